Context: an optimization exercise on an open-source flow, tuned for small area and a short achievable clock period. The choices shown serve that exercise and are no tape-out recipe.
At most, simulation tests tie the RTL to the original design; equivalence was not proved.
Order is by start time. A run may have started before the one above it ended, and the first run may already hold edits.
Some runs may be left out. An edit can pass the tests and still lose a function that they never use.
Only the layout flow was run in runs 2, 9 and 17; the RTL was not checked for function there.
Power and IR drop assume default switching activity.

`design/flow/run.sh`:
```
#!/bin/bash
# synth_recipe.tcl (not shown) runs the flow's synth.tcl, then flattens the netlist and writes it again
# the make line also repeats each setting of config.mk as NAME=value (left out here)
make -C /OpenROAD-flow-scripts/flow DESIGN_CONFIG=/design/flow/config.mk WORK_HOME=/design/flow/orfs CLKGATE_MAP_FILE= SYNTH_SCRIPT=/design/flow/synth_recipe.tcl finish
```
`design/flow/config.mk`:
```
export PLATFORM = sky130hd
export DESIGN_NAME = fifo_sync
export DESIGN_NICKNAME = fifo_sync
export VERILOG_FILES = /design/flow/design.v
export SDC_FILE = /design/flow/constraint.sdc
export NUM_CORES = 4
export LEC_CHECK = 0
export CAP_MARGIN = 20
export CORE_MARGIN = 2
export CORE_UTILIZATION = 40
export SLEW_MARGIN = 20
```
`design/flow/constraint.sdc`:
```
create_clock -name core_clock -period 3.2 [get_ports {clk}]
set_input_delay 0.6400 -clock core_clock [delete_from_list [all_inputs] [get_ports {clk}]]
set_output_delay 0.6400 -clock core_clock [all_outputs]
set_load 0.01 [all_outputs]
```
`design/flow/design.v`:
```
`timescale 1ns / 1ps
module fifo_sync #(
    parameter DATA_WIDTH         = 32,                       
    parameter DEPTH              = 16,                       
    parameter ADDR_WIDTH         = $clog2(DEPTH),            
    parameter ALMOST_FULL_THRESH = DEPTH - 2,                
    parameter ALMOST_EMPTY_THRESH = 2                        
) (
    input  wire                    clk,        
    input  wire                    rst_n,      
    input  wire                    wr_en,      
    input  wire [DATA_WIDTH-1:0]   wr_data,    
    output reg                     full,       
    output reg                     almost_full,   
    output reg                     overflow,   
    input  wire                    rd_en,      
    output reg  [DATA_WIDTH-1:0]   rd_data,    
    output reg                     empty,      
    output reg                     almost_empty,  
    output reg                     underflow,  
    output reg  [ADDR_WIDTH:0]     data_count,   
    output reg  [ADDR_WIDTH:0]     peak_count    
);
    reg [DATA_WIDTH-1:0] mem [0:DEPTH-1];
    reg [ADDR_WIDTH:0] wr_ptr;     
    reg [ADDR_WIDTH:0] rd_ptr;     
    wire [ADDR_WIDTH:0] next_wr_ptr;   
    wire [ADDR_WIDTH:0] next_rd_ptr;   
    wire [ADDR_WIDTH:0] next_data_count;   
    wire full_cond;    
    wire empty_cond;   
    wire do_write;     
    wire do_read;      
    wire [ADDR_WIDTH-1:0] wr_addr = wr_ptr[ADDR_WIDTH-1:0];
    wire [ADDR_WIDTH-1:0] rd_addr = rd_ptr[ADDR_WIDTH-1:0];
    assign empty_cond = (wr_ptr == rd_ptr);
    assign full_cond = (wr_ptr[ADDR_WIDTH-1:0] == rd_ptr[ADDR_WIDTH-1:0]) &&
                       (wr_ptr[ADDR_WIDTH] != rd_ptr[ADDR_WIDTH]);
    assign do_write = wr_en && !full;     
    assign do_read  = rd_en && !empty;    
    assign next_wr_ptr = do_write ? (wr_ptr + 1'b1) : wr_ptr;
    assign next_rd_ptr = do_read  ? (rd_ptr + 1'b1) : rd_ptr;
    assign next_data_count = next_wr_ptr - next_rd_ptr;
    always @(posedge clk) begin
        if (!rst_n) begin
            wr_ptr <= {(ADDR_WIDTH+1){1'b0}};
        end
        else if (do_write) begin
            mem[wr_addr] <= wr_data;
            wr_ptr <= wr_ptr + 1'b1;
        end
    end
    always @(posedge clk) begin
        if (!rst_n) begin
            rd_ptr <= {(ADDR_WIDTH+1){1'b0}};
            rd_data <= {DATA_WIDTH{1'b0}};
        end
        else if (do_read) begin
            rd_data <= mem[rd_addr];
            rd_ptr <= rd_ptr + 1'b1;
        end
    end
    always @(posedge clk) begin
        if (!rst_n) begin
            full         <= 1'b0;
            empty        <= 1'b1;   
            almost_full  <= 1'b0;
            almost_empty <= 1'b1;   
            data_count   <= {(ADDR_WIDTH+1){1'b0}};
        end
        else begin
            data_count <= next_data_count;
            full <= (next_wr_ptr[ADDR_WIDTH-1:0] == next_rd_ptr[ADDR_WIDTH-1:0]) &&
                    (next_wr_ptr[ADDR_WIDTH] != next_rd_ptr[ADDR_WIDTH]);
            empty <= (next_wr_ptr == next_rd_ptr);
            almost_full <= (next_data_count >= ALMOST_FULL_THRESH);
            almost_empty <= (next_data_count <= ALMOST_EMPTY_THRESH);
        end
    end
    always @(posedge clk) begin
        if (!rst_n) begin
            overflow  <= 1'b0;
            underflow <= 1'b0;
        end
        else begin
            overflow <= wr_en && full;
            underflow <= rd_en && empty;
        end
    end
    always @(posedge clk) begin
        if (!rst_n) begin
            peak_count <= {(ADDR_WIDTH+1){1'b0}};
        end
        else if (next_data_count > peak_count) begin
            peak_count <= next_data_count;
        end
    end
endmodule
```
==> results of run 1 <==
area by class of cell:
| class | instances | area [um^2] |
|---|---|---|
| flip-flops and latches | 570 | 16550 |
| inverters | 13 | 48.80 |
| repair buffers | 153 | 1535 |
| well taps | 696 | 870.8 |
| multi-input cells | 371 | 5134 |
| clock buffers | 75 | 1587 |
| clock inverters | 29 | 195.2 |
| fillers | 4374 | 27900 |
registers in the layout, summed over array words and instances, names as in the netlist:
signal	flops
rd_data	32
empty	1
almost_empty	1
data_count	5
rd_ptr	5
mem	512
overflow	1
almost_full	1
underflow	1
full	1
peak_count	5
wr_ptr	5
cell usage after synthesis, types with 3 or more instances:
library cell  instances  area share
a21boi_1             32       0.011
and2_1               16      0.0046
buf_1                 5     0.00086
buf_2                13      0.0030
clkbuf_1             32      0.0055
dfxtp_1              58       0.053
edfxtp_1            512        0.71
ha_1                 13      0.0075
inv_1                13      0.0022
mux2i_1               5      0.0023
mux4_2              160        0.17
nand2_1              73       0.013
nand4_1               3     0.00086
nor2_1               12      0.0021
nor2b_1              13      0.0037
xnor2_1               8      0.0032
xor2_1                5      0.0020
cells by family after synthesis:
group	synth area share
AO/OA/AOI/OAI	0.01459
XOR/XNOR	0.009017
adder cells (fa/ha/maj)	0.007926
buffers and inverters	0.01195
flip-flops	0.7591
multiplexers	0.1684
AND/OR/NAND/NOR	0.02906
per-stage QoR:
| stage | util | hold slack, ps | instance area (um^2) | setup WS, ps |
|---|---|---|---|---|
| after floorplan | - | 479.2 | 21850 | -108.9 |
| after global placement | 0.4473 | 444.1 | 24070 | -616.2 |
| after detailed placement | 0.4473 | 446.4 | 24070 | -691.2 |
| after CTS | 0.4805 | 454.8 | 25860 | 26.18 |
| after global routing | 0.4816 | 337.9 | 25920 | -2.739 |
| final | 0.4816 | 359.7 | 25920 | 190.4 |
how the worst max path moves through the flow:
| stage | from | end | slack [ps] | cells after the start |
|---|---|---|---|---|
| finish | rd_ptr[0] | peak_count[0] | 190 | 13 |
| global route | full | peak_count[0] | -3 | 14 |
| CTS | wr_en | peak_count[1] | 30 | 16 |
| detailed placement | rd_en | peak_count[1] | -690 | 16 |
| global placement | rd_en | peak_count[0] | -620 | 15 |
| floorplan | rd_en | peak_count[0] | -110 | 15 |
timing repair:
action / CTS / global route
hold endpoints to repair: 0 / 0
endpoints found under the setup margin: 4 / 5
gates resized for setup: 1 / 10
gates cloned: 0 / 0
pin swaps: 1 / 7
hold buffers: 0 / 0
setup buffers: 0 / 2
layout by cell type, fill, tap and decap left out, drive strengths merged:
| master | instances |
|---|---|
| edfxtp | 512 |
| mux4 | 160 |
| clkdlybuf4s50 | 80 |
| clkbuf | 75 |
| nand2 | 73 |
| buf | 71 |
| dfxtp | 58 |
| a21boi | 32 |
| clkinv | 25 |
| and2 | 16 |
| inv | 15 |
| nor2b | 14 |
| ha | 13 |
| nor2 | 12 |
| xnor2 | 9 |
| xor2 | 7 |
| mux2i | 5 |
| nand4 | 5 |
| o21ai | 4 |
| nand3b | 2 |
| nand2b | 2 |
| and3 | 2 |
| clkinvlp | 2 |
| dlymetal6s2s | 2 |
| a21oi | 2 |
| nor3 | 2 |
| a31oi | 2 |
| and2b | 1 |
| a221oi | 1 |
| or2b | 1 |
| nand3 | 1 |
| maj3 | 1 |
| xnor3 | 1 |
| o21a | 1 |
| mux2 | 1 |
| o41ai | 1 |
where the power goes:
| group | switching (mW) | internal, mW |
|---|---|---|
| registers | 0.0737 | 8.25 |
| logic | 0.897 | 1.04 |
| clock network | 2.80 | 3.50 |
worst reg2reg max path, stage by stage (launching register included):
cell      delay (ps)
dfxtp_4          390
ha_1             330
mux2i_4          200
xnor2_1          140
ha_4             180
nor2_4            90
nor2_2            40
a221oi_2         250
xor2_1           130
ha_1             370
buf_4            130
nand4_1          110
o21ai_2          210
mux2_4           310
per-layer routing:
layer,track usage,up-vias,wire (um)
met5,0,-,14
met4,0.04917,2,992
met3,0.02961,64,2256
met2,0.2855,235,23500
met1,0.2376,5473,20730
li1,-,4440,-
==> results.yml, run 1 <==
place:
  port-buffer-count: 83
  globalplace.congestion: 0.7462
  dp.final_hpwl_um: 25520
  place.detailed.instances: 1801
worst_setup_path:
  reg2reg_setup_slack_ps: 190
  critical_path_launch_point_type: "flop"
  r2r-start: "rd_ptr[0]"
  critical_path.reg2reg.endpoint: "peak_count[0]"
  timing.critical_path.to_type: "flop"
  cp_slowest_cell: "dfxtp_4"
  critical_path_arrival_ps: 3510
  critical-path-top-delay-family: "adder cells"
  crit_fanout: 5
  crit_type: "flop to flop"
  worst_path_largest_cell_delay_ps: 390
  worst_r2r_path_depth: 13
  timing.critical_path.buf_inv: 1
  cpMostUsedCell: "ha_1"
  worst_ep_required_time_ps: 3700
  critical_path.cell_chain: "ha_1 -> mux2i_4 -> xnor2_1 -> ha_4 -> nor2_4 -> nor2_2 -> a221oi_2 -> xor2_1 -> ha_1 -> buf_4 -> nand4_1 -> o21ai_2 -> mux2_4"
global_routing:
  vias_in_the_first_global_route: 10730
  grt_pass1_wl_um: 70760
  global_route_total_overflow: 0
  antenna_found_initial: 1
  grt.total_usage: 0.1726
  grt_start_max_net_pins: 129
power_and_ir_drop:
  leakage_dissipation_nw: 8.118
  powerDensity_nw_per_um2: 639.0
  total_power_consumption_mw: 16.56
  vdd_ir_drop_max_mv: 0.4348
yosys:
  average_footprint_of_a_synthesized_cell_um2: 21.68
  syn-cell-area_um2: 21780
  synth_ff_type: "edfxtp_1"
  synth_edf_count: 512
  ys_warn_count: 1
  yosys_register_bits: 570
  ys_seq_area_frac: 0.7591
  postSynthNetCount: 1054
  synth_cells: 1005
  synth_cell_types: 41
  ys_async_sr_fraction: 0
timing:
  layout_worst_path_cycle_share: 0.9405
  final_period_minus_worst_setup_slack_ps: 3010
  slew_violations: 0
  finClkSkew_ps: 12.33
  maxSlewHeadroom: 0.3850
  number_of_hold_slack_violations_in_the_final_timing_report: 0
  finalSetupViolCount: 0
  worstMarginPinSlew_ps: 922.5
  timing.setup.tns_ps: 0
  fmax_mhz: 332.3
detailed_routing:
  remaining_drc_errors: 0
  via_count: 10210
  wirelength_um: 47500
  first_drt_iteration_drcs: 834
  drtPass1Iterations: 5
  ant_nets: 0
  routed_wire_length_per_instance_um: 24.91
  detail_route.vias_per_cell: 5.356
die:
  rows: 85
  placeableCoreArea_um2: 53810
  die_h_um: 237.4
  die_width_um: 237.4
  start_util: 0.4048
  ioPinCount: 84
  design.die.area_um2: 56340
final_layout:
  final_cell_count_without_fillers: 1907
  drive_gt1_frac: 0.2940
  synthToLayoutAreaGrowth_pct: 18.96
  finalNetCount: 1217
  count_of_inserted_antenna_diode_cells: 0
run_status:
  outcome: "no timing/DRC/antenna violations"
cts:
  insertion_delay_ps: 620
  clock_tree_from_tritoncts: "yes"
  clock-sinks: 570
  clockBufferDepth: 3
  worst_setup_hold_path_clk_slew_ps: 60
  tritoncts.num_buffers: 59
  cts_max_level: 2
  ctsRootBufferMaster: "clkbuf_16"
worst_hold_path:
  hold_path.class: "input pin to flop"
  timing.hold.worst_path_depth: 2
  timing.hold.worst.start: "wr_en"
  hold-path-endpoint: "overflow"
job:
  max_cap_viol_count: 0
==> inputs of run 2 (changes only) <==
==> design/flow/design.v (replaced) <==
`timescale 1ns / 1ps
module fifo_sync #(
    parameter DATA_WIDTH          = 32,
    parameter DEPTH               = 16,
    parameter ADDR_WIDTH          = $clog2(DEPTH),
    parameter ALMOST_FULL_THRESH  = DEPTH - 2,
    parameter ALMOST_EMPTY_THRESH = 2
) (
    input  wire                    clk,
    input  wire                    rst_n,
    input  wire                    wr_en,
    input  wire [DATA_WIDTH-1:0]   wr_data,
    output reg                     full,
    output reg                     almost_full,
    output reg                     overflow,
    input  wire                    rd_en,
    output reg  [DATA_WIDTH-1:0]   rd_data,
    output reg                     empty,
    output reg                     almost_empty,
    output reg                     underflow,
    output reg  [ADDR_WIDTH:0]     data_count,
    output reg  [ADDR_WIDTH:0]     peak_count
);
    reg [DATA_WIDTH-1:0] mem [0:DEPTH-1];
    reg [ADDR_WIDTH-1:0] wr_ptr;
    reg [ADDR_WIDTH-1:0] rd_ptr;
    wire do_write = wr_en & ~full;
    wire do_read  = rd_en & ~empty;
    wire inc      = do_write & ~do_read;
    wire dec      = do_read & ~do_write;
    integer i;
    always @(posedge clk) begin
        for (i = 0; i < DEPTH; i = i + 1)
            if (!full && wr_ptr == i)
                mem[i] <= wr_data;
    end
    reg [DATA_WIDTH-1:0] rd_word;
    always @(*) begin
        rd_word = {DATA_WIDTH{1'b0}};
        for (i = 0; i < DEPTH; i = i + 1)
            rd_word = rd_word | (mem[i] & {DATA_WIDTH{rd_ptr == i}});
    end
    always @(posedge clk) begin
        if (!rst_n) begin
            wr_ptr  <= {ADDR_WIDTH{1'b0}};
            rd_ptr  <= {ADDR_WIDTH{1'b0}};
            rd_data <= {DATA_WIDTH{1'b0}};
        end else begin
            if (do_write) wr_ptr <= wr_ptr + 1'b1;
            if (do_read) begin
                rd_ptr  <= rd_ptr + 1'b1;
                rd_data <= rd_word;
            end
        end
    end
    wire [ADDR_WIDTH:0] cnt_up = data_count + 1'b1;
    wire [ADDR_WIDTH:0] cnt_dn = data_count - 1'b1;
    wire peak_hit = (peak_count == data_count);
    always @(posedge clk) begin
        if (!rst_n) begin
            full         <= 1'b0;
            empty        <= 1'b1;
            almost_full  <= 1'b0;
            almost_empty <= 1'b1;
            data_count   <= {(ADDR_WIDTH+1){1'b0}};
            peak_count   <= {(ADDR_WIDTH+1){1'b0}};
            overflow     <= 1'b0;
            underflow    <= 1'b0;
        end else begin
            overflow  <= wr_en & full;
            underflow <= rd_en & empty;
            if (inc) begin
                data_count   <= cnt_up;
                full         <= (cnt_up == DEPTH);
                empty        <= 1'b0;
                almost_full  <= (cnt_up >= ALMOST_FULL_THRESH);
                almost_empty <= (cnt_up <= ALMOST_EMPTY_THRESH);
                if (peak_hit) peak_count <= cnt_up;
            end else if (dec) begin
                data_count   <= cnt_dn;
                full         <= 1'b0;
                empty        <= (cnt_dn == 0);
                almost_full  <= (cnt_dn >= ALMOST_FULL_THRESH);
                almost_empty <= (cnt_dn <= ALMOST_EMPTY_THRESH);
            end
        end
    end
endmodule
==> results.yml, run 2 <==
run_status:
  outcome: "no timing/DRC/antenna violations"
detailed_routing:
  first_drt_iteration_drcs: 1354
  ant_nets: 0
  routed_wire_length_per_instance_um: 26.73
  remaining_drc_errors: 0
  detail_route.vias_per_cell: 5.991
  drtPass1Iterations: 5
  via_count: 13210
  wirelength_um: 58910
final_layout:
  mostFrequentLayoutCells: "edfxtp_1, a22oi_1, clkdlybuf4s50_1"
  drive_gt1_frac: 0.1107
  finalNetCount: 1511
  top_register: "mem"
  largest_register_ff_count: 512
  fillerInstances: 4554
  count_of_inserted_antenna_diode_cells: 0
  fin_area_um2: 25410
  synthToLayoutAreaGrowth_pct: 16.85
  final-seq-area_um2: 16500
  multiInputGateArea_um2: 4758
  biggestRegsByFlops: "mem x512, rd_data x32"
  layout_commonest_cell: "edfxtp_1"
worst_setup_path:
  critical_path.cell_chain: "clkdlybuf4s50_1"
  critical-path-top-delay-family: "flip-flops"
  timing.critical_path.to_type: "output port"
  crit_fanout: 17
  worst_path_largest_cell_delay_ps: 690
  critical_path_launch_point_type: "flop"
  reg2reg_setup_slack_ps: 750
  timing.critical_path.buf_inv: 1
  crit_type: "flop to output port"
  cp_slowest_cell: "dfxtp_1"
  worst_ep_required_time_ps: 2560
  critical_path_arrival_ps: 1940
yosys:
  syn-cell-area_um2: 21740
  synth_largest_area_cell: "edfxtp_1"
  ys_warn_count: 2
  average_footprint_of_a_synthesized_cell_um2: 15.72
  postSynthNetCount: 1432
  yosys_register_bits: 568
  synth_ff_type: "edfxtp_1"
  synth_cells: 1383
  synth_largest_type_area_fraction: 0.7071
  ys_seq_area_frac: 0.7587
  ys_async_sr_fraction: 0
  count_leader_synth: "edfxtp_1"
  synth_edf_count: 512
  synthTopCellsByArea: "edfxtp_1, dfxtp_1, a22oi_1, a21oi_1, o21ai_0"
  leading_post_synthesis_cells_by_instance_count: "edfxtp_1, a22oi_1, a21oi_1"
  synth_cell_types: 61
die:
  placeableCoreArea_um2: 53810
  ioPinCount: 84
  start_util: 0.4040
  design.die.area_um2: 56240
  die_width_um: 237.1
  rows: 85
  die_h_um: 237.1
place:
  dp.final_hpwl_um: 30370
  port-buffer-count: 83
  placed_instance_area_um2: 23600
  globalplace.congestion: 0.7557
  place_ws_ps: 412.8
cts:
  tritoncts.num_buffers: 55
  buffers_inserted_by_post_cts_timing_repair: 0
  post_cts.resized_instances: 0
  clock-sinks: 568
  cts-hold-fix-buffers: 0
  clock_tree_from_tritoncts: "yes"
  cts_max_level: 2
  ctsRootBufferMaster: "clkbuf_16"
  worst_setup_hold_path_clk_slew_ps: 60
  clockBufferDepth: 3
  insertion_delay_ps: 610
timing:
  number_of_hold_slack_violations_in_the_final_timing_report: 0
  maxSlewHeadroom: 0.4381
  hold-worst-slack_ps: 509.7
  fmax_mhz: 386.9
  finalSetupViolCount: 0
  timing.setup.tns_ps: 0
  layout_worst_path_cycle_share: 0.8077
  worstMarginPinSlew_ps: 841.9
  final_period_minus_worst_setup_slack_ps: 2585
  final.setup.worst_slack_ps: 615.5
  slew_violations: 0
  grt_setup_unrepaired: "no"
  finClkSkew_ps: 18.27
global_routing:
  grt.total_usage: 0.2089
  grt_start_max_net_pins: 62
  global_route_total_overflow: 0
  antenna_found_initial: 1
  vias_in_the_first_global_route: 13190
  grt_pass1_wl_um: 87170
worst_hold_path:
  hold_path.class: "flop to flop"
power_and_ir_drop:
  powerDensity_nw_per_um2: 634.0
  leakage_dissipation_nw: 8.025
  p_int_mw: 12.55
  switching_power_summed_over_all_nets_mw: 3.560
  clock_power_share: 0.402
  sequentialPowerShare: 0.524
  vdd_ir_drop_max_mv: 0.4125
  sw_frac_of_total: 0.2210
  total_power_consumption_mw: 16.11
  pwr-share-comb: 0.074
job:
  max_cap_viol_count: 0
## run 2: final timing paths
kind                                     from       endpoint  depth (start not counted)
worst max register to register      rd_ptr[0]     rd_data[6]                          7
worst min register to register  peak_count[1]  peak_count[1]                          2
worst max-delay path            data_count[0]  data_count[0]                          1
worst min-delay path            peak_count[1]  peak_count[1]                          2
## run 2: area by class of cell
type,instances,share of cell area
tap,696,0.03428
timing repair buffer,136,0.05555
inverter,14,0.002068
sequential,568,0.6496
clock inverter,24,0.01029
clock buffer,79,0.06092
multi-input combinational,687,0.1873
## run 2: cell families (layout without fill, tap and decap cells)
family	count (synthesis)	after routing	synth area share
adder cells (fa/ha/maj)	13	13	0.007481
XOR/XNOR	18	18	0.007251
buffers and inverters	128	253	0.02601
flip-flops	568	568	0.7587
AO/OA/AOI/OAI	431	431	0.1393
multiplexers	24	24	0.01416
AND/OR/NAND/NOR	201	201	0.04713
## run 2: routing by layer
metal	vias to the layer above	wire length, um	GRT usage
met5	-	14	0
met1	6770	25310	0.2943
met4	2	1347	0.05946
met2	561	27700	0.3344
met3	89	4548	0.03786
li1	5783	-	-
## run 2: metrics by stage
step,instances,util
after floorplan,1383,-
after global placement,2101,0.4385
after detailed placement,2101,0.4385
after CTS,2204,0.4721
after global routing,2204,0.4721
final,2204,0.4721
## run 2: power by group through the flow
stage	Clock, mW	Sequential [mW]	Combinational, mW
after floorplan	0	8.56	0.645
after detailed placement	0	8.59	1.19
after global placement	0	8.59	1.17
after CTS	6.58	8.43	1.19
after global routing	6.85	8.46	1.30
final	6.48	8.43	1.19
==> inputs of run 3 (changes only) <==
--- a/design/flow/design.v
+++ b/design/flow/design.v
@@ -22,40 +22,44 @@
     output reg  [ADDR_WIDTH:0]     peak_count
 );
     reg [DATA_WIDTH-1:0] mem [0:DEPTH-1];
-    reg [ADDR_WIDTH-1:0] wr_ptr;
-    reg [ADDR_WIDTH-1:0] rd_ptr;
-    wire do_write = wr_en & ~full;
-    wire do_read  = rd_en & ~empty;
+    reg [ADDR_WIDTH-1:0] wr_ptr;      
+    reg [DEPTH-1:0]      rd_sel;      
+    reg [ADDR_WIDTH:0]   cnt_n;
+    reg                  full_n;
+    reg                  empty_n;
+    wire [ADDR_WIDTH:0]  cnt = ~cnt_n;
+    wire do_write = wr_en & full_n;
+    wire do_read  = rd_en & empty_n;
     wire inc      = do_write & ~do_read;
     wire dec      = do_read & ~do_write;
     integer i;
     always @(posedge clk) begin
         for (i = 0; i < DEPTH; i = i + 1)
-            if (!full && wr_ptr == i)
+            if (full_n && wr_ptr == i)
                 mem[i] <= wr_data;
     end
     reg [DATA_WIDTH-1:0] rd_word;
     always @(*) begin
         rd_word = {DATA_WIDTH{1'b0}};
         for (i = 0; i < DEPTH; i = i + 1)
-            rd_word = rd_word | (mem[i] & {DATA_WIDTH{rd_ptr == i}});
+            rd_word = rd_word | (mem[i] & {DATA_WIDTH{rd_sel[i]}});
     end
     always @(posedge clk) begin
         if (!rst_n) begin
             wr_ptr  <= {ADDR_WIDTH{1'b0}};
-            rd_ptr  <= {ADDR_WIDTH{1'b0}};
+            rd_sel  <= {{(DEPTH-1){1'b0}}, 1'b1};
             rd_data <= {DATA_WIDTH{1'b0}};
         end else begin
             if (do_write) wr_ptr <= wr_ptr + 1'b1;
             if (do_read) begin
-                rd_ptr  <= rd_ptr + 1'b1;
+                rd_sel  <= {rd_sel[DEPTH-2:0], rd_sel[DEPTH-1]};
                 rd_data <= rd_word;
             end
         end
     end
-    wire [ADDR_WIDTH:0] cnt_up = data_count + 1'b1;
-    wire [ADDR_WIDTH:0] cnt_dn = data_count - 1'b1;
-    wire peak_hit = (peak_count == data_count);
+    wire [ADDR_WIDTH:0] cnt_up = cnt + 1'b1;
+    wire [ADDR_WIDTH:0] cnt_dn = cnt - 1'b1;
+    wire peak_hit = (peak_count == cnt);
     always @(posedge clk) begin
         if (!rst_n) begin
             full         <= 1'b0;
@@ -66,20 +70,29 @@
             peak_count   <= {(ADDR_WIDTH+1){1'b0}};
             overflow     <= 1'b0;
             underflow    <= 1'b0;
+            cnt_n        <= {(ADDR_WIDTH+1){1'b1}};
+            full_n       <= 1'b1;
+            empty_n      <= 1'b0;
         end else begin
-            overflow  <= wr_en & full;
-            underflow <= rd_en & empty;
+            overflow  <= wr_en & ~full_n;
+            underflow <= rd_en & ~empty_n;
             if (inc) begin
                 data_count   <= cnt_up;
+                cnt_n        <= ~cnt_up;
                 full         <= (cnt_up == DEPTH);
+                full_n       <= (cnt_up != DEPTH);
                 empty        <= 1'b0;
+                empty_n      <= 1'b1;
                 almost_full  <= (cnt_up >= ALMOST_FULL_THRESH);
                 almost_empty <= (cnt_up <= ALMOST_EMPTY_THRESH);
                 if (peak_hit) peak_count <= cnt_up;
             end else if (dec) begin
                 data_count   <= cnt_dn;
+                cnt_n        <= ~cnt_dn;
                 full         <= 1'b0;
+                full_n       <= 1'b1;
                 empty        <= (cnt_dn == 0);
+                empty_n      <= (cnt_dn != 0);
                 almost_full  <= (cnt_dn >= ALMOST_FULL_THRESH);
                 almost_empty <= (cnt_dn <= ALMOST_EMPTY_THRESH);
             end
--- a/design/flow/config.mk
+++ b/design/flow/config.mk
@@ -8,4 +8,5 @@
 export CAP_MARGIN = 20
 export CORE_MARGIN = 2
 export CORE_UTILIZATION = 40
+export SETUP_SLACK_MARGIN = 1.6
 export SLEW_MARGIN = 20
==> results.yml, run 3 <==
run_status:
  outcome: "no timing/DRC/antenna violations"
global_routing:
  vias_in_the_first_global_route: 12750
  global_route_total_overflow: 0
  grt_start_max_net_pins: 49
  grt.total_usage: 0.2344
  antenna_found_initial: 1
  grt_pass1_wl_um: 90610
worst_setup_path:
  reg2reg_setup_slack_ps: 1530
  critical-path-top-delay-family: "flip-flops"
  setup.worst_path.end: "rd_data[22]"
  critical_path_source: "rd_data[22]"
  worst_r2r_path_depth: 6
  critical_path.reg2reg.endpoint: "mem[0][26]"
  worst-path-stages: 1
  timing.critical_path.to_type: "output port"
  cp_slowest_cell: "dfxtp_4"
  critical_path_launch_point_type: "flop"
  worst_path_largest_cell_delay_ps: 360
  critical_path_arrival_ps: 1130
  critical_path.cell_chain: "buf_6"
  timing.critical_path.buf_inv: 1
  crit_type: "flop to output port"
  worst_ep_required_time_ps: 2560
  crit_fanout: 2
  r2r-start: "wr_ptr[0]"
timing:
  final_period_minus_worst_setup_slack_ps: 1770
  final.setup.worst_slack_ps: 1430
  layout_worst_path_cycle_share: 0.5532
  fmax_mhz: 564.9
  finClkSkew_ps: 45.44
  worstMarginPinSlew_ps: 623.3
  grt_setup_unrepaired: "yes"
  finalSetupViolCount: 0
  maxSlewHeadroom: 0.5832
  slew_violations: 0
  timing.setup.tns_ps: 0
  number_of_hold_slack_violations_in_the_final_timing_report: 0
final_layout:
  largest_register_ff_count: 512
  layout.core_utilization: 0.5185
  final_cell_count_without_fillers: 2199
  top_register: "mem"
  fin_area_um2: 27190
  synthToLayoutAreaGrowth_pct: 28.52
  finalNetCount: 1507
  layout_commonest_cell: "edfxtp_1"
  biggestRegsByFlops: "mem x512, rd_data x32, rd_sel x16"
  mostFrequentLayoutCells: "edfxtp_1, a22oi_1, buf_4"
  drive_gt1_frac: 0.2987
cts:
  insertion_delay_ps: 650
  worst_setup_hold_path_clk_slew_ps: 60
  cts_max_level: 2
  clock-sinks: 587
  tritoncts.num_buffers: 57
  clockBufferDepth: 3
  cts-hold-fix-buffers: 0
  ctsRootBufferMaster: "clkbuf_16"
  clock_tree_from_tritoncts: "yes"
yosys:
  synth_largest_type_area_fraction: 0.7267
  ys_warn_count: 2
  synthTopCellsByArea: "edfxtp_1, dfxtp_1, a22oi_1, a222oi_1, a2111oi_0"
  ys_seq_area_frac: 0.7976
  postSynthNetCount: 1304
  average_footprint_of_a_synthesized_cell_um2: 16.81
  synth_edf_count: 512
  syn-cell-area_um2: 21160
  synth_largest_area_cell: "edfxtp_1"
  leading_post_synthesis_cells_by_instance_count: "edfxtp_1, a22oi_1, dfxtp_1"
  yosys_register_bits: 587
  count_leader_synth: "edfxtp_1"
  ys_async_sr_fraction: 0
  synth_ff_type: "edfxtp_1"
  synth_cell_types: 38
  synth_cells: 1259
detailed_routing:
  dr_wl_met2_um: 30280
  via_count: 13150
  wirelength_um: 64880
  dr.max_layer_used: "met5"
  remaining_drc_errors: 0
  wl_met3_um: 6485
  route.layer.met1.wl_um: 26010
  routed_wire_length_per_instance_um: 29.50
  first_drt_iteration_drcs: 1738
  drtPass1Iterations: 6
  detail_route.vias_per_cell: 5.978
  ant_nets: 0
place:
  place.detailed.instances: 1981
  placed_instance_area_um2: 23140
  globalplace.congestion: 0.7819
  port-buffer-count: 83
  place_ws_ps: 673.6
  dp.final_hpwl_um: 28980
die:
  ioPinCount: 84
  design.die.area_um2: 54750
  rows: 84
  die_h_um: 234.0
  die_width_um: 234.0
  placeableCoreArea_um2: 52450
  start_util: 0.4034
worst_hold_path:
  hold_path.class: "input pin to flop"
power_and_ir_drop:
  leakage_dissipation_nw: 8.854
  powerDensity_nw_per_um2: 638.5
  vdd_ir_drop_max_mv: 0.4599
job:
  max_cap_viol_count: 0
## run 3: layer usage
| metal | up-vias | global-route usage |
|---|---|---|
| li1 | 5538 | - |
| met1 | 6735 | 0.3278 |
| met2 | 727 | 0.3695 |
| met3 | 143 | 0.03952 |
| met4 | 2 | 0.08703 |
| met5 | - | 0 |
## run 3: stage by stage
step                total power [mW]  hold WS, ps
CTS                            17.23        283.5
finish                         17.36        303.4
detailed placement             10.31        447.4
global route                   17.87        321.9
global placement               10.29        446.9
floorplan                      9.702        442.7
## run 3: cell families (layout without fill, tap and decap cells)
group	count (synthesis)	after routing	share of synthesized area
flops	587	587	0.7976
other cells	0	1	0
buf+inv	108	359	0.02200
xor+xnor	18	18	0.007451
fa+ha+maj	9	9	0.005322
compound gates	329	329	0.1170
mux	10	10	0.004731
simple gates	198	198	0.04583
## run 3: worst min-delay path by stage
stage / start / end / slack, ps / cells after the start
global placement: empty / empty / 450 / 1
CTS: rst_n / overflow / 280 / 3
detailed placement: full / full / 450 / 2
global route: rst_n / overflow / 320 / 3
finish: rst_n / overflow / 300 / 3
floorplan: empty_n / empty_n / 440 / 2
## run 3: cell type report
class / instances / area, um^2
Inverter: 14 / 67.56
Timing Repair Buffer: 238 / 2809
Antenna cell: 1 / 2.502
Fill cell: 4130 / 25250
Multi-Input combinational cell: 564 / 4503
Clock buffer: 84 / 1638
Clock inverter: 23 / 272.8
Tap cell: 688 / 860.8
Sequential cell: 587 / 17040
## run 3: power breakdown
| part | switching, mW | internal, mW |
|---|---|---|
| combinational | 0.981 | 0.759 |
| clock | 2.89 | 3.89 |
| sequential | 0.189 | 8.65 |
| total | 4.06 | 13.3 |
## run 3: what timing repair did
| action | CTS | global route |
|---|---|---|
| pin swaps | 21 | 39 |
| setup buffers | 72 | 32 |
| gates resized for setup | 401 | 66 |
| hold endpoints to repair | 0 | 0 |
| endpoints found under the setup margin | 611 | 174 |
| cloned | 2 | 4 |
==> inputs of run 4 (changes only) <==
--- a/design/flow/config.mk
+++ b/design/flow/config.mk
@@ -8,5 +8,4 @@
 export CAP_MARGIN = 20
 export CORE_MARGIN = 2
 export CORE_UTILIZATION = 40
-export SETUP_SLACK_MARGIN = 1.6
 export SLEW_MARGIN = 20
==> results.yml, run 4 <==
run_status:
  outcome: "no timing/DRC/antenna violations"
yosys:
  synth_edf_count: 512
  leading_post_synthesis_cells_by_instance_count: "edfxtp_1, a22oi_1, dfxtp_1"
  synth_cells: 1259
  syn-cell-area_um2: 21160
  yosys_register_bits: 587
  synth_largest_area_cell: "edfxtp_1"
  ys_warn_count: 2
  synth_ff_type: "edfxtp_1"
  postSynthNetCount: 1304
  synth_cell_types: 38
  average_footprint_of_a_synthesized_cell_um2: 16.81
  synth_largest_type_area_fraction: 0.7267
  ys_seq_area_frac: 0.7976
  count_leader_synth: "edfxtp_1"
  synthTopCellsByArea: "edfxtp_1, dfxtp_1, a22oi_1, a222oi_1, a2111oi_0"
  ys_async_sr_fraction: 0
global_routing:
  grt.total_usage: 0.2129
  grt_pass1_wl_um: 83480
  global_route_total_overflow: 0
  vias_in_the_first_global_route: 12120
  grt_start_max_net_pins: 49
  antenna_found_initial: 4
timing:
  layout_worst_path_cycle_share: 0.7357
  finalSetupViolCount: 0
  worstMarginPinSlew_ps: 1169
  fmax_mhz: 424.8
  grt_setup_unrepaired: "no"
  slew_violations: 0
  final_period_minus_worst_setup_slack_ps: 2354
  maxSlewHeadroom: 0.2208
  number_of_hold_slack_violations_in_the_final_timing_report: 0
  timing.setup.tns_ps: 0
  hold-worst-slack_ps: 450.2
  finClkSkew_ps: 41.43
die:
  die_width_um: 234.0
  ioPinCount: 84
  rows: 84
  placeableCoreArea_um2: 52450
  start_util: 0.4034
  die_h_um: 234.0
  design.die.area_um2: 54750
detailed_routing:
  detail_route.vias_per_cell: 5.924
  first_drt_iteration_drcs: 1557
  routed_wire_length_per_instance_um: 27.97
  via_count: 12320
  remaining_drc_errors: 0
  wirelength_um: 58180
  ant_nets: 0
  drtPass1Iterations: 6
worst_setup_path:
  critical_path_arrival_ps: 2660
  reg2reg_setup_slack_ps: 850
  crit_type: "flop to flop"
  critical_path_launch_point_type: "flop"
  timing.critical_path.to_type: "flop"
  crit_fanout: 14
  worst_ep_required_time_ps: 3510
final_layout:
  layout_commonest_cell: "edfxtp_1"
  mostFrequentLayoutCells: "edfxtp_1, a22oi_1, clkdlybuf4s50_1"
  biggestRegsByFlops: "mem x512, rd_data x32, rd_sel x16"
  layout.core_utilization: 0.4729
  fillerInstances: 4360
  finalNetCount: 1389
  final_cell_count_without_fillers: 2080
  top_register: "mem"
  final-seq-area_um2: 16900
  drive_gt1_frac: 0.1150
  synthToLayoutAreaGrowth_pct: 17.23
  largest_register_ff_count: 512
  multiInputGateArea_um2: 3953
cts:
  post_cts.resized_instances: 0
  tritoncts.num_buffers: 56
  worst_setup_hold_path_clk_slew_ps: 60
  ctsRootBufferMaster: "clkbuf_16"
  clock_tree_from_tritoncts: "yes"
  buffers_inserted_by_post_cts_timing_repair: 0
  insertion_delay_ps: 630
  cts-hold-fix-buffers: 0
  clockBufferDepth: 3
  clock-sinks: 587
  cts_max_level: 2
power_and_ir_drop:
  pwr-share-comb: 0.076
  sequentialPowerShare: 0.534
  vdd_ir_drop_max_mv: 0.4848
  powerDensity_nw_per_um2: 666.9
  p_int_mw: 12.77
  clock_power_share: 0.390
  total_power_consumption_mw: 16.54
  sw_frac_of_total: 0.2278
  leakage_dissipation_nw: 7.758
  switching_power_summed_over_all_nets_mw: 3.769
job:
  max_cap_viol_count: 0
place:
  dp.final_hpwl_um: 29160
  port-buffer-count: 83
  globalplace.congestion: 0.8031
  place.detailed.instances: 1974
worst_hold_path:
  hold_path.class: "flop to flop"
run 4: cell counts after synthesis:
No cell type changed its count.
run 4: worst max-delay path, cell delays in order (launching register included):
cell and delay [ps]:
dfxtp_1 690, nand2b_1 370, nor2_4 600, buf_4 390
run 4: kinds of logic (layout without fill, tap and decap cells):
| family | Yosys count | in the layout | synth area share |
|---|---|---|---|
| compound gates | 329 | 329 | 0.1170 |
| xor+xnor | 18 | 18 | 0.007451 |
| fa+ha+maj | 9 | 9 | 0.005322 |
| buf+inv | 108 | 240 | 0.02200 |
| flops | 587 | 587 | 0.7976 |
| mux | 10 | 10 | 0.004731 |
| other cells | 0 | 1 | 0 |
| simple gates | 198 | 198 | 0.04583 |
run 4: through the flow:
step,cell area (um^2),setup slack [ps]
CTS,24800,844.4
global placement,22990,368.9
detailed placement,22990,354.1
finish,24800,845.9
global route,24800,719.9
floorplan,21180,632.3
run 4: layout make-up:
type	count	share of cell area
Antenna cell	1	0.0001009
Clock buffer	75	0.06185
Clock inverter	30	0.01110
Inverter	14	0.002119
Multi-Input combinational cell	564	0.1594
Sequential cell	587	0.6814
Tap cell	688	0.03471
Timing Repair Buffer	121	0.04934
run 4: power by group through the flow:
stage / registers [mW] / clock network, mW / logic [mW]
5_1_grt: 8.86 / 6.85 / 1.36
3_3_place_gp: 8.99 / 0 / 1.25
3_5_place_dp: 8.99 / 0 / 1.26
6_report: 8.83 / 6.46 / 1.26
4_1_cts: 8.83 / 6.56 / 1.26
2_1_floorplan: 8.94 / 0 / 0.678
run 4: worst paths after layout:
path | from | to | cells after the start
min | data_count[2] | data_count[2] | 2
max | wr_ptr[3] | mem[8][29] | 3
min reg2reg | data_count[2] | data_count[2] | 2
max reg2reg | wr_ptr[3] | mem[8][29] | 3
run 4: routing by layer:
metal / GRT usage / wire [um] / part of all wire / up-vias
li1: - / - / - / 5268
met1: 0.2963 / 23920 / 0.41 / 6325
met2: 0.3421 / 27650 / 0.48 / 620
met3: 0.03928 / 5269 / 0.091 / 102
met4: 0.06349 / 1296 / 0.022 / 6
met5: 0 / 41 / 0.00070 / -
==> inputs of run 5 (changes only) <==
--- a/design/flow/config.mk
+++ b/design/flow/config.mk
@@ -7,5 +7,7 @@
 export LEC_CHECK = 0
 export CAP_MARGIN = 20
 export CORE_MARGIN = 2
-export CORE_UTILIZATION = 40
+export CORE_UTILIZATION = 65
+export PLACE_DENSITY = 0.75
+export SETUP_SLACK_MARGIN = 1.4
 export SLEW_MARGIN = 20
==> results.yml, run 5 <==
detailed_routing:
  detail_route.vias_per_cell: 6.849
  remaining_drc_errors: 0
  via_count: 12600
  routed_wire_length_per_instance_um: 29.94
  ant_nets: 0
  wirelength_um: 55060
  drtPass1Iterations: 6
  first_drt_iteration_drcs: 1725
place:
  place_ws_ps: 672.9
  globalplace.congestion: 0.8158
  dp.final_hpwl_um: 24970
  port-buffer-count: 83
worst_setup_path:
  crit_fanout: 34
  crit_type: "flop to flop"
  worst_ep_required_time_ps: 3640
  timing.critical_path.to_type: "flop"
  reg2reg_setup_slack_ps: 1350
  critical_path_arrival_ps: 2300
  critical_path_launch_point_type: "flop"
final_layout:
  fillerInstances: 1822
  largest_register_ff_count: 512
  top_register: "mem"
  mostFrequentLayoutCells: "edfxtp_1, a22oi_1, clkbuf_16"
  biggestRegsByFlops: "mem x512, rd_data x32, rd_sel x16"
  drive_gt1_frac: 0.1999
  layout.core_utilization: 0.7659
  synthToLayoutAreaGrowth_pct: 16.89
  layout_commonest_cell: "edfxtp_1"
  finalNetCount: 1395
cts:
  clock-sinks: 587
  clock_tree_from_tritoncts: "yes"
  tritoncts.num_buffers: 55
  insertion_delay_ps: 580
  worst_setup_hold_path_clk_slew_ps: 60
  clockBufferDepth: 3
  ctsRootBufferMaster: "clkbuf_16"
  cts_max_level: 2
yosys:
  average_footprint_of_a_synthesized_cell_um2: 16.81
  ys_async_sr_fraction: 0
  synth_cells: 1259
  synth_edf_count: 512
  ys_warn_count: 2
  synth_largest_area_cell: "edfxtp_1"
  leading_post_synthesis_cells_by_instance_count: "edfxtp_1, a22oi_1, dfxtp_1"
  yosys_register_bits: 587
  synth_ff_type: "edfxtp_1"
  synthTopCellsByArea: "edfxtp_1, dfxtp_1, a22oi_1, a222oi_1, a2111oi_0"
  syn-cell-area_um2: 21160
  synth_cell_types: 38
  ys_seq_area_frac: 0.7976
  postSynthNetCount: 1304
  count_leader_synth: "edfxtp_1"
  synth_largest_type_area_fraction: 0.7267
die:
  die_width_um: 184.4
  start_util: 0.6553
  design.die.area_um2: 34010
  placeableCoreArea_um2: 32290
  die_h_um: 184.4
  rows: 66
  ioPinCount: 84
global_routing:
  antenna_found_initial: 1
  grt_start_max_net_pins: 49
  grt_pass1_wl_um: 78890
  grt.total_usage: 0.3269
  global_route_total_overflow: 0
  vias_in_the_first_global_route: 12150
timing:
  finClkSkew_ps: 15.04
  finalSetupViolCount: 0
  timing.setup.tns_ps: 0
  worstMarginPinSlew_ps: 705.8
  grt_setup_unrepaired: "yes"
  final.setup.worst_slack_ps: 1345
  layout_worst_path_cycle_share: 0.5796
  fmax_mhz: 539.1
  maxSlewHeadroom: 0.5295
  hold-worst-slack_ps: 451.4
  final_period_minus_worst_setup_slack_ps: 1855
  slew_violations: 0
  number_of_hold_slack_violations_in_the_final_timing_report: 0
worst_hold_path:
  hold_path.class: "flop to flop"
job:
  max_cap_viol_count: 0
power_and_ir_drop:
  total_power_consumption_mw: 16.51
  powerDensity_nw_per_um2: 667.6
  vdd_ir_drop_max_mv: 0.5093
  leakage_dissipation_nw: 7.904
run_status:
  outcome: "no timing/DRC/antenna violations"
run 5: through the flow:
step	area (um^2)	cells
floorplan	21460	1259
finish	24730	1839
global placement	22680	1714
CTS	24730	1830
global route	24730	1839
detailed placement	22680	1714
run 5: cell type report:
class | instances | area (um^2) | area share
flip-flops and latches | 587 | 16990 | 0.6870
multi-input cells | 564 | 4154 | 0.1680
clock buffers | 78 | 1605 | 0.06491
repair buffers | 128 | 1187 | 0.04801
well taps | 442 | 553.0 | 0.02236
clock inverters | 25 | 180.2 | 0.007285
inverters | 14 | 57.56 | 0.002327
diodes | 1 | 2.502 | 0.0001012
run 5: cell families after synthesis:
logic type	synth area share
fa+ha+maj	0.005322
simple gates	0.04583
compound gates	0.1170
flops	0.7976
mux	0.004731
xor+xnor	0.007451
buf+inv	0.02200
run 5: final timing paths:
path                            cells after the start    endpoint       from
worst max register to register                      4  rd_data[1]  rd_sel[9]
worst min-delay path                                1       empty      empty
worst min register to register                      1       empty      empty
worst max-delay path                                4  rd_data[1]  rd_sel[9]
run 5: worst max-delay path: stages, from the launching register on:
cell and delay, ps:
dfxtp_4 520, a222oi_1 470, nand3_1 120, a2111oi_0 470, nor2_1 100
run 5: what timing repair did:
item,in CTS,in global routing
setup buffers,13,8
resized for setup,200,55
hold buffers,0,0
pin swaps,6,2
setup endpoints to repair,601,89
run 5: layer usage:
metal	vias up	GRT usage	share of wire
met5	-	0	0
met4	0	0.1040	0.028
met3	124	0.05335	0.13
met2	940	0.5174	0.47
met1	6252	0.4751	0.37
li1	5280	-	-
run 5: where the power goes:
| part | internal (mW) | switching (mW) | leakage, nW | total, mW |
|---|---|---|---|---|
| clock | 3.65 | 2.71 | 0.880 | 6.36 |
| sequential | 8.65 | 0.220 | 5.28 | 8.87 |
| combinational | 0.513 | 0.772 | 1.74 | 1.29 |
==> inputs of run 6 (changes only) <==
--- a/design/flow/config.mk
+++ b/design/flow/config.mk
@@ -7,7 +7,8 @@
 export LEC_CHECK = 0
 export CAP_MARGIN = 20
 export CORE_MARGIN = 2
-export CORE_UTILIZATION = 65
-export PLACE_DENSITY = 0.75
+export CORE_UTILIZATION = 40
+export CTS_BUF_LIST = sky130_fd_sc_hd__clkbuf_8
+export CTS_CLUSTER_SIZE = 30
 export SETUP_SLACK_MARGIN = 1.4
 export SLEW_MARGIN = 20
==> results.yml, run 6 <==
worst_setup_path:
  cp_slowest_cell: "dfxtp_2"
  timing.critical_path.to_type: "output port"
  worst_path_largest_cell_delay_ps: 360
  crit_type: "flop to output port"
  worst-path-stages: 1
  critical_path_arrival_ps: 1170
  worst_ep_required_time_ps: 2560
  critical-path-top-delay-family: "flip-flops"
  crit_fanout: 2
  worst_r2r_path_depth: 5
  timing.critical_path.buf_inv: 1
  critical_path.cell_chain: "clkbuf_2"
  critical_path_launch_point_type: "flop"
timing:
  layout_worst_path_cycle_share: 0.5656
  finalSetupViolCount: 0
  slew_violations: 0
  timing.setup.tns_ps: 0
  final_period_minus_worst_setup_slack_ps: 1810
  grt_setup_unrepaired: "yes"
  fmax_mhz: 552.5
  finClkSkew_ps: 33.28
  worstMarginPinSlew_ps: 757.3
  maxSlewHeadroom: 0.4951
  number_of_hold_slack_violations_in_the_final_timing_report: 0
cts:
  cts_max_level: 3
  clock_tree_from_tritoncts: "yes"
  tritoncts.num_buffers: 95
  ctsRootBufferMaster: "clkbuf_8"
  insertion_delay_ps: 680
  clockBufferDepth: 3
  worst_setup_hold_path_clk_slew_ps: 50
  clock-sinks: 587
yosys:
  ys_seq_area_frac: 0.7976
  count_leader_synth: "edfxtp_1"
  leading_post_synthesis_cells_by_instance_count: "edfxtp_1, a22oi_1, dfxtp_1"
  syn-cell-area_um2: 21160
  synthTopCellsByArea: "edfxtp_1, dfxtp_1, a22oi_1, a222oi_1, a2111oi_0"
  postSynthNetCount: 1304
  synth_edf_count: 512
  synth_xor_area_frac: 0.007451
  synth_cell_types: 38
  synth_ff_type: "edfxtp_1"
  yosys-mux-area-fraction: 0.004731
  synth_largest_type_area_fraction: 0.7267
  complex_gate_fraction_of_the_synthesized_area: 0.1170
  ys_warn_count: 2
  yosys_register_bits: 587
  ys_async_sr_fraction: 0
  synth_simple_gate_area_share: 0.04583
  post_synth_fa_ha_maj_area_fraction: 0.005322
  synth_top_family_by_area: "compound AO/OA/AOI/OAI gates"
  synth_cells: 1259
  synth_largest_area_cell: "edfxtp_1"
  average_footprint_of_a_synthesized_cell_um2: 16.81
global_routing:
  grt_pass1_wl_um: 86960
  antenna_found_initial: 3
  grt.total_usage: 0.2218
  vias_in_the_first_global_route: 12750
  grt_start_max_net_pins: 49
  global_route_total_overflow: 0
worst_hold_path:
  timing.hold.worst_path_depth: 2
  hold_path.class: "flop to flop"
final_layout:
  drive_gt1_frac: 0.2406
  layout_commonest_cell: "edfxtp_1"
  finalNetCount: 1460
  mostFrequentLayoutCells: "edfxtp_1, a22oi_1, clkbuf_8"
  top_register: "mem"
  synthToLayoutAreaGrowth_pct: 20.92
  largest_register_ff_count: 512
  fin_area_um2: 25580
  biggestRegsByFlops: "mem x512, rd_data x32, rd_sel x16"
power_and_ir_drop:
  powerDensity_nw_per_um2: 637.9
  vdd_ir_drop_max_mv: 0.3494
  leakage_dissipation_nw: 8.372
place:
  port-buffer-count: 83
  globalplace.congestion: 0.7712
  dp.final_hpwl_um: 28210
  placed_instance_area_um2: 23080
detailed_routing:
  wirelength_um: 61680
  remaining_drc_errors: 0
  ant_nets: 0
  routed_wire_length_per_instance_um: 28.23
  first_drt_iteration_drcs: 1568
  via_count: 12800
  detail_route.vias_per_cell: 5.857
  drtPass1Iterations: 5
die:
  start_util: 0.4034
  die_h_um: 234.0
  ioPinCount: 84
  die_width_um: 234.0
  rows: 84
  placeableCoreArea_um2: 52450
  design.die.area_um2: 54750
run_status:
  outcome: "no timing/DRC/antenna violations"
job:
  max_cap_viol_count: 0
[run 6: layout make-up]
| class | instances | area (um^2) |
|---|---|---|
| inverter | 14 | 57.56 |
| clock inverter | 78 | 419.2 |
| sequential | 587 | 17020 |
| clock buffer | 100 | 1376 |
| fill | 4404 | 26860 |
| multi-input combinational | 564 | 4187 |
| antenna | 1 | 2.502 |
| tap | 688 | 860.8 |
| timing repair buffer | 153 | 1663 |
[run 6: worst reg2reg max path: cells and delay by family (launching register included)]
family / cells / cell delay [ps]
AOI/OAI and AO/OA: 2 / 700
DFF: 1 / 440
buffers and inverters: 1 / 260
and+or+nand+nor: 2 / 240
[run 6: timing repair]
action | 4_1_cts | 5_1_grt
resized for setup | 302 | 44
setup buffers | 16 | 16
pin swaps | 3 | 2
endpoints found under the hold margin | 0 | 0
endpoints found under the setup margin | 571 | 87
hold buffers | 0 | 0
[run 6: per-stage QoR]
stage          std cells  utilization  setup WS (ps)  power, mW  hold slack (ps)
3_5_place_dp        1974       0.4401          691.9      10.30            448.4
2_1_floorplan       1259            -           1140      9.701            442.7
3_3_place_gp        1974       0.4401          717.2      10.27            446.8
6_report            2185       0.4878           1390      16.32            445.5
5_1_grt             2184       0.4878           1332      16.89            467.5
4_1_cts             2168       0.4806           1144      16.33            454.0
[run 6: routing by layer]
metal	GRT usage	vias up	wire length, um
met5	0	-	24
met4	0.06052	4	1519
met3	0.04195	122	5874
met2	0.3549	671	28760
met1	0.3115	6556	25510
li1	-	5444	-
[run 6: worst paths after layout]
check | start | to | slack [ps]
worst max-delay path | rd_data[13] | rd_data[13] | 1390
worst min-delay path | data_count[3] | data_count[3] | 450
worst max register to register | rd_sel[7] | rd_data[14] | 1450
worst min register to register | data_count[3] | data_count[3] | 450
[run 6: cell families after synthesis]
logic type | after synthesis
flip-flops | 587
multiplexers | 10
buffers and inverters | 108
adder cells (fa/ha/maj) | 9
XOR/XNOR | 18
AO/OA/AOI/OAI | 329
AND/OR/NAND/NOR | 198
[run 6: report_power, final]
part,switching [mW],total [mW],leakage (nW),internal (mW)
logic,0.810,1.37,1.99,0.564
registers,0.210,8.87,5.29,8.66
clock network,2.93,6.08,1.09,3.15
==> inputs of run 7 (changes only) <==
--- a/design/flow/config.mk
+++ b/design/flow/config.mk
@@ -7,8 +7,9 @@
 export LEC_CHECK = 0
 export CAP_MARGIN = 20
 export CORE_MARGIN = 2
-export CORE_UTILIZATION = 40
-export CTS_BUF_LIST = sky130_fd_sc_hd__clkbuf_8
-export CTS_CLUSTER_SIZE = 30
+export CORE_UTILIZATION = 65
+export CTS_CLUSTER_DIAMETER = 100
+export CTS_CLUSTER_SIZE = 25
+export PLACE_DENSITY = 0.75
 export SETUP_SLACK_MARGIN = 1.4
 export SLEW_MARGIN = 20
==> results.yml, run 7 <==
yosys:
  synth_simple_gate_area_share: 0.04583
  yosys_register_bits: 587
  ys_warn_count: 2
  leading_post_synthesis_cells_by_instance_count: "edfxtp_1, a22oi_1, dfxtp_1"
  yosys-mux-area-fraction: 0.004731
  ys_async_sr_fraction: 0
  synth_xor_area_frac: 0.007451
  average_footprint_of_a_synthesized_cell_um2: 16.81
  complex_gate_fraction_of_the_synthesized_area: 0.1170
  postSynthNetCount: 1304
  synth_largest_area_cell: "edfxtp_1"
  synth_cell_types: 38
  post_synth_fa_ha_maj_area_fraction: 0.005322
  synth_largest_type_area_fraction: 0.7267
  synth_cells: 1259
  ys_seq_area_frac: 0.7976
  synth_ff_type: "edfxtp_1"
  synthTopCellsByArea: "edfxtp_1, dfxtp_1, a22oi_1, a222oi_1, a2111oi_0"
  syn-cell-area_um2: 21160
  count_leader_synth: "edfxtp_1"
  synth_edf_count: 512
  synth_top_family_by_area: "compound AO/OA/AOI/OAI gates"
timing:
  final_period_minus_worst_setup_slack_ps: 1850
  maxSlewHeadroom: 0.5245
  layout_worst_path_cycle_share: 0.5782
  grt_setup_unrepaired: "yes"
  finalSetupViolCount: 0
  slew_violations: 0
  final.setup.worst_slack_ps: 1350
  finClkSkew_ps: 23.61
  worstMarginPinSlew_ps: 713.3
  timing.setup.tns_ps: 0
  number_of_hold_slack_violations_in_the_final_timing_report: 0
  fmax_mhz: 540.4
detailed_routing:
  detail_route.vias_per_cell: 6.942
  via_count: 12420
  routed_wire_length_per_instance_um: 30.49
  drtPass1Iterations: 8
  first_drt_iteration_drcs: 1857
  ant_nets: 0
  remaining_drc_errors: 0
  wirelength_um: 54550
final_layout:
  finalNetCount: 1371
  fillerInstances: 1938
  layout_commonest_cell: "edfxtp_1"
  multiInputGateArea_um2: 4145
  drive_gt1_frac: 0.1790
  synthToLayoutAreaGrowth_pct: 12.27
  biggestRegsByFlops: "mem x512, rd_data x32, rd_sel x16"
  largest_register_ff_count: 512
  final-seq-area_um2: 17010
  mostFrequentLayoutCells: "edfxtp_1, a22oi_1, dfxtp_2"
  top_register: "mem"
cts:
  cts_max_level: 1
  clockBufferDepth: 3
  clock-sinks: 587
  tritoncts.num_buffers: 27
  worst_setup_hold_path_clk_slew_ps: 100
  cts-hold-fix-buffers: 0
  insertion_delay_ps: 590
  clock_tree_from_tritoncts: "yes"
  ctsRootBufferMaster: "clkbuf_16"
power_and_ir_drop:
  leakage_dissipation_nw: 7.428
  total_power_consumption_mw: 14.00
  powerDensity_nw_per_um2: 589.4
  vdd_ir_drop_max_mv: 0.5815
worst_setup_path:
  critical_path.cell_chain: "clkdlybuf4s50_1 -> and2_4 -> ha_4 -> clkbuf_2 -> buf_4 -> mux2i_1 -> o21ai_1 -> a21o_1"
  worst_path_largest_cell_delay_ps: 480
  timing.critical_path.buf_inv: 3
  critical_path_launch_point_type: "input pin"
  worst_ep_required_time_ps: 3690
  timing.critical_path.to_type: "flop"
  critical_path_arrival_ps: 2340
  crit_type: "input pin to flop"
  crit_fanout: 6
  cp_slowest_cell: "clkdlybuf4s50_1"
  critical-path-top-delay-family: "buffers and inverters"
run_status:
  outcome: "no timing/DRC/antenna violations"
place:
  globalplace.congestion: 0.8158
  place_ws_ps: 672.9
  dp.final_hpwl_um: 24970
  port-buffer-count: 83
job:
  max_cap_viol_count: 0
global_routing:
  antenna_found_initial: 1
  grt_start_max_net_pins: 49
  grt.total_usage: 0.3200
  vias_in_the_first_global_route: 11830
  grt_pass1_wl_um: 77120
  global_route_total_overflow: 0
die:
  placeableCoreArea_um2: 32290
  die_h_um: 184.4
  die_width_um: 184.4
  ioPinCount: 84
  rows: 66
  start_util: 0.6553
  design.die.area_um2: 34010
worst_hold_path:
  hold_path.class: "flop to flop"
run 7: cell types whose count changed in the layout (fill, tap and decap cells not counted), sizes merged:
cell / previous run / this run
inv: 63 / 15
bufinv: 3 / 0
clkinv: 26 / 0
clkdlybuf4s15: 0 / 9
buf: 118 / 85
clkbuf: 101 / 52
run 7: cell families (layout without fill, tap and decap cells):
family	count (synthesis)	in the layout
AND/OR/NAND/NOR	198	198
AO/OA/AOI/OAI	329	329
multiplexers	10	10
buffers and inverters	108	195
XOR/XNOR	18	18
flip-flops	587	587
other	0	1
adder cells (fa/ha/maj)	9	9
run 7: path summary, 6_finish.rpt:
check	startpoint	to	slack [ps]	cells past startpoint
setup / recovery	wr_en	cnt_n[4]	1350	8
setup reg to reg	full_n	cnt_n[4]	1380	7
hold / removal	empty	empty	460	1
hold reg to reg	empty	empty	460	1
run 7: layout make-up:
class,instances,share of cell area
diodes,1,0.0001053
clock buffers,48,0.03176
clock inverters,1,0.0006848
inverters,14,0.002423
multi-input cells,564,0.1745
flip-flops and latches,587,0.7161
well taps,442,0.02328
repair buffers,132,0.05115
run 7: timing repair:
item | in CTS | in global routing
resized for setup | 235 | 50
setup buffers | 13 | 12
pin swaps | 6 | 2
setup endpoints to repair | 602 | 88
run 7: report_power, final:
part           internal [mW]  total [mW]  switching (mW)  leakage (nW)
Clock                   1.62        3.84            2.22         0.365
Combinational          0.525        1.31           0.784          1.78
Sequential              8.64        8.85           0.210          5.29
run 7: metal layers:
layer | routed length [um] | vias to the layer above | global-route usage
li1 | - | 5205 | -
met1 | 20170 | 6220 | 0.4664
met2 | 26070 | 884 | 0.5146
met3 | 6602 | 111 | 0.03932
met4 | 1708 | 0 | 0.1024
met5 | 0 | - | 0
run 7: through the flow:
stage	hold WS (ps)	std cells	cell area, um^2	util
floorplan	442.7	1259	21460	-
global placement	439.1	1714	22680	0.7024
detailed placement	446.5	1714	22680	0.7024
CTS	456.9	1776	23690	0.7338
global route	478.5	1789	23750	0.7357
finish	455.3	1789	23750	0.7357
==> inputs of run 8 (changes only) <==
==> design/flow/flow/run.sh (new file) <==
#!/bin/bash
# Standard ORFS layout, with the port buffers made from plain buffers
# (sky130_fd_sc_hd__buf_4) instead of the default choice.
set -euo pipefail
export BUFFER_PORTS_ARGS="-buffer_cell sky130_fd_sc_hd__buf_4"
bash standard.sh > standard.log 2>&1
==> design/flow/standard.sh (new file) <==
#!/bin/bash
# synth_recipe.tcl (not shown) runs the flow's synth.tcl, then flattens the netlist and writes it again
# the make line also repeats each setting of config.mk as NAME=value (left out here)
make -C /OpenROAD-flow-scripts/flow DESIGN_CONFIG=/design/flow/config.mk WORK_HOME=/design/flow/orfs CLKGATE_MAP_FILE= SYNTH_SCRIPT=/design/flow/synth_recipe.tcl "${@:-finish}"
removed: design/flow/run.sh
==> results.yml, run 8 <==
timing:
  number_of_hold_slack_violations_in_the_final_timing_report: 0
  timing.setup.tns_ps: 0
  maxSlewHeadroom: 0.5423
  worstMarginPinSlew_ps: 686.6
  final_period_minus_worst_setup_slack_ps: 1810
  layout_worst_path_cycle_share: 0.5657
  hold-worst-slack_ps: 291.3
  grt_setup_unrepaired: "yes"
  finalSetupViolCount: 0
  finClkSkew_ps: 19.21
  fmax_mhz: 552.4
  slew_violations: 0
yosys:
  synth_xor_area_frac: 0.007451
  post_synth_fa_ha_maj_area_fraction: 0.005322
  ys_warn_count: 2
  ys_async_sr_fraction: 0
  synth_ff_type: "edfxtp_1"
  synth_largest_area_cell: "edfxtp_1"
  synth_edf_count: 512
  postSynthNetCount: 1304
  synth_cells: 1259
  synth_cell_types: 38
  syn-cell-area_um2: 21160
  average_footprint_of_a_synthesized_cell_um2: 16.81
  yosys_register_bits: 587
  synthTopCellsByArea: "edfxtp_1, dfxtp_1, a22oi_1, a222oi_1, a2111oi_0"
  count_leader_synth: "edfxtp_1"
  synth_simple_gate_area_share: 0.04583
  ys_seq_area_frac: 0.7976
  complex_gate_fraction_of_the_synthesized_area: 0.1170
  synth_top_family_by_area: "compound AO/OA/AOI/OAI gates"
  leading_post_synthesis_cells_by_instance_count: "edfxtp_1, a22oi_1, dfxtp_1"
  yosys-mux-area-fraction: 0.004731
  synth_largest_type_area_fraction: 0.7267
place:
  port-buffer-count: 83
  place.detailed.instances: 1719
  placed_instance_area_um2: 22470
  dp.final_hpwl_um: 26350
  globalplace.congestion: 0.8262
detailed_routing:
  route.layer.met1.wl_um: 20030
  drtPass1Iterations: 9
  ant_nets: 0
  first_drt_iteration_drcs: 1850
  routed_wire_length_per_instance_um: 30.01
  dr_wl_met2_um: 25460
  via_count: 12410
  remaining_drc_errors: 0
  detail_route.vias_per_cell: 6.957
  wirelength_um: 53540
  wl_met3_um: 6789
  dr.max_layer_used: "met4"
worst_setup_path:
  reg2reg_setup_slack_ps: 1390
  r2r-start: "rd_sel[4]"
  critical-path-top-delay-family: "flip-flops"
  critical_path.cell_chain: "buf_4"
  timing.critical_path.buf_inv: 1
  crit_fanout: 2
  worst-path-stages: 1
  critical_path_source: "rd_data[0]"
  cp_slowest_cell: "dfxtp_1"
  worst_path_largest_cell_delay_ps: 430
  timing.critical_path.to_type: "output port"
  worst_ep_required_time_ps: 2560
  critical_path_arrival_ps: 1170
  crit_type: "flop to output port"
  critical_path_launch_point_type: "flop"
  worst_r2r_path_depth: 5
power_and_ir_drop:
  leakage_dissipation_nw: 7.451
  powerDensity_nw_per_um2: 589.7
  vdd_ir_drop_max_mv: 0.4677
cts:
  clock_tree_from_tritoncts: "yes"
  clockBufferDepth: 3
  cts_max_level: 1
  insertion_delay_ps: 570
  tritoncts.num_buffers: 27
  ctsRootBufferMaster: "clkbuf_16"
  clock-sinks: 587
  worst_setup_hold_path_clk_slew_ps: 100
die:
  placeableCoreArea_um2: 32290
  die_width_um: 184.4
  ioPinCount: 84
  rows: 66
  design.die.area_um2: 34010
  die_h_um: 184.4
  start_util: 0.6553
final_layout:
  finalNetCount: 1367
  layout_commonest_cell: "edfxtp_1"
  fin_area_um2: 23660
  multiInputGateArea_um2: 4161
  mostFrequentLayoutCells: "edfxtp_1, a22oi_1, buf_4"
  largest_register_ff_count: 512
  biggestRegsByFlops: "mem x512, rd_data x32, rd_sel x16"
  drive_gt1_frac: 0.1736
  top_register: "mem"
  fillerInstances: 1920
  synthToLayoutAreaGrowth_pct: 11.84
  count_of_inserted_antenna_diode_cells: 0
  final-seq-area_um2: 16960
  final_cell_count_without_fillers: 1784
worst_hold_path:
  timing.hold.worst_path_depth: 3
  timing.hold.worst.start: "wr_en"
  hold_path.class: "input pin to flop"
global_routing:
  grt_start_max_net_pins: 49
  grt.total_usage: 0.3206
  grt_pass1_wl_um: 78160
  antenna_found_initial: 0
  vias_in_the_first_global_route: 12080
  global_route_total_overflow: 0
job:
  max_cap_viol_count: 0
run_status:
  outcome: "no timing/DRC/antenna violations"
run 8: final timing paths:
check                    end
setup / recovery  rd_data[0]
hold / removal      overflow
setup reg to reg  rd_data[9]
hold reg to reg     overflow
run 8: logic make-up (layout without fill, tap and decap cells):
| kind of cell | after synthesis | after routing |
|---|---|---|
| buffers and inverters | 108 | 191 |
| xor gates and xnor gates | 18 | 18 |
| adders and majority gates | 9 | 9 |
| muxes | 10 | 10 |
| AOI/OAI and AO/OA | 329 | 329 |
| DFF | 587 | 587 |
| and+or+nand+nor | 198 | 198 |
run 8: metrics by stage:
stage,worst slack [ps],power (mW),utilization
floorplan,1140,9.701,-
global placement,1088,10.19,0.6958
detailed placement,1024,10.23,0.6958
CTS,1402,13.93,0.7281
global route,1354,14.37,0.7329
finish,1390,13.95,0.7329
run 8: what timing repair did:
item                                    CTS  global route
hold buffers                              0             0
buffers inserted                          9             7
endpoints found under the setup margin  544           125
gates resized for setup                  48            27
pin swaps                                 4             4
run 8: layout make-up:
cell class | count | area share
Clock buffer | 48 | 0.03188
Clock inverter | 1 | 0.0006874
Inverter | 14 | 0.002432
Multi-Input combinational cell | 564 | 0.1759
Sequential cell | 587 | 0.7167
Tap cell | 442 | 0.02337
Timing Repair Buffer | 128 | 0.04902
run 8: per-layer routing:
metal	GRT usage	vias to the layer above
met5	0	-
met4	0.08800	0
met3	0.06639	100
met2	0.5047	924
met1	0.4640	6195
li1	-	5192
run 8: report_power, final:
part / leakage, nW / internal, mW / switching, mW
Clock: 0.365 / 1.62 / 2.21
Combinational: 1.81 / 0.505 / 0.772
Sequential: 5.27 / 8.62 / 0.223
run 8: worst min-delay path, delay by kind of cell:
family                 cells  cell delay [ps]
buffers and inverters      1               90
and+or+nand+nor            2              110
==> inputs of run 9 (changes only) <==
==> design/flow/design.v (replaced) <==
`timescale 1ns / 1ps
module fifo_sync #(
    parameter DATA_WIDTH          = 32,
    parameter DEPTH               = 16,
    parameter ADDR_WIDTH          = $clog2(DEPTH),
    parameter ALMOST_FULL_THRESH  = DEPTH - 2,
    parameter ALMOST_EMPTY_THRESH = 2
) (
    input  wire                    clk,
    input  wire                    rst_n,
    input  wire                    wr_en,
    input  wire [DATA_WIDTH-1:0]   wr_data,
    output reg                     full,
    output reg                     almost_full,
    output reg                     overflow,
    input  wire                    rd_en,
    output reg  [DATA_WIDTH-1:0]   rd_data,
    output reg                     empty,
    output reg                     almost_empty,
    output reg                     underflow,
    output reg  [ADDR_WIDTH:0]     data_count,
    output reg  [ADDR_WIDTH:0]     peak_count
);
    localparam CW = ADDR_WIDTH + 1;
    reg [DATA_WIDTH-1:0] mem [0:DEPTH-1];
    reg [ADDR_WIDTH-1:0] wr_ptr;      
    reg [DEPTH-1:0]      rd_sel;      
    reg [CW-1:0]         cnt_n;
    reg                  full_n;
    reg                  empty_n;
    wire [CW-1:0]        cnt = ~cnt_n;
    wire do_write = wr_en & full_n;
    wire do_read  = rd_en & empty_n;
    integer i;
    always @(posedge clk) begin
        for (i = 0; i < DEPTH; i = i + 1)
            if (full_n && wr_ptr == i)
                mem[i] <= wr_data;
    end
    reg [DATA_WIDTH-1:0] rd_word;
    always @(*) begin
        rd_word = {DATA_WIDTH{1'b0}};
        for (i = 0; i < DEPTH; i = i + 1)
            rd_word = rd_word | (mem[i] & {DATA_WIDTH{rd_sel[i]}});
    end
    always @(posedge clk) begin
        if (!rst_n) begin
            wr_ptr  <= {ADDR_WIDTH{1'b0}};
            rd_sel  <= {{(DEPTH-1){1'b0}}, 1'b1};
            rd_data <= {DATA_WIDTH{1'b0}};
        end else begin
            if (do_write) wr_ptr <= wr_ptr + 1'b1;
            if (do_read) begin
                rd_sel  <= {rd_sel[DEPTH-2:0], rd_sel[DEPTH-1]};
                rd_data <= rd_word;
            end
        end
    end
    wire [CW-1:0] cnt_up = cnt + 1'b1;
    wire [CW-1:0] cnt_dn = cnt - 1'b1;
    localparam SW = CW + 4;
    wire [SW-1:0] s_up   = {1'b1, cnt_up != DEPTH, cnt_up >= ALMOST_FULL_THRESH,
                            cnt_up <= ALMOST_EMPTY_THRESH, cnt_up};
    wire [SW-1:0] s_dn   = {cnt_dn != 0, 1'b1, cnt_dn >= ALMOST_FULL_THRESH,
                            cnt_dn <= ALMOST_EMPTY_THRESH, cnt_dn};
    wire [SW-1:0] s_hold = {empty_n, full_n, almost_full, almost_empty, cnt};
    wire [SW-1:0] s_w  = full_n  ? s_up : s_hold;                
    wire [SW-1:0] s_r  = empty_n ? s_dn : s_hold;                
    wire [SW-1:0] s_wr = !full_n ? s_dn : !empty_n ? s_up : s_hold;  
    wire pk_w  = full_n & (peak_count == cnt);
    wire pk_wr = !empty_n & (peak_count == cnt);
    reg [SW-1:0] s_nx;
    reg          pk_ld;
    always @(*) begin
        case ({wr_en, rd_en})
            2'b10:   begin s_nx = s_w;    pk_ld = pk_w;  end
            2'b01:   begin s_nx = s_r;    pk_ld = 1'b0;  end
            2'b11:   begin s_nx = s_wr;   pk_ld = pk_wr; end
            default: begin s_nx = s_hold; pk_ld = 1'b0;  end
        endcase
    end
    always @(posedge clk) begin
        if (!rst_n) begin
            full         <= 1'b0;
            empty        <= 1'b1;
            almost_full  <= 1'b0;
            almost_empty <= 1'b1;
            data_count   <= {CW{1'b0}};
            peak_count   <= {CW{1'b0}};
            overflow     <= 1'b0;
            underflow    <= 1'b0;
            cnt_n        <= {CW{1'b1}};
            full_n       <= 1'b1;
            empty_n      <= 1'b0;
        end else begin
            overflow     <= wr_en & ~full_n;
            underflow    <= rd_en & ~empty_n;
            empty_n      <= s_nx[SW-1];
            empty        <= ~s_nx[SW-1];
            full_n       <= s_nx[SW-2];
            full         <= ~s_nx[SW-2];
            almost_full  <= s_nx[SW-3];
            almost_empty <= s_nx[SW-4];
            data_count   <= s_nx[CW-1:0];
            cnt_n        <= ~s_nx[CW-1:0];
            if (pk_ld) peak_count <= cnt_up;
        end
    end
endmodule
==> design/flow/flow/run.sh (replaced) <==
#!/bin/bash
# Standard ORFS layout, with the port buffers made from plain buffers
# (sky130_fd_sc_hd__buf_2) instead of the default choice.
set -euo pipefail
export BUFFER_PORTS_ARGS="-buffer_cell sky130_fd_sc_hd__buf_2"
bash standard.sh > standard.log 2>&1
==> results.yml, run 9 <==
die:
  design.die.area_um2: 34390
  rows: 66
  start_util: 0.6595
  die_h_um: 185.5
  placeableCoreArea_um2: 32450
  ioPinCount: 84
  die_width_um: 185.5
yosys:
  syn-cell-area_um2: 21400
  synth_ff_type: "edfxtp_1"
  ys_warn_count: 2
  synth_largest_type_area_fraction: 0.7184
  synthTopCellsByArea: "edfxtp_1, dfxtp_1, a22oi_1, clkbuf_1, a222oi_1"
  synth_cell_types: 61
  count_leader_synth: "edfxtp_1"
  average_footprint_of_a_synthesized_cell_um2: 16.24
  ys_seq_area_frac: 0.7885
  postSynthNetCount: 1362
  synth_edf_count: 512
  synth_largest_area_cell: "edfxtp_1"
  yosys_register_bits: 587
  synth_cells: 1318
  leading_post_synthesis_cells_by_instance_count: "edfxtp_1, a22oi_1, clkbuf_1"
  ys_async_sr_fraction: 0
power_and_ir_drop:
  vdd_ir_drop_max_mv: 0.6591
  total_power_consumption_mw: 13.33
  powerDensity_nw_per_um2: 559.4
  leakage_dissipation_nw: 7.531
final_layout:
  biggestRegsByFlops: "mem x512, rd_data x32, rd_sel x16"
  top_register: "mem"
  largest_register_ff_count: 512
  mostFrequentLayoutCells: "edfxtp_1, a22oi_1, buf_2"
  layout_commonest_cell: "edfxtp_1"
  fillerInstances: 1993
  synthToLayoutAreaGrowth_pct: 11.34
  finalNetCount: 1425
  count_of_inserted_antenna_diode_cells: 0
  drive_gt1_frac: 0.1719
timing:
  maxSlewHeadroom: 0.5150
  worstMarginPinSlew_ps: 726.7
  timing.setup.tns_ps: 0
  finClkSkew_ps: 28.38
  grt_setup_unrepaired: "yes"
  layout_worst_path_cycle_share: 0.5541
  finalSetupViolCount: 0
  final_period_minus_worst_setup_slack_ps: 1773
  fmax_mhz: 563.9
  number_of_hold_slack_violations_in_the_final_timing_report: 0
  slew_violations: 0
worst_hold_path:
  timing.hold.worst_path_depth: 1
  hold_path.class: "input pin to flop"
global_routing:
  grt_start_max_net_pins: 43
  grt_pass1_wl_um: 77430
  global_route_total_overflow: 0
  grt.total_usage: 0.3130
  vias_in_the_first_global_route: 12440
  antenna_found_initial: 1
cts:
  cts-hold-fix-buffers: 0
  clock_tree_from_tritoncts: "yes"
  cts_max_level: 1
  tritoncts.num_buffers: 27
  worst_setup_hold_path_clk_slew_ps: 100
  clockBufferDepth: 3
  clock-sinks: 587
  ctsRootBufferMaster: "clkbuf_16"
  insertion_delay_ps: 590
detailed_routing:
  remaining_drc_errors: 0
  via_count: 12880
  drtPass1Iterations: 6
  detail_route.vias_per_cell: 6.985
  first_drt_iteration_drcs: 1766
  ant_nets: 0
  routed_wire_length_per_instance_um: 29.10
  wirelength_um: 53670
worst_setup_path:
  crit_fanout: 18
  critical_path_launch_point_type: "flop"
  crit_type: "flop to flop"
  worst_r2r_path_depth: 5
  critical_path_arrival_ps: 2240
  timing.critical_path.to_type: "flop"
  worst_ep_required_time_ps: 3670
place:
  globalplace.congestion: 0.8960
  port-buffer-count: 83
  dp.final_hpwl_um: 26870
run_status:
  outcome: "no timing/DRC/antenna violations"
job:
  max_cap_viol_count: 0
==> run 9: cell count changes after synthesis, sizes merged, moves of 7 or more <==
cell / before / now
a21boi: 16 / 1
nand3: 36 / 43
buf: 31 / 6
xnor2: 11 / 4
a21oi: 7 / 30
clkbuf: 63 / 96
mux2i: 10 / 0
nand2: 45 / 57
==> run 9: routing by layer <==
| layer | vias up | track usage | part of all wire |
|---|---|---|---|
| li1 | 5491 | - | - |
| met1 | 6363 | 0.4390 | 0.37 |
| met2 | 880 | 0.5087 | 0.48 |
| met3 | 145 | 0.05263 | 0.11 |
| met4 | 2 | 0.1038 | 0.034 |
| met5 | - | 0 | 0.00032 |
==> run 9: cell families after synthesis <==
kind of cell | after synthesis | share of synthesized area
buf+inv | 111 | 0.01976
simple gates | 224 | 0.05098
xor+xnor | 13 | 0.005320
flops | 587 | 0.7885
fa+ha+maj | 8 | 0.004677
compound gates | 375 | 0.1307
==> run 9: cell type report <==
cell class | count | area [um^2] | share of cell area
Multi-Input combinational cell | 620 | 4448 | 0.1867
Inverter | 9 | 48.80 | 0.002048
Timing Repair Buffer | 136 | 1035 | 0.04343
Clock inverter | 2 | 25.02 | 0.001050
Tap cell | 442 | 553.0 | 0.02321
Clock buffer | 48 | 754.5 | 0.03166
Sequential cell | 587 | 16960 | 0.7119
==> run 9: per-stage QoR <==
stage	hold slack, ps	area, um^2	util	setup WS [ps]	std cells
finish	419.4	23830	0.7342	1427	1844
global route	426.8	23830	0.7342	1374	1844
CTS	403.9	23610	0.7275	1392	1826
global placement	478.9	22650	0.6979	924.8	1764
detailed placement	488.6	22650	0.6979	817.8	1764
floorplan	468.7	21770	-	1227	1318
==> run 9: worst paths after layout <==
| check | startpoint | endpoint | slack (ps) |
|---|---|---|---|
| worst max-delay path | rd_sel[7] | rd_data[1] | 1430 |
| worst min register to register | mem[12][5] | rd_data[5] | 500 |
| worst max register to register | rd_sel[7] | rd_data[1] | 1430 |
| worst min-delay path | wr_data[24] | mem[0][24] | 420 |
==> run 9: critical path, cell delays in order, from the launching register on <==
cell       delay, ps
dfxtp_4          510
buf_12           260
a22oi_1          200
nand4_1          140
a2111oi_0        450
nor2_1           100
==> run 9: power by group <==
part / leakage [nW] / internal [mW] / switching [mW]
Clock: 0.369 / 1.62 / 2.18
Combinational: 1.88 / 0.319 / 0.563
Sequential: 5.28 / 8.50 / 0.142
Total: 7.53 / 10.4 / 2.89
==> run 9: what timing repair did <==
| action | 4_1_cts | 5_1_grt |
|---|---|---|
| pin swaps | 2 | 12 |
| setup endpoints to repair | 499 | 212 |
| buffers inserted | 12 | 18 |
| gates resized for setup | 30 | 24 |
==> inputs of run 10 (changes only) <==
==> design/flow/design.v: back to that of run 3 <==
--- a/design/flow/config.mk
+++ b/design/flow/config.mk
@@ -7,9 +7,9 @@
 export LEC_CHECK = 0
 export CAP_MARGIN = 20
 export CORE_MARGIN = 2
-export CORE_UTILIZATION = 65
+export CORE_UTILIZATION = 80
 export CTS_CLUSTER_DIAMETER = 100
 export CTS_CLUSTER_SIZE = 25
-export PLACE_DENSITY = 0.75
+export PLACE_DENSITY = 0.85
 export SETUP_SLACK_MARGIN = 1.4
 export SLEW_MARGIN = 20
==> results.yml, run 10 <==
timing:
  worstMarginPinSlew_ps: 732.9
  number_of_hold_slack_violations_in_the_final_timing_report: 0
  grt_setup_unrepaired: "yes"
  fmax_mhz: 511.9
  maxSlewHeadroom: 0.5114
  slew_violations: 0
  finClkSkew_ps: 50.41
  finalSetupViolCount: 0
  timing.setup.tns_ps: 0
  final_period_minus_worst_setup_slack_ps: 1954
  layout_worst_path_cycle_share: 0.6105
place:
  placed_instance_area_um2: 22310
  port-buffer-count: 83
  globalplace.congestion: 0.7888
  dp.final_hpwl_um: 28620
  place.detailed.instances: 1630
yosys:
  postSynthNetCount: 1304
  synth_ff_type: "edfxtp_1"
  synth_cells: 1259
  leading_post_synthesis_cells_by_instance_count: "edfxtp_1, a22oi_1, dfxtp_1"
  count_leader_synth: "edfxtp_1"
  synthTopCellsByArea: "edfxtp_1, dfxtp_1, a22oi_1, a222oi_1, a2111oi_0"
  synth_cell_types: 38
  synth_largest_area_cell: "edfxtp_1"
  syn-cell-area_um2: 21160
  synth_largest_type_area_fraction: 0.7267
  ys_warn_count: 2
  ys_seq_area_frac: 0.7976
  average_footprint_of_a_synthesized_cell_um2: 16.81
  yosys_register_bits: 587
  ys_async_sr_fraction: 0
  synth_edf_count: 512
final_layout:
  fin_area_um2: 23700
  multiInputGateArea_um2: 4329
  finalNetCount: 1396
  biggestRegsByFlops: "mem x512, rd_data x32, rd_sel x16"
  final-seq-area_um2: 16950
  layout_commonest_cell: "edfxtp_1"
  fillerInstances: 833
  mostFrequentLayoutCells: "edfxtp_1, a22oi_1, buf_2"
  top_register: "mem"
  synthToLayoutAreaGrowth_pct: 12.03
  drive_gt1_frac: 0.2013
  final_cell_count_without_fillers: 1707
  largest_register_ff_count: 512
cts:
  cts_max_level: 1
  worst_setup_hold_path_clk_slew_ps: 110
  insertion_delay_ps: 610
  cts-hold-fix-buffers: 0
  clock-sinks: 587
  ctsRootBufferMaster: "clkbuf_16"
  clockBufferDepth: 3
  tritoncts.num_buffers: 27
  clock_tree_from_tritoncts: "yes"
detailed_routing:
  first_drt_iteration_drcs: 2716
  drtPass1Iterations: 6
  routed_wire_length_per_instance_um: 36.55
  wirelength_um: 62400
  remaining_drc_errors: 0
  ant_nets: 0
  detail_route.vias_per_cell: 8.097
  via_count: 13820
die:
  die_width_um: 166.6
  ioPinCount: 84
  die_h_um: 166.6
  start_util: 0.8142
  placeableCoreArea_um2: 25980
  rows: 59
  design.die.area_um2: 27760
job:
  max_cap_viol_count: 0
run_status:
  outcome: "no timing/DRC/antenna violations"
global_routing:
  global_route_total_overflow: 0
  vias_in_the_first_global_route: 13540
  grt_pass1_wl_um: 86530
  grt.total_usage: 0.4312
  grt_start_max_net_pins: 49
  antenna_found_initial: 1
worst_setup_path:
  crit_type: "flop to flop"
  worst_r2r_path_depth: 5
  timing.critical_path.to_type: "flop"
  critical_path_launch_point_type: "flop"
  crit_fanout: 21
  critical_path_arrival_ps: 2450
  worst_ep_required_time_ps: 3690
worst_hold_path:
  hold_path.class: "input pin to flop"
  timing.hold.worst_path_depth: 3
power_and_ir_drop:
  leakage_dissipation_nw: 7.582
  vdd_ir_drop_max_mv: 0.7219
  powerDensity_nw_per_um2: 597.5
-- run 10: cell types whose count changed in the layout (fill, tap and decap cells not counted), moves of 7 or more --
cell       change
a21oi_1       -25
o21ai_0        -8
buf_4         +18
a21boi_0      +14
mux2i_1       +10
buf_12         -7
a2111oi_0     -14
a2111oi_2     +12
nand2_1       -11
xnor2_1        +7
nand3_1        -7
-- run 10: stage by stage --
stage          hold WS, ps  power (mW)  worst slack, ps    util
5_1_grt              272.6       14.42             1173  0.9121
3_3_place_gp         434.4       10.09            840.9  0.8584
3_5_place_dp         440.3       10.15            826.4  0.8584
6_report             255.8       14.16             1246  0.9122
4_1_cts              274.2       13.83             1402  0.8986
2_1_floorplan        442.7       9.701             1140       -
-- run 10: timing repair --
| action | CTS | global route |
|---|---|---|
| buffers inserted | 9 | 18 |
| gates resized for setup | 75 | 49 |
| setup endpoints to repair | 481 | 94 |
| endpoints found under the hold margin | 0 | 0 |
| pin swaps | 6 | 9 |
-- run 10: worst paths after layout --
kind / start / end / slack (ps)
worst max register to register: rd_sel[14] / rd_data[3] / 1250
worst min register to register: data_count[2] / data_count[2] / 450
worst min-delay path: wr_en / overflow / 260
worst max-delay path: rd_sel[14] / rd_data[3] / 1250
-- run 10: critical path, cell delays in order, from the launching register on --
cell and delay, ps:
dfxtp_4 520, buf_4 330, a22oi_1 240, nand4_1 210, a2111oi_2 440, nor2_1 100
-- run 10: report_power, final --
part / internal [mW] / switching, mW / leakage, nW
logic: 0.485 / 0.885 / 1.95
clock network: 1.62 / 2.32 / 0.364
registers: 8.63 / 0.221 / 5.27
total: 10.7 / 3.43 / 7.58
-- run 10: cell type report --
| cell class | instances | area share |
|---|---|---|
| Sequential cell | 587 | 0.7152 |
| Multi-Input combinational cell | 564 | 0.1826 |
| Timing Repair Buffer | 157 | 0.04920 |
| Clock buffer | 48 | 0.03183 |
| Tap cell | 335 | 0.01768 |
| Inverter | 14 | 0.002639 |
| Clock inverter | 1 | 0.0006862 |
| Antenna cell | 1 | 0.0001056 |
-- run 10: cell families (layout without fill, tap and decap cells) --
family | after synthesis | count (layout) | synth area share
flip-flops | 587 | 587 | 0.7976
AO/OA/AOI/OAI | 329 | 329 | 0.1170
AND/OR/NAND/NOR | 198 | 198 | 0.04583
buffers and inverters | 108 | 220 | 0.02200
XOR/XNOR | 18 | 18 | 0.007451
multiplexers | 10 | 10 | 0.004731
adder cells (fa/ha/maj) | 9 | 9 | 0.005322
other | 0 | 1 | 0
-- run 10: per-layer routing --
| layer | wire length (um) | vias up | GRT usage | share of wire |
|---|---|---|---|---|
| met4 | 4014 | 0 | 0.2324 | 0.064 |
| met5 | 0 | - | 0 | 0 |
| met3 | 10520 | 379 | 0.1067 | 0.17 |
| li1 | - | 5244 | - | - |
| met2 | 29600 | 1715 | 0.6728 | 0.47 |
| met1 | 18260 | 6484 | 0.5756 | 0.29 |
==> inputs of run 11 (changes only) <==
--- a/design/flow/config.mk
+++ b/design/flow/config.mk
@@ -7,9 +7,9 @@
 export LEC_CHECK = 0
 export CAP_MARGIN = 20
 export CORE_MARGIN = 2
-export CORE_UTILIZATION = 80
+export CORE_UTILIZATION = 65
 export CTS_CLUSTER_DIAMETER = 100
 export CTS_CLUSTER_SIZE = 25
-export PLACE_DENSITY = 0.85
-export SETUP_SLACK_MARGIN = 1.4
+export PLACE_DENSITY = 0.75
+export SETUP_SLACK_MARGIN = 1.55
 export SLEW_MARGIN = 20
==> results.yml, run 11 <==
timing:
  layout_worst_path_cycle_share: 0.5424
  final_period_minus_worst_setup_slack_ps: 1736
  final.setup.worst_slack_ps: 1464
  timing.setup.tns_ps: 0
  grt_setup_unrepaired: "yes"
  number_of_hold_slack_violations_in_the_final_timing_report: 0
  finalSetupViolCount: 0
  finClkSkew_ps: 16.86
  maxSlewHeadroom: 0.5396
  fmax_mhz: 576.1
  slew_violations: 0
  worstMarginPinSlew_ps: 690.6
detailed_routing:
  ant_nets: 0
  routed_wire_length_per_instance_um: 31.56
  detail_route.vias_per_cell: 7.044
  wirelength_um: 58420
  via_count: 13040
  remaining_drc_errors: 0
  first_drt_iteration_drcs: 2399
  drtPass1Iterations: 9
yosys:
  yosys_register_bits: 587
  leading_post_synthesis_cells_by_instance_count: "edfxtp_1, a22oi_1, dfxtp_1"
  synth_ff_type: "edfxtp_1"
  ys_seq_area_frac: 0.7976
  syn-cell-area_um2: 21160
  synth_largest_type_area_fraction: 0.7267
  synth_cells: 1259
  synth_largest_area_cell: "edfxtp_1"
  synthTopCellsByArea: "edfxtp_1, dfxtp_1, a22oi_1, a222oi_1, a2111oi_0"
  count_leader_synth: "edfxtp_1"
  synth_cell_types: 38
  ys_async_sr_fraction: 0
  synth_edf_count: 512
  average_footprint_of_a_synthesized_cell_um2: 16.81
  ys_warn_count: 2
  postSynthNetCount: 1304
die:
  placeableCoreArea_um2: 32290
  die_width_um: 184.4
  start_util: 0.6553
  rows: 66
  die_h_um: 184.4
  design.die.area_um2: 34010
  ioPinCount: 84
cts:
  ctsRootBufferMaster: "clkbuf_16"
  clock_tree_from_tritoncts: "yes"
  clockBufferDepth: 3
  clock-sinks: 587
  insertion_delay_ps: 580
  cts_max_level: 1
  tritoncts.num_buffers: 27
  worst_setup_hold_path_clk_slew_ps: 100
global_routing:
  antenna_found_initial: 1
  vias_in_the_first_global_route: 12300
  grt_start_max_net_pins: 49
  global_route_total_overflow: 0
  grt.total_usage: 0.3327
  grt_pass1_wl_um: 80780
worst_hold_path:
  timing.hold.worst_path_depth: 3
  timing.hold.worst.start: "wr_en"
  hold-path-endpoint: "overflow"
  hold_path.class: "input pin to flop"
power_and_ir_drop:
  vdd_ir_drop_max_mv: 0.4454
  leakage_dissipation_nw: 7.919
  total_power_consumption_mw: 14.31
  powerDensity_nw_per_um2: 575.5
final_layout:
  mostFrequentLayoutCells: "edfxtp_1, a22oi_1, buf_4"
  largest_register_ff_count: 512
  finalNetCount: 1433
  drive_gt1_frac: 0.2692
  top_register: "mem"
  biggestRegsByFlops: "mem x512, rd_data x32, rd_sel x16"
  synthToLayoutAreaGrowth_pct: 17.52
  layout_commonest_cell: "edfxtp_1"
  layout.core_utilization: 0.7701
place:
  globalplace.congestion: 0.8422
  place_ws_ps: 890.6
  port-buffer-count: 83
  dp.final_hpwl_um: 25720
job:
  max_cap_viol_count: 0
run_status:
  outcome: "no timing/DRC/antenna violations"
worst_setup_path:
  worst_ep_required_time_ps: 3670
  worst_r2r_path_depth: 4
  critical_path_launch_point_type: "flop"
  critical_path_arrival_ps: 2200
  reg2reg_setup_slack_ps: 1460
  r2r-start: "empty_n"
  timing.critical_path.to_type: "flop"
  critical_path.reg2reg.endpoint: "rd_sel[7]"
  crit_fanout: 48
  crit_type: "flop to flop"
==> run 11: timing repair <==
action	CTS	global route
pin swaps	6	15
resized for setup	190	66
setup buffers	38	45
hold buffers	0	0
hold endpoints to repair	0	0
setup endpoints to repair	603	308
==> run 11: area by class of cell <==
type	count	area, um^2
flip-flops and latches	587	17040
fillers	1721	7423
multi-input cells	564	4413
repair buffers	194	2018
clock buffers	48	754.5
well taps	442	553.0
inverters	14	72.57
clock inverters	1	16.27
diodes	1	2.502
==> run 11: worst max path at each step <==
stage,from,endpoint,depth (start not counted)
after floorplan,rd_en,almost_empty,10
after global placement,rd_en,almost_empty,8
after detailed placement,cnt_n[0],data_count[4],7
after CTS,rd_data[31],rd_data[31],1
after global routing,cnt_n[1],almost_empty,7
final,empty_n,rd_sel[7],4
==> run 11: stage by stage <==
stage,cell area [um^2],hold WS (ps),cells
after floorplan,21480,442.7,1259
after global placement,22280,434.0,1718
after detailed placement,22280,437.7,1718
after CTS,24090,269.0,1805
after global routing,24860,287.4,1850
final,24870,280.3,1851
==> run 11: worst max-delay path, stage by stage, from the launching register on <==
cell	delay [ps]
dfxtp_1	350
and2_4	190
buf_4	550
nand2_1	190
a21boi_0	310
==> run 11: cell families (layout without fill, tap and decap cells) <==
logic type	after synthesis	after routing	share of synthesized area
simple gates	198	198	0.04583
flops	587	587	0.7976
mux	10	10	0.004731
xor+xnor	18	18	0.007451
buf+inv	108	257	0.02200
compound gates	329	329	0.1170
other cells	0	1	0
fa+ha+maj	9	9	0.005322
==> run 11: power breakdown <==
group / leakage, nW / internal, mW / switching, mW / total, mW
logic: 2.26 / 0.671 / 0.927 / 1.60
registers: 5.29 / 8.64 / 0.205 / 8.85
clock network: 0.365 / 1.62 / 2.24 / 3.87
==> run 11: routing by layer <==
layer | GRT usage | routed length (um)
met1 | 0.4702 | 20910
met2 | 0.5370 | 27880
met3 | 0.06520 | 7700
met4 | 0.09504 | 1920
met5 | 0 | 11
==> inputs of run 12 (changes only) <==
--- a/design/flow/config.mk
+++ b/design/flow/config.mk
@@ -11,5 +11,5 @@
 export CTS_CLUSTER_DIAMETER = 100
 export CTS_CLUSTER_SIZE = 25
 export PLACE_DENSITY = 0.75
-export SETUP_SLACK_MARGIN = 1.55
+export SETUP_SLACK_MARGIN = 1.4
 export SLEW_MARGIN = 20
==> results.yml, run 12 <==
yosys:
  synth_cell_types: 38
  synth_edf_count: 512
  synth_largest_area_cell: "edfxtp_1"
  syn-cell-area_um2: 21160
  average_footprint_of_a_synthesized_cell_um2: 16.81
  synthTopCellsByArea: "edfxtp_1, dfxtp_1, a22oi_1, a222oi_1, a2111oi_0"
  synth_largest_type_area_fraction: 0.7267
  yosys_register_bits: 587
  ys_warn_count: 2
  ys_async_sr_fraction: 0
  leading_post_synthesis_cells_by_instance_count: "edfxtp_1, a22oi_1, dfxtp_1"
  synth_cells: 1259
  ys_seq_area_frac: 0.7976
  postSynthNetCount: 1304
  synth_ff_type: "edfxtp_1"
  count_leader_synth: "edfxtp_1"
final_layout:
  top_register: "mem"
  synthToLayoutAreaGrowth_pct: 12.11
  largest_register_ff_count: 512
  fin_area_um2: 23720
  fillerInstances: 1923
  layout_commonest_cell: "edfxtp_1"
  drive_gt1_frac: 0.1931
  mostFrequentLayoutCells: "edfxtp_1, a22oi_1, buf_2"
  final_cell_count_without_fillers: 1805
  multiInputGateArea_um2: 4249
  finalNetCount: 1386
  final-seq-area_um2: 16960
  layout.core_utilization: 0.7346
  biggestRegsByFlops: "mem x512, rd_data x32, rd_sel x16"
cts:
  ctsRootBufferMaster: "clkbuf_16"
  clockBufferDepth: 3
  worst_setup_hold_path_clk_slew_ps: 100
  insertion_delay_ps: 590
  cts-hold-fix-buffers: 0
  clock_tree_from_tritoncts: "yes"
  cts_max_level: 1
  tritoncts.num_buffers: 27
  clock-sinks: 587
timing:
  hold-worst-slack_ps: 272.5
  final_period_minus_worst_setup_slack_ps: 1768
  timing.setup.tns_ps: 0
  finalSetupViolCount: 0
  grt_setup_unrepaired: "yes"
  number_of_hold_slack_violations_in_the_final_timing_report: 0
  slew_violations: 0
  final.setup.worst_slack_ps: 1432
  worstMarginPinSlew_ps: 691.2
  finClkSkew_ps: 20.02
  fmax_mhz: 565.7
  layout_worst_path_cycle_share: 0.5524
  maxSlewHeadroom: 0.5392
place:
  placed_instance_area_um2: 22330
  globalplace.congestion: 0.8168
  place_ws_ps: 842.3
  dp.final_hpwl_um: 28510
  port-buffer-count: 83
  place.detailed.instances: 1722
worst_setup_path:
  crit_fanout: 18
  crit_type: "flop to flop"
  critical_path.cell_chain: "buf_4 -> a22oi_1 -> nand4_1 -> a2111oi_1 -> nor2_1"
  critical_path_launch_point_type: "flop"
  timing.critical_path.to_type: "flop"
  critical_path_arrival_ps: 2230
  worst_path_largest_cell_delay_ps: 470
  worst_ep_required_time_ps: 3670
  cp_slowest_cell: "dfxtp_4"
detailed_routing:
  routed_wire_length_per_instance_um: 30.52
  remaining_drc_errors: 0
  ant_nets: 0
  first_drt_iteration_drcs: 1982
  drtPass1Iterations: 6
  via_count: 12670
  detail_route.vias_per_cell: 7.017
  wirelength_um: 55080
global_routing:
  vias_in_the_first_global_route: 12090
  global_route.usage.met3: 0.04327
  top_usage_layer: "met2"
  grt.total_usage: 0.3207
  global_route_total_overflow: 0
  grt_start_max_net_pins: 49
  antenna_found_initial: 1
  gr-usage-met2: 0.5075
  grt_pass1_wl_um: 78630
  met1_usage: 0.4774
power_and_ir_drop:
  powerDensity_nw_per_um2: 588.7
  total_power_consumption_mw: 13.96
  vdd_ir_drop_max_mv: 0.5171
  leakage_dissipation_nw: 7.522
die:
  design.die.area_um2: 34010
  placeableCoreArea_um2: 32290
  ioPinCount: 84
  die_width_um: 184.4
  die_h_um: 184.4
  start_util: 0.6553
  rows: 66
job:
  max_cap_viol_count: 0
worst_hold_path:
  hold_path.class: "input pin to flop"
run_status:
  outcome: "no timing/DRC/antenna violations"
## run 12: critical path: cells and delay by family (launching register included)
kind,cells,cell delay (ps)
AOI/OAI and AO/OA,2,640
buffers and inverters,1,280
DFF,1,470
and+or+nand+nor,2,220
## run 12: layout make-up
type                       instances  share of cell area
antenna                            1           0.0001055
clock buffer                      48             0.03181
clock inverter                     2            0.001055
inverter                          14            0.002743
multi-input combinational        565              0.1791
sequential                       587              0.7151
tap                              442             0.02331
timing repair buffer             146             0.04673
## run 12: report_power, final
group / internal [mW] / switching (mW)
sequential: 8.62 / 0.210
clock: 1.63 / 2.24
combinational: 0.464 / 0.800
total: 10.7 / 3.25
## run 12: worst paths after layout
check | slack (ps) | cells past startpoint | start | to
max | 1430 | 5 | rd_sel[3] | rd_data[0]
min | 270 | 3 | wr_en | overflow
max reg2reg | 1430 | 5 | rd_sel[3] | rd_data[0]
min reg2reg | 460 | 2 | data_count[4] | data_count[4]
## run 12: routing by layer
layer | vias up | part of all wire
met5 | - | 0
met2 | 961 | 0.48
met4 | 0 | 0.021
met3 | 84 | 0.12
li1 | 5231 | -
met1 | 6390 | 0.38
## run 12: cell families (layout without fill, tap and decap cells)
| kind of cell | after synthesis | after routing | synth area share |
|---|---|---|---|
| mux | 10 | 10 | 0.004731 |
| flops | 587 | 587 | 0.7976 |
| xor+xnor | 18 | 18 | 0.007451 |
| fa+ha+maj | 9 | 9 | 0.005322 |
| other cells | 0 | 1 | 0 |
| buf+inv | 108 | 210 | 0.02200 |
| compound gates | 329 | 329 | 0.1170 |
| simple gates | 198 | 199 | 0.04583 |
## run 12: what timing repair did
item                                    CTS  global route
pin swaps                                 8             6
gates cloned                              1             1
endpoints found under the setup margin  432           190
setup buffers                            13            17
gates resized for setup                  48            53
==> inputs of run 13 (changes only) <==
--- a/design/flow/config.mk
+++ b/design/flow/config.mk
@@ -8,8 +8,8 @@
 export CAP_MARGIN = 20
 export CORE_MARGIN = 2
 export CORE_UTILIZATION = 65
-export CTS_CLUSTER_DIAMETER = 100
-export CTS_CLUSTER_SIZE = 25
+export CTS_CLUSTER_DIAMETER = 60
+export CTS_CLUSTER_SIZE = 40
 export PLACE_DENSITY = 0.75
 export SETUP_SLACK_MARGIN = 1.4
 export SLEW_MARGIN = 20
==> results.yml, run 13 <==
cts:
  worst_setup_hold_path_clk_slew_ps: 90
  ctsRootBufferMaster: "clkbuf_16"
  tritoncts.num_buffers: 34
  clock-sinks: 587
  insertion_delay_ps: 560
  clock_tree_from_tritoncts: "yes"
  clockBufferDepth: 3
  cts_max_level: 2
  cts-hold-fix-buffers: 0
power_and_ir_drop:
  powerDensity_nw_per_um2: 634.6
  vdd_ir_drop_max_mv: 0.6013
  total_power_consumption_mw: 15.41
  leakage_dissipation_nw: 7.789
place:
  port-buffer-count: 83
  placed_instance_area_um2: 22330
  place.detailed.instances: 1722
  globalplace.congestion: 0.8168
  dp.final_hpwl_um: 28510
final_layout:
  biggestRegsByFlops: "mem x512, rd_data x32, rd_sel x16"
  mostFrequentLayoutCells: "edfxtp_1, a22oi_1, buf_2"
  fin_area_um2: 24280
  synthToLayoutAreaGrowth_pct: 14.75
  top_register: "mem"
  drive_gt1_frac: 0.2092
  largest_register_ff_count: 512
  count_of_inserted_antenna_diode_cells: 0
  finalNetCount: 1391
  final_cell_count_without_fillers: 1814
  layout_commonest_cell: "edfxtp_1"
yosys:
  yosys_register_bits: 587
  synth_edf_count: 512
  synth_largest_area_cell: "edfxtp_1"
  leading_post_synthesis_cells_by_instance_count: "edfxtp_1, a22oi_1, dfxtp_1"
  synth_largest_type_area_fraction: 0.7267
  ys_async_sr_fraction: 0
  synthTopCellsByArea: "edfxtp_1, dfxtp_1, a22oi_1, a222oi_1, a2111oi_0"
  synth_ff_type: "edfxtp_1"
  ys_warn_count: 2
  postSynthNetCount: 1304
  average_footprint_of_a_synthesized_cell_um2: 16.81
  count_leader_synth: "edfxtp_1"
  ys_seq_area_frac: 0.7976
  synth_cells: 1259
  synth_cell_types: 38
  syn-cell-area_um2: 21160
detailed_routing:
  first_drt_iteration_drcs: 2113
  ant_nets: 0
  remaining_drc_errors: 0
  detail_route.vias_per_cell: 7.077
  drtPass1Iterations: 8
  wirelength_um: 55980
  via_count: 12840
  routed_wire_length_per_instance_um: 30.86
worst_setup_path:
  critical_path_arrival_ps: 2240
  cp_slowest_cell: "dfxtp_4"
  worst_path_largest_cell_delay_ps: 460
  timing.critical_path.buf_inv: 1
  crit_fanout: 18
  timing.critical_path.to_type: "flop"
  crit_type: "flop to flop"
  critical-path-top-delay-family: "compound AO/OA/AOI/OAI gates"
  critical_path.cell_chain: "buf_4 -> a222oi_1 -> nand3_1 -> a2111oi_1 -> nor2_1"
  critical_path_launch_point_type: "flop"
  worst_ep_required_time_ps: 3620
global_routing:
  global_route_total_overflow: 0
  grt.total_usage: 0.3258
  antenna_found_initial: 0
  grt_start_max_net_pins: 49
  grt_pass1_wl_um: 79320
  vias_in_the_first_global_route: 12300
run_status:
  outcome: "no timing/DRC/antenna violations"
timing:
  fmax_mhz: 549.7
  hold-worst-slack_ps: 314.8
  worstMarginPinSlew_ps: 685.4
  finClkSkew_ps: 30.62
  maxSlewHeadroom: 0.5431
  finalSetupViolCount: 0
  timing.setup.tns_ps: 0
  grt_setup_unrepaired: "yes"
  layout_worst_path_cycle_share: 0.5685
  final_period_minus_worst_setup_slack_ps: 1819
  slew_violations: 0
  number_of_hold_slack_violations_in_the_final_timing_report: 0
die:
  start_util: 0.6553
  die_width_um: 184.4
  rows: 66
  design.die.area_um2: 34010
  placeableCoreArea_um2: 32290
  ioPinCount: 84
  die_h_um: 184.4
worst_hold_path:
  hold_path.class: "input pin to flop"
job:
  max_cap_viol_count: 0
[run 13: cell type report]
class / instances / area [um^2]
sequential: 587 / 16960
fill: 1789 / 8010
multi-input combinational: 565 / 4237
timing repair buffer: 144 / 1116
clock buffer: 37 / 925.9
tap: 442 / 553.0
clock inverter: 25 / 422.9
inverter: 14 / 65.06
[run 13: worst paths after layout]
| kind | startpoint | endpoint | slack (ps) | cells after the start |
|---|---|---|---|---|
| min | wr_en | overflow | 310 | 3 |
| max | rd_sel[3] | rd_data[7] | 1380 | 5 |
| max reg2reg | rd_sel[3] | rd_data[7] | 1380 | 5 |
| min reg2reg | data_count[4] | data_count[4] | 460 | 2 |
[run 13: timing repair]
item,in CTS,in global routing
setup endpoints to repair,444,179
pin swaps,8,5
resized for setup,47,41
setup buffers,13,16
cloned,1,0
[run 13: power by group]
part / leakage, nW / internal (mW) / switching, mW
clock network: 0.642 / 2.50 / 2.80
registers: 5.27 / 8.62 / 0.198
logic: 1.87 / 0.465 / 0.823
[run 13: worst register-to-register path: cells and delay by family, from the launching register on]
| family | cells | cell delay [ps] |
|---|---|---|
| DFF | 1 | 460 |
| AOI/OAI and AO/OA | 2 | 730 |
| and+or+nand+nor | 2 | 210 |
| buffers and inverters | 1 | 290 |
[run 13: per-layer routing]
layer	global-route usage	vias up	share of wire
met5	0	-	0
met1	0.4734	6435	0.37
met4	0.1053	0	0.031
met2	0.5158	1012	0.47
li1	-	5249	-
met3	0.05137	142	0.13
[run 13: stage by stage]
step                      setup WS (ps)  utilization
after CTS                          1311       0.7421
final                              1381       0.7519
after floorplan                    1140            -
after detailed placement          842.3       0.6916
after global routing               1278       0.7519
after global placement            889.5       0.6916
[run 13: cell families (layout without fill, tap and decap cells)]
family / Yosys count / after routing / synth area share
muxes: 10 / 10 / 0.004731
AOI/OAI and AO/OA: 329 / 329 / 0.1170
DFF: 587 / 587 / 0.7976
xor gates and xnor gates: 18 / 18 / 0.007451
adders and majority gates: 9 / 9 / 0.005322
and+or+nand+nor: 198 / 199 / 0.04583
buffers and inverters: 108 / 220 / 0.02200
==> inputs of run 14 (changes only) <==
--- a/design/flow/config.mk
+++ b/design/flow/config.mk
@@ -8,8 +8,8 @@
 export CAP_MARGIN = 20
 export CORE_MARGIN = 2
 export CORE_UTILIZATION = 65
-export CTS_CLUSTER_DIAMETER = 60
-export CTS_CLUSTER_SIZE = 40
+export CTS_CLUSTER_DIAMETER = 80
+export CTS_CLUSTER_SIZE = 32
 export PLACE_DENSITY = 0.75
 export SETUP_SLACK_MARGIN = 1.4
 export SLEW_MARGIN = 20
==> results.yml, run 14 <==
place:
  place.detailed.instances: 1722
  dp.final_hpwl_um: 28510
  globalplace.congestion: 0.8168
  placed_instance_area_um2: 22330
  port-buffer-count: 83
die:
  start_util: 0.6553
  die_h_um: 184.4
  ioPinCount: 84
  rows: 66
  design.die.area_um2: 34010
  placeableCoreArea_um2: 32290
  die_width_um: 184.4
detailed_routing:
  ant_nets: 0
  via_count: 12640
  drtPass1Iterations: 6
  routed_wire_length_per_instance_um: 30.55
  first_drt_iteration_drcs: 2012
  wirelength_um: 54930
  remaining_drc_errors: 0
  detail_route.vias_per_cell: 7.031
final_layout:
  layout_commonest_cell: "edfxtp_1"
  top_register: "mem"
  synthToLayoutAreaGrowth_pct: 12.11
  final_cell_count_without_fillers: 1798
  finalNetCount: 1383
  multiInputGateArea_um2: 4245
  layout.core_utilization: 0.7346
  fin_area_um2: 23720
  final-seq-area_um2: 16960
  largest_register_ff_count: 512
  drive_gt1_frac: 0.1984
  fillerInstances: 1899
  count_of_inserted_antenna_diode_cells: 0
  mostFrequentLayoutCells: "edfxtp_1, a22oi_1, buf_2"
  biggestRegsByFlops: "mem x512, rd_data x32, rd_sel x16"
cts:
  clockBufferDepth: 3
  clock-sinks: 587
  cts-hold-fix-buffers: 0
  cts_max_level: 1
  ctsRootBufferMaster: "clkbuf_16"
  worst_setup_hold_path_clk_slew_ps: 120
  clock_tree_from_tritoncts: "yes"
  insertion_delay_ps: 580
  tritoncts.num_buffers: 24
yosys:
  ys_async_sr_fraction: 0
  syn-cell-area_um2: 21160
  yosys_register_bits: 587
  synth_largest_type_area_fraction: 0.7267
  average_footprint_of_a_synthesized_cell_um2: 16.81
  ys_warn_count: 2
  synth_ff_type: "edfxtp_1"
  synth_edf_count: 512
  ys_seq_area_frac: 0.7976
  synth_cells: 1259
  synth_cell_types: 38
  count_leader_synth: "edfxtp_1"
  synthTopCellsByArea: "edfxtp_1, dfxtp_1, a22oi_1, a222oi_1, a2111oi_0"
  postSynthNetCount: 1304
  leading_post_synthesis_cells_by_instance_count: "edfxtp_1, a22oi_1, dfxtp_1"
  synth_largest_area_cell: "edfxtp_1"
power_and_ir_drop:
  leakage_dissipation_nw: 7.534
  vdd_ir_drop_max_mv: 0.4626
  powerDensity_nw_per_um2: 591.3
timing:
  timing.setup.tns_ps: 0
  layout_worst_path_cycle_share: 0.5693
  slew_violations: 0
  finalSetupViolCount: 0
  fmax_mhz: 548.9
  worstMarginPinSlew_ps: 689.7
  finClkSkew_ps: 35.08
  number_of_hold_slack_violations_in_the_final_timing_report: 0
  maxSlewHeadroom: 0.5402
  final_period_minus_worst_setup_slack_ps: 1822
  grt_setup_unrepaired: "yes"
global_routing:
  global_route_total_overflow: 0
  grt.total_usage: 0.3215
  grt_pass1_wl_um: 78840
  grt_start_max_net_pins: 49
  vias_in_the_first_global_route: 12120
  antenna_found_initial: 0
worst_setup_path:
  critical_path_launch_point_type: "flop"
  crit_fanout: 34
  worst_ep_required_time_ps: 3640
  timing.critical_path.to_type: "flop"
  crit_type: "flop to flop"
  critical_path_arrival_ps: 2260
worst_hold_path:
  hold_path.class: "input pin to flop"
run_status:
  outcome: "no timing/DRC/antenna violations"
job:
  max_cap_viol_count: 0
run 14: cell count changes in the layout (fill, tap and decap cells not counted), moves of 5 or more:
cell / before / now
clkbuf_1: 0 / 10
a2111oi_1: 13 / 8
a2111oi_2: 10 / 15
clkbuf_16: 37 / 25
clkinv_8: 6 / 0
run 14: final timing paths:
| kind | slack [ps] | to | cells past startpoint | start |
|---|---|---|---|---|
| worst min-delay path | 280 | overflow | 3 | wr_en |
| worst min register to register | 470 | data_count[4] | 2 | data_count[4] |
| worst max-delay path | 1380 | rd_data[2] | 4 | rd_sel[5] |
| worst max register to register | 1380 | rd_data[2] | 4 | rd_sel[5] |
run 14: kinds of logic after synthesis:
family	Yosys count	share of synthesized area
adders and majority gates	9	0.005322
and+or+nand+nor	198	0.04583
AOI/OAI and AO/OA	329	0.1170
xor gates and xnor gates	18	0.007451
buffers and inverters	108	0.02200
DFF	587	0.7976
muxes	10	0.004731
run 14: cell type report:
type,instances,share of cell area
Sequential cell,587,0.7151
Multi-Input combinational cell,565,0.1790
Timing Repair Buffer,146,0.04668
Clock buffer,35,0.02796
Tap cell,442,0.02331
Clock inverter,9,0.005222
Inverter,14,0.002743
run 14: what timing repair did:
item                                    4_1_cts  5_1_grt
pin swaps                                     8        5
gates cloned                                  1        0
endpoints found under the setup margin      449      188
gates resized for setup                      51       51
setup buffers                                20       11
run 14: metrics by stage:
| step | hold slack (ps) | setup slack, ps | power [mW] |
|---|---|---|---|
| after detailed placement | 453.4 | 842.3 | 10.18 |
| after global routing | 263.3 | 1338 | 14.42 |
| final | 278.5 | 1378 | 14.02 |
| after floorplan | 442.7 | 1140 | 9.701 |
| after global placement | 451.4 | 889.5 | 10.13 |
| after CTS | 261.2 | 1358 | 13.94 |
run 14: worst max-delay path: stages, from the launching register on:
cell	delay, ps
dfxtp_4	540
a222oi_1	500
nand3_1	180
a2111oi_2	340
nor2_1	90
run 14: per-layer routing:
metal  share of wire  track usage
met5               0            0
met4           0.021      0.08128
met3            0.12      0.04347
met2            0.48       0.5119
met1            0.38       0.4796
run 14: power breakdown:
group          switching, mW  total (mW)  internal (mW)
Combinational          0.800        1.27          0.466
Sequential             0.208        8.83           8.62
Clock                   2.31        3.93           1.62
==> inputs of run 15 (changes only) <==
==> design/flow/config.mk (replaced) <==
export PLATFORM = sky130hd
export DESIGN_NAME = fifo_sync
export DESIGN_NICKNAME = fifo_sync
export VERILOG_FILES = /design/flow/design.v
export SDC_FILE = /design/flow/constraint.sdc
export NUM_CORES = 4
export LEC_CHECK = 0
export CAP_MARGIN = 5
export CORE_MARGIN = 2
export CORE_UTILIZATION = 65
export CTS_CLUSTER_DIAMETER = 100
export CTS_CLUSTER_SIZE = 25
export PLACE_DENSITY = 0.75
export SETUP_SLACK_MARGIN = 1.4
export SLEW_MARGIN = 5
==> results.yml, run 15 <==
detailed_routing:
  drtPass1Iterations: 6
  routed_wire_length_per_instance_um: 30.52
  remaining_drc_errors: 0
  via_count: 12670
  detail_route.vias_per_cell: 7.017
  ant_nets: 0
  wirelength_um: 55080
  first_drt_iteration_drcs: 1982
cts:
  clockBufferDepth: 3
  cts_max_level: 1
  tritoncts.num_buffers: 27
  clock_tree_from_tritoncts: "yes"
  clock-sinks: 587
  worst_setup_hold_path_clk_slew_ps: 100
  ctsRootBufferMaster: "clkbuf_16"
  insertion_delay_ps: 590
power_and_ir_drop:
  powerDensity_nw_per_um2: 588.7
  vdd_ir_drop_max_mv: 0.5171
  leakage_dissipation_nw: 7.522
yosys:
  synth_ff_type: "edfxtp_1"
  syn-cell-area_um2: 21160
  count_leader_synth: "edfxtp_1"
  synth_edf_count: 512
  ys_warn_count: 2
  synth_cells: 1259
  synth_largest_type_area_fraction: 0.7267
  leading_post_synthesis_cells_by_instance_count: "edfxtp_1, a22oi_1, dfxtp_1"
  synthTopCellsByArea: "edfxtp_1, dfxtp_1, a22oi_1, a222oi_1, a2111oi_0"
  synth_largest_area_cell: "edfxtp_1"
  postSynthNetCount: 1304
  average_footprint_of_a_synthesized_cell_um2: 16.81
  ys_seq_area_frac: 0.7976
  yosys_register_bits: 587
  ys_async_sr_fraction: 0
  synth_cell_types: 38
timing:
  worstMarginPinSlew_ps: 691.2
  finalSetupViolCount: 0
  fmax_mhz: 565.7
  grt_setup_unrepaired: "yes"
  timing.setup.tns_ps: 0
  maxSlewHeadroom: 0.5392
  finClkSkew_ps: 20.02
  slew_violations: 0
  number_of_hold_slack_violations_in_the_final_timing_report: 0
  final_period_minus_worst_setup_slack_ps: 1768
  layout_worst_path_cycle_share: 0.5524
  final.setup.worst_slack_ps: 1432
worst_setup_path:
  critical_path.cell_chain: "buf_4 -> a22oi_1 -> nand4_1 -> a2111oi_1 -> nor2_1"
  worst_ep_required_time_ps: 3670
  cp_slowest_cell: "dfxtp_4"
  critical_path_source: "rd_sel[3]"
  timing.critical_path.to_type: "flop"
  critical_path_arrival_ps: 2230
  worst_path_largest_cell_delay_ps: 470
  critical_path_launch_point_type: "flop"
  critical-path-top-delay-family: "compound AO/OA/AOI/OAI gates"
  crit_type: "flop to flop"
  r2r-start: "rd_sel[3]"
  crit_fanout: 18
  timing.critical_path.buf_inv: 1
place:
  place_ws_ps: 842.3
  dp.final_hpwl_um: 28510
  globalplace.congestion: 0.8168
  port-buffer-count: 83
final_layout:
  layout_commonest_cell: "edfxtp_1"
  biggestRegsByFlops: "mem x512, rd_data x32, rd_sel x16"
  synthToLayoutAreaGrowth_pct: 12.11
  top_register: "mem"
  finalNetCount: 1386
  fillerInstances: 1923
  drive_gt1_frac: 0.1931
  mostFrequentLayoutCells: "edfxtp_1, a22oi_1, buf_2"
  largest_register_ff_count: 512
worst_hold_path:
  timing.hold.worst.start: "wr_en"
  hold_path.class: "input pin to flop"
global_routing:
  grt_pass1_wl_um: 78630
  grt_start_max_net_pins: 49
  grt.total_usage: 0.3207
  antenna_found_initial: 1
  vias_in_the_first_global_route: 12090
  global_route_total_overflow: 0
die:
  die_width_um: 184.4
  rows: 66
  design.die.area_um2: 34010
  ioPinCount: 84
  die_h_um: 184.4
  start_util: 0.6553
  placeableCoreArea_um2: 32290
run_status:
  outcome: "no timing/DRC/antenna violations"
job:
  max_cap_viol_count: 0
[run 15: cell count changes in the layout (fill, tap and decap cells not counted), moves of 2 or more]
cell | before | now
clkbuf_1 | 10 | 21
buf_4 | 39 | 41
inv_16 | 2 | 0
a2111oi_1 | 8 | 11
clkbuf_16 | 25 | 28
buf_6 | 7 | 4
a2111oi_2 | 15 | 12
[run 15: worst reg2reg max path: stages, from the launching register on]
cell       delay, ps
dfxtp_4          470
buf_4            290
a22oi_1          220
nand4_1          160
a2111oi_1        440
nor2_1            70
[run 15: final cells by class]
| cell class | instances | area [um^2] | share of cell area |
|---|---|---|---|
| repair buffers | 146 | 1109 | 0.04673 |
| inverters | 14 | 65.06 | 0.002743 |
| clock inverters | 2 | 25.02 | 0.001055 |
| multi-input cells | 565 | 4249 | 0.1791 |
| diodes | 1 | 2.502 | 0.0001055 |
| clock buffers | 48 | 754.5 | 0.03181 |
| well taps | 442 | 553.0 | 0.02331 |
| flip-flops and latches | 587 | 16960 | 0.7151 |
[run 15: metal layers]
layer  share of wire  track usage  vias up
li1                -            -     5231
met1            0.38       0.4774     6390
met2            0.48       0.5075      961
met3            0.12      0.04327       84
met4           0.021      0.08992        0
met5               0            0        -
[run 15: what timing repair did]
action                                  CTS  global route
endpoints found under the setup margin  432           190
gates cloned                              1             1
hold buffers                              0             0
setup buffers                            13            17
resized for setup                        48            53
pin swaps                                 8             6
[run 15: power breakdown]
group	internal (mW)	switching, mW	leakage, nW
logic	0.464	0.800	1.88
clock network	1.63	2.24	0.369
registers	8.62	0.210	5.27
[run 15: path summary, 6_finish.rpt]
| check | endpoint | slack, ps | cells after the start |
|---|---|---|---|
| max | rd_data[0] | 1430 | 5 |
| min | overflow | 270 | 3 |
| max reg2reg | rd_data[0] | 1430 | 5 |
| min reg2reg | data_count[4] | 460 | 2 |
[run 15: cells by family (layout without fill, tap and decap cells)]
| logic type | Yosys count | after routing | synth area share |
|---|---|---|---|
| compound gates | 329 | 329 | 0.1170 |
| xor+xnor | 18 | 18 | 0.007451 |
| fa+ha+maj | 9 | 9 | 0.005322 |
| buf+inv | 108 | 210 | 0.02200 |
| flops | 587 | 587 | 0.7976 |
| mux | 10 | 10 | 0.004731 |
| other cells | 0 | 1 | 0 |
| simple gates | 198 | 199 | 0.04583 |
[run 15: metrics by stage]
stage | power, mW | std cells | area [um^2] | hold slack [ps] | util
floorplan | 9.701 | 1259 | 21460 | 442.7 | -
global placement | 10.13 | 1722 | 22330 | 451.4 | 0.6916
detailed placement | 10.18 | 1722 | 22330 | 453.4 | 0.6916
CTS | 13.90 | 1786 | 23360 | 253.1 | 0.7236
global route | 14.35 | 1804 | 23720 | 271.2 | 0.7346
finish | 13.96 | 1805 | 23720 | 272.5 | 0.7346
==> inputs of run 16 (changes only) <==
==> design/flow/config.mk (replaced) <==
export PLATFORM = sky130hd
export DESIGN_NAME = fifo_sync
export DESIGN_NICKNAME = fifo_sync
export VERILOG_FILES = /design/flow/design.v
export SDC_FILE = /design/flow/constraint.sdc
export NUM_CORES = 4
export LEC_CHECK = 0
export CAP_MARGIN = 20
export CORE_MARGIN = 2
export CORE_UTILIZATION = 65
export CTS_CLUSTER_DIAMETER = 100
export CTS_CLUSTER_SIZE = 25
export PLACE_DENSITY = 0.75
export SETUP_SLACK_MARGIN = 1.25
export SLEW_MARGIN = 20
==> results.yml, run 16 <==
yosys:
  leading_post_synthesis_cells_by_instance_count: "edfxtp_1, a22oi_1, dfxtp_1"
  synth_edf_count: 512
  yosys_register_bits: 587
  synthTopCellsByArea: "edfxtp_1, dfxtp_1, a22oi_1, a222oi_1, a2111oi_0"
  synth_cells: 1259
  syn-cell-area_um2: 21160
  synth_largest_area_cell: "edfxtp_1"
  ys_warn_count: 2
  ys_seq_area_frac: 0.7976
  count_leader_synth: "edfxtp_1"
  synth_cell_types: 38
  synth_ff_type: "edfxtp_1"
  average_footprint_of_a_synthesized_cell_um2: 16.81
  synth_largest_type_area_fraction: 0.7267
  postSynthNetCount: 1304
  ys_async_sr_fraction: 0
power_and_ir_drop:
  powerDensity_nw_per_um2: 596.5
  clock_power_share: 0.279
  sequentialPowerShare: 0.637
  pwr-share-comb: 0.084
  sw_frac_of_total: 0.2297
  leakage_dissipation_nw: 7.364
  switching_power_summed_over_all_nets_mw: 3.183
  vdd_ir_drop_max_mv: 0.5925
  p_int_mw: 10.68
global_routing:
  global_route_total_overflow: 0
  antenna_found_initial: 1
  grt.total_usage: 0.3175
  vias_in_the_first_global_route: 11840
  grt_pass1_wl_um: 77590
  grt_start_max_net_pins: 50
final_layout:
  count_of_inserted_antenna_diode_cells: 0
  layout_commonest_cell: "edfxtp_1"
  drive_gt1_frac: 0.1517
  finalNetCount: 1362
  final_cell_count_without_fillers: 1780
  synthToLayoutAreaGrowth_pct: 9.829
  mostFrequentLayoutCells: "edfxtp_1, a22oi_1, buf_2"
  top_register: "mem"
  biggestRegsByFlops: "mem x512, rd_data x32, rd_sel x16"
  largest_register_ff_count: 512
worst_setup_path:
  crit_type: "flop to flop"
  crit_fanout: 26
  critical_path_arrival_ps: 2440
  cp_slowest_cell: "dfxtp_4"
  worst_path_largest_cell_delay_ps: 540
  worst_ep_required_time_ps: 3660
  reg2reg_setup_slack_ps: 1230
  critical_path_launch_point_type: "flop"
  timing.critical_path.to_type: "flop"
  critical_path.cell_chain: "buf_4 -> a22oi_1 -> nand4_1 -> a2111oi_2 -> nor2_1"
worst_hold_path:
  hold_path.class: "input pin to flop"
job:
  max_cap_viol_count: 0
timing:
  finClkSkew_ps: 24.45
  maxSlewHeadroom: 0.3358
  grt_setup_unrepaired: "yes"
  timing.setup.tns_ps: 0
  number_of_hold_slack_violations_in_the_final_timing_report: 0
  final_period_minus_worst_setup_slack_ps: 1974
  fmax_mhz: 506.6
  layout_worst_path_cycle_share: 0.6169
  worstMarginPinSlew_ps: 996.3
  finalSetupViolCount: 0
  slew_violations: 0
place:
  dp.final_hpwl_um: 26700
  place.detailed.instances: 1723
  globalplace.congestion: 0.8284
  port-buffer-count: 83
die:
  start_util: 0.6553
  design.die.area_um2: 34010
  ioPinCount: 84
  rows: 66
  die_width_um: 184.4
  placeableCoreArea_um2: 32290
  die_h_um: 184.4
cts:
  clock_tree_from_tritoncts: "yes"
  ctsRootBufferMaster: "clkbuf_16"
  tritoncts.num_buffers: 27
  cts_max_level: 1
  clockBufferDepth: 3
  insertion_delay_ps: 600
  worst_setup_hold_path_clk_slew_ps: 100
  clock-sinks: 587
detailed_routing:
  routed_wire_length_per_instance_um: 30.15
  via_count: 12350
  ant_nets: 0
  drtPass1Iterations: 6
  detail_route.vias_per_cell: 6.939
  first_drt_iteration_drcs: 1862
  wirelength_um: 53660
  remaining_drc_errors: 0
run_status:
  outcome: "no timing/DRC/antenna violations"
-- run 16: power groups by stage --
stage | Clock (mW) | Combinational, mW | Sequential [mW]
3_3_place_gp | 0 | 1.09 | 8.99
6_report | 3.87 | 1.17 | 8.82
3_5_place_dp | 0 | 1.11 | 9.00
4_1_cts | 3.88 | 1.13 | 8.82
2_1_floorplan | 0 | 0.722 | 8.93
5_1_grt | 4.13 | 1.27 | 8.85
-- run 16: per-layer routing --
metal | vias up | GRT usage | part of all wire
li1 | 5171 | - | -
met1 | 6150 | 0.4628 | 0.37
met2 | 923 | 0.5104 | 0.47
met3 | 106 | 0.05453 | 0.13
met4 | 2 | 0.07616 | 0.027
met5 | - | 0 | 0.00024
-- run 16: final timing paths --
kind                            depth (start not counted)          start             to
worst max-delay path                                    5     rd_sel[11]    rd_data[11]
worst min-delay path                                    3          wr_en       overflow
worst max register to register                          5     rd_sel[11]    rd_data[11]
worst min register to register                          2  data_count[3]  data_count[3]
-- run 16: metrics by stage --
step	hold slack [ps]	setup slack [ps]	util	power (mW)	cell area [um^2]
2_1_floorplan	442.7	1116	-	9.654	21350
3_3_place_gp	438.4	753.8	0.6871	10.07	22190
3_5_place_dp	437.8	745.2	0.6871	10.11	22190
4_1_cts	255.2	963.4	0.7151	13.83	23090
5_1_grt	258.9	1153	0.7197	14.26	23240
6_report	271.1	1226	0.7197	13.86	23240
-- run 16: final cells by class --
type	instances	area [um^2]
well taps	442	553.0
multi-input cells	564	4031
flip-flops and latches	587	16940
clock inverters	2	25.02
clock buffers	48	754.5
fillers	2003	9051
repair buffers	123	875.8
inverters	14	55.05
-- run 16: critical path: cells and delay by family (launching register included) --
kind / cells / cell delay [ps]
buffers and inverters: 1 / 280
AND/OR/NAND/NOR: 2 / 300
AO/OA/AOI/OAI: 2 / 730
flip-flops: 1 / 540
-- run 16: timing repair --
action                                 in CTS  in global routing
gates resized for setup                    29                 38
hold buffers                                0                  0
setup endpoints to repair                 476                205
setup buffers                               4                  3
pin swaps                                   2                  1
endpoints found under the hold margin       0                  0
-- run 16: cell families after synthesis --
group | synth area share
simple gates | 0.04583
buf+inv | 0.02200
xor+xnor | 0.007451
fa+ha+maj | 0.005322
mux | 0.004731
flops | 0.7976
compound gates | 0.1170
==> inputs of run 17 (changes only) <==
--- a/design/flow/design.v
+++ b/design/flow/design.v
@@ -24,6 +24,7 @@
     reg [DATA_WIDTH-1:0] mem [0:DEPTH-1];
     reg [ADDR_WIDTH-1:0] wr_ptr;      
     reg [DEPTH-1:0]      rd_sel;      
+    reg [DEPTH-1:0]      rd_sel_n;    
     reg [ADDR_WIDTH:0]   cnt_n;
     reg                  full_n;
     reg                  empty_n;
@@ -42,17 +43,20 @@
     always @(*) begin
         rd_word = {DATA_WIDTH{1'b0}};
         for (i = 0; i < DEPTH; i = i + 1)
-            rd_word = rd_word | (mem[i] & {DATA_WIDTH{rd_sel[i]}});
+            rd_word = rd_word | (mem[i] & {{(DATA_WIDTH/2){~rd_sel_n[i]}},
+                                           {(DATA_WIDTH/2){rd_sel[i]}}});
     end
     always @(posedge clk) begin
         if (!rst_n) begin
             wr_ptr  <= {ADDR_WIDTH{1'b0}};
             rd_sel  <= {{(DEPTH-1){1'b0}}, 1'b1};
+            rd_sel_n <= {{(DEPTH-1){1'b1}}, 1'b0};
             rd_data <= {DATA_WIDTH{1'b0}};
         end else begin
             if (do_write) wr_ptr <= wr_ptr + 1'b1;
             if (do_read) begin
                 rd_sel  <= {rd_sel[DEPTH-2:0], rd_sel[DEPTH-1]};
+                rd_sel_n <= {rd_sel_n[DEPTH-2:0], rd_sel_n[DEPTH-1]};
                 rd_data <= rd_word;
             end
         end
--- a/design/flow/config.mk
+++ b/design/flow/config.mk
@@ -11,5 +11,5 @@
 export CTS_CLUSTER_DIAMETER = 100
 export CTS_CLUSTER_SIZE = 25
 export PLACE_DENSITY = 0.75
-export SETUP_SLACK_MARGIN = 1.25
+export SETUP_SLACK_MARGIN = 1.4
 export SLEW_MARGIN = 20
==> results.yml, run 17 <==
final_layout:
  fillerInstances: 1996
  drive_gt1_frac: 0.1886
  synthToLayoutAreaGrowth_pct: 11.57
  biggestRegsByFlops: "mem x512, rd_data x32"
  layout_commonest_cell: "edfxtp_1"
  final_cell_count_without_fillers: 1871
  finalNetCount: 1444
  top_register: "mem"
  mostFrequentLayoutCells: "edfxtp_1, a22oi_1, buf_2"
  layout.core_utilization: 0.7299
  largest_register_ff_count: 512
yosys:
  synth_top_family_by_area: "compound AO/OA/AOI/OAI gates"
  synth_cell_types: 48
  synth_simple_gate_area_share: 0.04517
  synth_edf_count: 512
  post_synth_fa_ha_maj_area_fraction: 0.005172
  yosys-mux-area-fraction: 0.004597
  postSynthNetCount: 1355
  ys_warn_count: 2
  count_leader_synth: "edfxtp_1"
  leading_post_synthesis_cells_by_instance_count: "edfxtp_1, a22oi_1, dfxtp_1"
  ys_seq_area_frac: 0.7898
  complex_gate_fraction_of_the_synthesized_area: 0.1252
  synth_largest_area_cell: "edfxtp_1"
  ys_async_sr_fraction: 0
  yosys_register_bits: 603
  synth_xor_area_frac: 0.007241
  synth_cells: 1310
  average_footprint_of_a_synthesized_cell_um2: 16.62
  synth_ff_type: "edfxtp_1"
  synth_largest_type_area_fraction: 0.7061
  synthTopCellsByArea: "edfxtp_1, dfxtp_1, a22oi_1, a22o_1, a222oi_1"
  syn-cell-area_um2: 21770
detailed_routing:
  via_count: 12750
  wirelength_um: 53650
  drtPass1Iterations: 6
  remaining_drc_errors: 0
  routed_wire_length_per_instance_um: 28.67
  first_drt_iteration_drcs: 1838
  detail_route.vias_per_cell: 6.812
  ant_nets: 0
worst_setup_path:
  worst_ep_required_time_ps: 3470
  worst_path_largest_cell_delay_ps: 530
  critical_path.cell_chain: "nand2b_2 -> nor2_4 -> buf_12"
  cp_slowest_cell: "dfxtp_2"
  crit_fanout: 24
  timing.critical_path.to_type: "flop"
  crit_type: "flop to flop"
  critical_path_launch_point_type: "flop"
  critical_path_arrival_ps: 2060
place:
  dp.final_hpwl_um: 28360
  port-buffer-count: 83
  place.detailed.instances: 1788
  globalplace.congestion: 0.7980
global_routing:
  grt_pass1_wl_um: 79320
  global_route_total_overflow: 0
  grt_start_max_net_pins: 78
  antenna_found_initial: 2
  vias_in_the_first_global_route: 12490
  grt.total_usage: 0.3068
cts:
  clockBufferDepth: 3
  ctsRootBufferMaster: "clkbuf_16"
  cts-hold-fix-buffers: 0
  worst_setup_hold_path_clk_slew_ps: 100
  insertion_delay_ps: 590
  cts_max_level: 1
  clock-sinks: 603
  tritoncts.num_buffers: 28
  clock_tree_from_tritoncts: "yes"
timing:
  number_of_hold_slack_violations_in_the_final_timing_report: 0
  worstMarginPinSlew_ps: 682.8
  final_period_minus_worst_setup_slack_ps: 1789
  slew_violations: 0
  hold-worst-slack_ps: 275.8
  layout_worst_path_cycle_share: 0.5592
  grt_setup_unrepaired: "yes"
  finClkSkew_ps: 27.87
  fmax_mhz: 558.9
  maxSlewHeadroom: 0.5448
  timing.setup.tns_ps: 0
  finalSetupViolCount: 0
job:
  max_cap_viol_count: 0
power_and_ir_drop:
  leakage_dissipation_nw: 7.879
  vdd_ir_drop_max_mv: 0.5458
  powerDensity_nw_per_um2: 608.3
die:
  placeableCoreArea_um2: 33280
  die_width_um: 187.0
  design.die.area_um2: 34980
  ioPinCount: 84
  die_h_um: 187.0
  rows: 67
  start_util: 0.6542
worst_hold_path:
  hold_path.class: "input pin to flop"
run_status:
  outcome: "no timing/DRC/antenna violations"
[run 17: timing repair]
action                                  4_1_cts  5_1_grt
pin swaps                                     9        8
setup buffers                                16       13
endpoints found under the hold margin         0        0
endpoints found under the setup margin      479      139
resized for setup                            42       32
[run 17: layout make-up]
cell class              count  area (um^2)  area share
diodes                      2        5.005   0.0002060
clock buffers              51        808.3     0.03327
clock inverters             1        30.03    0.001236
inverters                  30        152.6    0.006284
multi-input cells         593         4397      0.1810
flip-flops and latches    603        17250      0.7103
well taps                 448        560.5     0.02308
repair buffers            143         1085     0.04466
[run 17: final timing paths]
| path | from | endpoint | slack, ps | cells after the start |
|---|---|---|---|---|
| worst max-delay path | wr_ptr[3] | mem[10][12] | 1410 | 3 |
| worst min register to register | data_count[2] | data_count[2] | 450 | 2 |
| worst max register to register | wr_ptr[3] | mem[10][12] | 1410 | 3 |
| worst min-delay path | wr_en | overflow | 280 | 3 |
[run 17: where the power goes]
group | total (mW) | switching [mW] | internal [mW] | leakage, nW
sequential | 9.07 | 0.216 | 8.85 | 5.40
clock | 4.03 | 2.29 | 1.74 | 0.395
combinational | 1.68 | 1.02 | 0.654 | 2.08
total | 14.8 | 3.53 | 11.2 | 7.88
[run 17: per-stage QoR]
stage | total power, mW | worst slack [ps] | area, um^2
2_1_floorplan | 10.19 | 990.2 | 22100
3_3_place_gp | 10.74 | 791.9 | 23020
3_5_place_dp | 10.79 | 775.3 | 23020
4_1_cts | 14.72 | 1406 | 24100
5_1_grt | 15.21 | 1367 | 24290
6_report | 14.78 | 1411 | 24290
[run 17: critical path, delay by kind of cell, from the launching register on]
kind	cells	cell delay [ps]
buf+inv	1	300
flops	1	530
simple gates	2	640
[run 17: layer usage]
layer  vias to the layer above  track usage  part of all wire
met1                      6335       0.4387              0.38
met4                         0      0.07814             0.021
met5                         -            0                 0
li1                       5429            -                 -
met3                        97      0.06435              0.13
met2                       884       0.4913              0.48
[run 17: kinds of logic (layout without fill, tap and decap cells)]
kind of cell | Yosys count | after routing
buf+inv | 114 | 225
flops | 603 | 603
mux | 10 | 10
simple gates | 195 | 195
compound gates | 361 | 361
xor+xnor | 18 | 18
other cells | 0 | 2
fa+ha+maj | 9 | 9
==> inputs of run 18 (changes only) <==
--- a/design/flow/design.v
+++ b/design/flow/design.v
@@ -24,7 +24,6 @@
     reg [DATA_WIDTH-1:0] mem [0:DEPTH-1];
     reg [ADDR_WIDTH-1:0] wr_ptr;      
     reg [DEPTH-1:0]      rd_sel;      
-    reg [DEPTH-1:0]      rd_sel_n;    
     reg [ADDR_WIDTH:0]   cnt_n;
     reg                  full_n;
     reg                  empty_n;
@@ -39,26 +38,22 @@
             if (full_n && wr_ptr == i)
                 mem[i] <= wr_data;
     end
-    reg [DATA_WIDTH-1:0] rd_word;
+    reg [DATA_WIDTH-1:0] rd_next;
     always @(*) begin
-        rd_word = {DATA_WIDTH{1'b0}};
+        rd_next = rd_data & {DATA_WIDTH{~do_read}};
         for (i = 0; i < DEPTH; i = i + 1)
-            rd_word = rd_word | (mem[i] & {{(DATA_WIDTH/2){~rd_sel_n[i]}},
-                                           {(DATA_WIDTH/2){rd_sel[i]}}});
+            rd_next = rd_next | (mem[i] & {DATA_WIDTH{rd_sel[i] & do_read}});
     end
     always @(posedge clk) begin
         if (!rst_n) begin
             wr_ptr  <= {ADDR_WIDTH{1'b0}};
             rd_sel  <= {{(DEPTH-1){1'b0}}, 1'b1};
-            rd_sel_n <= {{(DEPTH-1){1'b1}}, 1'b0};
             rd_data <= {DATA_WIDTH{1'b0}};
         end else begin
             if (do_write) wr_ptr <= wr_ptr + 1'b1;
-            if (do_read) begin
+            rd_data <= rd_next;
+            if (do_read)
                 rd_sel  <= {rd_sel[DEPTH-2:0], rd_sel[DEPTH-1]};
-                rd_sel_n <= {rd_sel_n[DEPTH-2:0], rd_sel_n[DEPTH-1]};
-                rd_data <= rd_word;
-            end
         end
     end
     wire [ADDR_WIDTH:0] cnt_up = cnt + 1'b1;
--- a/design/flow/config.mk
+++ b/design/flow/config.mk
@@ -11,5 +11,5 @@
 export CTS_CLUSTER_DIAMETER = 100
 export CTS_CLUSTER_SIZE = 25
 export PLACE_DENSITY = 0.75
-export SETUP_SLACK_MARGIN = 1.4
+export SETUP_SLACK_MARGIN = 1.6
 export SLEW_MARGIN = 20
==> results.yml, run 18 <==
run_status:
  outcome: "no timing/DRC/antenna violations"
timing:
  final_period_minus_worst_setup_slack_ps: 1847
  finalSetupViolCount: 0
  finClkSkew_ps: 17.42
  slew_violations: 0
  worstMarginPinSlew_ps: 711.8
  layout_worst_path_cycle_share: 0.5772
  number_of_hold_slack_violations_in_the_final_timing_report: 0
  maxSlewHeadroom: 0.5255
  grt_setup_unrepaired: "yes"
  timing.setup.tns_ps: 0
  fmax_mhz: 541.4
worst_setup_path:
  crit_fanout: 6
  timing.critical_path.to_type: "flop"
  worst_ep_required_time_ps: 3680
  critical_path_arrival_ps: 2330
  critical_path_launch_point_type: "flop"
  crit_type: "flop to flop"
power_and_ir_drop:
  p_int_mw: 11.22
  sw_frac_of_total: 0.2503
  clock_power_share: 0.263
  sequentialPowerShare: 0.590
  powerDensity_nw_per_um2: 565.0
  pwr-share-comb: 0.147
  leakage_dissipation_nw: 8.648
  total_power_consumption_mw: 14.96
  switching_power_summed_over_all_nets_mw: 3.746
  vdd_ir_drop_max_mv: 0.6492
final_layout:
  fillerInstances: 1418
  mostFrequentLayoutCells: "edfxtp_1, a22oi_1, buf_4"
  top_register: "mem"
  largest_register_ff_count: 512
  drive_gt1_frac: 0.3285
  biggestRegsByFlops: "mem x512, rd_data x32, rd_sel x16"
  multiInputGateArea_um2: 4777
  finalNetCount: 1543
  synthToLayoutAreaGrowth_pct: 25.33
  final-seq-area_um2: 17040
  layout_commonest_cell: "edfxtp_1"
die:
  rows: 66
  start_util: 0.6545
  ioPinCount: 84
  die_h_um: 184.3
  die_width_um: 184.3
  design.die.area_um2: 33970
  placeableCoreArea_um2: 32290
detailed_routing:
  drtPass1Iterations: 7
  routed_wire_length_per_instance_um: 35.33
  detail_route.vias_per_cell: 7.328
  wirelength_um: 69420
  first_drt_iteration_drcs: 2466
  via_count: 14400
  ant_nets: 0
  remaining_drc_errors: 0
yosys:
  synth_top_family_by_area: "compound AO/OA/AOI/OAI gates"
  average_footprint_of_a_synthesized_cell_um2: 16.52
  synth_cells: 1279
  synth_edf_count: 512
  synth_cell_types: 45
  complex_gate_fraction_of_the_synthesized_area: 0.1185
  synth_largest_type_area_fraction: 0.7275
  ys_warn_count: 2
  postSynthNetCount: 1324
  synth_ff_type: "edfxtp_1"
  syn-cell-area_um2: 21130
  ys_seq_area_frac: 0.7985
  leading_post_synthesis_cells_by_instance_count: "edfxtp_1, a22oi_1, clkbuf_1"
  synth_simple_gate_area_share: 0.04991
  synth_largest_area_cell: "edfxtp_1"
  synth_xor_area_frac: 0.006631
  synthTopCellsByArea: "edfxtp_1, dfxtp_1, a22oi_1, clkbuf_1, a222oi_1"
  count_leader_synth: "edfxtp_1"
  yosys_register_bits: 587
  post_synth_fa_ha_maj_area_fraction: 0.005328
  ys_async_sr_fraction: 0
  yosys-mux-area-fraction: 0.002368
place:
  globalplace.congestion: 0.8410
  dp.final_hpwl_um: 25320
  port-buffer-count: 83
cts:
  insertion_delay_ps: 590
  tritoncts.num_buffers: 27
  worst_setup_hold_path_clk_slew_ps: 110
  cts-hold-fix-buffers: 0
  clockBufferDepth: 3
  ctsRootBufferMaster: "clkbuf_16"
  cts_max_level: 1
  clock-sinks: 587
  clock_tree_from_tritoncts: "yes"
worst_hold_path:
  hold_path.class: "input pin to flop"
global_routing:
  antenna_found_initial: 2
  grt.total_usage: 0.3516
  grt_start_max_net_pins: 49
  grt_pass1_wl_um: 84590
  vias_in_the_first_global_route: 12660
  global_route_total_overflow: 0
job:
  max_cap_viol_count: 0
==> run 18: cell count changes in the layout (fill, tap and decap cells not counted), moves of 25 or more <==
cell	previous run	this run
a221oi_1	32	0
a22o_1	40	0
a22oi_1	120	186
buf_12	16	57
buf_2	83	37
buf_4	39	104
buf_6	5	68
dfxtp_1	57	3
nand2_1	69	44
==> run 18: final timing paths <==
check / from / endpoint / slack (ps) / cells past startpoint
min reg2reg: data_count[2] / data_count[2] / 460 / 2
min: rd_en / underflow / 260 / 3
max: empty_n / data_count[3] / 1350 / 8
max reg2reg: empty_n / data_count[3] / 1350 / 8
==> run 18: per-layer routing <==
metal / routed length (um) / vias up / track usage / share of wire
met5: 26 / - / 0 / 0.00037
met4: 4977 / 4 / 0.1021 / 0.072
met1: 21640 / 6927 / 0.4829 / 0.31
met2: 31880 / 1492 / 0.5875 / 0.46
li1: - / 5605 / - / -
met3: 10890 / 372 / 0.06106 / 0.16
==> run 18: logic make-up (layout without fill, tap and decap cells) <==
| family | after synthesis | in the layout |
|---|---|---|
| DFF | 587 | 587 |
| AOI/OAI and AO/OA | 340 | 340 |
| and+or+nand+nor | 218 | 218 |
| buffers and inverters | 104 | 344 |
| xor gates and xnor gates | 16 | 16 |
| adders and majority gates | 9 | 9 |
| muxes | 5 | 5 |
| other | 0 | 4 |
==> run 18: through the flow <==
stage / instances / instance area, um^2 / util / setup WS [ps] / hold slack, ps
3_3_place_gp: 1736 / 22240 / 0.6889 / 870.4 / 435.1
2_1_floorplan: 1279 / 21410 / - / 844.2 / 405.4
5_1_grt: 1961 / 26480 / 0.8200 / 1338 / 299.7
3_5_place_dp: 1736 / 22240 / 0.6889 / 743.4 / 434.3
4_1_cts: 1863 / 24660 / 0.7639 / 1448 / 267.0
6_report: 1965 / 26490 / 0.8204 / 1353 / 261.5
==> run 18: final cells by class <==
type | instances | area share
Clock inverter | 2 | 0.0009447
Timing Repair Buffer | 284 | 0.1238
Antenna cell | 4 | 0.0003779
Multi-Input combinational cell | 588 | 0.1803
Inverter | 10 | 0.002031
Sequential cell | 587 | 0.6432
Clock buffer | 48 | 0.02848
Tap cell | 442 | 0.02088
==> run 18: critical path, stage by stage, from the launching register on <==
cell,delay (ps)
dfxtp_2,340
and2_4,140
inv_4,80
ha_4,190
buf_6,140
and4b_1,210
a21oi_2,200
xnor2_1,130
a21oi_1,290
==> run 18: what timing repair did <==
action | CTS | global route
resized for setup | 212 | 126
setup endpoints to repair | 603 | 334
pin swaps | 21 | 52
setup buffers | 76 | 84
gates cloned | 1 | 14
==> run 18: power by group through the flow <==
stage               sequential, mW  clock (mW)  combinational (mW)
floorplan                     8.93           0               0.755
global placement              8.98           0                1.14
detailed placement            9.00           0                1.18
CTS                           8.81        3.85                1.58
global route                  8.85        4.13                2.28
finish                        8.83        3.93                2.21
==> inputs of run 19 (changes only) <==
--- a/design/flow/config.mk
+++ b/design/flow/config.mk
@@ -11,5 +11,5 @@
 export CTS_CLUSTER_DIAMETER = 100
 export CTS_CLUSTER_SIZE = 25
 export PLACE_DENSITY = 0.75
-export SETUP_SLACK_MARGIN = 1.6
+export SETUP_SLACK_MARGIN = 1.5
 export SLEW_MARGIN = 20
==> results.yml, run 19 <==
yosys:
  count_leader_synth: "edfxtp_1"
  synth_largest_area_cell: "edfxtp_1"
  ys_seq_area_frac: 0.7985
  yosys_register_bits: 587
  synth_largest_type_area_fraction: 0.7275
  average_footprint_of_a_synthesized_cell_um2: 16.52
  postSynthNetCount: 1324
  synth_edf_count: 512
  syn-cell-area_um2: 21130
  synth_ff_type: "edfxtp_1"
  ys_warn_count: 2
  synthTopCellsByArea: "edfxtp_1, dfxtp_1, a22oi_1, clkbuf_1, a222oi_1"
  synth_cell_types: 45
  ys_async_sr_fraction: 0
  synth_cells: 1279
  leading_post_synthesis_cells_by_instance_count: "edfxtp_1, a22oi_1, clkbuf_1"
worst_setup_path:
  worst_ep_required_time_ps: 3750
  critical_path_launch_point_type: "flop"
  critical_path.cell_chain: "and2_4 -> ha_4 -> or3b_4 -> mux2i_4 -> a21boi_2 -> a311o_1"
  cp_slowest_cell: "or3b_4"
  crit_fanout: 6
  critical_path_arrival_ps: 2340
  crit_type: "flop to flop"
  timing.critical_path.to_type: "flop"
  worst_path_largest_cell_delay_ps: 400
final_layout:
  top_register: "mem"
  largest_register_ff_count: 512
  synthToLayoutAreaGrowth_pct: 17.09
  finalNetCount: 1460
  biggestRegsByFlops: "mem x512, rd_data x32, rd_sel x16"
  layout_commonest_cell: "edfxtp_1"
  mostFrequentLayoutCells: "edfxtp_1, a22oi_1, buf_4"
  drive_gt1_frac: 0.2597
timing:
  finalSetupViolCount: 0
  fmax_mhz: 557.4
  layout_worst_path_cycle_share: 0.5607
  final_period_minus_worst_setup_slack_ps: 1794
  finClkSkew_ps: 20.02
  grt_setup_unrepaired: "yes"
  number_of_hold_slack_violations_in_the_final_timing_report: 0
  maxSlewHeadroom: 0.5560
  timing.setup.tns_ps: 0
  slew_violations: 0
  hold-worst-slack_ps: 253.1
  worstMarginPinSlew_ps: 666.0
power_and_ir_drop:
  leakage_dissipation_nw: 7.987
  powerDensity_nw_per_um2: 579.1
  vdd_ir_drop_max_mv: 0.6321
place:
  dp.final_hpwl_um: 26250
  globalplace.congestion: 0.8084
  port-buffer-count: 83
die:
  design.die.area_um2: 33970
  die_width_um: 184.3
  start_util: 0.6545
  rows: 66
  ioPinCount: 84
  die_h_um: 184.3
  placeableCoreArea_um2: 32290
global_routing:
  antenna_found_initial: 2
  grt.total_usage: 0.3363
  global_route_total_overflow: 0
  grt_start_max_net_pins: 49
  grt_pass1_wl_um: 81300
  vias_in_the_first_global_route: 12400
detailed_routing:
  routed_wire_length_per_instance_um: 31.25
  remaining_drc_errors: 0
  ant_nets: 0
  via_count: 13080
  first_drt_iteration_drcs: 2197
  wirelength_um: 58720
  drtPass1Iterations: 8
  detail_route.vias_per_cell: 6.962
cts:
  clock-sinks: 587
  insertion_delay_ps: 600
  tritoncts.num_buffers: 27
  clockBufferDepth: 3
  ctsRootBufferMaster: "clkbuf_16"
  cts_max_level: 1
  clock_tree_from_tritoncts: "yes"
  worst_setup_hold_path_clk_slew_ps: 100
  cts-hold-fix-buffers: 0
job:
  max_cap_viol_count: 0
worst_hold_path:
  hold_path.class: "input pin to flop"
run_status:
  outcome: "no timing/DRC/antenna violations"
-- run 19: cell counts after synthesis --
Identical to the previous run, type by type.
-- run 19: timing repair --
| action | CTS | global route |
|---|---|---|
| gates resized for setup | 136 | 68 |
| endpoints found under the setup margin | 552 | 192 |
| gates cloned | 0 | 1 |
| buffers inserted | 43 | 47 |
| pin swaps | 15 | 12 |
-- run 19: final timing paths --
check / from / end / slack (ps) / depth (start not counted)
max reg2reg: full_n / almost_empty / 1410 / 6
min reg2reg: data_count[2] / data_count[2] / 460 / 2
min: rd_en / underflow / 250 / 3
max: full_n / almost_empty / 1410 / 6
-- run 19: cell type report --
class	instances	area, um^2
multi-input cells	588	4307
diodes	1	2.502
clock buffers	48	754.5
inverters	10	37.54
flip-flops and latches	587	17020
clock inverters	2	36.28
well taps	442	553.0
repair buffers	201	2033
fillers	1771	7543
-- run 19: logic make-up (layout without fill, tap and decap cells) --
| family | after synthesis | count (layout) | share of synthesized area |
|---|---|---|---|
| other | 0 | 1 | 0 |
| buffers and inverters | 104 | 261 | 0.01877 |
| adders and majority gates | 9 | 9 | 0.005328 |
| DFF | 587 | 587 | 0.7985 |
| xor gates and xnor gates | 16 | 16 | 0.006631 |
| muxes | 5 | 5 | 0.002368 |
| and+or+nand+nor | 218 | 218 | 0.04991 |
| AOI/OAI and AO/OA | 340 | 340 | 0.1185 |
-- run 19: stage by stage --
stage | instances | setup WS [ps] | instance area, um^2 | util | total power [mW]
6_report | 1879 | 1406 | 24750 | 0.7664 | 14.33
5_1_grt | 1878 | 1356 | 24740 | 0.7663 | 14.72
4_1_cts | 1830 | 1419 | 24010 | 0.7435 | 14.10
3_5_place_dp | 1737 | 784.6 | 22300 | 0.6906 | 10.16
3_3_place_gp | 1737 | 873.9 | 22300 | 0.6906 | 10.12
2_1_floorplan | 1279 | 844.2 | 21390 | - | 9.677
-- run 19: power by group --
| group | internal [mW] | switching, mW | leakage (nW) |
|---|---|---|---|
| registers | 8.63 | 0.209 | 5.29 |
| logic | 0.686 | 0.903 | 2.32 |
| clock network | 1.63 | 2.26 | 0.374 |
-- run 19: per-layer routing --
metal,track usage,vias to the layer above,share of wire
met5,0,-,0.00046
met4,0.1229,4,0.042
met3,0.07034,185,0.13
met2,0.5389,964,0.47
li1,-,5434,-
met1,0.4639,6494,0.36
-- run 19: worst max-delay path, delay by kind of cell, from the launching register on --
family / cells / cell delay (ps)
AOI/OAI and AO/OA: 2 / 340
muxes: 1 / 180
DFF: 1 / 370
adders and majority gates: 1 / 270
and+or+nand+nor: 2 / 590
==> inputs of run 20 (changes only) <==
--- a/design/flow/config.mk
+++ b/design/flow/config.mk
@@ -11,5 +11,5 @@
 export CTS_CLUSTER_DIAMETER = 100
 export CTS_CLUSTER_SIZE = 25
 export PLACE_DENSITY = 0.75
-export SETUP_SLACK_MARGIN = 1.5
+export SETUP_SLACK_MARGIN = 1.4
 export SLEW_MARGIN = 20
==> results.yml, run 20 <==
timing:
  maxSlewHeadroom: 0.4672
  slew_violations: 0
  layout_worst_path_cycle_share: 0.5540
  finClkSkew_ps: 19.14
  number_of_hold_slack_violations_in_the_final_timing_report: 0
  grt_setup_unrepaired: "yes"
  final_period_minus_worst_setup_slack_ps: 1773
  final.setup.worst_slack_ps: 1427
  worstMarginPinSlew_ps: 799.2
  timing.setup.tns_ps: 0
  finalSetupViolCount: 0
  fmax_mhz: 564.0
final_layout:
  final-seq-area_um2: 16960
  multiInputGateArea_um2: 4178
  drive_gt1_frac: 0.1869
  top_register: "mem"
  layout_commonest_cell: "edfxtp_1"
  finalNetCount: 1411
  synthToLayoutAreaGrowth_pct: 11.85
  biggestRegsByFlops: "mem x512, rd_data x32, rd_sel x16"
  largest_register_ff_count: 512
  fillerInstances: 1998
  mostFrequentLayoutCells: "edfxtp_1, a22oi_1, buf_2"
yosys:
  average_footprint_of_a_synthesized_cell_um2: 16.52
  synth_edf_count: 512
  synth_cells: 1279
  synth_cell_types: 45
  ys_seq_area_frac: 0.7985
  ys_async_sr_fraction: 0
  postSynthNetCount: 1324
  leading_post_synthesis_cells_by_instance_count: "edfxtp_1, a22oi_1, clkbuf_1"
  ys_warn_count: 2
  synth_largest_area_cell: "edfxtp_1"
  syn-cell-area_um2: 21130
  count_leader_synth: "edfxtp_1"
  synth_ff_type: "edfxtp_1"
  yosys_register_bits: 587
  synth_largest_type_area_fraction: 0.7275
  synthTopCellsByArea: "edfxtp_1, dfxtp_1, a22oi_1, clkbuf_1, a222oi_1"
cts:
  insertion_delay_ps: 590
  clock_tree_from_tritoncts: "yes"
  worst_setup_hold_path_clk_slew_ps: 100
  cts-hold-fix-buffers: 0
  clockBufferDepth: 3
  clock-sinks: 587
  tritoncts.num_buffers: 27
  ctsRootBufferMaster: "clkbuf_16"
  cts_max_level: 1
power_and_ir_drop:
  pwr-share-comb: 0.098
  clock_power_share: 0.273
  vdd_ir_drop_max_mv: 0.5739
  total_power_consumption_mw: 13.98
  switching_power_summed_over_all_nets_mw: 3.223
  p_int_mw: 10.75
  powerDensity_nw_per_um2: 591.3
  leakage_dissipation_nw: 7.556
  sw_frac_of_total: 0.2306
  sequentialPowerShare: 0.629
worst_setup_path:
  crit_fanout: 5
  critical_path_source: "cnt_n[0]"
  crit_type: "flop to flop"
  r2r-start: "cnt_n[0]"
  critical_path_launch_point_type: "flop"
  worst_ep_required_time_ps: 3680
  critical_path_arrival_ps: 2260
  timing.critical_path.to_type: "flop"
detailed_routing:
  wirelength_um: 53090
  via_count: 12520
  first_drt_iteration_drcs: 1815
  ant_nets: 0
  routed_wire_length_per_instance_um: 29.03
  detail_route.vias_per_cell: 6.844
  remaining_drc_errors: 0
  drtPass1Iterations: 6
global_routing:
  grt.total_usage: 0.3090
  vias_in_the_first_global_route: 12020
  grt_pass1_wl_um: 75680
  grt_start_max_net_pins: 49
  antenna_found_initial: 1
  global_route_total_overflow: 0
worst_hold_path:
  hold_path.class: "input pin to flop"
  timing.hold.worst.start: "rd_en"
die:
  die_h_um: 184.3
  start_util: 0.6545
  rows: 66
  placeableCoreArea_um2: 32290
  design.die.area_um2: 33970
  die_width_um: 184.3
  ioPinCount: 84
run_status:
  outcome: "no timing/DRC/antenna violations"
place:
  place_ws_ps: 843.4
  dp.final_hpwl_um: 26410
  port-buffer-count: 83
  globalplace.congestion: 0.8503
job:
  max_cap_viol_count: 0
[run 20: path summary, 6_finish.rpt]
path	to	slack [ps]	cells past startpoint
setup / recovery	almost_empty	1430	8
hold / removal	underflow	280	3
setup reg to reg	almost_empty	1430	8
hold reg to reg	underflow	430	1
[run 20: worst max-delay path, cell delays in order, from the launching register on]
cell and delay, ps:
dfxtp_2 350, buf_6 130, inv_4 50, ha_4 170, nor3b_4 150, buf_4 160, mux2i_4 190, a21boi_2 160
a311o_1 310
[run 20: through the flow]
stage	area, um^2	std cells	hold WS [ps]	utilization
floorplan	21370	1279	405.4	-
CTS	23340	1807	269.4	0.7227
global placement	22270	1741	438.0	0.6898
detailed placement	22270	1741	442.5	0.6898
finish	23640	1829	279.4	0.7321
global route	23640	1828	285.6	0.7320
[run 20: cell families after synthesis]
family	synth area share
flip-flops	0.7985
AO/OA/AOI/OAI	0.1185
AND/OR/NAND/NOR	0.04991
buffers and inverters	0.01877
XOR/XNOR	0.006631
adder cells (fa/ha/maj)	0.005328
multiplexers	0.002368
[run 20: metal layers]
layer | global-route usage | share of wire | up-vias
met2 | 0.5120 | 0.49 | 770
met1 | 0.4322 | 0.38 | 6324
met5 | 0 | 0 | -
met4 | 0.09824 | 0.027 | 0
li1 | - | - | 5323
met3 | 0.04288 | 0.10 | 101
[run 20: cell type report]
class,instances,area share
antenna,1,0.0001059
clock inverter,1,0.0006881
timing repair buffer,152,0.04806
multi-input combinational,588,0.1767
inverter,10,0.001694
clock buffer,48,0.03192
tap,442,0.02340
sequential,587,0.7174
[run 20: power groups by stage]
stage	registers, mW	clock network [mW]	logic [mW]
after floorplan	8.93	0	0.747
after global placement	8.96	0	1.16
after detailed placement	8.97	0	1.19
after CTS	8.79	3.86	1.24
after global routing	8.82	4.08	1.47
final	8.79	3.82	1.36
[run 20: timing repair]
action,CTS,global route
setup endpoints to repair,476,153
buffers inserted,17,20
cloned,0,1
resized for setup,52,36
pin swaps,10,8
==> inputs of run 21 (changes only) <==
==> design/flow/flow/run.sh (replaced) <==
#!/bin/bash
# Standard ORFS layout, with two changes:
#  - the port buffers are plain buffers (sky130_fd_sc_hd__buf_2) instead of
#    the default choice;
#  - after global routing's timing repair, cells off the critical paths are
#    downsized (area recovery) while keeping the setup slack margin.
set -euo pipefail
HERE=$(pwd)
export BUFFER_PORTS_ARGS="-buffer_cell sky130_fd_sc_hd__buf_2"
export PRE_GLOBAL_ROUTE_TCL="$HERE/flow/recover.tcl"
bash standard.sh > standard.log 2>&1
==> design/flow/flow/recover.tcl (new file) <==
# Area recovery after global routing's timing repair: downsize cells whose
# paths keep at least the setup slack margin.
proc recover_power_helper { } {
  puts "Area recovery with setup margin $::env(SETUP_SLACK_MARGIN)"
  report_wns
  log_cmd repair_timing -recover_power 100 -setup_margin $::env(SETUP_SLACK_MARGIN) -match_cell_footprint -verbose
  report_wns
}
==> results.yml, run 21 <==
yosys:
  yosys-mux-area-fraction: 0.002368
  synth_largest_area_cell: "edfxtp_1"
  yosys_register_bits: 587
  ys_async_sr_fraction: 0
  synthTopCellsByArea: "edfxtp_1, dfxtp_1, a22oi_1, clkbuf_1, a222oi_1"
  synth_xor_area_frac: 0.006631
  postSynthNetCount: 1324
  leading_post_synthesis_cells_by_instance_count: "edfxtp_1, a22oi_1, clkbuf_1"
  ys_seq_area_frac: 0.7985
  average_footprint_of_a_synthesized_cell_um2: 16.52
  synth_cells: 1279
  synth_top_family_by_area: "compound AO/OA/AOI/OAI gates"
  syn-cell-area_um2: 21130
  synth_edf_count: 512
  complex_gate_fraction_of_the_synthesized_area: 0.1185
  ys_warn_count: 2
  synth_cell_types: 45
  count_leader_synth: "edfxtp_1"
  synth_largest_type_area_fraction: 0.7275
  synth_ff_type: "edfxtp_1"
  post_synth_fa_ha_maj_area_fraction: 0.005328
  synth_simple_gate_area_share: 0.04991
die:
  start_util: 0.6545
  design.die.area_um2: 33970
  placeableCoreArea_um2: 32290
  die_h_um: 184.3
  die_width_um: 184.3
  rows: 66
  ioPinCount: 84
timing:
  number_of_hold_slack_violations_in_the_final_timing_report: 0
  layout_worst_path_cycle_share: 0.7523
  timing.setup.tns_ps: 0
  worstMarginPinSlew_ps: 1391
  finClkSkew_ps: 20.90
  fmax_mhz: 415.4
  finalSetupViolCount: 0
  maxSlewHeadroom: 0.07291
  final.setup.worst_slack_ps: 792.7
  final_period_minus_worst_setup_slack_ps: 2407
  grt_setup_unrepaired: "yes"
  slew_violations: 0
final_layout:
  top_register: "mem"
  biggestRegsByFlops: "mem x512, rd_data x32, rd_sel x16"
  mostFrequentLayoutCells: "edfxtp_1, a22oi_1, buf_1"
  layout_commonest_cell: "edfxtp_1"
  fin_area_um2: 23210
  count_of_inserted_antenna_diode_cells: 0
  finalNetCount: 1411
  largest_register_ff_count: 512
  drive_gt1_frac: 0.08947
  fillerInstances: 2124
  final_cell_count_without_fillers: 1828
  synthToLayoutAreaGrowth_pct: 9.846
power_and_ir_drop:
  total_power_consumption_mw: 13.90
  powerDensity_nw_per_um2: 598.8
  vdd_ir_drop_max_mv: 0.5739
  leakage_dissipation_nw: 7.169
global_routing:
  top_usage_layer: "met2"
  vias_in_the_first_global_route: 12020
  global_route_total_overflow: 0
  gr-usage-met2: 0.5120
  global_route.usage.met3: 0.04288
  grt_pass1_wl_um: 75680
  grt_start_max_net_pins: 49
  antenna_found_initial: 0
  grt.total_usage: 0.3090
  met1_usage: 0.4322
place:
  place_ws_ps: 843.4
  place.detailed.instances: 1741
  port-buffer-count: 83
  placed_instance_area_um2: 22270
  dp.final_hpwl_um: 26410
  globalplace.congestion: 0.8503
cts:
  clock-sinks: 587
  ctsRootBufferMaster: "clkbuf_16"
  worst_setup_hold_path_clk_slew_ps: 100
  clock_tree_from_tritoncts: "yes"
  tritoncts.num_buffers: 27
  cts_max_level: 1
  insertion_delay_ps: 590
  clockBufferDepth: 3
worst_setup_path:
  critical_path.cell_chain: "inv_1 -> ha_1 -> nand2_4 -> nor2_1 -> buf_1"
  critical_path_launch_point_type: "flop"
  critical_path_arrival_ps: 2610
  worst_path_largest_cell_delay_ps: 1050
  crit_type: "flop to flop"
  crit_fanout: 13
  timing.critical_path.to_type: "flop"
  worst_ep_required_time_ps: 3400
  cp_slowest_cell: "buf_1"
detailed_routing:
  ant_nets: 0
  routed_wire_length_per_instance_um: 29.10
  first_drt_iteration_drcs: 1825
  via_count: 12550
  remaining_drc_errors: 0
  wirelength_um: 53190
  drtPass1Iterations: 6
  detail_route.vias_per_cell: 6.865
run_status:
  outcome: "no timing/DRC/antenna violations"
worst_hold_path:
  hold_path.class: "input pin to flop"
job:
  max_cap_viol_count: 0
run 21: layout make-up:
class | instances | area, um^2 | share of cell area
clock buffers | 48 | 754.5 | 0.03250
clock inverters | 1 | 16.27 | 0.0007007
inverters | 10 | 40.04 | 0.001725
multi-input cells | 588 | 3973 | 0.1711
flip-flops and latches | 587 | 16950 | 0.7302
well taps | 442 | 553.0 | 0.02382
repair buffers | 152 | 927.1 | 0.03994
run 21: power by group:
group,switching [mW],leakage (nW),internal (mW)
Clock,2.20,0.365,1.62
Sequential,0.175,5.27,8.62
Combinational,0.826,1.53,0.457
run 21: layer usage:
| layer | routed length (um) | vias to the layer above |
|---|---|---|
| li1 | - | 5329 |
| met1 | 20020 | 6342 |
| met2 | 26310 | 782 |
| met3 | 5491 | 96 |
| met4 | 1375 | 0 |
| met5 | 0 | - |
run 21: repair_timing:
item | 4_1_cts | 5_1_grt
setup buffers | 17 | 20
setup endpoints to repair | 476 | 153
resized for setup | 52 | 36
gates cloned | 0 | 1
pin swaps | 10 | 8
hold buffers | 0 | 0
run 21: logic make-up after synthesis:
| kind of cell | Yosys count |
|---|---|
| flip-flops | 587 |
| AO/OA/AOI/OAI | 340 |
| AND/OR/NAND/NOR | 218 |
| buffers and inverters | 104 |
| XOR/XNOR | 16 |
| adder cells (fa/ha/maj) | 9 |
| multiplexers | 5 |
run 21: path summary, 6_finish.rpt:
kind            startpoint       endpoint  slack (ps)  depth (start not counted)
max reg2reg      wr_ptr[1]    mem[13][23]         790                          5
min                  rd_en      underflow         280                          3
min reg2reg  data_count[2]  data_count[2]         460                          2
max              wr_ptr[1]    mem[13][23]         790                          5
run 21: through the flow:
step	util	hold WS (ps)
6_report	0.7190	275.2
5_1_grt	0.7190	285.5
4_1_cts	0.7227	269.4
3_5_place_dp	0.6898	442.5
3_3_place_gp	0.6898	438.0
2_1_floorplan	-	405.4
run 21: critical path: cells and delay by family (launching register included):
| kind | cells | cell delay (ps) |
|---|---|---|
| adder cells (fa/ha/maj) | 1 | 200 |
| AND/OR/NAND/NOR | 2 | 300 |
| buffers and inverters | 2 | 1160 |
| flip-flops | 1 | 360 |
==> inputs of run 22 (changes only) <==
--- a/design/flow/design.v
+++ b/design/flow/design.v
@@ -24,18 +24,14 @@
     reg [DATA_WIDTH-1:0] mem [0:DEPTH-1];
     reg [ADDR_WIDTH-1:0] wr_ptr;      
     reg [DEPTH-1:0]      rd_sel;      
-    reg [ADDR_WIDTH:0]   cnt_n;
-    reg                  full_n;
-    reg                  empty_n;
-    wire [ADDR_WIDTH:0]  cnt = ~cnt_n;
-    wire do_write = wr_en & full_n;
-    wire do_read  = rd_en & empty_n;
+    wire do_write = wr_en & ~full;
+    wire do_read  = rd_en & ~empty;
     wire inc      = do_write & ~do_read;
     wire dec      = do_read & ~do_write;
     integer i;
     always @(posedge clk) begin
         for (i = 0; i < DEPTH; i = i + 1)
-            if (full_n && wr_ptr == i)
+            if (!full && wr_ptr == i)
                 mem[i] <= wr_data;
     end
     reg [DATA_WIDTH-1:0] rd_next;
@@ -50,15 +46,15 @@
             rd_sel  <= {{(DEPTH-1){1'b0}}, 1'b1};
             rd_data <= {DATA_WIDTH{1'b0}};
         end else begin
+            rd_data <= rd_next;
             if (do_write) wr_ptr <= wr_ptr + 1'b1;
-            rd_data <= rd_next;
             if (do_read)
                 rd_sel  <= {rd_sel[DEPTH-2:0], rd_sel[DEPTH-1]};
         end
     end
-    wire [ADDR_WIDTH:0] cnt_up = cnt + 1'b1;
-    wire [ADDR_WIDTH:0] cnt_dn = cnt - 1'b1;
-    wire peak_hit = (peak_count == cnt);
+    wire [ADDR_WIDTH:0] cnt_up = data_count + 1'b1;
+    wire [ADDR_WIDTH:0] cnt_dn = data_count - 1'b1;
+    wire peak_hit = (peak_count == data_count);
     always @(posedge clk) begin
         if (!rst_n) begin
             full         <= 1'b0;
@@ -69,29 +65,20 @@
             peak_count   <= {(ADDR_WIDTH+1){1'b0}};
             overflow     <= 1'b0;
             underflow    <= 1'b0;
-            cnt_n        <= {(ADDR_WIDTH+1){1'b1}};
-            full_n       <= 1'b1;
-            empty_n      <= 1'b0;
         end else begin
-            overflow  <= wr_en & ~full_n;
-            underflow <= rd_en & ~empty_n;
+            overflow  <= wr_en & full;
+            underflow <= rd_en & empty;
             if (inc) begin
                 data_count   <= cnt_up;
-                cnt_n        <= ~cnt_up;
                 full         <= (cnt_up == DEPTH);
-                full_n       <= (cnt_up != DEPTH);
                 empty        <= 1'b0;
-                empty_n      <= 1'b1;
                 almost_full  <= (cnt_up >= ALMOST_FULL_THRESH);
                 almost_empty <= (cnt_up <= ALMOST_EMPTY_THRESH);
                 if (peak_hit) peak_count <= cnt_up;
             end else if (dec) begin
                 data_count   <= cnt_dn;
-                cnt_n        <= ~cnt_dn;
                 full         <= 1'b0;
-                full_n       <= 1'b1;
                 empty        <= (cnt_dn == 0);
-                empty_n      <= (cnt_dn != 0);
                 almost_full  <= (cnt_dn >= ALMOST_FULL_THRESH);
                 almost_empty <= (cnt_dn <= ALMOST_EMPTY_THRESH);
             end
==> design/flow/flow/run.sh (replaced) <==
#!/bin/bash
# Standard ORFS layout, with the port buffers made from plain buffers
# (sky130_fd_sc_hd__buf_2) instead of the default choice.
set -euo pipefail
export BUFFER_PORTS_ARGS="-buffer_cell sky130_fd_sc_hd__buf_2"
bash standard.sh > standard.log 2>&1
removed: design/flow/flow/recover.tcl
==> results.yml, run 22 <==
run_status:
  outcome: "no timing/DRC/antenna violations"
timing:
  fmax_mhz: 561.4
  finClkSkew_ps: 31.28
  grt_setup_unrepaired: "yes"
  number_of_hold_slack_violations_in_the_final_timing_report: 0
  final_period_minus_worst_setup_slack_ps: 1781
  worstMarginPinSlew_ps: 716.6
  slew_violations: 0
  layout_worst_path_cycle_share: 0.5567
  maxSlewHeadroom: 0.5223
  timing.setup.tns_ps: 0
  finalSetupViolCount: 0
cts:
  worst_setup_hold_path_clk_slew_ps: 100
  clock-sinks: 580
  cts-hold-fix-buffers: 0
  clockBufferDepth: 3
  ctsRootBufferMaster: "clkbuf_16"
  clock_tree_from_tritoncts: "yes"
  tritoncts.num_buffers: 27
  cts_max_level: 1
  insertion_delay_ps: 590
yosys:
  ys_async_sr_fraction: 0
  synthTopCellsByArea: "edfxtp_1, a22oi_1, dfxtp_1, a222oi_1, a2111oi_0"
  syn-cell-area_um2: 21020
  ys_warn_count: 2
  synth_largest_area_cell: "edfxtp_1"
  synth_cell_types: 47
  synth_top_family_by_area: "compound AO/OA/AOI/OAI gates"
  synth_cells: 1231
  yosys_register_bits: 580
  synth_ff_type: "edfxtp_1"
  synth_simple_gate_area_share: 0.04810
  yosys-mux-area-fraction: 0.001905
  synth_edf_count: 512
  post_synth_fa_ha_maj_area_fraction: 0.005358
  postSynthNetCount: 1276
  synth_largest_type_area_fraction: 0.7316
  synth_xor_area_frac: 0.005834
  complex_gate_fraction_of_the_synthesized_area: 0.1194
  count_leader_synth: "edfxtp_1"
  leading_post_synthesis_cells_by_instance_count: "edfxtp_1, a22oi_1, dfxtp_1"
  average_footprint_of_a_synthesized_cell_um2: 17.07
  ys_seq_area_frac: 0.7963
power_and_ir_drop:
  leakage_dissipation_nw: 7.498
  vdd_ir_drop_max_mv: 0.4430
  powerDensity_nw_per_um2: 569.4
final_layout:
  synthToLayoutAreaGrowth_pct: 10.50
  biggestRegsByFlops: "mem x512, rd_data x32, rd_sel x16"
  final_cell_count_without_fillers: 1747
  layout_commonest_cell: "edfxtp_1"
  drive_gt1_frac: 0.1863
  multiInputGateArea_um2: 3988
  layout.core_utilization: 0.7322
  final-seq-area_um2: 16820
  top_register: "mem"
  largest_register_ff_count: 512
  fillerInstances: 1918
  finalNetCount: 1366
  mostFrequentLayoutCells: "edfxtp_1, a22oi_1, buf_2"
  fin_area_um2: 23220
worst_setup_path:
  worst_r2r_path_depth: 5
  worst_path_largest_cell_delay_ps: 390
  crit_type: "flop to output port"
  critical_path_launch_point_type: "flop"
  worst-path-stages: 1
  worst_ep_required_time_ps: 2560
  timing.critical_path.buf_inv: 1
  critical-path-top-delay-family: "flip-flops"
  timing.critical_path.to_type: "output port"
  crit_fanout: 2
  cp_slowest_cell: "dfxtp_1"
  critical_path.cell_chain: "buf_2"
  critical_path_arrival_ps: 1140
detailed_routing:
  detail_route.vias_per_cell: 7.073
  routed_wire_length_per_instance_um: 30.13
  remaining_drc_errors: 0
  drtPass1Iterations: 9
  via_count: 12360
  wirelength_um: 52640
  ant_nets: 0
  first_drt_iteration_drcs: 1901
global_routing:
  grt_start_max_net_pins: 49
  vias_in_the_first_global_route: 11940
  antenna_found_initial: 2
  grt.total_usage: 0.3118
  global_route_total_overflow: 0
  grt_pass1_wl_um: 75960
die:
  placeableCoreArea_um2: 31720
  die_width_um: 183.8
  rows: 65
  die_h_um: 183.8
  design.die.area_um2: 33790
  start_util: 0.6626
  ioPinCount: 84
place:
  placed_instance_area_um2: 21840
  place.detailed.instances: 1657
  dp.final_hpwl_um: 26910
  port-buffer-count: 83
  globalplace.congestion: 0.8332
job:
  max_cap_viol_count: 0
worst_hold_path:
  timing.hold.worst_path_depth: 2
  hold_path.class: "input pin to flop"
==> run 22: where the power goes <==
| part | internal (mW) | leakage, nW | switching [mW] |
|---|---|---|---|
| Combinational | 0.327 | 1.90 | 0.539 |
| Clock | 1.63 | 0.372 | 2.20 |
| Sequential | 8.41 | 5.22 | 0.117 |
==> run 22: path summary, 6_finish.rpt <==
| kind | startpoint | endpoint | slack, ps |
|---|---|---|---|
| worst max-delay path | rd_data[11] | rd_data[11] | 1420 |
| worst max register to register | rd_sel[3] | rd_data[0] | 1420 |
| worst min register to register | peak_count[2] | peak_count[2] | 490 |
| worst min-delay path | rd_en | underflow | 320 |
==> run 22: kinds of logic after synthesis <==
| logic type | after synthesis |
|---|---|
| AO/OA/AOI/OAI | 331 |
| adder cells (fa/ha/maj) | 9 |
| XOR/XNOR | 14 |
| buffers and inverters | 99 |
| multiplexers | 4 |
| AND/OR/NAND/NOR | 194 |
| flip-flops | 580 |
==> run 22: cell type report <==
cell class | count | share of cell area
flip-flops and latches | 580 | 0.7244
multi-input cells | 552 | 0.1717
repair buffers | 152 | 0.04660
clock buffers | 48 | 0.03249
well taps | 402 | 0.02166
inverters | 8 | 0.001616
clock inverters | 2 | 0.001239
diodes | 3 | 0.0003233
==> run 22: through the flow <==
| stage | hold slack [ps] | worst slack [ps] | power (mW) |
|---|---|---|---|
| floorplan | 460.6 | 1183 | 9.128 |
| global placement | 477.0 | 769.8 | 9.446 |
| detailed placement | 477.9 | 740.8 | 9.475 |
| CTS | 304.3 | 1233 | 13.20 |
| global route | 320.5 | 1315 | 13.58 |
| finish | 317.6 | 1419 | 13.22 |
==> run 22: worst reg2reg max path, delay by kind of cell (launching register included) <==
kind	cells	cell delay, ps
flops	1	440
buf+inv	1	260
compound gates	2	640
simple gates	2	310
==> run 22: timing repair <==
item	in CTS	in global routing
pin swaps	4	3
setup buffers	15	22
setup endpoints to repair	321	198
gates resized for setup	61	32
==> run 22: routing by layer <==
metal,track usage,vias up,part of all wire
li1,-,5191,-
met1,0.4499,6218,0.38
met2,0.5109,820,0.48
met3,0.03903,125,0.11
met4,0.09088,2,0.029
met5,0,-,0.00025
==> inputs of run 23 (changes only) <==
--- a/design/flow/config.mk
+++ b/design/flow/config.mk
@@ -7,9 +7,9 @@
 export LEC_CHECK = 0
 export CAP_MARGIN = 20
 export CORE_MARGIN = 2
-export CORE_UTILIZATION = 65
+export CORE_UTILIZATION = 55
 export CTS_CLUSTER_DIAMETER = 100
 export CTS_CLUSTER_SIZE = 25
-export PLACE_DENSITY = 0.75
+export PLACE_DENSITY = 0.7
 export SETUP_SLACK_MARGIN = 1.4
 export SLEW_MARGIN = 20
==> results.yml, run 23 <==
run_status:
  outcome: "no timing/DRC/antenna violations"
yosys:
  average_footprint_of_a_synthesized_cell_um2: 17.07
  synth_simple_gate_area_share: 0.04810
  synth_cell_types: 47
  yosys_register_bits: 580
  count_leader_synth: "edfxtp_1"
  ys_seq_area_frac: 0.7963
  post_synth_fa_ha_maj_area_fraction: 0.005358
  synth_largest_type_area_fraction: 0.7316
  ys_warn_count: 2
  postSynthNetCount: 1276
  leading_post_synthesis_cells_by_instance_count: "edfxtp_1, a22oi_1, dfxtp_1"
  synth_cells: 1231
  syn-cell-area_um2: 21020
  complex_gate_fraction_of_the_synthesized_area: 0.1194
  synth_top_family_by_area: "compound AO/OA/AOI/OAI gates"
  synth_edf_count: 512
  synth_xor_area_frac: 0.005834
  synth_largest_area_cell: "edfxtp_1"
  yosys-mux-area-fraction: 0.001905
  synthTopCellsByArea: "edfxtp_1, a22oi_1, dfxtp_1, a222oi_1, a2111oi_0"
  synth_ff_type: "edfxtp_1"
  ys_async_sr_fraction: 0
timing:
  number_of_hold_slack_violations_in_the_final_timing_report: 0
  timing.setup.tns_ps: 0
  final_period_minus_worst_setup_slack_ps: 1792
  fmax_mhz: 558.0
  slew_violations: 0
  worstMarginPinSlew_ps: 758.8
  maxSlewHeadroom: 0.4941
  finClkSkew_ps: 21.64
  layout_worst_path_cycle_share: 0.5601
  finalSetupViolCount: 0
  final.setup.worst_slack_ps: 1408
  grt_setup_unrepaired: "yes"
  hold-worst-slack_ps: 291.2
detailed_routing:
  drtPass1Iterations: 8
  wirelength_um: 52980
  first_drt_iteration_drcs: 1732
  routed_wire_length_per_instance_um: 28.41
  ant_nets: 0
  detail_route.vias_per_cell: 6.560
  via_count: 12240
  remaining_drc_errors: 0
worst_setup_path:
  worst_r2r_path_depth: 4
  worst_ep_required_time_ps: 3490
  critical_path_arrival_ps: 2080
  r2r-start: "full"
  critical_path_launch_point_type: "flop"
  crit_fanout: 12
  crit_type: "flop to flop"
  critical_path.reg2reg.endpoint: "mem[10][3]"
  reg2reg_setup_slack_ps: 1410
  timing.critical_path.to_type: "flop"
cts:
  tritoncts.num_buffers: 27
  worst_setup_hold_path_clk_slew_ps: 100
  cts-hold-fix-buffers: 0
  clock_tree_from_tritoncts: "yes"
  insertion_delay_ps: 610
  clockBufferDepth: 3
  cts_max_level: 1
  ctsRootBufferMaster: "clkbuf_16"
  clock-sinks: 580
final_layout:
  mostFrequentLayoutCells: "edfxtp_1, a22oi_1, buf_2"
  layout_commonest_cell: "edfxtp_1"
  top_register: "mem"
  synthToLayoutAreaGrowth_pct: 11.57
  biggestRegsByFlops: "mem x512, rd_data x32, rd_sel x16"
  largest_register_ff_count: 512
  finalNetCount: 1375
  drive_gt1_frac: 0.1939
  fillerInstances: 2702
worst_hold_path:
  timing.hold.worst_path_depth: 2
  timing.hold.worst.start: "wr_en"
  hold_path.class: "input pin to flop"
  hold-path-endpoint: "overflow"
power_and_ir_drop:
  leakage_dissipation_nw: 7.551
  vdd_ir_drop_max_mv: 0.5118
  powerDensity_nw_per_um2: 566.9
  pwr-share-comb: 0.067
  sequentialPowerShare: 0.641
  clock_power_share: 0.292
  p_int_mw: 10.39
  sw_frac_of_total: 0.2187
  switching_power_summed_over_all_nets_mw: 2.907
die:
  design.die.area_um2: 39790
  ioPinCount: 84
  die_width_um: 199.5
  die_h_um: 199.5
  start_util: 0.5580
  placeableCoreArea_um2: 37670
  rows: 71
global_routing:
  grt_pass1_wl_um: 76040
  vias_in_the_first_global_route: 11640
  global_route_total_overflow: 0
  antenna_found_initial: 1
  grt_start_max_net_pins: 49
  grt.total_usage: 0.2657
place:
  globalplace.congestion: 0.8192
  port-buffer-count: 83
  place_ws_ps: 862.1
  dp.final_hpwl_um: 27650
job:
  max_cap_viol_count: 0
==> run 23: cell count changes in the layout (fill, tap and decap cells not counted), moves of 3 or more <==
cell	change
and2_4	+3
buf_6	+6
a2111oi_1	+3
and2_2	-3
a2111oi_0	-4
dfxtp_1	-4
buf_8	-4
buf_4	+5
==> run 23: how the worst max path moves through the flow <==
stage / slack [ps] / cells after the start / end / start
detailed placement: 860 / 8 / almost_full / rd_en
floorplan: 1180 / 10 / almost_full / rd_en
global placement: 880 / 8 / almost_full / rd_en
CTS: 1240 / 1 / data_count[2] / data_count[2]
finish: 1410 / 4 / mem[10][3] / full
global route: 1240 / 5 / rd_data[8] / rd_sel[15]
==> run 23: critical path: stages, from the launching register on <==
cell and delay, ps:
dfxtp_4 400, buf_4 150, nor3b_4 270, and2_4 360, buf_4 290
==> run 23: cell families (layout without fill, tap and decap cells) <==
group	after synthesis	after routing
adder cells (fa/ha/maj)	9	9
AND/OR/NAND/NOR	194	194
AO/OA/AOI/OAI	331	331
other	0	3
buffers and inverters	99	219
multiplexers	4	4
XOR/XNOR	14	14
flip-flops	580	580
==> run 23: cell type report <==
class                   count  area, um^2  share of cell area
repair buffers            161        1165             0.04968
multi-input cells         552        3974              0.1695
clock buffers              47       750.7             0.03202
flip-flops and latches    580       16830              0.7178
inverters                   8       35.03            0.001494
well taps                 511       639.4             0.02727
diodes                      3       7.507           0.0003202
clock inverters             3       45.04            0.001921
==> run 23: through the flow <==
stage	std cells	util	total power [mW]	cell area (um^2)
floorplan	1231	-	9.128	21090
global placement	1771	0.5852	9.459	22040
detailed placement	1771	0.5852	9.481	22040
CTS	1829	0.6110	13.24	23010
global route	1862	0.6223	13.65	23440
finish	1865	0.6225	13.29	23450
==> run 23: metal layers <==
layer | GRT usage | up-vias | share of wire | wire length, um
met5 | 0 | - | 0 | 0
met3 | 0.04456 | 106 | 0.11 | 6055
met4 | 0.06941 | 0 | 0.027 | 1455
met2 | 0.4175 | 780 | 0.46 | 24300
li1 | - | 5197 | - | -
met1 | 0.3917 | 6152 | 0.40 | 21170
==> run 23: power by group through the flow <==
stage / combinational [mW] / sequential, mW / clock [mW]
2_1_floorplan: 0.450 / 8.68 / 0
3_3_place_gp: 0.738 / 8.72 / 0
3_5_place_dp: 0.754 / 8.73 / 0
4_1_cts: 0.813 / 8.52 / 3.90
5_1_grt: 0.965 / 8.54 / 4.15
6_report: 0.886 / 8.52 / 3.89
==> run 23: timing repair <==
item	in CTS	in global routing
setup endpoints to repair	343	354
pin swaps	0	3
gates resized for setup	53	46
setup buffers	8	33
==> inputs of run 24 (changes only) <==
--- a/design/flow/config.mk
+++ b/design/flow/config.mk
@@ -7,9 +7,9 @@
 export LEC_CHECK = 0
 export CAP_MARGIN = 20
 export CORE_MARGIN = 2
-export CORE_UTILIZATION = 55
+export CORE_UTILIZATION = 65
 export CTS_CLUSTER_DIAMETER = 100
 export CTS_CLUSTER_SIZE = 25
-export PLACE_DENSITY = 0.7
-export SETUP_SLACK_MARGIN = 1.4
+export PLACE_DENSITY = 0.75
+export SETUP_SLACK_MARGIN = 1.45
 export SLEW_MARGIN = 20
==> results.yml, run 24 <==
timing:
  fmax_mhz: 549.9
  slew_violations: 0
  finalSetupViolCount: 0
  worstMarginPinSlew_ps: 736.9
  grt_setup_unrepaired: "yes"
  timing.setup.tns_ps: 0
  number_of_hold_slack_violations_in_the_final_timing_report: 0
  maxSlewHeadroom: 0.5087
  finClkSkew_ps: 20.46
  layout_worst_path_cycle_share: 0.5683
  final_period_minus_worst_setup_slack_ps: 1818
final_layout:
  finalNetCount: 1382
  layout.core_utilization: 0.7416
  drive_gt1_frac: 0.2069
  largest_register_ff_count: 512
  top_register: "mem"
  synthToLayoutAreaGrowth_pct: 11.92
  layout_commonest_cell: "edfxtp_1"
  mostFrequentLayoutCells: "edfxtp_1, a22oi_1, buf_2"
  biggestRegsByFlops: "mem x512, rd_data x32, rd_sel x16"
die:
  design.die.area_um2: 33790
  die_width_um: 183.8
  die_h_um: 183.8
  rows: 65
  ioPinCount: 84
  placeableCoreArea_um2: 31720
  start_util: 0.6626
global_routing:
  grt.total_usage: 0.3167
  global_route_total_overflow: 0
  grt_pass1_wl_um: 77020
  antenna_found_initial: 2
  grt_start_max_net_pins: 49
  vias_in_the_first_global_route: 11940
place:
  port-buffer-count: 83
  dp.final_hpwl_um: 26250
  globalplace.congestion: 0.8038
power_and_ir_drop:
  powerDensity_nw_per_um2: 564.8
  switching_power_summed_over_all_nets_mw: 2.904
  pwr-share-comb: 0.067
  p_int_mw: 10.38
  total_power_consumption_mw: 13.29
  vdd_ir_drop_max_mv: 0.6435
  clock_power_share: 0.292
  sequentialPowerShare: 0.641
  leakage_dissipation_nw: 7.633
  sw_frac_of_total: 0.2186
cts:
  clockBufferDepth: 3
  ctsRootBufferMaster: "clkbuf_16"
  clock_tree_from_tritoncts: "yes"
  cts_max_level: 1
  tritoncts.num_buffers: 27
  clock-sinks: 580
  insertion_delay_ps: 590
  worst_setup_hold_path_clk_slew_ps: 100
  cts-hold-fix-buffers: 0
yosys:
  synth_cells: 1231
  average_footprint_of_a_synthesized_cell_um2: 17.07
  synthTopCellsByArea: "edfxtp_1, a22oi_1, dfxtp_1, a222oi_1, a2111oi_0"
  ys_seq_area_frac: 0.7963
  synth_largest_area_cell: "edfxtp_1"
  synth_cell_types: 47
  syn-cell-area_um2: 21020
  ys_warn_count: 2
  yosys_register_bits: 580
  postSynthNetCount: 1276
  count_leader_synth: "edfxtp_1"
  ys_async_sr_fraction: 0
  synth_largest_type_area_fraction: 0.7316
  synth_edf_count: 512
  synth_ff_type: "edfxtp_1"
  leading_post_synthesis_cells_by_instance_count: "edfxtp_1, a22oi_1, dfxtp_1"
worst_setup_path:
  timing.critical_path.buf_inv: 2
  critical_path_source: "wr_ptr[0]"
  cp_slowest_cell: "and3_4"
  worst_ep_required_time_ps: 3490
  critical_path_arrival_ps: 2110
  crit_fanout: 10
  critical_path_launch_point_type: "flop"
  timing.critical_path.to_type: "flop"
  worst_r2r_path_depth: 4
  worst_path_largest_cell_delay_ps: 420
  reg2reg_setup_slack_ps: 1380
  crit_type: "flop to flop"
  r2r-start: "wr_ptr[0]"
  critical_path.cell_chain: "inv_1 -> ha_1 -> and3_4 -> buf_4"
  critical-path-top-delay-family: "simple AND/OR/NAND/NOR gates"
  critical_path.reg2reg.endpoint: "mem[6][31]"
worst_hold_path:
  hold_path.class: "input pin to flop"
  timing.hold.worst.start: "wr_en"
  timing.hold.worst_path_depth: 2
  hold-path-endpoint: "overflow"
detailed_routing:
  wirelength_um: 55210
  via_count: 12550
  drtPass1Iterations: 6
  detail_route.vias_per_cell: 7.119
  first_drt_iteration_drcs: 1807
  remaining_drc_errors: 0
  routed_wire_length_per_instance_um: 31.32
  ant_nets: 0
job:
  max_cap_viol_count: 0
run_status:
  outcome: "no timing/DRC/antenna violations"
-- run 24: cell types whose count changed in the layout (fill, tap and decap cells not counted), sizes merged --
cell / change
and2: +2
and3: +1
buf: +4
-- run 24: power groups by stage --
stage | combinational (mW) | clock [mW] | sequential [mW]
3_3_place_gp | 0.725 | 0 | 8.72
5_1_grt | 0.962 | 4.15 | 8.54
4_1_cts | 0.823 | 3.88 | 8.52
6_report | 0.890 | 3.87 | 8.52
2_1_floorplan | 0.450 | 0 | 8.68
3_5_place_dp | 0.742 | 0 | 8.73
-- run 24: area by class of cell --
class	count	area, um^2
flip-flops and latches	580	16850
diodes	3	7.507
clock buffers	47	750.7
inverters	8	37.54
clock inverters	3	43.79
repair buffers	165	1338
multi-input cells	555	3991
well taps	402	503.0
fillers	1850	8197
-- run 24: what timing repair did --
action,4_1_cts,5_1_grt
gates cloned,0,3
endpoints found under the setup margin,462,433
gates resized for setup,77,45
pin swaps,6,9
buffers inserted,21,28
-- run 24: per-stage QoR --
step | area, um^2 | hold slack [ps] | setup slack [ps] | cells
after floorplan | 21100 | 460.6 | 1183 | 1231
after global placement | 21860 | 477.1 | 849.1 | 1658
after detailed placement | 21860 | 478.3 | 797.1 | 1658
after CTS | 23040 | 279.6 | 1312 | 1729
after global routing | 23510 | 298.8 | 1344 | 1760
final | 23520 | 304.3 | 1382 | 1763
-- run 24: worst max path at each step --
stage               depth (start not counted)          end  slack (ps)
global placement                            8  almost_full         850
CTS                                         3    mem[3][3]        1310
floorplan                                  10  almost_full        1180
detailed placement                          7        empty         800
finish                                      4   mem[6][31]        1380
global route                                3  mem[13][17]        1340
-- run 24: cells by family after synthesis --
group                    Yosys count  synth area share
adder cells (fa/ha/maj)            9          0.005358
buffers and inverters             99           0.02310
flip-flops                       580            0.7963
AO/OA/AOI/OAI                    331            0.1194
AND/OR/NAND/NOR                  194           0.04810
XOR/XNOR                          14          0.005834
multiplexers                       4          0.001905
-- run 24: routing by layer --
metal | up-vias | share of wire | track usage
met1 | 6274 | 0.36 | 0.4534
met3 | 114 | 0.13 | 0.05824
met4 | 2 | 0.033 | 0.09568
met2 | 934 | 0.47 | 0.5063
met5 | - | 0.00024 | 0
li1 | 5227 | - | -
-- run 24: worst register-to-register path, delay by kind of cell (launching register included) --
family | cells | cell delay (ps)
and+or+nand+nor | 1 | 420
DFF | 1 | 360
adders and majority gates | 1 | 330
buffers and inverters | 2 | 410
==> inputs of run 25 (changes only) <==
--- a/design/flow/config.mk
+++ b/design/flow/config.mk
@@ -11,5 +11,5 @@
 export CTS_CLUSTER_DIAMETER = 100
 export CTS_CLUSTER_SIZE = 25
 export PLACE_DENSITY = 0.75
-export SETUP_SLACK_MARGIN = 1.45
+export SETUP_SLACK_MARGIN = 1.35
 export SLEW_MARGIN = 20
==> results.yml, run 25 <==
run_status:
  outcome: "no timing/DRC/antenna violations"
final_layout:
  biggestRegsByFlops: "mem x512, rd_data x32, rd_sel x16"
  multiInputGateArea_um2: 3914
  layout_commonest_cell: "edfxtp_1"
  top_register: "mem"
  final_cell_count_without_fillers: 1720
  layout.core_utilization: 0.7221
  synthToLayoutAreaGrowth_pct: 8.972
  drive_gt1_frac: 0.1595
  final-seq-area_um2: 16820
  fillerInstances: 1965
  finalNetCount: 1341
  mostFrequentLayoutCells: "edfxtp_1, a22oi_1, buf_2"
  largest_register_ff_count: 512
cts:
  ctsRootBufferMaster: "clkbuf_16"
  insertion_delay_ps: 590
  worst_setup_hold_path_clk_slew_ps: 100
  clock_tree_from_tritoncts: "yes"
  tritoncts.num_buffers: 27
  clockBufferDepth: 3
  cts_max_level: 1
  clock-sinks: 580
place:
  place.detailed.instances: 1656
  place_ws_ps: 910.5
  globalplace.congestion: 0.7967
  dp.final_hpwl_um: 26600
  port-buffer-count: 83
yosys:
  synth_ff_type: "edfxtp_1"
  synth_cells: 1231
  postSynthNetCount: 1276
  yosys_register_bits: 580
  leading_post_synthesis_cells_by_instance_count: "edfxtp_1, a22oi_1, dfxtp_1"
  ys_async_sr_fraction: 0
  average_footprint_of_a_synthesized_cell_um2: 17.07
  ys_seq_area_frac: 0.7963
  synth_cell_types: 47
  synth_largest_area_cell: "edfxtp_1"
  ys_warn_count: 2
  count_leader_synth: "edfxtp_1"
  syn-cell-area_um2: 21020
  synth_largest_type_area_fraction: 0.7316
  synthTopCellsByArea: "edfxtp_1, a22oi_1, dfxtp_1, a222oi_1, a2111oi_0"
  synth_edf_count: 512
global_routing:
  grt_pass1_wl_um: 75640
  grt.total_usage: 0.3125
  antenna_found_initial: 1
  vias_in_the_first_global_route: 11710
  grt_start_max_net_pins: 49
  global_route_total_overflow: 0
detailed_routing:
  detail_route.vias_per_cell: 7.106
  wirelength_um: 52880
  routed_wire_length_per_instance_um: 30.74
  remaining_drc_errors: 0
  first_drt_iteration_drcs: 1988
  drtPass1Iterations: 7
  via_count: 12220
  ant_nets: 0
worst_setup_path:
  critical_path_launch_point_type: "flop"
  worst_ep_required_time_ps: 3470
  crit_type: "flop to flop"
  critical_path_arrival_ps: 2190
  reg2reg_setup_slack_ps: 1280
  timing.critical_path.to_type: "flop"
  crit_fanout: 18
  critical_path.reg2reg.endpoint: "mem[6][17]"
  r2r-start: "wr_ptr[0]"
  worst_r2r_path_depth: 4
timing:
  maxSlewHeadroom: 0.5315
  final_period_minus_worst_setup_slack_ps: 1918
  grt_setup_unrepaired: "yes"
  finalSetupViolCount: 0
  final.setup.worst_slack_ps: 1282
  finClkSkew_ps: 19.99
  worstMarginPinSlew_ps: 702.8
  number_of_hold_slack_violations_in_the_final_timing_report: 0
  hold-worst-slack_ps: 299.4
  slew_violations: 0
  layout_worst_path_cycle_share: 0.5994
  timing.setup.tns_ps: 0
  fmax_mhz: 521.3
power_and_ir_drop:
  sequentialPowerShare: 0.647
  sw_frac_of_total: 0.2165
  p_int_mw: 10.34
  powerDensity_nw_per_um2: 576.0
  clock_power_share: 0.292
  leakage_dissipation_nw: 7.339
  switching_power_summed_over_all_nets_mw: 2.857
  pwr-share-comb: 0.061
  vdd_ir_drop_max_mv: 0.5665
die:
  design.die.area_um2: 33790
  placeableCoreArea_um2: 31720
  start_util: 0.6626
  ioPinCount: 84
  die_width_um: 183.8
  die_h_um: 183.8
  rows: 65
worst_hold_path:
  timing.hold.worst.start: "wr_en"
  timing.hold.worst_path_depth: 2
  hold-path-endpoint: "overflow"
  hold_path.class: "input pin to flop"
job:
  max_cap_viol_count: 0
[run 25: cell counts after synthesis]
No cell type changed its count.
[run 25: how the worst max path moves through the flow]
| stage | slack, ps | end | startpoint |
|---|---|---|---|
| floorplan | 1180 | almost_full | rd_en |
| CTS | 1230 | data_count[0] | data_count[0] |
| global route | 1220 | mem[6][17] | wr_ptr[0] |
| finish | 1280 | mem[6][17] | wr_ptr[0] |
| detailed placement | 910 | almost_full | wr_en |
| global placement | 970 | almost_full | wr_en |
[run 25: routing by layer]
layer	GRT usage	vias to the layer above	part of all wire
met5	0	-	0
met4	0.09120	0	0.028
met3	0.03982	124	0.11
met2	0.5176	831	0.49
met1	0.4452	6130	0.38
li1	-	5137	-
[run 25: what timing repair did]
| action | CTS | global route |
|---|---|---|
| resized for setup | 41 | 24 |
| gates cloned | 0 | 1 |
| endpoints found under the setup margin | 338 | 264 |
| hold buffers | 0 | 0 |
| setup buffers | 1 | 11 |
| pin swaps | 0 | 3 |
[run 25: layout make-up]
| cell class | count | area share |
|---|---|---|
| sequential | 580 | 0.7343 |
| multi-input combinational | 553 | 0.1709 |
| timing repair buffer | 126 | 0.03710 |
| clock buffer | 48 | 0.03294 |
| tap | 402 | 0.02196 |
| inverter | 8 | 0.001420 |
| clock inverter | 2 | 0.001257 |
| antenna | 1 | 0.0001093 |
[run 25: stage by stage]
| stage | area [um^2] | power (mW) |
|---|---|---|
| floorplan | 21090 | 9.128 |
| global placement | 21850 | 9.440 |
| detailed placement | 21850 | 9.464 |
| CTS | 22740 | 13.17 |
| global route | 22900 | 13.57 |
| finish | 22900 | 13.19 |
[run 25: power by group through the flow]
stage	Sequential [mW]	Combinational [mW]	Clock [mW]
2_1_floorplan	8.68	0.450	0
3_3_place_gp	8.72	0.723	0
3_5_place_dp	8.73	0.738	0
4_1_cts	8.54	0.757	3.87
5_1_grt	8.55	0.876	4.14
6_report	8.53	0.802	3.86
[run 25: worst max-delay path: stages (launching register included)]
cell and delay (ps):
dfxtp_1 360, inv_1 120, ha_1 360, and3_4 510, buf_12 260
[run 25: kinds of logic after synthesis]
family,synth area share
AOI/OAI and AO/OA,0.1194
xor gates and xnor gates,0.005834
adders and majority gates,0.005358
buffers and inverters,0.02310
DFF,0.7963
muxes,0.001905
and+or+nand+nor,0.04810
==> inputs of run 26 (changes only) <==
--- a/design/flow/config.mk
+++ b/design/flow/config.mk
@@ -9,7 +9,7 @@
 export CORE_MARGIN = 2
 export CORE_UTILIZATION = 65
 export CTS_CLUSTER_DIAMETER = 100
-export CTS_CLUSTER_SIZE = 25
+export CTS_CLUSTER_SIZE = 30
 export PLACE_DENSITY = 0.75
-export SETUP_SLACK_MARGIN = 1.35
+export SETUP_SLACK_MARGIN = 1.4
 export SLEW_MARGIN = 20
==> results.yml, run 26 <==
worst_setup_path:
  r2r-start: "rd_sel[10]"
  crit_type: "flop to flop"
  crit_fanout: 13
  timing.critical_path.to_type: "flop"
  critical_path_launch_point_type: "flop"
  critical_path.reg2reg.endpoint: "rd_data[1]"
  critical_path_arrival_ps: 2240
  reg2reg_setup_slack_ps: 1410
  critical_path_source: "rd_sel[10]"
  worst_ep_required_time_ps: 3650
  worst_r2r_path_depth: 5
  setup.worst_path.end: "rd_data[1]"
timing:
  finalSetupViolCount: 0
  slew_violations: 0
  timing.setup.tns_ps: 0
  finClkSkew_ps: 21.65
  number_of_hold_slack_violations_in_the_final_timing_report: 0
  fmax_mhz: 560.2
  final.setup.worst_slack_ps: 1415
  worstMarginPinSlew_ps: 717.5
  grt_setup_unrepaired: "yes"
  maxSlewHeadroom: 0.5217
  layout_worst_path_cycle_share: 0.5578
  final_period_minus_worst_setup_slack_ps: 1785
  hold-worst-slack_ps: 327.9
cts:
  insertion_delay_ps: 570
  cts-hold-fix-buffers: 0
  ctsRootBufferMaster: "clkbuf_16"
  clockBufferDepth: 3
  cts_max_level: 1
  clock-sinks: 580
  clock_tree_from_tritoncts: "yes"
  tritoncts.num_buffers: 23
  worst_setup_hold_path_clk_slew_ps: 110
die:
  rows: 65
  design.die.area_um2: 33790
  die_width_um: 183.8
  ioPinCount: 84
  placeableCoreArea_um2: 31720
  die_h_um: 183.8
  start_util: 0.6626
detailed_routing:
  wirelength_um: 52750
  remaining_drc_errors: 0
  via_count: 12320
  ant_nets: 0
  drtPass1Iterations: 7
  first_drt_iteration_drcs: 1687
  routed_wire_length_per_instance_um: 30.28
  detail_route.vias_per_cell: 7.075
place:
  place_ws_ps: 740.8
  dp.final_hpwl_um: 26910
  port-buffer-count: 83
  place.detailed.instances: 1657
  globalplace.congestion: 0.8332
worst_hold_path:
  hold_path.class: "input pin to flop"
global_routing:
  grt.total_usage: 0.3117
  grt_start_max_net_pins: 49
  vias_in_the_first_global_route: 11950
  grt_pass1_wl_um: 76150
  antenna_found_initial: 1
  global_route_total_overflow: 0
final_layout:
  biggestRegsByFlops: "mem x512, rd_data x32, rd_sel x16"
  top_register: "mem"
  layout_commonest_cell: "edfxtp_1"
  synthToLayoutAreaGrowth_pct: 10.19
  drive_gt1_frac: 0.1862
  finalNetCount: 1365
  fillerInstances: 1915
  mostFrequentLayoutCells: "edfxtp_1, a22oi_1, buf_2"
  largest_register_ff_count: 512
  final_cell_count_without_fillers: 1742
yosys:
  synth_largest_type_area_fraction: 0.7316
  count_leader_synth: "edfxtp_1"
  synth_simple_gate_area_share: 0.04810
  ys_async_sr_fraction: 0
  synth_xor_area_frac: 0.005834
  synth_cell_types: 47
  synth_top_family_by_area: "compound AO/OA/AOI/OAI gates"
  average_footprint_of_a_synthesized_cell_um2: 17.07
  syn-cell-area_um2: 21020
  yosys-mux-area-fraction: 0.001905
  yosys_register_bits: 580
  complex_gate_fraction_of_the_synthesized_area: 0.1194
  ys_seq_area_frac: 0.7963
  postSynthNetCount: 1276
  synth_cells: 1231
  synth_edf_count: 512
  synthTopCellsByArea: "edfxtp_1, a22oi_1, dfxtp_1, a222oi_1, a2111oi_0"
  leading_post_synthesis_cells_by_instance_count: "edfxtp_1, a22oi_1, dfxtp_1"
  synth_largest_area_cell: "edfxtp_1"
  post_synth_fa_ha_maj_area_fraction: 0.005358
  synth_ff_type: "edfxtp_1"
  ys_warn_count: 2
power_and_ir_drop:
  powerDensity_nw_per_um2: 562.5
  vdd_ir_drop_max_mv: 0.5113
  leakage_dissipation_nw: 7.474
job:
  max_cap_viol_count: 0
run_status:
  outcome: "no timing/DRC/antenna violations"
==> run 26: cell counts after synthesis <==
No cell type changed its count.
==> run 26: cells by family after synthesis <==
family,count (synthesis)
fa+ha+maj,9
simple gates,194
flops,580
compound gates,331
buf+inv,99
mux,4
xor+xnor,14
==> run 26: power by group <==
part           total, mW  leakage (nW)  switching [mW]  internal, mW
combinational      0.876          1.92           0.541         0.335
clock               3.63         0.328            2.15          1.48
sequential          8.52          5.22           0.117          8.41
total               13.0          7.47            2.80          10.2
==> run 26: timing repair <==
item                                    in CTS  in global routing
resized for setup                           59                 31
hold endpoints to repair                     0                  0
endpoints found under the setup margin     321                212
setup buffers                               15                 25
pin swaps                                    4                  1
==> run 26: metrics by stage <==
| step | total power, mW | area (um^2) | util |
|---|---|---|---|
| floorplan | 9.128 | 21090 | - |
| global placement | 9.446 | 21840 | 0.6886 |
| detailed placement | 9.475 | 21840 | 0.6886 |
| CTS | 12.99 | 22830 | 0.7198 |
| global route | 13.37 | 23150 | 0.7299 |
| finish | 13.03 | 23160 | 0.7301 |
==> run 26: worst max-delay path, cell delays in order (launching register included) <==
cell and delay [ps]:
dfxtp_4 460, buf_4 250, a222oi_1 410, nand3_1 180, a2111oi_2 270, nor2_1 80
==> run 26: layout make-up <==
cell class / count / area [um^2] / area share
clock buffer: 39 / 635.6 / 0.02745
multi-input combinational: 552 / 3971 / 0.1715
clock inverter: 3 / 55.05 / 0.002377
timing repair buffer: 155 / 1125 / 0.04857
sequential: 580 / 16820 / 0.7264
inverter: 8 / 37.54 / 0.001621
tap: 402 / 503.0 / 0.02172
antenna: 3 / 7.507 / 0.0003242
==> run 26: worst min-delay path by stage <==
stage | depth (start not counted) | from | slack, ps | to
after detailed placement | 2 | peak_count[2] | 480 | peak_count[2]
after floorplan | 2 | mem[10][25] | 460 | rd_data[25]
after CTS | 2 | wr_en | 320 | overflow
after global routing | 2 | rd_en | 320 | underflow
after global placement | 2 | peak_count[2] | 480 | peak_count[2]
final | 2 | rd_en | 330 | underflow
==> run 26: routing by layer <==
| metal | share of wire | up-vias | global-route usage |
|---|---|---|---|
| met1 | 0.38 | 6263 | 0.4531 |
| met4 | 0.027 | 0 | 0.07232 |
| li1 | - | 5185 | - |
| met5 | 0 | - | 0 |
| met2 | 0.48 | 769 | 0.5182 |
| met3 | 0.11 | 107 | 0.03625 |
==> inputs of run 27 (changes only) <==
--- a/design/flow/config.mk
+++ b/design/flow/config.mk
@@ -9,7 +9,7 @@
 export CORE_MARGIN = 2
 export CORE_UTILIZATION = 65
 export CTS_CLUSTER_DIAMETER = 100
-export CTS_CLUSTER_SIZE = 30
-export PLACE_DENSITY = 0.75
+export CTS_CLUSTER_SIZE = 25
+export PLACE_DENSITY = 0.85
 export SETUP_SLACK_MARGIN = 1.4
 export SLEW_MARGIN = 20
==> results.yml, run 27 <==
cts:
  cts-hold-fix-buffers: 0
  clockBufferDepth: 3
  tritoncts.num_buffers: 27
  ctsRootBufferMaster: "clkbuf_16"
  clock-sinks: 580
  insertion_delay_ps: 590
  worst_setup_hold_path_clk_slew_ps: 100
  cts_max_level: 1
  clock_tree_from_tritoncts: "yes"
final_layout:
  synthToLayoutAreaGrowth_pct: 11.00
  biggestRegsByFlops: "mem x512, rd_data x32, rd_sel x16"
  final_cell_count_without_fillers: 1759
  layout_commonest_cell: "edfxtp_1"
  mostFrequentLayoutCells: "edfxtp_1, a22oi_1, buf_2"
  drive_gt1_frac: 0.1970
  fin_area_um2: 23330
  finalNetCount: 1379
  largest_register_ff_count: 512
  top_register: "mem"
worst_setup_path:
  critical_path.cell_chain: "buf_4 -> a222oi_1 -> nand3_1 -> a2111oi_4 -> nor2_1"
  r2r-start: "rd_sel[8]"
  critical_path_source: "rd_sel[8]"
  worst_ep_required_time_ps: 3670
  timing.critical_path.to_type: "flop"
  critical_path_arrival_ps: 2300
  crit_type: "flop to flop"
  crit_fanout: 14
  worst_path_largest_cell_delay_ps: 450
  critical-path-top-delay-family: "compound AO/OA/AOI/OAI gates"
  timing.critical_path.buf_inv: 1
  critical_path_launch_point_type: "flop"
  cp_slowest_cell: "dfxtp_4"
timing:
  timing.setup.tns_ps: 0
  grt_setup_unrepaired: "yes"
  layout_worst_path_cycle_share: 0.5697
  fmax_mhz: 548.5
  number_of_hold_slack_violations_in_the_final_timing_report: 0
  worstMarginPinSlew_ps: 825.1
  maxSlewHeadroom: 0.4499
  hold-worst-slack_ps: 309.8
  finClkSkew_ps: 21.31
  final_period_minus_worst_setup_slack_ps: 1823
  slew_violations: 0
  finalSetupViolCount: 0
yosys:
  ys_seq_area_frac: 0.7963
  synth_edf_count: 512
  ys_warn_count: 2
  synth_cells: 1231
  synth_largest_area_cell: "edfxtp_1"
  postSynthNetCount: 1276
  count_leader_synth: "edfxtp_1"
  average_footprint_of_a_synthesized_cell_um2: 17.07
  leading_post_synthesis_cells_by_instance_count: "edfxtp_1, a22oi_1, dfxtp_1"
  synthTopCellsByArea: "edfxtp_1, a22oi_1, dfxtp_1, a222oi_1, a2111oi_0"
  syn-cell-area_um2: 21020
  ys_async_sr_fraction: 0
  synth_largest_type_area_fraction: 0.7316
  yosys_register_bits: 580
  synth_cell_types: 47
  synth_ff_type: "edfxtp_1"
die:
  ioPinCount: 84
  rows: 65
  design.die.area_um2: 33790
  placeableCoreArea_um2: 31720
  die_width_um: 183.8
  die_h_um: 183.8
  start_util: 0.6626
detailed_routing:
  ant_nets: 0
  wirelength_um: 54230
  first_drt_iteration_drcs: 2500
  detail_route.vias_per_cell: 7.335
  remaining_drc_errors: 0
  routed_wire_length_per_instance_um: 30.83
  via_count: 12900
  drtPass1Iterations: 8
power_and_ir_drop:
  pwr-share-comb: 0.069
  leakage_dissipation_nw: 7.579
  sequentialPowerShare: 0.638
  vdd_ir_drop_max_mv: 0.6111
  powerDensity_nw_per_um2: 571.5
  p_int_mw: 10.41
  clock_power_share: 0.292
  sw_frac_of_total: 0.2192
  switching_power_summed_over_all_nets_mw: 2.923
global_routing:
  grt_pass1_wl_um: 77610
  antenna_found_initial: 3
  grt_start_max_net_pins: 49
  vias_in_the_first_global_route: 12420
  grt.total_usage: 0.3184
  global_route_total_overflow: 0
place:
  place.detailed.instances: 1679
  placed_instance_area_um2: 21990
  dp.final_hpwl_um: 28820
  port-buffer-count: 83
  globalplace.congestion: 0.8385
worst_hold_path:
  timing.hold.worst.start: "wr_en"
  hold_path.class: "input pin to flop"
job:
  max_cap_viol_count: 0
run_status:
  outcome: "no timing/DRC/antenna violations"
run 27: power by group through the flow:
stage	sequential (mW)	combinational [mW]	clock [mW]
floorplan	8.68	0.450	0
global placement	8.69	0.749	0
detailed placement	8.71	0.772	0
CTS	8.51	0.843	3.87
global route	8.52	0.982	4.14
finish	8.51	0.924	3.90
run 27: repair_timing:
action	CTS	global route
buffers inserted	9	17
pin swaps	3	7
gates cloned	0	2
resized for setup	63	51
endpoints found under the setup margin	331	287
hold endpoints to repair	0	0
run 27: layout make-up:
class | count | area, um^2
Sequential cell | 580 | 16800
Fill cell | 1744 | 8391
Multi-Input combinational cell | 554 | 4024
Timing Repair Buffer | 163 | 1155
Clock buffer | 48 | 764.5
Tap cell | 402 | 503.0
Clock inverter | 2 | 40.04
Inverter | 8 | 37.54
Antenna cell | 2 | 5.005
run 27: kinds of logic after synthesis:
group | after synthesis | synth area share
AOI/OAI and AO/OA | 331 | 0.1194
xor gates and xnor gates | 14 | 0.005834
adders and majority gates | 9 | 0.005358
buffers and inverters | 99 | 0.02310
DFF | 580 | 0.7963
muxes | 4 | 0.001905
and+or+nand+nor | 194 | 0.04810
run 27: worst register-to-register path: cells and delay by family, from the launching register on:
family | cells | cell delay, ps
compound gates | 2 | 720
buf+inv | 1 | 250
flops | 1 | 450
simple gates | 2 | 280
run 27: metrics by stage:
step / power [mW] / setup WS (ps) / utilization
floorplan: 9.128 / 1183 / -
global placement: 9.442 / 770.4 / 0.6933
detailed placement: 9.479 / 739.9 / 0.6933
CTS: 13.23 / 1308 / 0.7253
global route: 13.64 / 1359 / 0.7354
finish: 13.33 / 1377 / 0.7355
run 27: worst paths after layout:
check / endpoint / slack, ps / cells after the start
setup / recovery: rd_data[12] / 1380 / 5
setup reg to reg: rd_data[12] / 1380 / 5
hold / removal: overflow / 310 / 2
hold reg to reg: peak_count[3] / 490 / 2
run 27: layer usage:
layer	up-vias	track usage	wire, um
met1	6265	0.4566	18280
met3	165	0.06418	8759
met2	1252	0.4933	25150
met5	-	0	24
li1	5216	-	-
met4	4	0.1200	2018
==> inputs of run 28 (changes only) <==
--- a/design/flow/config.mk
+++ b/design/flow/config.mk
@@ -7,9 +7,9 @@
 export LEC_CHECK = 0
 export CAP_MARGIN = 20
 export CORE_MARGIN = 2
-export CORE_UTILIZATION = 65
+export CORE_UTILIZATION = 70
 export CTS_CLUSTER_DIAMETER = 100
 export CTS_CLUSTER_SIZE = 25
-export PLACE_DENSITY = 0.85
+export PLACE_DENSITY = 0.8
 export SETUP_SLACK_MARGIN = 1.4
 export SLEW_MARGIN = 20
==> results.yml, run 28 <==
timing:
  layout_worst_path_cycle_share: 0.5727
  final_period_minus_worst_setup_slack_ps: 1833
  number_of_hold_slack_violations_in_the_final_timing_report: 0
  maxSlewHeadroom: 0.5201
  finClkSkew_ps: 22.12
  fmax_mhz: 545.7
  worstMarginPinSlew_ps: 719.8
  slew_violations: 0
  timing.setup.tns_ps: 0
  grt_setup_unrepaired: "yes"
  finalSetupViolCount: 0
  hold-worst-slack_ps: 289.5
worst_hold_path:
  timing.hold.worst_path_depth: 2
  hold_path.class: "input pin to flop"
  timing.hold.worst.start: "wr_en"
global_routing:
  global_route_total_overflow: 0
  vias_in_the_first_global_route: 12120
  grt_start_max_net_pins: 49
  antenna_found_initial: 4
  grt_pass1_wl_um: 77110
  grt.total_usage: 0.3450
yosys:
  leading_post_synthesis_cells_by_instance_count: "edfxtp_1, a22oi_1, dfxtp_1"
  yosys_register_bits: 580
  synth_ff_type: "edfxtp_1"
  synth_cell_types: 47
  syn-cell-area_um2: 21020
  synth_largest_type_area_fraction: 0.7316
  ys_warn_count: 2
  synth_largest_area_cell: "edfxtp_1"
  synth_cells: 1231
  average_footprint_of_a_synthesized_cell_um2: 17.07
  synth_edf_count: 512
  count_leader_synth: "edfxtp_1"
  ys_async_sr_fraction: 0
  ys_seq_area_frac: 0.7963
  postSynthNetCount: 1276
  synthTopCellsByArea: "edfxtp_1, a22oi_1, dfxtp_1, a222oi_1, a2111oi_0"
cts:
  clock_tree_from_tritoncts: "yes"
  worst_setup_hold_path_clk_slew_ps: 110
  ctsRootBufferMaster: "clkbuf_16"
  clock-sinks: 580
  cts_max_level: 1
  insertion_delay_ps: 600
  clockBufferDepth: 3
  tritoncts.num_buffers: 27
worst_setup_path:
  critical_path_source: "full"
  worst_r2r_path_depth: 4
  critical_path_arrival_ps: 2130
  worst_ep_required_time_ps: 3500
  timing.critical_path.to_type: "flop"
  critical_path_launch_point_type: "flop"
  r2r-start: "full"
  crit_type: "flop to flop"
  crit_fanout: 20
final_layout:
  mostFrequentLayoutCells: "edfxtp_1, a22oi_1, buf_2"
  largest_register_ff_count: 512
  layout_commonest_cell: "edfxtp_1"
  drive_gt1_frac: 0.1945
  finalNetCount: 1372
  biggestRegsByFlops: "mem x512, rd_data x32, rd_sel x16"
  top_register: "mem"
  synthToLayoutAreaGrowth_pct: 10.94
  fin_area_um2: 23310
  layout.core_utilization: 0.7866
power_and_ir_drop:
  leakage_dissipation_nw: 7.557
  powerDensity_nw_per_um2: 570.1
  total_power_consumption_mw: 13.29
  vdd_ir_drop_max_mv: 0.5995
detailed_routing:
  drtPass1Iterations: 6
  routed_wire_length_per_instance_um: 32.19
  via_count: 12820
  dr_wl_met2_um: 26710
  ant_nets: 0
  dr.max_layer_used: "met5"
  first_drt_iteration_drcs: 2205
  detail_route.vias_per_cell: 7.371
  wirelength_um: 55970
  wl_met3_um: 7588
  route.layer.met1.wl_um: 19290
  remaining_drc_errors: 0
run_status:
  outcome: "no timing/DRC/antenna violations"
die:
  rows: 63
  die_width_um: 177.3
  design.die.area_um2: 31420
  start_util: 0.7091
  ioPinCount: 84
  placeableCoreArea_um2: 29640
  die_h_um: 177.3
place:
  placed_instance_area_um2: 21820
  dp.final_hpwl_um: 26790
  globalplace.congestion: 0.8154
  port-buffer-count: 83
job:
  max_cap_viol_count: 0
## run 28: cell counts after synthesis
No cell type changed its count.
## run 28: logic make-up after synthesis
kind of cell / Yosys count / synth area share
AND/OR/NAND/NOR: 194 / 0.04810
flip-flops: 580 / 0.7963
XOR/XNOR: 14 / 0.005834
buffers and inverters: 99 / 0.02310
AO/OA/AOI/OAI: 331 / 0.1194
adder cells (fa/ha/maj): 9 / 0.005358
multiplexers: 4 / 0.001905
## run 28: final timing paths
kind | to | slack [ps]
max reg2reg | mem[11][30] | 1370
max | mem[11][30] | 1370
min | overflow | 290
min reg2reg | peak_count[4] | 490
## run 28: cell type report
type                            count  area (um^2)
Sequential cell                   580        16830
Timing Repair Buffer              157         1161
Inverter                            8        37.54
Multi-Input combinational cell    553         4003
Fill cell                        1587         6324
Clock inverter                      2        40.04
Clock buffer                       47        750.7
Antenna cell                        2        5.005
Tap cell                          390        488.0
## run 28: timing repair
item                                    CTS  global route
gates resized for setup                  56            45
endpoints found under the hold margin     0             0
buffers inserted                         12            32
hold buffers                              0             0
cloned                                    0             1
endpoints found under the setup margin  363           290
pin swaps                                 3             7
## run 28: routing by layer
metal / up-vias / global-route usage
li1: 5207 / -
met1: 6366 / 0.4826
met2: 1072 / 0.5503
met4: 2 / 0.1315
met3: 172 / 0.06637
met5: - / 0
## run 28: worst max-delay path: stages (launching register included)
cell and delay [ps]:
dfxtp_4 400, buf_4 140, nor3b_2 300, and2_4 420
buf_12 260
## run 28: where the power goes
| group | total, mW | internal, mW | switching (mW) |
|---|---|---|---|
| registers | 8.53 | 8.41 | 0.123 |
| logic | 0.873 | 0.323 | 0.549 |
| clock network | 3.89 | 1.64 | 2.25 |
| total | 13.3 | 10.4 | 2.92 |
## run 28: metrics by stage
stage | worst slack, ps | std cells
final | 1367 | 1739
after detailed placement | 746.1 | 1643
after global placement | 792.4 | 1643
after global routing | 1336 | 1738
after CTS | 1272 | 1704
after floorplan | 1183 | 1231
==> inputs of run 29 (changes only) <==
--- a/design/flow/config.mk
+++ b/design/flow/config.mk
@@ -7,9 +7,10 @@
 export LEC_CHECK = 0
 export CAP_MARGIN = 20
 export CORE_MARGIN = 2
-export CORE_UTILIZATION = 70
+export CORE_UTILIZATION = 65
 export CTS_CLUSTER_DIAMETER = 100
 export CTS_CLUSTER_SIZE = 25
-export PLACE_DENSITY = 0.8
+export GPL_ROUTABILITY_DRIVEN = 0
+export PLACE_DENSITY = 0.75
 export SETUP_SLACK_MARGIN = 1.4
 export SLEW_MARGIN = 20
==> results.yml, run 29 <==
run_status:
  outcome: "no timing/DRC/antenna violations"
yosys:
  synth_cell_types: 47
  average_footprint_of_a_synthesized_cell_um2: 17.07
  yosys_register_bits: 580
  count_leader_synth: "edfxtp_1"
  ys_seq_area_frac: 0.7963
  synthTopCellsByArea: "edfxtp_1, a22oi_1, dfxtp_1, a222oi_1, a2111oi_0"
  synth_cells: 1231
  postSynthNetCount: 1276
  syn-cell-area_um2: 21020
  leading_post_synthesis_cells_by_instance_count: "edfxtp_1, a22oi_1, dfxtp_1"
  synth_largest_type_area_fraction: 0.7316
  ys_async_sr_fraction: 0
  synth_edf_count: 512
  synth_ff_type: "edfxtp_1"
  synth_largest_area_cell: "edfxtp_1"
  ys_warn_count: 2
timing:
  finalSetupViolCount: 0
  maxSlewHeadroom: 0.5223
  timing.setup.tns_ps: 0
  layout_worst_path_cycle_share: 0.5567
  final_period_minus_worst_setup_slack_ps: 1781
  grt_setup_unrepaired: "yes"
  slew_violations: 0
  fmax_mhz: 561.4
  worstMarginPinSlew_ps: 716.6
  number_of_hold_slack_violations_in_the_final_timing_report: 0
  finClkSkew_ps: 31.28
final_layout:
  final_cell_count_without_fillers: 1747
  top_register: "mem"
  largest_register_ff_count: 512
  mostFrequentLayoutCells: "edfxtp_1, a22oi_1, buf_2"
  biggestRegsByFlops: "mem x512, rd_data x32, rd_sel x16"
  drive_gt1_frac: 0.1863
  synthToLayoutAreaGrowth_pct: 10.50
  finalNetCount: 1366
  layout_commonest_cell: "edfxtp_1"
cts:
  worst_setup_hold_path_clk_slew_ps: 100
  ctsRootBufferMaster: "clkbuf_16"
  tritoncts.num_buffers: 27
  clock-sinks: 580
  cts_max_level: 1
  clockBufferDepth: 3
  clock_tree_from_tritoncts: "yes"
  insertion_delay_ps: 590
  cts-hold-fix-buffers: 0
global_routing:
  antenna_found_initial: 2
  vias_in_the_first_global_route: 11940
  global_route_total_overflow: 0
  grt_start_max_net_pins: 49
  grt_pass1_wl_um: 75960
  grt.total_usage: 0.3118
power_and_ir_drop:
  p_int_mw: 10.36
  powerDensity_nw_per_um2: 569.4
  vdd_ir_drop_max_mv: 0.4430
  sequentialPowerShare: 0.645
  sw_frac_of_total: 0.2162
  leakage_dissipation_nw: 7.498
  clock_power_share: 0.290
  pwr-share-comb: 0.066
  switching_power_summed_over_all_nets_mw: 2.858
die:
  die_width_um: 183.8
  rows: 65
  design.die.area_um2: 33790
  placeableCoreArea_um2: 31720
  start_util: 0.6626
  die_h_um: 183.8
  ioPinCount: 84
worst_setup_path:
  timing.critical_path.to_type: "output port"
  timing.critical_path.buf_inv: 1
  crit_type: "flop to output port"
  worst_ep_required_time_ps: 2560
  cp_slowest_cell: "dfxtp_1"
  critical-path-top-delay-family: "flip-flops"
  worst_path_largest_cell_delay_ps: 390
  crit_fanout: 2
  critical_path.cell_chain: "buf_2"
  critical_path_arrival_ps: 1140
  critical_path_launch_point_type: "flop"
place:
  dp.final_hpwl_um: 26910
  port-buffer-count: 83
  place.detailed.instances: 1657
detailed_routing:
  via_count: 12360
  ant_nets: 0
  detail_route.vias_per_cell: 7.073
  routed_wire_length_per_instance_um: 30.13
  drtPass1Iterations: 9
  first_drt_iteration_drcs: 1901
  remaining_drc_errors: 0
  wirelength_um: 52640
job:
  max_cap_viol_count: 0
worst_hold_path:
  hold_path.class: "input pin to flop"
-- run 29: layer usage --
| layer | wire, um | share of wire | up-vias | GRT usage |
|---|---|---|---|---|
| met5 | 13 | 0.00025 | - | 0 |
| met4 | 1551 | 0.029 | 2 | 0.09088 |
| met3 | 5766 | 0.11 | 125 | 0.03903 |
| met2 | 25250 | 0.48 | 820 | 0.5109 |
| met1 | 20060 | 0.38 | 6218 | 0.4499 |
| li1 | - | - | 5191 | - |
-- run 29: repair_timing --
item | 4_1_cts | 5_1_grt
endpoints found under the setup margin | 321 | 198
setup buffers | 15 | 22
resized for setup | 61 | 32
pin swaps | 4 | 3
-- run 29: layout make-up --
type                            count  area [um^2]
Sequential cell                   580        16820
Fill cell                        1918         8494
Multi-Input combinational cell    552         3988
Timing Repair Buffer              152         1082
Clock buffer                       48        754.5
Tap cell                          402        503.0
Inverter                            8        37.54
Clock inverter                      2        28.78
Antenna cell                        3        7.507
-- run 29: final timing paths --
check                                   start       endpoint  slack (ps)  depth (start not counted)
worst max-delay path              rd_data[11]    rd_data[11]        1420                          1
worst min-delay path                    rd_en      underflow         320                          2
worst max register to register      rd_sel[3]     rd_data[0]        1420                          5
worst min register to register  peak_count[2]  peak_count[2]         490                          2
-- run 29: kinds of logic (layout without fill, tap and decap cells) --
kind of cell    after synthesis  count (layout)  share of synthesized area
mux                           4               4                   0.001905
fa+ha+maj                     9               9                   0.005358
buf+inv                      99             210                    0.02310
flops                       580             580                     0.7963
simple gates                194             194                    0.04810
compound gates              331             331                     0.1194
other cells                   0               3                          0
xor+xnor                     14              14                   0.005834
-- run 29: worst reg2reg max path, stage by stage, from the launching register on --
cell and delay [ps]:
dfxtp_4 440, buf_4 260, a22oi_1 210, nand4_1 230, a2111oi_4 430, nor2_1 80
-- run 29: metrics by stage --
| stage | hold WS (ps) | setup WS [ps] | cell area, um^2 | utilization | power, mW |
|---|---|---|---|---|---|
| CTS | 304.3 | 1233 | 22920 | 0.7225 | 13.20 |
| floorplan | 460.6 | 1183 | 21090 | - | 9.128 |
| global placement | 477.0 | 769.8 | 21840 | 0.6886 | 9.446 |
| finish | 317.6 | 1419 | 23220 | 0.7322 | 13.22 |
| global route | 320.5 | 1315 | 23220 | 0.7320 | 13.58 |
| detailed placement | 477.9 | 740.8 | 21840 | 0.6886 | 9.475 |
-- run 29: power groups by stage --
stage	Clock, mW	Combinational, mW	Sequential [mW]
6_report	3.83	0.866	8.52
5_1_grt	4.09	0.944	8.54
4_1_cts	3.85	0.817	8.53
3_5_place_dp	0	0.745	8.73
3_3_place_gp	0	0.727	8.72
2_1_floorplan	0	0.450	8.68
==> inputs of run 30 (changes only) <==
--- a/design/flow/config.mk
+++ b/design/flow/config.mk
@@ -7,10 +7,10 @@
 export LEC_CHECK = 0
 export CAP_MARGIN = 20
 export CORE_MARGIN = 2
-export CORE_UTILIZATION = 65
+export CORE_UTILIZATION = 60
 export CTS_CLUSTER_DIAMETER = 100
 export CTS_CLUSTER_SIZE = 25
-export GPL_ROUTABILITY_DRIVEN = 0
+export HOLD_SLACK_MARGIN = 0.05
 export PLACE_DENSITY = 0.75
 export SETUP_SLACK_MARGIN = 1.4
 export SLEW_MARGIN = 20
==> results.yml, run 30 <==
timing:
  finClkSkew_ps: 20.27
  finalSetupViolCount: 0
  layout_worst_path_cycle_share: 0.5586
  maxSlewHeadroom: 0.4763
  fmax_mhz: 559.4
  grt_setup_unrepaired: "yes"
  final_period_minus_worst_setup_slack_ps: 1788
  final.setup.worst_slack_ps: 1412
  timing.setup.tns_ps: 0
  number_of_hold_slack_violations_in_the_final_timing_report: 0
  slew_violations: 0
  hold-worst-slack_ps: 307.5
  worstMarginPinSlew_ps: 785.5
yosys:
  syn-cell-area_um2: 21020
  synth_cells: 1231
  synth_ff_type: "edfxtp_1"
  synthTopCellsByArea: "edfxtp_1, a22oi_1, dfxtp_1, a222oi_1, a2111oi_0"
  leading_post_synthesis_cells_by_instance_count: "edfxtp_1, a22oi_1, dfxtp_1"
  ys_warn_count: 2
  synth_largest_area_cell: "edfxtp_1"
  postSynthNetCount: 1276
  count_leader_synth: "edfxtp_1"
  synth_cell_types: 47
  synth_edf_count: 512
  ys_seq_area_frac: 0.7963
  synth_largest_type_area_fraction: 0.7316
  average_footprint_of_a_synthesized_cell_um2: 17.07
  ys_async_sr_fraction: 0
  yosys_register_bits: 580
detailed_routing:
  first_drt_iteration_drcs: 1884
  wirelength_um: 53570
  via_count: 12340
  drtPass1Iterations: 7
  routed_wire_length_per_instance_um: 30.06
  ant_nets: 0
  detail_route.vias_per_cell: 6.923
  remaining_drc_errors: 0
die:
  design.die.area_um2: 36540
  ioPinCount: 84
  rows: 68
  die_h_um: 191.2
  start_util: 0.6084
  placeableCoreArea_um2: 34540
  die_width_um: 191.2
global_routing:
  vias_in_the_first_global_route: 11690
  grt.total_usage: 0.2873
  antenna_found_initial: 1
  grt_start_max_net_pins: 49
  global_route_total_overflow: 0
  grt_pass1_wl_um: 75510
worst_setup_path:
  worst_ep_required_time_ps: 3650
  critical_path_arrival_ps: 2240
  timing.critical_path.to_type: "flop"
  r2r-start: "rd_sel[2]"
  critical_path_launch_point_type: "flop"
  crit_fanout: 24
  reg2reg_setup_slack_ps: 1410
  crit_type: "flop to flop"
  critical_path.reg2reg.endpoint: "rd_data[11]"
  worst_r2r_path_depth: 5
final_layout:
  top_register: "mem"
  fin_area_um2: 23230
  layout.core_utilization: 0.6726
  mostFrequentLayoutCells: "edfxtp_1, a22oi_1, buf_2"
  final_cell_count_without_fillers: 1782
  count_of_inserted_antenna_diode_cells: 0
  largest_register_ff_count: 512
  synthToLayoutAreaGrowth_pct: 10.54
  finalNetCount: 1352
  drive_gt1_frac: 0.1733
  biggestRegsByFlops: "mem x512, rd_data x32, rd_sel x16"
  layout_commonest_cell: "edfxtp_1"
worst_hold_path:
  timing.hold.worst_path_depth: 2
  hold-path-endpoint: "underflow"
  hold_path.class: "input pin to flop"
  timing.hold.worst.start: "rd_en"
cts:
  tritoncts.num_buffers: 27
  insertion_delay_ps: 570
  clock_tree_from_tritoncts: "yes"
  worst_setup_hold_path_clk_slew_ps: 100
  cts-hold-fix-buffers: 0
  cts_max_level: 1
  clock-sinks: 580
  ctsRootBufferMaster: "clkbuf_16"
  clockBufferDepth: 3
power_and_ir_drop:
  vdd_ir_drop_max_mv: 0.4453
  leakage_dissipation_nw: 7.440
  total_power_consumption_mw: 13.20
  powerDensity_nw_per_um2: 568.1
place:
  place_ws_ps: 783.2
  port-buffer-count: 83
  placed_instance_area_um2: 21920
  place.detailed.instances: 1707
  dp.final_hpwl_um: 25690
  globalplace.congestion: 0.8242
job:
  max_cap_viol_count: 0
run_status:
  outcome: "no timing/DRC/antenna violations"
-- run 30: cell types whose count changed in the layout (fill, tap and decap cells not counted), moves of 2 or more --
cell,previous run,this run
buf_12,6,14
diode_2,3,0
buf_6,4,2
buf_4,54,31
a2111oi_2,9,6
a2111oi_1,7,12
-- run 30: how the worst max path moves through the flow --
stage	from	endpoint	slack, ps
floorplan	rd_en	almost_full	1180
global placement	rd_en	almost_full	830
detailed placement	rd_en	almost_full	780
CTS	wr_ptr[0]	mem[4][29]	1270
global route	rd_sel[10]	rd_data[11]	1310
finish	rd_sel[2]	rd_data[11]	1410
-- run 30: final cells by class --
class	count	area, um^2
multi-input cells	553	3948
inverters	8	37.54
repair buffers	137	1079
clock inverters	2	23.77
clock buffers	47	750.7
flip-flops and latches	580	16820
fillers	2326	11310
well taps	455	569.3
-- run 30: cells by family (layout without fill, tap and decap cells) --
logic type,count (synthesis),count (layout),synth area share
compound gates,331,331,0.1194
xor+xnor,14,14,0.005834
fa+ha+maj,9,9,0.005358
buf+inv,99,194,0.02310
flops,580,580,0.7963
mux,4,4,0.001905
simple gates,194,195,0.04810
-- run 30: report_power, final --
group	switching [mW]	leakage (nW)	internal, mW
registers	0.112	5.22	8.41
clock network	2.17	0.364	1.62
logic	0.549	1.85	0.341
-- run 30: metal layers --
metal / global-route usage / up-vias / routed length (um)
met3: 0.04792 / 121 / 7026
met2: 0.4497 / 889 / 25020
met5: 0 / - / 7
li1: - / 5153 / -
met1: 0.4275 / 6172 / 20190
met4: 0.07308 / 2 / 1316
-- run 30: repair_timing --
action                     4_1_cts  5_1_grt
gates cloned                     0        1
setup endpoints to repair      395      346
resized for setup               50       37
pin swaps                        1        7
buffers inserted                 8       17
-- run 30: worst max-delay path, stage by stage, from the launching register on --
cell and delay (ps):
dfxtp_4 500, buf_4 270, a22oi_1 230, nand3_1 110, a2111oi_1 450, nor2_1 100
==> inputs of run 31 (changes only) <==
--- a/design/flow/config.mk
+++ b/design/flow/config.mk
@@ -7,10 +7,9 @@
 export LEC_CHECK = 0
 export CAP_MARGIN = 20
 export CORE_MARGIN = 2
-export CORE_UTILIZATION = 60
+export CORE_UTILIZATION = 65
 export CTS_CLUSTER_DIAMETER = 100
 export CTS_CLUSTER_SIZE = 25
-export HOLD_SLACK_MARGIN = 0.05
 export PLACE_DENSITY = 0.75
-export SETUP_SLACK_MARGIN = 1.4
+export SETUP_SLACK_MARGIN = 1.42
 export SLEW_MARGIN = 20
==> results.yml, run 31 <==
final_layout:
  synthToLayoutAreaGrowth_pct: 10.69
  top_register: "mem"
  finalNetCount: 1361
  mostFrequentLayoutCells: "edfxtp_1, a22oi_1, buf_2"
  layout_commonest_cell: "edfxtp_1"
  biggestRegsByFlops: "mem x512, rd_data x32, rd_sel x16"
  largest_register_ff_count: 512
  final_cell_count_without_fillers: 1742
  drive_gt1_frac: 0.1892
power_and_ir_drop:
  p_int_mw: 10.36
  leakage_dissipation_nw: 7.503
  switching_power_summed_over_all_nets_mw: 2.890
  pwr-share-comb: 0.065
  total_power_consumption_mw: 13.25
  clock_power_share: 0.292
  sequentialPowerShare: 0.643
  sw_frac_of_total: 0.2181
  vdd_ir_drop_max_mv: 0.6462
  powerDensity_nw_per_um2: 569.6
worst_setup_path:
  cp_slowest_cell: "and3_4"
  critical-path-top-delay-family: "simple AND/OR/NAND/NOR gates"
  crit_fanout: 20
  setup.worst_path.end: "mem[6][31]"
  critical_path_arrival_ps: 2160
  critical_path.reg2reg.endpoint: "mem[6][31]"
  reg2reg_setup_slack_ps: 1330
  critical_path_source: "wr_ptr[0]"
  critical_path_launch_point_type: "flop"
  timing.critical_path.buf_inv: 2
  timing.critical_path.to_type: "flop"
  r2r-start: "wr_ptr[0]"
  worst_ep_required_time_ps: 3490
  crit_type: "flop to flop"
  worst_path_largest_cell_delay_ps: 520
  worst-path-stages: 4
  worst_r2r_path_depth: 4
  critical_path.cell_chain: "inv_1 -> ha_1 -> and3_4 -> buf_4"
yosys:
  postSynthNetCount: 1276
  ys_seq_area_frac: 0.7963
  synth_ff_type: "edfxtp_1"
  count_leader_synth: "edfxtp_1"
  leading_post_synthesis_cells_by_instance_count: "edfxtp_1, a22oi_1, dfxtp_1"
  synth_cell_types: 47
  synthTopCellsByArea: "edfxtp_1, a22oi_1, dfxtp_1, a222oi_1, a2111oi_0"
  yosys_register_bits: 580
  synth_cells: 1231
  synth_largest_type_area_fraction: 0.7316
  average_footprint_of_a_synthesized_cell_um2: 17.07
  synth_edf_count: 512
  syn-cell-area_um2: 21020
  ys_async_sr_fraction: 0
  ys_warn_count: 2
  synth_largest_area_cell: "edfxtp_1"
timing:
  finClkSkew_ps: 18.32
  fmax_mhz: 534.8
  grt_setup_unrepaired: "yes"
  finalSetupViolCount: 0
  timing.setup.tns_ps: 0
  maxSlewHeadroom: 0.5116
  number_of_hold_slack_violations_in_the_final_timing_report: 0
  final_period_minus_worst_setup_slack_ps: 1870
  worstMarginPinSlew_ps: 732.6
  slew_violations: 0
  layout_worst_path_cycle_share: 0.5843
global_routing:
  grt_pass1_wl_um: 76720
  vias_in_the_first_global_route: 11910
  grt_start_max_net_pins: 49
  grt.total_usage: 0.3150
  antenna_found_initial: 2
  global_route_total_overflow: 0
detailed_routing:
  via_count: 12340
  detail_route.vias_per_cell: 7.084
  drtPass1Iterations: 6
  wirelength_um: 53760
  remaining_drc_errors: 0
  first_drt_iteration_drcs: 1757
  routed_wire_length_per_instance_um: 30.86
  ant_nets: 0
cts:
  tritoncts.num_buffers: 27
  cts_max_level: 1
  ctsRootBufferMaster: "clkbuf_16"
  worst_setup_hold_path_clk_slew_ps: 100
  clock_tree_from_tritoncts: "yes"
  cts-hold-fix-buffers: 0
  clock-sinks: 580
  clockBufferDepth: 3
  insertion_delay_ps: 590
die:
  die_h_um: 183.8
  start_util: 0.6626
  design.die.area_um2: 33790
  placeableCoreArea_um2: 31720
  die_width_um: 183.8
  rows: 65
  ioPinCount: 84
worst_hold_path:
  hold_path.class: "input pin to flop"
place:
  globalplace.congestion: 0.8038
  dp.final_hpwl_um: 26250
  port-buffer-count: 83
  place.detailed.instances: 1658
run_status:
  outcome: "no timing/DRC/antenna violations"
job:
  max_cap_viol_count: 0
==> run 31: changes by cell type in the layout (fill, tap and decap cells not counted), sizes merged <==
cell      previous run  this run
buf                134       145
diode                0         3
clkbuf              50        48
clkinv               0         1
clkinvlp             1         0
inv                  9        10
==> run 31: area by class of cell <==
type	count	area, um^2
Antenna cell	3	7.507
Inverter	8	35.03
Multi-Input combinational cell	553	3949
Timing Repair Buffer	146	1135
Sequential cell	580	16840
Fill cell	1881	8454
Tap cell	402	503.0
Clock inverter	3	43.79
Clock buffer	47	750.7
==> run 31: how the worst min path moves through the flow <==
stage                   from             to  slack, ps  cells past startpoint
6_report               wr_en       overflow        300                      2
5_1_grt                wr_en       overflow        300                      2
4_1_cts                wr_en       overflow        280                      2
3_5_place_dp   peak_count[2]  peak_count[2]        480                      2
3_3_place_gp   peak_count[3]  peak_count[3]        480                      2
2_1_floorplan    mem[10][25]    rd_data[25]        460                      2
==> run 31: power groups by stage <==
stage               Combinational (mW)  Sequential, mW  Clock (mW)
global placement                 0.725            8.72           0
finish                           0.855            8.52        3.87
CTS                              0.819            8.52        3.88
detailed placement               0.742            8.73           0
floorplan                        0.450            8.68           0
global route                     0.927            8.54        4.16
==> run 31: what timing repair did <==
| item | CTS | global route |
|---|---|---|
| gates resized for setup | 62 | 34 |
| cloned | 0 | 1 |
| setup endpoints to repair | 438 | 336 |
| pin swaps | 5 | 3 |
| buffers inserted | 20 | 10 |
==> run 31: metrics by stage <==
| stage | area [um^2] | util | hold slack (ps) | setup WS (ps) |
|---|---|---|---|---|
| final | 23260 | 0.7335 | 298.8 | 1330 |
| after global routing | 23260 | 0.7332 | 299.7 | 1259 |
| after CTS | 22990 | 0.7249 | 279.6 | 1316 |
| after detailed placement | 21860 | 0.6893 | 478.3 | 797.1 |
| after global placement | 21860 | 0.6893 | 477.1 | 849.1 |
| after floorplan | 21100 | - | 460.6 | 1183 |
==> run 31: cells by family (layout without fill, tap and decap cells) <==
group           count (synthesis)  in the layout  share of synthesized area
other cells                     0              3                          0
compound gates                331            331                     0.1194
simple gates                  194            195                    0.04810
fa+ha+maj                       9              9                   0.005358
flops                         580            580                     0.7963
mux                             4              4                   0.001905
buf+inv                        99            204                    0.02310
xor+xnor                       14             14                   0.005834
==> run 31: routing by layer <==
metal | part of all wire | GRT usage
met5 | 0.00024 | 0
met4 | 0.029 | 0.09952
met3 | 0.12 | 0.05586
met2 | 0.48 | 0.5029
met1 | 0.37 | 0.4514

==> afterwards: timing with drivers on the ports <==
The flow's constraints put no driver on any port. The routed layouts listed below were extracted and timed again, unchanged, in two steps. Step 1, drivers: a clkbuf_16 drives clk and a buf_2 each remaining input, both assumed. Step 2 adds t to the input delays and takes it off the output delays; t is the mean of the earliest and latest rising clock arrival at the registers after step 1. Input paths then give back, and output paths get back, about the clock's delay inside the block. Three values: ideal ports, drivers, drivers and shift; two values: the first two.
| run | t, ns | slack for setup (ns) | worst setup path at the end | cell pins on the clock port's net |
|---|---|---|---|---|
| run 1 | 0.678 | 0.190 / 0.190 / -0.248 | input to register | 1 |
| run 2 | 0.653 | 0.615 / 0.562 / 0.439 | input to register | 1 |
| run 3 | 0.682 | 1.430 / 1.372 / 1.029 | input to register | 1 |
| run 4 | 0.666 | 0.846 / 0.846 / 0.305 | input to register | 1 |
| run 5 | 0.622 | 1.345 / 1.345 / 0.820 | input to register | 1 |
| run 6 | 0.718 | 1.390 / 1.334 / 0.782 | input to register | 1 |
| run 7 | 0.631 | 1.350 / 1.372 / 0.748 | input to register | 1 |
| run 8 | 0.620 | 1.390 / 1.338 / 1.131 | input to register | 1 |
| run 9 | 0.629 | 1.427 / 1.373 / 1.003 | input to register | 1 |
| run 10 | 0.635 | 1.246 / 1.246 / 0.973 | input to register | 1 |
| run 11 | 0.626 | 1.464 / 1.432 / 1.078 | input to register | 1 |
| run 12 | 0.633 | 1.432 / 1.393 / 1.071 | input to register | 1 |
| run 13 | 0.595 | 1.381 / 1.381 / 0.944 | input to register | 1 |
| run 14 | 0.621 | 1.378 / 1.378 / 1.068 | input to register | 1 |
| run 15 | 0.633 | 1.432 / 1.393 / 1.071 | input to register | 1 |
| run 16 | 0.635 | 1.226 / 1.226 / 0.909 | input to register | 1 |
| run 17 | 0.627 | 1.411 / 1.370 / 1.127 | input to register | 1 |
| run 18 | 0.637 | 1.353 / 1.353 / 0.918 | input to register | 1 |
| run 19 | 0.646 | 1.406 / 1.406 / 1.001 | input to register | 1 |
| run 20 | 0.628 | 1.427 / 1.381 / 1.035 | input to register | 1 |
| run 21 | 0.631 | 0.793 / 0.793 / 0.240 | input to register | 1 |
| run 22 | 0.627 | 1.419 / 1.368 / 1.110 | input to register | 1 |
| run 23 | 0.646 | 1.408 / 1.366 / 1.092 | input to register | 1 |
| run 24 | 0.637 | 1.382 / 1.376 / 1.141 | input to register | 1 |
| run 25 | 0.636 | 1.282 / 1.282 / 1.066 | input to register | 1 |
| run 26 | 0.609 | 1.415 / 1.379 / 1.104 | input to register | 1 |
| run 27 | 0.631 | 1.377 / 1.352 / 1.073 | input to register | 1 |
| run 28 | 0.637 | 1.367 / 1.363 / 0.992 | input to register | 1 |
| run 29 | 0.627 | 1.419 / 1.368 / 1.110 | input to register | 1 |
| run 30 | 0.621 | 1.412 / 1.357 / 1.037 | input to register | 1 |
| run 31 | 0.637 | 1.330 / 1.330 / 1.096 | input to register | 1 |
Met with ideal ports but missed after step 2: setup timing in run 1. The setup slack of run 6, which loses most, moves by -0.056 ns with the drivers and by -0.608 ns with both steps.
